From an optimization exercise on the open Yosys and OpenROAD flow, aimed at small area and a short achievable clock period; shortcuts taken in it are not production practice.
RTL that was checked went through simulation tests only; none was proved equivalent to the original.
Order is by start time. A run may have started before the one above it ended, and the first run may already hold edits.
Not every run is shown, and edits may drop behaviour that the tests do not exercise.
Function not checked in runs 2 to 7: the RTL went through the layout flow alone.

`flow/design.v`:
```
`timescale 1ns/100ps
module buffer1#(
    parameter WORD_SIZE = 8
)(
    in,
    out,
    clk,
    clear
);
  input [0:WORD_SIZE-1] in;
  input clk,clear;
  output reg [0:WORD_SIZE-1] out;
  always @(posedge clk or posedge clear)
    begin
      if (clear)
        begin
          out <= {WORD_SIZE{1'b0}};
        end
      else
        begin
          out <= in;
        end
      end
endmodule
`timescale 1ns/100ps
module buffern#(
    parameter WORD_SIZE = 8,
    parameter LENGTH = 1
)(
    in,
    out,
    clk,
    clear
);
  input [0:WORD_SIZE-1] in;
  input clk,clear;
  output [0:WORD_SIZE-1] out;
  wire [0:(WORD_SIZE*(LENGTH + 1))-1] intermediates;
  assign intermediates [0:WORD_SIZE - 1] = in;
  assign out = intermediates [WORD_SIZE*LENGTH:WORD_SIZE*(LENGTH+1) - 1];
  genvar k;
  generate
  for(k=0; k < LENGTH; k = k + 1)
    begin:gen1
      buffer1#(
        .WORD_SIZE(WORD_SIZE)
        ) buffer(
          .in (intermediates[WORD_SIZE*k:WORD_SIZE*(k+1) -1]),
          .out(intermediates[WORD_SIZE*(k+1):WORD_SIZE*(k+2)-1]),
          .clk(clk),
          .clear(clear)
        );
    end
  endgenerate
endmodule
`timescale 1ns/100ps
module MAC#(
    parameter IN_WORD_SIZE = 8,
    parameter OUT_WORD_SIZE = 16
)(
    a,
    b,
    a_fwd,
    b_fwd,
    out,
    clk,
    clear
);
  input [0:IN_WORD_SIZE-1] a,b;
  input clk,clear;
  output reg [0:OUT_WORD_SIZE-1] out;
  output reg [0:IN_WORD_SIZE-1] a_fwd,b_fwd;
  wire [0:OUT_WORD_SIZE-1] mult_out;
  wire [0:OUT_WORD_SIZE-1] adder_out;
  assign mult_out = a * b;
  assign adder_out = mult_out + out;
  always @(posedge clk or posedge clear)
    begin
      if (clear)
        begin
          a_fwd <= {IN_WORD_SIZE{1'b0}};
          b_fwd <= {IN_WORD_SIZE{1'b0}};
          out <= {OUT_WORD_SIZE{1'b0}};
        end
      else
        begin
          a_fwd <= a;
          b_fwd <= b;
          out <= adder_out;
        end
      end
endmodule
`timescale 1ns/100ps
module systolic_array#(
    parameter NUM_ROW = 8,
    parameter NUM_COL = 8,
    parameter IN_WORD_SIZE = 8,
    parameter OUT_WORD_SIZE = 24
)(
    clk,
    rst,
    top_inputs,
    left_inputs,
    compute_done,
    cycles_count,
    pe_register_vals
);
input clk;
input rst;
input [0:NUM_COL * IN_WORD_SIZE-1] top_inputs;
input [0:NUM_ROW * IN_WORD_SIZE-1] left_inputs;
output reg compute_done;
output reg  [OUT_WORD_SIZE-1:0] cycles_count;
output [0 : (OUT_WORD_SIZE * NUM_ROW * NUM_COL) -1] pe_register_vals;
wire [0:IN_WORD_SIZE*(NUM_COL + NUM_COL * NUM_ROW)-1] top_fwd;
wire [0:IN_WORD_SIZE*(NUM_ROW + NUM_ROW * NUM_COL)-1] left_fwd;
wire [OUT_WORD_SIZE-1:0] tie_high;
assign tie_high ={OUT_WORD_SIZE{1'b1}};
assign left_fwd[0:IN_WORD_SIZE-1] = left_inputs[IN_WORD_SIZE*(NUM_ROW-1):IN_WORD_SIZE*(NUM_ROW)-1];
assign top_fwd[0:IN_WORD_SIZE-1] = top_inputs[IN_WORD_SIZE*(NUM_COL-1):IN_WORD_SIZE*(NUM_COL)-1];
genvar row,col;
generate
  for(col=1; col<NUM_COL; col=col+1)
    begin:gen1
     buffern #(
	.WORD_SIZE(IN_WORD_SIZE),
	.LENGTH(col)
	) buffer_inst_c(
	.in(top_inputs[IN_WORD_SIZE*(NUM_COL-1-col):IN_WORD_SIZE*(NUM_COL-col)-1]),
	.out(top_fwd[IN_WORD_SIZE*(col):IN_WORD_SIZE*(col+1)-1]),
	.clk(clk),
	.clear(rst)
	);
     end
  for(row=1; row<NUM_ROW; row=row+1)
   begin:gen2
      buffern #(
	.WORD_SIZE(IN_WORD_SIZE),
	.LENGTH(row)
	) buffer_inst_r(
	.in(left_inputs[IN_WORD_SIZE*(NUM_ROW-1-row):IN_WORD_SIZE*(NUM_ROW-row)-1]),
	.out(left_fwd[IN_WORD_SIZE*(row):IN_WORD_SIZE*(row+1)-1]),
	.clk(clk),
	.clear(rst)
	);
    end  
  for(row=0; row<NUM_ROW; row=row+1)
    begin:gen3
      for(col=0; col<NUM_COL; col=col+1)
        begin:gen4
          MAC #(
            .IN_WORD_SIZE(IN_WORD_SIZE),
            .OUT_WORD_SIZE(OUT_WORD_SIZE)
            ) mac_inst(
            .a        ( left_fwd[IN_WORD_SIZE*(row + col*NUM_ROW):IN_WORD_SIZE*(row + 1 + col*NUM_ROW)-1]       ),
            .b        ( top_fwd[IN_WORD_SIZE*(col + row*NUM_COL):IN_WORD_SIZE*(col + 1 + row*NUM_COL)-1]        ),
            .a_fwd    ( left_fwd[IN_WORD_SIZE*(row + (col + 1)*NUM_ROW):IN_WORD_SIZE*(row + 1 + (col + 1)*NUM_ROW)-1]   ),
            .b_fwd    ( top_fwd[IN_WORD_SIZE*(col + (row + 1)*NUM_COL):IN_WORD_SIZE*(col + 1 + (row + 1)*NUM_COL)-1]    ),
            .out      ( pe_register_vals[OUT_WORD_SIZE * (row * NUM_COL + col):OUT_WORD_SIZE * (row * NUM_COL + col + 1) - 1]       ),
            .clk      ( clk                                                                                                         ),
            .clear    ( rst                                                                                                         )
            );
        end
    end
endgenerate
always @(posedge clk)
begin
    if(rst==1'b1)
    begin
        compute_done <= 1'b0;
        cycles_count <= 0;
    end
    else
    begin
        cycles_count <= cycles_count + 1;
	if(cycles_count > (5+NUM_ROW+NUM_COL))
	begin
	  compute_done <= 1'b1;
        end
    end
end
endmodule
```
`flow/run.sh`:
```
#!/bin/bash
# synth_recipe.tcl (not shown) runs the flow's synth.tcl, then flattens the netlist and writes it again
# the make line also repeats each setting of config.mk as NAME=value (left out here)
make -C /OpenROAD-flow-scripts/flow DESIGN_CONFIG=/design/flow/config.mk WORK_HOME=/design/flow/orfs CLKGATE_MAP_FILE= SYNTH_SCRIPT=/design/flow/synth_recipe.tcl finish
```
`flow/config.mk`:
```
export PLATFORM = sky130hd
export DESIGN_NAME = systolic_array
export DESIGN_NICKNAME = systolic_array
export VERILOG_FILES = /design/flow/design.v
export SDC_FILE = /design/flow/constraint.sdc
export NUM_CORES = 4
export LEC_CHECK = 0
export CAP_MARGIN = 20
export CORE_MARGIN = 2
export CORE_UTILIZATION = 40
export SLEW_MARGIN = 20
```
`flow/constraint.sdc`:
```
create_clock -name core_clock -period 7.0 [get_ports {clk}]
set_input_delay 1.4000 -clock core_clock [delete_from_list [all_inputs] [get_ports {clk}]]
set_output_delay 1.4000 -clock core_clock [all_outputs]
set_load 0.01 [all_outputs]
```
==> summary.txt, run 1 <==
- Register area: 0.07257 mm^2
- Unrepaired setup endpoints after global routing: false
- Final instance area: 0.3021 mm^2
- Die Wd: 808.4 um
- Footprint of the multi-input gates: 0.1723 mm^2
- Simple-gate share of the synthesized area: 14.45%
- Post-synthesis async set-or-reset flop share: 99.14%
- CTS H-Tree Depth: 5
- First-pass GRT wire length: 1209000 um
- Vias per cell: 5.102
- Worst-path clk slew: 0.07 ns
- Slew Limit Headroom: 30.85%
- Clock latency on the worst-skew pair: 1.05 ns
- Worst-margin pin slew: 1.026 ns
- Residual DRC: 0
- Post-synth net total: 31314
- Max-capacitance violation count: 0
- Largest net degree at the start of global routing: 155
- EDFF count, synth: 0
- Dpl cell area: 0.2886 mm^2
- PortBufs: 1690
- Share of the synthesized area in the top cell type: 27.84%
- Max clock buf depth: 4
- CTS tree: yes
- Die Span Y: 808.4 um
- Routed WL: 790600 um
- Cts bufs inserted: 369
- Share of layout cells above drive strength 1: 3.585%
- Mean post-synth cell area: 10.21 um^2
- Fillers: 60692
- Kind of critical path: reg -> reg
- Synth-to-layout area growth: 16.71%
- Fmax achieved: 152.0 MHz
- # IOs: 1691
- Overall Global Routing Usage: 24.07%
- Multiplexer share of the synthesized area: 0.02417%
- Post-route minimum period: 6.581 ns
- Crit start category: flop
- Synth Area in Adders: 35.04%
- Cell taking the most area after synthesis: dfrtp_1
- Wire per inst: 21.57 um
- Post-Synth XOR/XNOR Area: 7.015%
- Total clock sinks: 2905
- Routed Antenna Nets: 0
- Worst-path fanout max: 9
- Post-synthesis register bit count: 2905
- Total number of vias: 186980
- Final period util: 94.01%
- GR Overflow Total: 0
- Vias in the first global route: 195824
- Drt first-iter violations: 9214
- Synth Area in Compound Gates: 10.05%
- Starting Density: 40.12%
- Synth cell types: 89
- Largest family of logic cells by synthesized area: adder cells
- HP Class: reg -> reg
- Gate Count Post-Synth: 25357
- CP Capture Type: flop
- Clock root buffer: clkbuf_16
- Ranking of synthesized cells by area: dfrtp_1, fa_1, ha_1
- Final setup viols: 0
- # rows: 295
- Seq/Total Area, Yosys: 28.04%
- Final net count: 33575
- Placer Congestion: 0.9098
- Initial antenna violation count: 46
- Hold-fix buffers, CTS: 0
- Synth warn: 3
- Fin. Hold Viols: 0
- Clock Skews: 0.08593 ns
- Syn Std Cell Area: 0.2588 mm^2
- Worst endpoint required time: 7.87 ns
- DR pass1 iterations: 6
- Status: complete, no violations
- Die area: 0.6535 mm^2
- Post-DP HPWL: 654400 um
- Core ar.: 0.6452 mm^2
- Max-slew violation count: 0
- Critical path arrival: 7.45 ns
- Main synth FF type: dfrtp_1
==> path summary, 6_finish.rpt <==
path,startpoint,end,slack [ns],cells past startpoint
max reg2reg,gen3[2].gen4[3].mac_inst.a_fwd[6],gen3[2].gen4[4].mac_inst.out[3],0.42,24
min,gen2[7].buffer_inst_r.gen1[1].buffer.out[0],gen2[7].buffer_inst_r.gen1[2].buffer.out[0],0.31,0
max in group asynchronous,rst,gen3[4].gen4[7].mac_inst.out[18],4.40,4
min reg2reg,gen2[7].buffer_inst_r.gen1[1].buffer.out[0],gen2[7].buffer_inst_r.gen1[2].buffer.out[0],0.31,0
max,gen3[2].gen4[3].mac_inst.a_fwd[6],gen3[2].gen4[4].mac_inst.out[3],0.42,24
min in group asynchronous,rst,gen1[7].buffer_inst_c.gen1[6].buffer.out[3],0.81,2
==> layer usage <==
metal  wire length (um)  GRT usage [%]
met5                125              0
met4              51190          12.59
met3              36420          3.851
met2             395600          42.96
met1             307300          27.76
==> registers in the layout, summed over array words and instances, names as in the netlist <==
name,flops
gen2.buffer_inst_r.gen1.buffer.out,224
gen3.gen4.mac_inst.b_fwd,448
cycles_count,24
compute_done,1
gen1.buffer_inst_c.gen1.buffer.out,224
gen3.gen4.mac_inst.out,1536
gen3.gen4.mac_inst.a_fwd,448
==> per-stage QoR <==
step | setup slack [ns] | util [%] | hold WS (ns) | TNS, ns | instances
6_report | 0.4193 | 46.82 | 0.3105 | 0 | 36647
5_1_grt | 0.005150 | 46.80 | 0.3039 | 0 | 36609
4_1_cts | 0.3797 | 46.78 | 0.3043 | 0 | 36538
3_5_place_dp | -0.3344 | 44.73 | 0.3347 | -2.294 | 35860
3_3_place_gp | -0.4355 | 44.73 | 0.3316 | -3.410 | 35860
2_1_floorplan | -34.63 | - | 0.3312 | - | 25357
==> placed cells by master, fill, tap and decap left out, types with 253 or more instances in the layout <==
cell and instances:
ha_1 3459, clkdlybuf4s50_1 1688, clkbuf_16 369, fa_1 2368
xor2_1 667, and3_1 253, xnor2_1 1406, a21oi_1 1361
nand3_1 273, o21ai_0 603, nand2_1 1256, dfrtp_1 2878
a21o_1 689, and2_1 3506, o21bai_1 279, inv_1 3650
nor2_1 764
==> synthesized netlist by cell type (69+ instances only) <==
cell	count
o21bai_1	279
and3_1	253
o21ai_0	603
xor2_1	667
nand2_1	1256
nor2b_1	174
ha_1	3459
fa_1	2368
nand4_1	78
o21a_1	193
a21o_1	689
xnor2_1	1406
nand3_1	273
nor2_1	764
a21oi_1	1361
nand2b_1	140
a211oi_1	124
nor3_1	119
a221oi_1	90
a31oi_1	107
dfrtp_1	2880
and2_1	3506
a221o_1	69
inv_1	3651
==> final cells by class <==
cell class              instances  share of cell area [%]
clock buffers                 471                   3.362
flip-flops and latches       2905                   24.02
repair buffers               1948                   6.367
inverters                    3651                   4.538
well taps                    8613                   3.568
diodes                        109                 0.09030
clock inverters               207                   1.002
multi-input cells           18743                   57.05
==> cell families after synthesis <==
kind of cell    after synthesis
fa+ha+maj                  5827
compound gates             4021
simple gates               6816
flops                      2905
xor+xnor                   2073
mux                           6
buf+inv                    3709
==> critical path: stages (launching register included) <==
cell	delay, ns
dfrtp_1	0.59
nand2_1	0.14
fa_1	0.49
fa_1	0.49
inv_1	0.05
fa_1	0.47
inv_1	0.05
fa_1	0.47
inv_1	0.04
ha_1	0.33
a21o_1	0.21
a221oi_1	0.44
nor2b_1	0.09
o21a_1	0.19
or3_1	0.31
a21oi_1	0.23
xnor2_1	0.12
ha_1	0.38
and3_1	0.22
nand3_1	0.10
o211a_1	0.22
o31a_1	0.13
a21oi_1	0.35
nand3_1	0.15
xnor2_1	0.14
==> what timing repair did <==
item | 4_1_cts | 5_1_grt
resized for setup | 0 | 2
setup buffers | 0 | 0
endpoints found under the setup margin | 0 | 2
endpoints found under the hold margin | 0 | 0
Power of run 1 is not shown: the default activity estimate is doubtful for this run.
==> inputs of run 2 (changes only) <==
==> flow/design.v (replaced) <==
`timescale 1ns/100ps
`timescale 1ns/100ps
`timescale 1ns/100ps
module fadd (input a, input b, input c, output s, output co);
  assign s  = a ^ b ^ c;
  assign co = (a & b) | (a & c) | (b & c);
endmodule
module hadd (input a, input b, output s, output co);
  assign s  = a ^ b;
  assign co = a & b;
endmodule
module mac_tree (input [7:0] a, input [7:0] b, input [23:0] acc, output [23:0] y);
  wire pp0_0 = a[0] & b[0];
  wire pp0_1 = a[0] & b[1];
  wire pp0_2 = a[0] & b[2];
  wire pp0_3 = a[0] & b[3];
  wire pp0_4 = a[0] & b[4];
  wire pp0_5 = a[0] & b[5];
  wire pp0_6 = a[0] & b[6];
  wire pp0_7 = a[0] & b[7];
  wire pp1_0 = a[1] & b[0];
  wire pp1_1 = a[1] & b[1];
  wire pp1_2 = a[1] & b[2];
  wire pp1_3 = a[1] & b[3];
  wire pp1_4 = a[1] & b[4];
  wire pp1_5 = a[1] & b[5];
  wire pp1_6 = a[1] & b[6];
  wire pp1_7 = a[1] & b[7];
  wire pp2_0 = a[2] & b[0];
  wire pp2_1 = a[2] & b[1];
  wire pp2_2 = a[2] & b[2];
  wire pp2_3 = a[2] & b[3];
  wire pp2_4 = a[2] & b[4];
  wire pp2_5 = a[2] & b[5];
  wire pp2_6 = a[2] & b[6];
  wire pp2_7 = a[2] & b[7];
  wire pp3_0 = a[3] & b[0];
  wire pp3_1 = a[3] & b[1];
  wire pp3_2 = a[3] & b[2];
  wire pp3_3 = a[3] & b[3];
  wire pp3_4 = a[3] & b[4];
  wire pp3_5 = a[3] & b[5];
  wire pp3_6 = a[3] & b[6];
  wire pp3_7 = a[3] & b[7];
  wire pp4_0 = a[4] & b[0];
  wire pp4_1 = a[4] & b[1];
  wire pp4_2 = a[4] & b[2];
  wire pp4_3 = a[4] & b[3];
  wire pp4_4 = a[4] & b[4];
  wire pp4_5 = a[4] & b[5];
  wire pp4_6 = a[4] & b[6];
  wire pp4_7 = a[4] & b[7];
  wire pp5_0 = a[5] & b[0];
  wire pp5_1 = a[5] & b[1];
  wire pp5_2 = a[5] & b[2];
  wire pp5_3 = a[5] & b[3];
  wire pp5_4 = a[5] & b[4];
  wire pp5_5 = a[5] & b[5];
  wire pp5_6 = a[5] & b[6];
  wire pp5_7 = a[5] & b[7];
  wire pp6_0 = a[6] & b[0];
  wire pp6_1 = a[6] & b[1];
  wire pp6_2 = a[6] & b[2];
  wire pp6_3 = a[6] & b[3];
  wire pp6_4 = a[6] & b[4];
  wire pp6_5 = a[6] & b[5];
  wire pp6_6 = a[6] & b[6];
  wire pp6_7 = a[6] & b[7];
  wire pp7_0 = a[7] & b[0];
  wire pp7_1 = a[7] & b[1];
  wire pp7_2 = a[7] & b[2];
  wire pp7_3 = a[7] & b[3];
  wire pp7_4 = a[7] & b[4];
  wire pp7_5 = a[7] & b[5];
  wire pp7_6 = a[7] & b[6];
  wire pp7_7 = a[7] & b[7];
  wire m0s, m0c;
  hadd m0 (.a(pp0_5), .b(pp1_4), .s(m0s), .co(m0c));
  wire m1s, m1c;
  fadd m1 (.a(pp0_6), .b(pp1_5), .c(pp2_4), .s(m1s), .co(m1c));
  wire m2s, m2c;
  hadd m2 (.a(pp3_3), .b(pp4_2), .s(m2s), .co(m2c));
  wire m3s, m3c;
  fadd m3 (.a(pp0_7), .b(pp1_6), .c(pp2_5), .s(m3s), .co(m3c));
  wire m4s, m4c;
  fadd m4 (.a(pp3_4), .b(pp4_3), .c(pp5_2), .s(m4s), .co(m4c));
  wire m5s, m5c;
  hadd m5 (.a(pp6_1), .b(pp7_0), .s(m5s), .co(m5c));
  wire m6s, m6c;
  fadd m6 (.a(pp1_7), .b(pp2_6), .c(pp3_5), .s(m6s), .co(m6c));
  wire m7s, m7c;
  fadd m7 (.a(pp4_4), .b(pp5_3), .c(pp6_2), .s(m7s), .co(m7c));
  wire m8s, m8c;
  hadd m8 (.a(pp7_1), .b(acc[8]), .s(m8s), .co(m8c));
  wire m9s, m9c;
  fadd m9 (.a(pp2_7), .b(pp3_6), .c(pp4_5), .s(m9s), .co(m9c));
  wire m10s, m10c;
  fadd m10 (.a(pp5_4), .b(pp6_3), .c(pp7_2), .s(m10s), .co(m10c));
  wire m11s, m11c;
  fadd m11 (.a(pp3_7), .b(pp4_6), .c(pp5_5), .s(m11s), .co(m11c));
  wire m12s, m12c;
  hadd m12 (.a(pp0_3), .b(pp1_2), .s(m12s), .co(m12c));
  wire m13s, m13c;
  fadd m13 (.a(pp0_4), .b(pp1_3), .c(pp2_2), .s(m13s), .co(m13c));
  wire m14s, m14c;
  hadd m14 (.a(pp3_1), .b(pp4_0), .s(m14s), .co(m14c));
  wire m15s, m15c;
  fadd m15 (.a(m0s), .b(pp2_3), .c(pp3_2), .s(m15s), .co(m15c));
  wire m16s, m16c;
  fadd m16 (.a(pp4_1), .b(pp5_0), .c(acc[5]), .s(m16s), .co(m16c));
  wire m17s, m17c;
  fadd m17 (.a(m0c), .b(m1s), .c(m2s), .s(m17s), .co(m17c));
  wire m18s, m18c;
  fadd m18 (.a(pp5_1), .b(pp6_0), .c(acc[6]), .s(m18s), .co(m18c));
  wire m19s, m19c;
  fadd m19 (.a(m1c), .b(m2c), .c(m3s), .s(m19s), .co(m19c));
  wire m20s, m20c;
  fadd m20 (.a(m4s), .b(m5s), .c(acc[7]), .s(m20s), .co(m20c));
  wire m21s, m21c;
  fadd m21 (.a(m3c), .b(m4c), .c(m5c), .s(m21s), .co(m21c));
  wire m22s, m22c;
  fadd m22 (.a(m6s), .b(m7s), .c(m8s), .s(m22s), .co(m22c));
  wire m23s, m23c;
  fadd m23 (.a(m6c), .b(m7c), .c(m8c), .s(m23s), .co(m23c));
  wire m24s, m24c;
  fadd m24 (.a(m9s), .b(m10s), .c(acc[9]), .s(m24s), .co(m24c));
  wire m25s, m25c;
  fadd m25 (.a(m9c), .b(m10c), .c(m11s), .s(m25s), .co(m25c));
  wire m26s, m26c;
  fadd m26 (.a(pp6_4), .b(pp7_3), .c(acc[10]), .s(m26s), .co(m26c));
  wire m27s, m27c;
  fadd m27 (.a(m11c), .b(pp4_7), .c(pp5_6), .s(m27s), .co(m27c));
  wire m28s, m28c;
  fadd m28 (.a(pp6_5), .b(pp7_4), .c(acc[11]), .s(m28s), .co(m28c));
  wire m29s, m29c;
  fadd m29 (.a(pp5_7), .b(pp6_6), .c(pp7_5), .s(m29s), .co(m29c));
  wire m30s, m30c;
  hadd m30 (.a(pp0_2), .b(pp1_1), .s(m30s), .co(m30c));
  wire m31s, m31c;
  fadd m31 (.a(m12s), .b(pp2_1), .c(pp3_0), .s(m31s), .co(m31c));
  wire m32s, m32c;
  fadd m32 (.a(m12c), .b(m13s), .c(m14s), .s(m32s), .co(m32c));
  wire m33s, m33c;
  fadd m33 (.a(m13c), .b(m14c), .c(m15s), .s(m33s), .co(m33c));
  wire m34s, m34c;
  fadd m34 (.a(m15c), .b(m16c), .c(m17s), .s(m34s), .co(m34c));
  wire m35s, m35c;
  fadd m35 (.a(m17c), .b(m18c), .c(m19s), .s(m35s), .co(m35c));
  wire m36s, m36c;
  fadd m36 (.a(m19c), .b(m20c), .c(m21s), .s(m36s), .co(m36c));
  wire m37s, m37c;
  fadd m37 (.a(m21c), .b(m22c), .c(m23s), .s(m37s), .co(m37c));
  wire m38s, m38c;
  fadd m38 (.a(m23c), .b(m24c), .c(m25s), .s(m38s), .co(m38c));
  wire m39s, m39c;
  fadd m39 (.a(m25c), .b(m26c), .c(m27s), .s(m39s), .co(m39c));
  wire m40s, m40c;
  fadd m40 (.a(m27c), .b(m28c), .c(m29s), .s(m40s), .co(m40c));
  wire m41s, m41c;
  fadd m41 (.a(m29c), .b(pp6_7), .c(pp7_6), .s(m41s), .co(m41c));
  wire m42s, m42c;
  hadd m42 (.a(pp0_1), .b(pp1_0), .s(m42s), .co(m42c));
  wire m43s, m43c;
  fadd m43 (.a(m30s), .b(pp2_0), .c(acc[2]), .s(m43s), .co(m43c));
  wire m44s, m44c;
  fadd m44 (.a(m30c), .b(m31s), .c(acc[3]), .s(m44s), .co(m44c));
  wire m45s, m45c;
  fadd m45 (.a(m31c), .b(m32s), .c(acc[4]), .s(m45s), .co(m45c));
  wire m46s, m46c;
  fadd m46 (.a(m32c), .b(m33s), .c(m16s), .s(m46s), .co(m46c));
  wire m47s, m47c;
  fadd m47 (.a(m33c), .b(m34s), .c(m18s), .s(m47s), .co(m47c));
  wire m48s, m48c;
  fadd m48 (.a(m34c), .b(m35s), .c(m20s), .s(m48s), .co(m48c));
  wire m49s, m49c;
  fadd m49 (.a(m35c), .b(m36s), .c(m22s), .s(m49s), .co(m49c));
  wire m50s, m50c;
  fadd m50 (.a(m36c), .b(m37s), .c(m24s), .s(m50s), .co(m50c));
  wire m51s, m51c;
  fadd m51 (.a(m37c), .b(m38s), .c(m26s), .s(m51s), .co(m51c));
  wire m52s, m52c;
  fadd m52 (.a(m38c), .b(m39s), .c(m28s), .s(m52s), .co(m52c));
  wire m53s, m53c;
  fadd m53 (.a(m39c), .b(m40s), .c(acc[12]), .s(m53s), .co(m53c));
  wire m54s, m54c;
  fadd m54 (.a(m40c), .b(m41s), .c(acc[13]), .s(m54s), .co(m54c));
  wire m55s, m55c;
  fadd m55 (.a(m41c), .b(pp7_7), .c(acc[14]), .s(m55s), .co(m55c));
  cpa_mac cpa (.x({acc[23], acc[22], acc[21], acc[20], acc[19], acc[18], acc[17], acc[16], m55c, m54c, m53c, m52c, m51c, m50c, m49c, m48c, m47c, m46c, m45c, m44c, m43c, m42c, m42s, pp0_0}), .z({acc[15], m55s, m54s, m53s, m52s, m51s, m50s, m49s, m48s, m47s, m46s, m45s, m44s, m43s, acc[1], acc[0]}), .y(y));
endmodule
module cpa_mac (input [23:0] x, input [15:0] z, output [23:0] y);
  assign y = x + z;
endmodule
module pp_tree (input [7:0] a, input [7:0] b, output [15:0] s, output [15:0] c);
  wire pp0_0 = a[0] & b[0];
  wire pp0_1 = a[0] & b[1];
  wire pp0_2 = a[0] & b[2];
  wire pp0_3 = a[0] & b[3];
  wire pp0_4 = a[0] & b[4];
  wire pp0_5 = a[0] & b[5];
  wire pp0_6 = a[0] & b[6];
  wire pp0_7 = a[0] & b[7];
  wire pp1_0 = a[1] & b[0];
  wire pp1_1 = a[1] & b[1];
  wire pp1_2 = a[1] & b[2];
  wire pp1_3 = a[1] & b[3];
  wire pp1_4 = a[1] & b[4];
  wire pp1_5 = a[1] & b[5];
  wire pp1_6 = a[1] & b[6];
  wire pp1_7 = a[1] & b[7];
  wire pp2_0 = a[2] & b[0];
  wire pp2_1 = a[2] & b[1];
  wire pp2_2 = a[2] & b[2];
  wire pp2_3 = a[2] & b[3];
  wire pp2_4 = a[2] & b[4];
  wire pp2_5 = a[2] & b[5];
  wire pp2_6 = a[2] & b[6];
  wire pp2_7 = a[2] & b[7];
  wire pp3_0 = a[3] & b[0];
  wire pp3_1 = a[3] & b[1];
  wire pp3_2 = a[3] & b[2];
  wire pp3_3 = a[3] & b[3];
  wire pp3_4 = a[3] & b[4];
  wire pp3_5 = a[3] & b[5];
  wire pp3_6 = a[3] & b[6];
  wire pp3_7 = a[3] & b[7];
  wire pp4_0 = a[4] & b[0];
  wire pp4_1 = a[4] & b[1];
  wire pp4_2 = a[4] & b[2];
  wire pp4_3 = a[4] & b[3];
  wire pp4_4 = a[4] & b[4];
  wire pp4_5 = a[4] & b[5];
  wire pp4_6 = a[4] & b[6];
  wire pp4_7 = a[4] & b[7];
  wire pp5_0 = a[5] & b[0];
  wire pp5_1 = a[5] & b[1];
  wire pp5_2 = a[5] & b[2];
  wire pp5_3 = a[5] & b[3];
  wire pp5_4 = a[5] & b[4];
  wire pp5_5 = a[5] & b[5];
  wire pp5_6 = a[5] & b[6];
  wire pp5_7 = a[5] & b[7];
  wire pp6_0 = a[6] & b[0];
  wire pp6_1 = a[6] & b[1];
  wire pp6_2 = a[6] & b[2];
  wire pp6_3 = a[6] & b[3];
  wire pp6_4 = a[6] & b[4];
  wire pp6_5 = a[6] & b[5];
  wire pp6_6 = a[6] & b[6];
  wire pp6_7 = a[6] & b[7];
  wire pp7_0 = a[7] & b[0];
  wire pp7_1 = a[7] & b[1];
  wire pp7_2 = a[7] & b[2];
  wire pp7_3 = a[7] & b[3];
  wire pp7_4 = a[7] & b[4];
  wire pp7_5 = a[7] & b[5];
  wire pp7_6 = a[7] & b[6];
  wire pp7_7 = a[7] & b[7];
  wire p0s, p0c;
  hadd p0 (.a(pp0_6), .b(pp1_5), .s(p0s), .co(p0c));
  wire p1s, p1c;
  fadd p1 (.a(pp0_7), .b(pp1_6), .c(pp2_5), .s(p1s), .co(p1c));
  wire p2s, p2c;
  hadd p2 (.a(pp3_4), .b(pp4_3), .s(p2s), .co(p2c));
  wire p3s, p3c;
  fadd p3 (.a(pp1_7), .b(pp2_6), .c(pp3_5), .s(p3s), .co(p3c));
  wire p4s, p4c;
  hadd p4 (.a(pp4_4), .b(pp5_3), .s(p4s), .co(p4c));
  wire p5s, p5c;
  fadd p5 (.a(pp2_7), .b(pp3_6), .c(pp4_5), .s(p5s), .co(p5c));
  wire p6s, p6c;
  hadd p6 (.a(pp0_4), .b(pp1_3), .s(p6s), .co(p6c));
  wire p7s, p7c;
  fadd p7 (.a(pp0_5), .b(pp1_4), .c(pp2_3), .s(p7s), .co(p7c));
  wire p8s, p8c;
  hadd p8 (.a(pp3_2), .b(pp4_1), .s(p8s), .co(p8c));
  wire p9s, p9c;
  fadd p9 (.a(p0s), .b(pp2_4), .c(pp3_3), .s(p9s), .co(p9c));
  wire p10s, p10c;
  fadd p10 (.a(pp4_2), .b(pp5_1), .c(pp6_0), .s(p10s), .co(p10c));
  wire p11s, p11c;
  fadd p11 (.a(p0c), .b(p1s), .c(p2s), .s(p11s), .co(p11c));
  wire p12s, p12c;
  fadd p12 (.a(pp5_2), .b(pp6_1), .c(pp7_0), .s(p12s), .co(p12c));
  wire p13s, p13c;
  fadd p13 (.a(p1c), .b(p2c), .c(p3s), .s(p13s), .co(p13c));
  wire p14s, p14c;
  fadd p14 (.a(p4s), .b(pp6_2), .c(pp7_1), .s(p14s), .co(p14c));
  wire p15s, p15c;
  fadd p15 (.a(p3c), .b(p4c), .c(p5s), .s(p15s), .co(p15c));
  wire p16s, p16c;
  fadd p16 (.a(pp5_4), .b(pp6_3), .c(pp7_2), .s(p16s), .co(p16c));
  wire p17s, p17c;
  fadd p17 (.a(p5c), .b(pp3_7), .c(pp4_6), .s(p17s), .co(p17c));
  wire p18s, p18c;
  fadd p18 (.a(pp5_5), .b(pp6_4), .c(pp7_3), .s(p18s), .co(p18c));
  wire p19s, p19c;
  fadd p19 (.a(pp4_7), .b(pp5_6), .c(pp6_5), .s(p19s), .co(p19c));
  wire p20s, p20c;
  hadd p20 (.a(pp0_3), .b(pp1_2), .s(p20s), .co(p20c));
  wire p21s, p21c;
  fadd p21 (.a(p6s), .b(pp2_2), .c(pp3_1), .s(p21s), .co(p21c));
  wire p22s, p22c;
  fadd p22 (.a(p6c), .b(p7s), .c(p8s), .s(p22s), .co(p22c));
  wire p23s, p23c;
  fadd p23 (.a(p7c), .b(p8c), .c(p9s), .s(p23s), .co(p23c));
  wire p24s, p24c;
  fadd p24 (.a(p9c), .b(p10c), .c(p11s), .s(p24s), .co(p24c));
  wire p25s, p25c;
  fadd p25 (.a(p11c), .b(p12c), .c(p13s), .s(p25s), .co(p25c));
  wire p26s, p26c;
  fadd p26 (.a(p13c), .b(p14c), .c(p15s), .s(p26s), .co(p26c));
  wire p27s, p27c;
  fadd p27 (.a(p15c), .b(p16c), .c(p17s), .s(p27s), .co(p27c));
  wire p28s, p28c;
  fadd p28 (.a(p17c), .b(p18c), .c(p19s), .s(p28s), .co(p28c));
  wire p29s, p29c;
  fadd p29 (.a(p19c), .b(pp5_7), .c(pp6_6), .s(p29s), .co(p29c));
  wire p30s, p30c;
  hadd p30 (.a(pp0_2), .b(pp1_1), .s(p30s), .co(p30c));
  wire p31s, p31c;
  fadd p31 (.a(p20s), .b(pp2_1), .c(pp3_0), .s(p31s), .co(p31c));
  wire p32s, p32c;
  fadd p32 (.a(p20c), .b(p21s), .c(pp4_0), .s(p32s), .co(p32c));
  wire p33s, p33c;
  fadd p33 (.a(p21c), .b(p22s), .c(pp5_0), .s(p33s), .co(p33c));
  wire p34s, p34c;
  fadd p34 (.a(p22c), .b(p23s), .c(p10s), .s(p34s), .co(p34c));
  wire p35s, p35c;
  fadd p35 (.a(p23c), .b(p24s), .c(p12s), .s(p35s), .co(p35c));
  wire p36s, p36c;
  fadd p36 (.a(p24c), .b(p25s), .c(p14s), .s(p36s), .co(p36c));
  wire p37s, p37c;
  fadd p37 (.a(p25c), .b(p26s), .c(p16s), .s(p37s), .co(p37c));
  wire p38s, p38c;
  fadd p38 (.a(p26c), .b(p27s), .c(p18s), .s(p38s), .co(p38c));
  wire p39s, p39c;
  fadd p39 (.a(p27c), .b(p28s), .c(pp7_4), .s(p39s), .co(p39c));
  wire p40s, p40c;
  fadd p40 (.a(p28c), .b(p29s), .c(pp7_5), .s(p40s), .co(p40c));
  wire p41s, p41c;
  fadd p41 (.a(p29c), .b(pp6_7), .c(pp7_6), .s(p41s), .co(p41c));
  assign s = {1'b0, p41c, p40c, p39c, p38c, p37c, p36c, p35c, p34c, p33c, p32c, p31c, p30c, p30s, pp0_1, pp0_0};
  assign c = {1'b0, pp7_7, p41s, p40s, p39s, p38s, p37s, p36s, p35s, p34s, p33s, p32s, p31s, pp2_0, pp1_0, 1'b0};
endmodule
module add3 (input [23:0] acc, input [15:0] s, input [15:0] c, output [23:0] y);
  wire q0s, q0c;
  hadd q0 (.a(acc[1]), .b(s[1]), .s(q0s), .co(q0c));
  wire q1s, q1c;
  fadd q1 (.a(acc[2]), .b(s[2]), .c(c[2]), .s(q1s), .co(q1c));
  wire q2s, q2c;
  fadd q2 (.a(acc[3]), .b(s[3]), .c(c[3]), .s(q2s), .co(q2c));
  wire q3s, q3c;
  fadd q3 (.a(acc[4]), .b(s[4]), .c(c[4]), .s(q3s), .co(q3c));
  wire q4s, q4c;
  fadd q4 (.a(acc[5]), .b(s[5]), .c(c[5]), .s(q4s), .co(q4c));
  wire q5s, q5c;
  fadd q5 (.a(acc[6]), .b(s[6]), .c(c[6]), .s(q5s), .co(q5c));
  wire q6s, q6c;
  fadd q6 (.a(acc[7]), .b(s[7]), .c(c[7]), .s(q6s), .co(q6c));
  wire q7s, q7c;
  fadd q7 (.a(acc[8]), .b(s[8]), .c(c[8]), .s(q7s), .co(q7c));
  wire q8s, q8c;
  fadd q8 (.a(acc[9]), .b(s[9]), .c(c[9]), .s(q8s), .co(q8c));
  wire q9s, q9c;
  fadd q9 (.a(acc[10]), .b(s[10]), .c(c[10]), .s(q9s), .co(q9c));
  wire q10s, q10c;
  fadd q10 (.a(acc[11]), .b(s[11]), .c(c[11]), .s(q10s), .co(q10c));
  wire q11s, q11c;
  fadd q11 (.a(acc[12]), .b(s[12]), .c(c[12]), .s(q11s), .co(q11c));
  wire q12s, q12c;
  fadd q12 (.a(acc[13]), .b(s[13]), .c(c[13]), .s(q12s), .co(q12c));
  wire q13s, q13c;
  fadd q13 (.a(acc[14]), .b(s[14]), .c(c[14]), .s(q13s), .co(q13c));
  cpa_add3 cpa (.x({acc[23], acc[22], acc[21], acc[20], acc[19], acc[18], acc[17], acc[16], q13c, q12c, q11c, q10c, q9c, q8c, q7c, q6c, q5c, q4c, q3c, q2c, q1c, q0c, q0s, acc[0]}), .z({acc[15], q13s, q12s, q11s, q10s, q9s, q8s, q7s, q6s, q5s, q4s, q3s, q2s, q1s, c[1], s[0]}), .y(y));
endmodule
module cpa_add3 (input [23:0] x, input [15:0] z, output [23:0] y);
  assign y = x + z;
endmodule
`timescale 1ns/100ps
module systolic_array#(
    parameter NUM_ROW = 8,
    parameter NUM_COL = 8,
    parameter IN_WORD_SIZE = 8,
    parameter OUT_WORD_SIZE = 24
)(
    clk,
    rst,
    top_inputs,
    left_inputs,
    compute_done,
    cycles_count,
    pe_register_vals
);
input clk;
input rst;
input [0:NUM_COL * IN_WORD_SIZE-1] top_inputs;
input [0:NUM_ROW * IN_WORD_SIZE-1] left_inputs;
output reg compute_done;
output reg  [OUT_WORD_SIZE-1:0] cycles_count;
output [0 : (OUT_WORD_SIZE * NUM_ROW * NUM_COL) -1] pe_register_vals;
wire [8*16*NUM_ROW-1:0] ldl;
wire [8*16*NUM_COL-1:0] tdl;
genvar r, c, k;
generate
  for (r = 0; r < NUM_ROW; r = r + 1) begin : lrow
    assign ldl[(16*r)*8 +: 8] = left_inputs[8*(NUM_ROW-1-r) +: 8];
    for (k = 1; k <= r + NUM_COL - 1; k = k + 1) begin : st
      reg [7:0] q;
      always @(posedge clk or posedge rst)
        if (rst) q <= 8'd0;
        else     q <= ldl[(16*r+k-1)*8 +: 8];
      assign ldl[(16*r+k)*8 +: 8] = q;
    end
  end
  for (c = 0; c < NUM_COL; c = c + 1) begin : tcol
    assign tdl[(16*c)*8 +: 8] = top_inputs[8*(NUM_COL-1-c) +: 8];
    for (k = 1; k <= c + NUM_ROW - 1; k = k + 1) begin : st
      reg [7:0] q;
      always @(posedge clk or posedge rst)
        if (rst) q <= 8'd0;
        else     q <= tdl[(16*c+k-1)*8 +: 8];
      assign tdl[(16*c+k)*8 +: 8] = q;
    end
  end
  for (r = 0; r < NUM_ROW; r = r + 1) begin : pr
    for (c = 0; c < NUM_COL; c = c + 1) begin : pc
      if (r + c == 0) begin : pe00
        wire [15:0] ps, pcy;
        wire [23:0] sum;
        reg  [14:0] s;
        reg  [14:1] cy;
        reg  [23:0] acc;
        pp_tree pt (
          .a(ldl[7:0]),
          .b(tdl[7:0]),
          .s(ps),
          .c(pcy)
        );
        add3 ad (
          .acc(acc),
          .s  ({1'b0, s}),
          .c  ({1'b0, cy, 1'b0}),
          .y  (sum)
        );
        always @(posedge clk or posedge rst)
          if (rst) begin
            s   <= 15'd0;
            cy  <= 14'd0;
            acc <= 24'd0;
          end else begin
            s   <= ps[14:0];
            cy  <= pcy[14:1];
            acc <= sum;
          end
        assign pe_register_vals[0 +: 24] = sum;
      end else begin : pe
        reg  [23:0] acc;
        wire [23:0] nxt;
        mac_tree mt (
          .a  (ldl[(16*r+r+c)*8 +: 8]),
          .b  (tdl[(16*c+r+c)*8 +: 8]),
          .acc(acc),
          .y  (nxt)
        );
        always @(posedge clk or posedge rst)
          if (rst) acc <= 24'd0;
          else     acc <= nxt;
        assign pe_register_vals[24*(NUM_COL*r+c) +: 24] = acc;
      end
    end
  end
endgenerate
always @(posedge clk)
begin
    if(rst==1'b1)
    begin
        compute_done <= 1'b0;
        cycles_count <= 0;
    end
    else
    begin
        cycles_count <= cycles_count + 1;
        if(cycles_count > (5+NUM_ROW+NUM_COL))
        begin
          compute_done <= 1'b1;
        end
    end
end
endmodule
--- a/flow/config.mk
+++ b/flow/config.mk
@@ -9,3 +9,5 @@
 export CORE_MARGIN = 2
 export CORE_UTILIZATION = 40
 export SLEW_MARGIN = 20
+export SYNTH_HIERARCHICAL = 1
+export SYNTH_MINIMUM_KEEP_SIZE = 0
==> run 2 against run 1 <==
Compared with the run above:
- critical path depth decreased by 15
- final cell count decreased by 21%
- synthesized area decreased by 12%
- die area decreased by 12%
- count of clock-buffer cells in the layout decreased by 10
- maximum frequency increased by 16%
- register-to-register slack improved by 1.6 ns
- via count decreased by 18%
- synthesized cell count decreased by 25%
- still clean
- highest routed layer unchanged
- routed wire length decreased by 8.9%
- final area decreased by 11%
==> summary.txt, run 2 <==
- Placer Congestion: 0.9210 (was 0.9098)
- Vias per cell: 5.296 (was 5.102)
- Hold-fix buffers, CTS: 0 (unchanged)
- Number of flip-flops in the largest register: 1512 (was 1536)
- Die Span Y: 760.5 um (was 808.4 um)
- Unrepaired setup endpoints after global routing: false (unchanged)
- Status: complete, no violations (unchanged)
- Overall Global Routing Usage: 25.03% (was 24.07%)
- Post-synth net total: 23946 (was 31314)
- # rows: 277 (was 295)
- Fmax achieved: 176.5 MHz (was 152.0 MHz)
- Total number of vias: 153241 (was 186980)
- Vias in the first global route: 167226 (was 195824)
- Synth-to-layout area growth: 16.84% (was 16.71%)
- Clock latency on the worst-skew pair: 1.01 ns (was 1.05 ns)
- Worst endpoint required time: 5.60 ns (was 7.87 ns)
- Reg2Reg Depth: 12 (was 24)
- Max clock buf depth: 4 (unchanged)
- Starting Density: 40.20% (was 40.12%)
- CTS-repair resized insts: 0 (unchanged)
- Final worst slack: 1.333 ns (was 0.4193 ns)
- Final period util: 80.96% (was 94.01%)
- Synth warn: 7 (was 3)
- Largest Register: pr.pc.pe.acc (was gen3.gen4.mac_inst.out)
- Commonest non-fill, non-tap cell in the layout: and2_1 (was inv_1)
- Max-slew violation count: 0 (unchanged)
- Clock Skews: 0.05745 ns (was 0.08593 ns)
- Largest net degree at the start of global routing: 167 (was 155)
- Final setup viols: 0 (unchanged)
- Clock root buffer: clkbuf_16 (unchanged)
- HP Class: reg -> reg (unchanged)
- Total clock sinks: 2934 (was 2905)
- PortBufs: 1690 (unchanged)
- Pre-CTS WS: 1.857 ns (was -0.3344 ns)
- Worst-margin pin slew: 1.034 ns (was 1.026 ns)
- Post-DP HPWL: 591300 um (was 654400 um)
- Kind of critical path: reg -> out (was reg -> reg)
- CTS H-Tree Depth: 5 (unchanged)
- Initial antenna violation count: 47 (was 46)
- CTS tree: yes (unchanged)
- DR pass1 iterations: 5 (was 6)
- Mean post-synth cell area: 11.96 um^2 (was 10.21 um^2)
- Wire per inst: 24.89 um (was 21.57 um)
- Cts bufs inserted: 356 (was 369)
- GR Overflow Total: 0 (unchanged)
- Slew Limit Headroom: 30.46% (was 30.85%)
- Worst-path fanout max: 5 (was 9)
- CP Capture Type: output pin (was flop)
- Crit start category: flop (unchanged)
- Post-route minimum period: 5.667 ns (was 6.581 ns)
- Fillers: 51615 (was 60692)
- Largest regs: pr.pc.pe.acc: 1512 flops, lrow.st.q: 672 flops, tcol.st.q: 672 flops (was gen3.gen4.mac_inst.out: 1536 flops, gen3.gen4.mac_inst.a_fwd: 448 flops, gen3.gen4.mac_inst.b_fwd: 448 flops)
- Critical path arrival: 4.27 ns (was 7.45 ns)
- Routed Antenna Nets: 0 (unchanged)
- Commonest non-fill, non-tap cells in the layout: and2_1, fa_1, dfrtp_1 (was inv_1, and2_1, ha_1)
- Final net count: 25884 (was 33575)
- Die area: 0.5783 mm^2 (was 0.6535 mm^2)
- First-pass GRT wire length: 1100000 um (was 1209000 um)
- Max-capacitance violation count: 0 (unchanged)
- Syn Std Cell Area: 0.2289 mm^2 (was 0.2588 mm^2)
- Setup TNS: 0 ns (unchanged)
- Fin. Hold Viols: 0 (unchanged)
- Post-CTS setup buffer count: 0 (unchanged)
- Core ar.: 0.5694 mm^2 (was 0.6452 mm^2)
- Gate Count Post-Synth: 19141 (was 25357)
- Die Wd: 760.5 um (was 808.4 um)
- Drt first-iter violations: 8606 (was 9214)
- Routed WL: 720100 um (was 790600 um)
- Share of layout cells above drive strength 1: 5.161% (was 3.585%)
- Worst-path clk slew: 0.06 ns (was 0.07 ns)
- Residual DRC: 0 (unchanged)
- Hold path depth: 0 (unchanged)
- # IOs: 1691 (unchanged)
==> run 2: through the flow <==
step | cells | hold slack [ns] | area (um^2) | util [%]
final | 28935 | 0.3177 | 267400 | 46.97
after global routing | 28919 | 0.3395 | 267400 | 46.96
after CTS | 28906 | 0.3228 | 267400 | 46.95
after detailed placement | 28254 | 0.3347 | 254700 | 44.72
after global placement | 28254 | 0.3313 | 254700 | 44.72
after floorplan | 19141 | 0.3312 | 228900 | -
==> run 2: final timing paths <==
path	from	endpoint	slack (ns)
max	pr[0].pc[0].pe00.acc[3]	pe_register_vals[2]	1.33
min	tcol[5].st[1].q[0]	tcol[5].st[2].q[0]	0.32
max reg2reg	tcol[4].st[8].q[4]	pr[4].pc[4].pe.acc[21]	1.99
min reg2reg	tcol[5].st[1].q[0]	tcol[5].st[2].q[0]	0.32
max in group asynchronous	rst	pr[4].pc[4].pe.acc[22]	3.89
min in group asynchronous	rst	pr[4].pc[2].pe.acc[16]	1.25
==> run 2: area by class of cell <==
type / count / area [um^2] / share of cell area (%)
flip-flops and latches: 2934 / 73300 / 27.41
well taps: 7533 / 9425 / 3.524
clock inverters: 191 / 2864 / 1.071
diodes: 29 / 72.57 / 0.02713
inverters: 198 / 747.0 / 0.2793
clock buffers: 461 / 9827 / 3.674
multi-input cells: 15845 / 153600 / 57.43
repair buffers: 1744 / 17610 / 6.586
==> run 2: metal layers <==
| metal | track usage [%] | vias up | wire length [um] |
|---|---|---|---|
| met4 | 10.41 | 14 | 35860 |
| met5 | 0 | - | 89 |
| li1 | - | 68655 | - |
| met1 | 31.87 | 80184 | 296800 |
| met3 | 5.162 | 939 | 43030 |
| met2 | 41.58 | 3449 | 344400 |
==> run 2: critical path, cell delays in order, from the launching register on <==
cell and delay (ns):
dfrtp_1 0.38, fa_1 0.48, ha_1 0.37, a21o_1 0.20, a21oi_1 0.26, a211oi_1 0.17
nor4_2 0.47, nor3b_1 0.13, xor2_1 0.22, clkdlybuf4s50_1 0.58
Power of run 2 is not shown: the default activity estimate is doubtful for this run.
==> inputs of run 3 (changes only) <==
--- a/flow/design.v
+++ b/flow/design.v
@@ -5,6 +5,10 @@
   assign s  = a ^ b ^ c;
   assign co = (a & b) | (a & c) | (b & c);
 endmodule
+module hadd_n (input a, input b, output s, output co);
+  assign s  = ~(a ^ b);
+  assign co = a | b;
+endmodule
 module hadd (input a, input b, output s, output co);
   assign s  = a ^ b;
   assign co = a & b;
@@ -191,192 +195,6 @@
 module cpa_mac (input [23:0] x, input [15:0] z, output [23:0] y);
   assign y = x + z;
 endmodule
-module pp_tree (input [7:0] a, input [7:0] b, output [15:0] s, output [15:0] c);
-  wire pp0_0 = a[0] & b[0];
-  wire pp0_1 = a[0] & b[1];
-  wire pp0_2 = a[0] & b[2];
-  wire pp0_3 = a[0] & b[3];
-  wire pp0_4 = a[0] & b[4];
-  wire pp0_5 = a[0] & b[5];
-  wire pp0_6 = a[0] & b[6];
-  wire pp0_7 = a[0] & b[7];
-  wire pp1_0 = a[1] & b[0];
-  wire pp1_1 = a[1] & b[1];
-  wire pp1_2 = a[1] & b[2];
-  wire pp1_3 = a[1] & b[3];
-  wire pp1_4 = a[1] & b[4];
-  wire pp1_5 = a[1] & b[5];
-  wire pp1_6 = a[1] & b[6];
-  wire pp1_7 = a[1] & b[7];
-  wire pp2_0 = a[2] & b[0];
-  wire pp2_1 = a[2] & b[1];
-  wire pp2_2 = a[2] & b[2];
-  wire pp2_3 = a[2] & b[3];
-  wire pp2_4 = a[2] & b[4];
-  wire pp2_5 = a[2] & b[5];
-  wire pp2_6 = a[2] & b[6];
-  wire pp2_7 = a[2] & b[7];
-  wire pp3_0 = a[3] & b[0];
-  wire pp3_1 = a[3] & b[1];
-  wire pp3_2 = a[3] & b[2];
-  wire pp3_3 = a[3] & b[3];
-  wire pp3_4 = a[3] & b[4];
-  wire pp3_5 = a[3] & b[5];
-  wire pp3_6 = a[3] & b[6];
-  wire pp3_7 = a[3] & b[7];
-  wire pp4_0 = a[4] & b[0];
-  wire pp4_1 = a[4] & b[1];
-  wire pp4_2 = a[4] & b[2];
-  wire pp4_3 = a[4] & b[3];
-  wire pp4_4 = a[4] & b[4];
-  wire pp4_5 = a[4] & b[5];
-  wire pp4_6 = a[4] & b[6];
-  wire pp4_7 = a[4] & b[7];
-  wire pp5_0 = a[5] & b[0];
-  wire pp5_1 = a[5] & b[1];
-  wire pp5_2 = a[5] & b[2];
-  wire pp5_3 = a[5] & b[3];
-  wire pp5_4 = a[5] & b[4];
-  wire pp5_5 = a[5] & b[5];
-  wire pp5_6 = a[5] & b[6];
-  wire pp5_7 = a[5] & b[7];
-  wire pp6_0 = a[6] & b[0];
-  wire pp6_1 = a[6] & b[1];
-  wire pp6_2 = a[6] & b[2];
-  wire pp6_3 = a[6] & b[3];
-  wire pp6_4 = a[6] & b[4];
-  wire pp6_5 = a[6] & b[5];
-  wire pp6_6 = a[6] & b[6];
-  wire pp6_7 = a[6] & b[7];
-  wire pp7_0 = a[7] & b[0];
-  wire pp7_1 = a[7] & b[1];
-  wire pp7_2 = a[7] & b[2];
-  wire pp7_3 = a[7] & b[3];
-  wire pp7_4 = a[7] & b[4];
-  wire pp7_5 = a[7] & b[5];
-  wire pp7_6 = a[7] & b[6];
-  wire pp7_7 = a[7] & b[7];
-  wire p0s, p0c;
-  hadd p0 (.a(pp0_6), .b(pp1_5), .s(p0s), .co(p0c));
-  wire p1s, p1c;
-  fadd p1 (.a(pp0_7), .b(pp1_6), .c(pp2_5), .s(p1s), .co(p1c));
-  wire p2s, p2c;
-  hadd p2 (.a(pp3_4), .b(pp4_3), .s(p2s), .co(p2c));
-  wire p3s, p3c;
-  fadd p3 (.a(pp1_7), .b(pp2_6), .c(pp3_5), .s(p3s), .co(p3c));
-  wire p4s, p4c;
-  hadd p4 (.a(pp4_4), .b(pp5_3), .s(p4s), .co(p4c));
-  wire p5s, p5c;
-  fadd p5 (.a(pp2_7), .b(pp3_6), .c(pp4_5), .s(p5s), .co(p5c));
-  wire p6s, p6c;
-  hadd p6 (.a(pp0_4), .b(pp1_3), .s(p6s), .co(p6c));
-  wire p7s, p7c;
-  fadd p7 (.a(pp0_5), .b(pp1_4), .c(pp2_3), .s(p7s), .co(p7c));
-  wire p8s, p8c;
-  hadd p8 (.a(pp3_2), .b(pp4_1), .s(p8s), .co(p8c));
-  wire p9s, p9c;
-  fadd p9 (.a(p0s), .b(pp2_4), .c(pp3_3), .s(p9s), .co(p9c));
-  wire p10s, p10c;
-  fadd p10 (.a(pp4_2), .b(pp5_1), .c(pp6_0), .s(p10s), .co(p10c));
-  wire p11s, p11c;
-  fadd p11 (.a(p0c), .b(p1s), .c(p2s), .s(p11s), .co(p11c));
-  wire p12s, p12c;
-  fadd p12 (.a(pp5_2), .b(pp6_1), .c(pp7_0), .s(p12s), .co(p12c));
-  wire p13s, p13c;
-  fadd p13 (.a(p1c), .b(p2c), .c(p3s), .s(p13s), .co(p13c));
-  wire p14s, p14c;
-  fadd p14 (.a(p4s), .b(pp6_2), .c(pp7_1), .s(p14s), .co(p14c));
-  wire p15s, p15c;
-  fadd p15 (.a(p3c), .b(p4c), .c(p5s), .s(p15s), .co(p15c));
-  wire p16s, p16c;
-  fadd p16 (.a(pp5_4), .b(pp6_3), .c(pp7_2), .s(p16s), .co(p16c));
-  wire p17s, p17c;
-  fadd p17 (.a(p5c), .b(pp3_7), .c(pp4_6), .s(p17s), .co(p17c));
-  wire p18s, p18c;
-  fadd p18 (.a(pp5_5), .b(pp6_4), .c(pp7_3), .s(p18s), .co(p18c));
-  wire p19s, p19c;
-  fadd p19 (.a(pp4_7), .b(pp5_6), .c(pp6_5), .s(p19s), .co(p19c));
-  wire p20s, p20c;
-  hadd p20 (.a(pp0_3), .b(pp1_2), .s(p20s), .co(p20c));
-  wire p21s, p21c;
-  fadd p21 (.a(p6s), .b(pp2_2), .c(pp3_1), .s(p21s), .co(p21c));
-  wire p22s, p22c;
-  fadd p22 (.a(p6c), .b(p7s), .c(p8s), .s(p22s), .co(p22c));
-  wire p23s, p23c;
-  fadd p23 (.a(p7c), .b(p8c), .c(p9s), .s(p23s), .co(p23c));
-  wire p24s, p24c;
-  fadd p24 (.a(p9c), .b(p10c), .c(p11s), .s(p24s), .co(p24c));
-  wire p25s, p25c;
-  fadd p25 (.a(p11c), .b(p12c), .c(p13s), .s(p25s), .co(p25c));
-  wire p26s, p26c;
-  fadd p26 (.a(p13c), .b(p14c), .c(p15s), .s(p26s), .co(p26c));
-  wire p27s, p27c;
-  fadd p27 (.a(p15c), .b(p16c), .c(p17s), .s(p27s), .co(p27c));
-  wire p28s, p28c;
-  fadd p28 (.a(p17c), .b(p18c), .c(p19s), .s(p28s), .co(p28c));
-  wire p29s, p29c;
-  fadd p29 (.a(p19c), .b(pp5_7), .c(pp6_6), .s(p29s), .co(p29c));
-  wire p30s, p30c;
-  hadd p30 (.a(pp0_2), .b(pp1_1), .s(p30s), .co(p30c));
-  wire p31s, p31c;
-  fadd p31 (.a(p20s), .b(pp2_1), .c(pp3_0), .s(p31s), .co(p31c));
-  wire p32s, p32c;
-  fadd p32 (.a(p20c), .b(p21s), .c(pp4_0), .s(p32s), .co(p32c));
-  wire p33s, p33c;
-  fadd p33 (.a(p21c), .b(p22s), .c(pp5_0), .s(p33s), .co(p33c));
-  wire p34s, p34c;
-  fadd p34 (.a(p22c), .b(p23s), .c(p10s), .s(p34s), .co(p34c));
-  wire p35s, p35c;
-  fadd p35 (.a(p23c), .b(p24s), .c(p12s), .s(p35s), .co(p35c));
-  wire p36s, p36c;
-  fadd p36 (.a(p24c), .b(p25s), .c(p14s), .s(p36s), .co(p36c));
-  wire p37s, p37c;
-  fadd p37 (.a(p25c), .b(p26s), .c(p16s), .s(p37s), .co(p37c));
-  wire p38s, p38c;
-  fadd p38 (.a(p26c), .b(p27s), .c(p18s), .s(p38s), .co(p38c));
-  wire p39s, p39c;
-  fadd p39 (.a(p27c), .b(p28s), .c(pp7_4), .s(p39s), .co(p39c));
-  wire p40s, p40c;
-  fadd p40 (.a(p28c), .b(p29s), .c(pp7_5), .s(p40s), .co(p40c));
-  wire p41s, p41c;
-  fadd p41 (.a(p29c), .b(pp6_7), .c(pp7_6), .s(p41s), .co(p41c));
-  assign s = {1'b0, p41c, p40c, p39c, p38c, p37c, p36c, p35c, p34c, p33c, p32c, p31c, p30c, p30s, pp0_1, pp0_0};
-  assign c = {1'b0, pp7_7, p41s, p40s, p39s, p38s, p37s, p36s, p35s, p34s, p33s, p32s, p31s, pp2_0, pp1_0, 1'b0};
-endmodule
-module add3 (input [23:0] acc, input [15:0] s, input [15:0] c, output [23:0] y);
-  wire q0s, q0c;
-  hadd q0 (.a(acc[1]), .b(s[1]), .s(q0s), .co(q0c));
-  wire q1s, q1c;
-  fadd q1 (.a(acc[2]), .b(s[2]), .c(c[2]), .s(q1s), .co(q1c));
-  wire q2s, q2c;
-  fadd q2 (.a(acc[3]), .b(s[3]), .c(c[3]), .s(q2s), .co(q2c));
-  wire q3s, q3c;
-  fadd q3 (.a(acc[4]), .b(s[4]), .c(c[4]), .s(q3s), .co(q3c));
-  wire q4s, q4c;
-  fadd q4 (.a(acc[5]), .b(s[5]), .c(c[5]), .s(q4s), .co(q4c));
-  wire q5s, q5c;
-  fadd q5 (.a(acc[6]), .b(s[6]), .c(c[6]), .s(q5s), .co(q5c));
-  wire q6s, q6c;
-  fadd q6 (.a(acc[7]), .b(s[7]), .c(c[7]), .s(q6s), .co(q6c));
-  wire q7s, q7c;
-  fadd q7 (.a(acc[8]), .b(s[8]), .c(c[8]), .s(q7s), .co(q7c));
-  wire q8s, q8c;
-  fadd q8 (.a(acc[9]), .b(s[9]), .c(c[9]), .s(q8s), .co(q8c));
-  wire q9s, q9c;
-  fadd q9 (.a(acc[10]), .b(s[10]), .c(c[10]), .s(q9s), .co(q9c));
-  wire q10s, q10c;
-  fadd q10 (.a(acc[11]), .b(s[11]), .c(c[11]), .s(q10s), .co(q10c));
-  wire q11s, q11c;
-  fadd q11 (.a(acc[12]), .b(s[12]), .c(c[12]), .s(q11s), .co(q11c));
-  wire q12s, q12c;
-  fadd q12 (.a(acc[13]), .b(s[13]), .c(c[13]), .s(q12s), .co(q12c));
-  wire q13s, q13c;
-  fadd q13 (.a(acc[14]), .b(s[14]), .c(c[14]), .s(q13s), .co(q13c));
-  cpa_add3 cpa (.x({acc[23], acc[22], acc[21], acc[20], acc[19], acc[18], acc[17], acc[16], q13c, q12c, q11c, q10c, q9c, q8c, q7c, q6c, q5c, q4c, q3c, q2c, q1c, q0c, q0s, acc[0]}), .z({acc[15], q13s, q12s, q11s, q10s, q9s, q8s, q7s, q6s, q5s, q4s, q3s, q2s, q1s, c[1], s[0]}), .y(y));
-endmodule
-module cpa_add3 (input [23:0] x, input [15:0] z, output [23:0] y);
-  assign y = x + z;
-endmodule
 `timescale 1ns/100ps
 module systolic_array#(
     parameter NUM_ROW = 8,
@@ -425,36 +243,7 @@
   end
   for (r = 0; r < NUM_ROW; r = r + 1) begin : pr
     for (c = 0; c < NUM_COL; c = c + 1) begin : pc
-      if (r + c == 0) begin : pe00
-        wire [15:0] ps, pcy;
-        wire [23:0] sum;
-        reg  [14:0] s;
-        reg  [14:1] cy;
-        reg  [23:0] acc;
-        pp_tree pt (
-          .a(ldl[7:0]),
-          .b(tdl[7:0]),
-          .s(ps),
-          .c(pcy)
-        );
-        add3 ad (
-          .acc(acc),
-          .s  ({1'b0, s}),
-          .c  ({1'b0, cy, 1'b0}),
-          .y  (sum)
-        );
-        always @(posedge clk or posedge rst)
-          if (rst) begin
-            s   <= 15'd0;
-            cy  <= 14'd0;
-            acc <= 24'd0;
-          end else begin
-            s   <= ps[14:0];
-            cy  <= pcy[14:1];
-            acc <= sum;
-          end
-        assign pe_register_vals[0 +: 24] = sum;
-      end else begin : pe
+      begin : pe
         reg  [23:0] acc;
         wire [23:0] nxt;
         mac_tree mt (
--- a/flow/config.mk
+++ b/flow/config.mk
@@ -7,7 +7,7 @@
 export LEC_CHECK = 0
 export CAP_MARGIN = 20
 export CORE_MARGIN = 2
-export CORE_UTILIZATION = 40
+export CORE_UTILIZATION = 55
 export SLEW_MARGIN = 20
 export SYNTH_HIERARCHICAL = 1
 export SYNTH_MINIMUM_KEEP_SIZE = 0
==> run 3 against run 2 <==
Compared with the run above:
- still clean
- routed wire length is 9.3% lower
- register-to-register slack worse by 0.14 ns
- flip-flop and latch count is 29 lower
- clock skew is 0.0029 ns lower
- synthesized cell count is 0.30% lower
- first-iteration DRC count is 3.6% higher
- count of clock-buffer cells in the layout is 6 higher
- maximum frequency is 8.8% higher
- sequential share of layout area is 0.13 points higher
- non-clock buffer count is 8 lower
- setup slack better by 0.46 ns
- final area is 1.4% lower
==> summary.txt, run 3 <==
- Status: complete, no violations (unchanged)
- Die Span Y: 647.8 um (was 760.5 um)
- Total number of vias: 151536 (was 153241)
- Routed WL: 652800 um (was 720100 um)
- Critical path arrival: 6.05 ns (was 4.27 ns)
- Max clock buf depth: 4 (unchanged)
- Starting Density: 55.22% (was 40.20%)
- CP Capture Type: flop (was output pin)
- Initial antenna violation count: 11 (was 47)
- Crit start category: primary input (was flop)
- Vias per cell: 5.657 (was 5.296)
- Routed Antenna Nets: 0 (unchanged)
- Clock Skews: 0.05458 ns (was 0.05745 ns)
- Die Wd: 647.8 um (was 760.5 um)
- # rows: 236 (was 277)
- Number of flip-flops in the largest register: 1536 (was 1512)
- CP top delay family: adder cells (unchanged)
- Commonest non-fill, non-tap cells in the layout: and2_1, fa_1, dfrtp_1 (unchanged)
- Synth cell count leaders: and2_1, fa_1, dfrtp_1
- Core ar.: 0.4128 mm^2 (was 0.5694 mm^2)
- Vias in the first global route: 165427 (was 167226)
- Cell taking the most area after synthesis: dfrtp_1
- Residual DRC: 0 (unchanged)
- Drt first-iter violations: 8914 (was 8606)
- Post-synthesis register bit count: 2905
- Overall Global Routing Usage: 31.79% (was 25.03%)
- Largest regs: pr.pc.pe.acc: 1536 flops, lrow.st.q: 672 flops, tcol.st.q: 672 flops (was pr.pc.pe.acc: 1512 flops, lrow.st.q: 672 flops, tcol.st.q: 672 flops)
- Register area: 0.07257 mm^2 (was 0.07330 mm^2)
- Post-synthesis async set-or-reset flop share: 99.14%
- Crit path cell chain: clkdlybuf4s50_1 > and2_1 > fa_1 > fa_1 > fa_1 > fa_1 > ha_1 > a21o_1 > a21oi_1 > o21ai_0 > nor4_2 > nor3b_1 > xor2_1 (was fa_1 > ha_1 > a21o_1 > a21oi_1 > a211oi_1 > nor4_2 > nor3b_1 > xor2_1 > clkdlybuf4s50_1)
- Clock root buffer: clkbuf_16 (unchanged)
- Critical Path Max Stage Delay: 0.63 ns (was 0.58 ns)
- Fmax achieved: 191.9 MHz (was 176.5 MHz)
- Largest Register: pr.pc.pe.acc (unchanged)
- CTS H-Tree Depth: 5 (unchanged)
- Mean post-synth cell area: 11.95 um^2 (was 11.96 um^2)
- Synth cell types: 50
- CP max-delay cell: clkdlybuf4s50_1 (unchanged)
- Post-CTS setup buffer count: 0 (unchanged)
- Footprint of the multi-input gates: 0.1536 mm^2 (about the same)
- Setup TNS: 0 ns (unchanged)
- Worst endpoint required time: 7.84 ns (was 5.60 ns)
- Clock latency on the worst-skew pair: 0.97 ns (was 1.01 ns)
- Final net count: 25834 (was 25884)
- Post-synth net total: 23888 (was 23946)
- Synth warn: 7 (unchanged)
- Synth-to-layout area growth: 15.62% (was 16.84%)
- CTS-repair resized insts: 0 (unchanged)
- CTS tree: yes (unchanged)
- Final period util: 74.44% (was 80.96%)
- Final setup viols: 0 (unchanged)
- Ranking of synthesized cells by area: dfrtp_1, fa_1, and2_1
- DR pass1 iterations: 6 (was 5)
- PortBufs: 1690 (unchanged)
- Commonest non-fill, non-tap cell in the layout: and2_1 (unchanged)
- Max-slew violation count: 0 (unchanged)
- Main synth FF type: dfrtp_1
- Cts bufs inserted: 343 (was 356)
- Wire per inst: 24.37 um (was 24.89 um)
- Total clock sinks: 2905 (was 2934)
- Fin. Hold Viols: 0 (unchanged)
- Seq/Total Area, Yosys: 31.83%
- Syn Std Cell Area: 0.2280 mm^2 (was 0.2289 mm^2)
- EDFF count, synth: 0
- Largest net degree at the start of global routing: 170 (was 167)
- Buf+Inv Stages, Crit Path: 1 (unchanged)
- # IOs: 1691 (unchanged)
- Max-capacitance violation count: 0 (unchanged)
- Kind of critical path: in -> reg (was reg -> out)
- Share of layout cells above drive strength 1: 5.074% (was 5.161%)
- Hold-fix buffers, CTS: 0 (unchanged)
- Die area: 0.4196 mm^2 (was 0.5783 mm^2)
- Fillers: 32880 (was 51615)
- First-pass GRT wire length: 1014000 um (was 1100000 um)
- Share of the synthesized area in the top cell type: 31.61%
- Slew Limit Headroom: 22.31% (was 30.46%)
- Post-route minimum period: 5.211 ns (was 5.667 ns)
- Worst-margin pin slew: 1.156 ns (was 1.034 ns)
- GR Overflow Total: 0 (unchanged)
- HP Class: reg -> reg (unchanged)
- Worst-path clk slew: 0.06 ns (about the same)
- Unrepaired setup endpoints after global routing: false (unchanged)
- Post-DP HPWL: 529300 um (was 591300 um)
- Gate Count Post-Synth: 19083 (was 19141)
- Worst-path fanout max: 9 (was 5)
- Most common cell in the netlist: and2_1
- Placer Congestion: 0.9247 (was 0.9210)
- Most Frequent Cell on Critical Path: fa_1
[run 3: cell count changes in the layout (fill, tap and decap cells not counted), sizes merged]
cell / before / now
bufinv: 52 / 50
clkbuf: 461 / 467
dfrtp: 2909 / 2880
buf: 54 / 46
diode: 29 / 10
clkinvlp: 40 / 28
clkinv: 83 / 59
inv: 214 / 215
[run 3: layout make-up]
cell class	instances	share of cell area (%)
inverters	198	0.2834
clock inverters	154	0.8464
well taps	5474	2.599
multi-input cells	15845	58.27
diodes	10	0.009494
repair buffers	1736	6.649
clock buffers	467	3.811
flip-flops and latches	2905	27.53
[run 3: final timing paths]
path                               startpoint                     end  slack, ns  depth (start not counted)
hold / removal             lrow[4].st[3].q[6]      lrow[4].st[4].q[6]       0.34                          0
setup / recovery              left_inputs[60]  pr[0].pc[0].pe.acc[19]       1.79                         13
hold reg to reg            lrow[4].st[3].q[6]      lrow[4].st[4].q[6]       0.34                          0
max in group asynchronous                 rst  pr[0].pc[3].pe.acc[22]       3.34                          4
min in group asynchronous                 rst      tcol[1].st[2].q[2]       1.89                          2
setup reg to reg           tcol[6].st[6].q[7]  pr[0].pc[6].pe.acc[19]       1.85                         12
[run 3: worst reg2reg max path, stage by stage, from the launching register on]
cell,delay (ns)
dfrtp_1,0.53
and2_1,0.24
fa_1,0.44
fa_1,0.46
fa_1,0.59
fa_1,0.43
ha_1,0.39
a21o_1,0.19
a21oi_1,0.20
o21ai_0,0.18
nor4_2,1.02
nor3b_1,0.18
xor2_1,0.20
[run 3: per-module statistics from Yosys, one instance, submodules excluded]
module	cells inside	cell area, um^2	flops+latches	times used
systolic_array	3019	73250	2905	1
cpa_mac	131	955.9	0	64
mac_tree	64	400.4	0	64
fadd	1	20.02	0	3072
hadd	1	12.51	0	512
[run 3: per-layer routing]
metal / track usage, % / share of wire (%)
met5: 0 / 0
met3: 6.040 / 5.7
met1: 39.80 / 40
met2: 51.57 / 47
met4: 18.95 / 7.4
[run 3: kinds of logic (layout without fill, tap and decap cells)]
family | Yosys count | in the layout | synth area share [%]
mux | 129 | 129 | 0.5670
xor+xnor | 1163 | 1163 | 4.468
other cells | 0 | 10 | 0
flops | 2905 | 2905 | 31.83
buf+inv | 333 | 2555 | 0.7975
compound gates | 2775 | 2775 | 8.172
simple gates | 7103 | 7103 | 18.17
fa+ha+maj | 4675 | 4675 | 35.99
[run 3: per-stage QoR]
stage          std cells  setup WS, ns  cell area, um^2  hold slack, ns  util [%]
3_3_place_gp       26158        0.7866           251300          0.3313     60.87
3_5_place_dp       26158        0.8272           251300          0.3347     60.87
6_report           26789         1.789           263600          0.3412     63.85
5_1_grt            26784         1.563           263600          0.3456     63.85
4_1_cts            26779         1.834           263500          0.3436     63.84
2_1_floorplan      19083        -35.79           228000          0.3312         -
Power of run 3 is not shown: the default activity estimate is doubtful for this run.
==> inputs of run 4 (changes only) <==
--- a/flow/design.v
+++ b/flow/design.v
@@ -6,8 +6,14 @@
   assign co = (a & b) | (a & c) | (b & c);
 endmodule
 module hadd_n (input a, input b, output s, output co);
-  assign s  = ~(a ^ b);
-  assign co = a | b;
+  xnor_g xs (.a(a), .b(b), .y(s));
+  or_g   xc (.a(a), .b(b), .y(co));
+endmodule
+module xnor_g (input a, input b, output y);
+  assign y = ~(a ^ b);
+endmodule
+module or_g (input a, input b, output y);
+  assign y = a | b;
 endmodule
 module hadd (input a, input b, output s, output co);
   assign s  = a ^ b;
@@ -193,7 +199,92 @@
   cpa_mac cpa (.x({acc[23], acc[22], acc[21], acc[20], acc[19], acc[18], acc[17], acc[16], m55c, m54c, m53c, m52c, m51c, m50c, m49c, m48c, m47c, m46c, m45c, m44c, m43c, m42c, m42s, pp0_0}), .z({acc[15], m55s, m54s, m53s, m52s, m51s, m50s, m49s, m48s, m47s, m46s, m45s, m44s, m43s, acc[1], acc[0]}), .y(y));
 endmodule
 module cpa_mac (input [23:0] x, input [15:0] z, output [23:0] y);
-  assign y = x + z;
+  wire g0 = x[0] & z[0];
+  wire p0 = x[0] ^ z[0];
+  wire g1 = x[1] & z[1];
+  wire p1 = x[1] ^ z[1];
+  wire g2 = x[2] & z[2];
+  wire p2 = x[2] ^ z[2];
+  wire g3 = x[3] & z[3];
+  wire p3 = x[3] ^ z[3];
+  wire g4 = x[4] & z[4];
+  wire p4 = x[4] ^ z[4];
+  wire g5 = x[5] & z[5];
+  wire p5 = x[5] ^ z[5];
+  wire g6 = x[6] & z[6];
+  wire p6 = x[6] ^ z[6];
+  wire g7 = x[7] & z[7];
+  wire p7 = x[7] ^ z[7];
+  wire g8 = x[8] & z[8];
+  wire p8 = x[8] ^ z[8];
+  wire g9 = x[9] & z[9];
+  wire p9 = x[9] ^ z[9];
+  wire g10 = x[10] & z[10];
+  wire p10 = x[10] ^ z[10];
+  wire g11 = x[11] & z[11];
+  wire p11 = x[11] ^ z[11];
+  wire g12 = x[12] & z[12];
+  wire p12 = x[12] ^ z[12];
+  wire g13 = x[13] & z[13];
+  wire p13 = x[13] ^ z[13];
+  wire g14 = x[14] & z[14];
+  wire p14 = x[14] ^ z[14];
+  wire g15 = x[15] & z[15];
+  wire p15 = x[15] ^ z[15];
+  wire G0 = g1 | (p1 & g0);
+  wire G1 = g3 | (p3 & g2);
+  wire P1 = p3 & p2;
+  wire G2 = g5 | (p5 & g4);
+  wire P2 = p5 & p4;
+  wire G3 = g7 | (p7 & g6);
+  wire P3 = p7 & p6;
+  wire G4 = g9 | (p9 & g8);
+  wire P4 = p9 & p8;
+  wire G5 = g11 | (p11 & g10);
+  wire P5 = p11 & p10;
+  wire G6 = g13 | (p13 & g12);
+  wire P6 = p13 & p12;
+  wire G7 = g15 | (p15 & g14);
+  wire P7 = p15 & p14;
+  wire G8 = G1 | (P1 & G0);
+  wire G9 = G3 | (P3 & G2);
+  wire P9 = P3 & P2;
+  wire G10 = G5 | (P5 & G4);
+  wire P10 = P5 & P4;
+  wire G11 = G7 | (P7 & G6);
+  wire P11 = P7 & P6;
+  wire G12 = G9 | (P9 & G8);
+  wire G13 = G11 | (P11 & G10);
+  wire P13 = P11 & P10;
+  wire G14 = G13 | (P13 & G12);
+  wire G15 = G10 | (P10 & G12);
+  wire G16 = G2 | (P2 & G8);
+  wire G17 = G4 | (P4 & G12);
+  wire G18 = G6 | (P6 & G15);
+  wire G19 = g2 | (p2 & G0);
+  wire G20 = g4 | (p4 & G8);
+  wire G21 = g6 | (p6 & G16);
+  wire G22 = g8 | (p8 & G12);
+  wire G23 = g10 | (p10 & G17);
+  wire G24 = g12 | (p12 & G15);
+  wire G25 = g14 | (p14 & G18);
+  assign y[0] = p0;
+  assign y[1] = p1 ^ g0;
+  assign y[2] = p2 ^ G0;
+  assign y[3] = p3 ^ G19;
+  assign y[4] = p4 ^ G8;
+  assign y[5] = p5 ^ G20;
+  assign y[6] = p6 ^ G16;
+  assign y[7] = p7 ^ G21;
+  assign y[8] = p8 ^ G12;
+  assign y[9] = p9 ^ G22;
+  assign y[10] = p10 ^ G17;
+  assign y[11] = p11 ^ G23;
+  assign y[12] = p12 ^ G15;
+  assign y[13] = p13 ^ G24;
+  assign y[14] = p14 ^ G18;
+  assign y[15] = p15 ^ G25;
+  assign y[23:16] = {x[23], x[22], x[21], x[20], x[19], x[18], x[17], x[16]} + G14;
 endmodule
 `timescale 1ns/100ps
 module systolic_array#(
@@ -235,28 +326,25 @@
     assign tdl[(16*c)*8 +: 8] = top_inputs[8*(NUM_COL-1-c) +: 8];
     for (k = 1; k <= c + NUM_ROW - 1; k = k + 1) begin : st
       reg [7:0] q;
-      always @(posedge clk or posedge rst)
-        if (rst) q <= 8'd0;
-        else     q <= tdl[(16*c+k-1)*8 +: 8];
+      always @(posedge clk)
+        q <= tdl[(16*c+k-1)*8 +: 8];
       assign tdl[(16*c+k)*8 +: 8] = q;
     end
   end
   for (r = 0; r < NUM_ROW; r = r + 1) begin : pr
     for (c = 0; c < NUM_COL; c = c + 1) begin : pc
-      begin : pe
-        reg  [23:0] acc;
-        wire [23:0] nxt;
-        mac_tree mt (
-          .a  (ldl[(16*r+r+c)*8 +: 8]),
-          .b  (tdl[(16*c+r+c)*8 +: 8]),
-          .acc(acc),
-          .y  (nxt)
-        );
-        always @(posedge clk or posedge rst)
-          if (rst) acc <= 24'd0;
-          else     acc <= nxt;
-        assign pe_register_vals[24*(NUM_COL*r+c) +: 24] = acc;
-      end
+      reg  [23:0] acc;
+      wire [23:0] nxt;
+      mac_tree mt (
+        .a  (ldl[(16*r+r+c)*8 +: 8]),
+        .b  (tdl[(16*c+r+c)*8 +: 8]),
+        .acc(acc),
+        .y  (nxt)
+      );
+      always @(posedge clk or posedge rst)
+        if (rst) acc <= 24'd0;
+        else     acc <= nxt;
+      assign pe_register_vals[24*(NUM_COL*r+c) +: 24] = acc;
     end
   end
 endgenerate
--- a/flow/config.mk
+++ b/flow/config.mk
@@ -8,6 +8,7 @@
 export CAP_MARGIN = 20
 export CORE_MARGIN = 2
 export CORE_UTILIZATION = 55
+export SETUP_SLACK_MARGIN = 2.5
 export SLEW_MARGIN = 20
 export SYNTH_HIERARCHICAL = 1
 export SYNTH_MINIMUM_KEEP_SIZE = 0
==> run 4 against run 3 <==
Compared with the run above:
- final cell count decreased by 7.8%
- synthesized area is 6.3% lower
- register-to-register slack gained 0.60 ns
- synthesized cell count shrank 13%
- non-clock buffer count up 583
- worst hold slack lost 0.026 ns
- final area shrank 0.82%
- clock skew decreased by 0.0062 ns
- setup slack improved by 0.66 ns
- critical path depth grew 1
- utilization increased by 3.8 points
- highest routed layer is now met5
==> summary.txt, run 4 <==
- Status: complete, no violations (unchanged)
- Finished Core Util: 67.68% (was 63.85%)
- Buf+Inv Stages, Crit Path: 0 (was 1)
- Critical path arrival: 5.37 ns (was 6.05 ns)
- Post-synthesis async set-or-reset flop share: 76.01% (was 99.14%)
- Mean post-synth cell area: 12.83 um^2 (was 11.95 um^2)
- CTS H-Tree Depth: 5 (unchanged)
- EDFF count, synth: 0 (unchanged)
- Largest Register: pr.pc.acc (was pr.pc.pe.acc)
- HP Start: tcol[7].st[1].q[1] (was lrow[4].st[3].q[6])
- Fin. Hold Viols: 0 (unchanged)
- Final net count: 24556 (was 25834)
- Unrepaired setup endpoints after global routing: true (was false)
- Crit path cell chain: and2_4 > fa_1 > fa_2 > fa_1 > fa_1 > ha_4 > o211ai_1 > nor2_1 > a41oi_2 > a21oi_4 > ha_4 > and3_4 > nand3_4 > xnor2_2 (was clkdlybuf4s50_1 > and2_1 > fa_1 > fa_1 > fa_1 > fa_1 > ha_1 > a21o_1 > a21oi_1 > o21ai_0 > nor4_2 > nor3b_1 > xor2_1)
- Die Span Y: 627.2 um (was 647.8 um)
- Routed Antenna Nets: 0 (unchanged)
- Die Wd: 627.2 um (was 647.8 um)
- Setup TNS: 0 ns (unchanged)
- Slew Limit Headroom: 23.19% (was 22.31%)
- Final period util: 65.05% (was 74.44%)
- Seq/Total Area, Yosys: 32.40% (was 31.83%)
- Crit Reg-Reg Startpoint: lrow[5].st[9].q[2] (was tcol[6].st[6].q[7])
- Dpl cell area: 0.2369 mm^2 (was 0.2513 mm^2)
- Worst endpoint required time: 7.82 ns (was 7.84 ns)
- # rows: 228 (was 236)
- Ranking of synthesized cells by area: fa_1, dfrtp_1, and2_1 (was dfrtp_1, fa_1, and2_1)
- Syn Std Cell Area: 0.2136 mm^2 (was 0.2280 mm^2)
- PortBufs: 1690 (unchanged)
- Wire per inst: 23.41 um (was 24.37 um)
- Crit start category: flop (was primary input)
- Post-synthesis register bit count: 2905 (unchanged)
- Share of layout cells above drive strength 1: 17.54% (was 5.074%)
- CP top delay family: adder cells (unchanged)
- Die area: 0.3934 mm^2 (was 0.4196 mm^2)
- CTS tree: yes (unchanged)
- Largest regs: pr.pc.acc: 1536 flops, lrow.st.q: 672 flops, tcol.st.q: 672 flops (was pr.pc.pe.acc: 1536 flops, lrow.st.q: 672 flops, tcol.st.q: 672 flops)
- Post-DP HPWL: 459900 um (was 529300 um)
- RR Endpoint: pr[5].pc[4].acc[23] (was pr[0].pc[6].pe.acc[19])
- Final setup viols: 0 (unchanged)
- GR Overflow Total: 0 (unchanged)
- Clock Skews: 0.04833 ns (was 0.05458 ns)
- Number of flip-flops in the largest register: 1536 (unchanged)
- Max clock buf depth: 4 (unchanged)
- Vias in the first global route: 147080 (was 165427)
- Share of the synthesized area in the top cell type: 33.59% (was 31.61%)
- Total number of vias: 131551 (was 151536)
- Max-capacitance violation count: 0 (unchanged)
- Hold path depth: 0 (unchanged)
- Reg2Reg Depth: 14 (was 12)
- Post-synth net total: 21968 (was 23888)
- Worst-path clk slew: 0.06 ns (about the same)
- Placer Congestion: 0.8951 (was 0.9247)
- Footprint of the multi-input gates: 0.1465 mm^2 (was 0.1536 mm^2)
- Hold path endpoint: tcol[7].st[2].q[1] (was lrow[4].st[4].q[6])
- Fillers: 28853 (was 32880)
- Gate Count Post-Synth: 16651 (was 19083)
- CP max-delay cell: fa_1 (was clkdlybuf4s50_1)
- DR pass1 iterations: 7 (was 6)
- Most common cell in the netlist: and2_1 (unchanged)
- Critical Path Max Stage Delay: 0.58 ns (was 0.63 ns)
- Post-route minimum period: 4.554 ns (was 5.211 ns)
- Starting Density: 55.31% (was 55.22%)
- Largest net degree at the start of global routing: 175 (was 170)
- Cts bufs inserted: 338 (was 343)
- Worst Setup SP: lrow[5].st[9].q[2] (was left_inputs[60])
- Vias per cell: 5.324 (was 5.657)
- R2r setup slk: 2.45 ns (was 1.85 ns)
- Overall Global Routing Usage: 29.91% (was 31.79%)
- Max-slew violation count: 0 (unchanged)
- # IOs: 1691 (unchanged)
- Synth warn: 7 (unchanged)
- Total clock sinks: 2905 (unchanged)
- Worst-path fanout max: 6 (was 9)
- Commonest non-fill, non-tap cell in the layout: and2_1 (unchanged)
- Worst-margin pin slew: 1.148 ns (was 1.156 ns)
- Register area: 0.07024 mm^2 (was 0.07257 mm^2)
- Kind of critical path: reg -> reg (was in -> reg)
- Commonest non-fill, non-tap cells in the layout: and2_1, fa_1, dfrtp_1 (unchanged)
- Residual DRC: 0 (unchanged)
- Cell taking the most area after synthesis: fa_1 (was dfrtp_1)
- CP Capture Type: flop (unchanged)
- Routed WL: 578500 um (was 652800 um)
- Final instance area: 0.2614 mm^2 (was 0.2636 mm^2)
- First-pass GRT wire length: 891800 um (was 1014000 um)
- Clock latency on the worst-skew pair: 0.98 ns (was 0.97 ns)
- Drt first-iter violations: 5655 (was 8914)
- Core ar.: 0.3863 mm^2 (was 0.4128 mm^2)
- Initial antenna violation count: 8 (was 11)
- Synth cell count leaders: and2_1, fa_1, dfrtp_1 (unchanged)
- Most Frequent Cell on Critical Path: fa_1 (unchanged)
- HP Class: reg -> reg (unchanged)
- Clock root buffer: clkbuf_16 (unchanged)
- Synth cell types: 42 (was 50)
- Fmax achieved: 219.6 MHz (was 191.9 MHz)
- Main synth FF type: dfrtp_1 (unchanged)
- Synth-to-layout area growth: 22.37% (was 15.62%)
-- run 4: kinds of logic after synthesis --
family / after synthesis / share of synthesized area [%]
AO/OA/AOI/OAI: 1367 / 4.709
XOR/XNOR: 843 / 3.456
adder cells (fa/ha/maj): 5187 / 42.97
buffers and inverters: 1229 / 2.277
flip-flops: 2905 / 32.40
multiplexers: 1 / 0.005271
AND/OR/NAND/NOR: 5119 / 14.18
-- run 4: routing by layer --
metal  routed length (um)  part of all wire [%]  up-vias  track usage [%]
met2               282300                    49     2531            49.72
met1               223100                    39    69407            36.58
met4                41830                   7.2        6            17.26
li1                     -                     -    58749                -
met5                   41                0.0071        -                0
met3                31140                   5.4      858            5.804
-- run 4: metrics by stage --
step	setup WS (ns)	hold WS, ns	instances
5_1_grt	2.320	0.3101	24706
6_report	2.446	0.3150	24707
3_5_place_dp	0.7166	0.3121	23476
2_1_floorplan	-26.34	0.3096	16651
3_3_place_gp	0.7513	0.3101	23476
4_1_cts	2.446	0.3029	24452
-- run 4: cell type report --
type                       count  share of cell area (%)
inverter                    1158                   1.664
timing repair buffer        2319                   8.354
antenna                        6                0.005743
clock buffer                 457                   3.718
multi-input combinational  12517                   56.03
tap                         5175                   2.477
clock inverter               170                  0.8773
sequential                  2905                   26.87
-- run 4: Yosys stat by module (local to each module, per instance) --
module          flops+latches  area, um^2  times used  cells
systolic_array           2905       69890           1   3019
fadd                        0       20.02        3072      1
hadd                        0       12.51         512      1
mac_tree                    0       400.4          64     64
cpa_mac                     0       784.5          64     93
-- run 4: worst register-to-register path, delay by kind of cell (launching register included) --
kind | cells | cell delay, ns
adders and majority gates | 6 | 2.57
AOI/OAI and AO/OA | 3 | 0.66
and+or+nand+nor | 4 | 0.62
DFF | 1 | 0.46
xor gates and xnor gates | 1 | 0.13
-- run 4: worst max-delay path by stage --
stage	slack [ns]	cells past startpoint	endpoint
2_1_floorplan	-26.34	5	cycles_count[11]
3_3_place_gp	0.75	15	pr[0].pc[0].acc[22]
3_5_place_dp	0.72	15	pr[0].pc[0].acc[21]
4_1_cts	2.45	14	pr[4].pc[4].acc[21]
5_1_grt	2.32	14	pr[3].pc[2].acc[23]
6_report	2.45	14	pr[5].pc[4].acc[23]
-- run 4: timing repair --
action / 4_1_cts / 5_1_grt
buffers inserted: 349 / 249
gates resized for setup: 1070 / 1180
pin swaps: 272 / 631
setup endpoints to repair: 488 / 576
hold buffers: 0 / 0
Power of run 4 is not shown: the default activity estimate is doubtful for this run.
==> inputs of run 5 (changes only) <==
==> flow/flow/run.sh (new file) <==
#!/bin/bash
set -euo pipefail
export BUFFER_PORTS_ARGS="-inputs -outputs -buffer_cell sky130_fd_sc_hd__buf_1"
bash standard.sh > make.log 2>&1
==> flow/standard.sh (new file) <==
#!/bin/bash
# synth_recipe.tcl (not shown) runs the flow's synth.tcl, then flattens the netlist and writes it again
# the make line also repeats each setting of config.mk as NAME=value (left out here)
make -C /OpenROAD-flow-scripts/flow DESIGN_CONFIG=/design/flow/config.mk WORK_HOME=/design/flow/orfs CLKGATE_MAP_FILE= SYNTH_SCRIPT=/design/flow/synth_recipe.tcl "${@:-finish}"
removed: flow/run.sh
==> run 5 against run 4 <==
Compared with the run above:
- flip-flop and latch count unchanged
- global-route usage decreased by 0.36 points
- critical path type unchanged
- synthesized area unchanged
- register-to-register slack improved by 0.02 ns
==> summary.txt, run 5 <==
- Cell taking the most area after synthesis: fa_1 (unchanged)
- Clock root buffer: clkbuf_16 (unchanged)
- Clock latency on the worst-skew pair: 0.99 ns (was 0.98 ns)
- HP Class: reg -> reg (unchanged)
- Final period util: 64.70% (was 65.05%)
- Routed Antenna Nets: 0 (unchanged)
- Routed WL: 573400 um (was 578500 um)
- Core ar.: 0.3863 mm^2 (unchanged)
- Fin. Hold Viols: 0 (unchanged)
- Unrepaired setup endpoints after global routing: true (unchanged)
- Most Frequent Cell on Critical Path: fa_1 (unchanged)
- Synth cell count leaders: and2_1, fa_1, dfrtp_1 (unchanged)
- Mean post-synth cell area: 12.83 um^2 (unchanged)
- Main synth FF type: dfrtp_1 (unchanged)
- DR pass1 iterations: 5 (was 7)
- Setup TNS: 0 ns (unchanged)
- Kind of critical path: reg -> reg (unchanged)
- EDFF count, synth: 0 (unchanged)
- Post-route minimum period: 4.529 ns (was 4.554 ns)
- Post-DP HPWL: 456500 um (was 459900 um)
- Worst-path clk slew: 0.06 ns (about the same)
- Starting Density: 55.31% (unchanged)
- CP Capture Type: flop (unchanged)
- Max-capacitance violation count: 0 (unchanged)
- # IOs: 1691 (unchanged)
- Synth warn: 7 (unchanged)
- Buf+Inv Stages, Crit Path: 0 (unchanged)
- Seq/Total Area, Yosys: 32.40% (unchanged)
- Number of flip-flops in the largest register: 1536 (unchanged)
- Gate Count Post-Synth: 16651 (unchanged)
- CTS tree: yes (unchanged)
- Die Span Y: 627.2 um (unchanged)
- Fillers: 30165 (was 28853)
- Placer Congestion: 0.8988 (was 0.8951)
- Worst-margin pin slew: 0.9050 ns (was 1.148 ns)
- Total clock sinks: 2905 (unchanged)
- Fmax achieved: 220.8 MHz (was 219.6 MHz)
- Status: complete, no violations (unchanged)
- Max clock buf depth: 4 (unchanged)
- Vias in the first global route: 145446 (was 147080)
- Largest Register: pr.pc.acc (unchanged)
- Die area: 0.3934 mm^2 (unchanged)
- Drt first-iter violations: 5780 (was 5655)
- Commonest non-fill, non-tap cell in the layout: and2_1 (unchanged)
- Cts bufs inserted: 339 (was 338)
- Slew Limit Headroom: 39.67% (was 23.19%)
- Commonest non-fill, non-tap cells in the layout: and2_1, fa_1, dfrtp_1 (unchanged)
- Critical path arrival: 5.40 ns (was 5.37 ns)
- Crit path cell chain: and2_4 > fa_2 > fa_1 > fa_1 > fa_1 > ha_4 > o211ai_1 > nor2_1 > a41oi_2 > a21oi_4 > ha_4 > and3_4 > nand3_2 > xnor2_1 (was and2_4 > fa_1 > fa_2 > fa_1 > fa_1 > ha_4 > o211ai_1 > nor2_1 > a41oi_2 > a21oi_4 > ha_4 > and3_4 > nand3_4 > xnor2_2)
- Largest regs: pr.pc.acc: 1536 flops, lrow.st.q: 672 flops, tcol.st.q: 672 flops (unchanged)
- Worst-path fanout max: 5 (was 6)
- Synth-to-layout area growth: 17.76% (was 22.37%)
- Post-synth net total: 21968 (unchanged)
- CTS H-Tree Depth: 5 (unchanged)
- Vias per cell: 5.301 (was 5.324)
- Largest net degree at the start of global routing: 159 (was 175)
- CP top delay family: adder cells (unchanged)
- # rows: 228 (unchanged)
- Syn Std Cell Area: 0.2136 mm^2 (unchanged)
- Initial antenna violation count: 9 (was 8)
- Ranking of synthesized cells by area: fa_1, dfrtp_1, and2_1 (unchanged)
- Share of the synthesized area in the top cell type: 33.59% (unchanged)
- Wire per inst: 23.16 um (was 23.41 um)
- Residual DRC: 0 (unchanged)
- GR Overflow Total: 0 (unchanged)
- Die Wd: 627.2 um (unchanged)
- Max-slew violation count: 0 (unchanged)
- Final net count: 24602 (was 24556)
- Most common cell in the netlist: and2_1 (unchanged)
- Clock Skews: 0.05364 ns (was 0.04833 ns)
- Post-synthesis async set-or-reset flop share: 76.01% (unchanged)
- Worst endpoint required time: 7.87 ns (was 7.82 ns)
- First-pass GRT wire length: 880700 um (was 891800 um)
- Critical Path Max Stage Delay: 0.56 ns (was 0.58 ns)
- Hold-fix buffers, CTS: 0 (unchanged)
- Final setup viols: 0 (unchanged)
- Crit start category: flop (unchanged)
- Overall Global Routing Usage: 29.55% (was 29.91%)
- Total number of vias: 131223 (was 131551)
- Share of layout cells above drive strength 1: 18.18% (was 17.54%)
- CP max-delay cell: fa_2 (was fa_1)
- Synth cell types: 42 (unchanged)
- PortBufs: 1690 (unchanged)
- Post-synthesis register bit count: 2905 (unchanged)
[run 5: cell counts after synthesis]
Identical to the previous run, type by type.
[run 5: final timing paths]
kind / from / end / slack [ns] / cells past startpoint
max: lrow[4].st[7].q[0] / pr[4].pc[3].acc[21] / 2.47 / 14
min: tcol[6].st[4].q[6] / tcol[6].st[5].q[6] / 0.31 / 0
max reg2reg: lrow[4].st[7].q[0] / pr[4].pc[3].acc[21] / 2.47 / 14
min reg2reg: tcol[6].st[4].q[6] / tcol[6].st[5].q[6] / 0.31 / 0
max in group asynchronous: rst / lrow[6].st[6].q[4] / 4.52 / 5
min in group asynchronous: rst / pr[6].pc[2].acc[9] / 1.11 / 4
[run 5: per-stage QoR]
stage	hold WS, ns	setup slack [ns]	cells	util, %	instance area, um^2
after floorplan	0.3096	-26.34	16651	-	213600
after global placement	0.3095	1.165	23476	58.62	226400
after detailed placement	0.3121	1.071	23476	58.62	226400
after CTS	0.3073	2.433	24461	63.17	244000
after global routing	0.3208	2.350	24754	65.13	251600
final	0.3112	2.471	24755	65.13	251600
[run 5: routing by layer]
layer  wire length (um)  part of all wire (%)  vias up  track usage, %
met4              42410                   7.4        4           17.37
met5                 25                0.0044        -               0
li1                   -                     -    58883               -
met1             222100                    39    69072           36.18
met3              31150                   5.4      897           5.939
met2             277700                    48     2367           48.77
[run 5: cells by family after synthesis]
family	Yosys count	synth area share (%)
buffers and inverters	1229	2.277
XOR/XNOR	843	3.456
flip-flops	2905	32.40
adder cells (fa/ha/maj)	5187	42.97
AND/OR/NAND/NOR	5119	14.18
multiplexers	1	0.005271
AO/OA/AOI/OAI	1367	4.709
[run 5: final cells by class]
cell class                 instances  area [um^2]  area share [%]
multi-input combinational      12517       146900           58.39
sequential                      2905        70310           27.95
timing repair buffer            2364        11740           4.668
clock buffer                     471         9858           3.919
tap                             5175         6475           2.574
inverter                        1158         4350           1.729
clock inverter                   159         1936          0.7694
antenna                            6        15.01        0.005968
[run 5: per-module statistics from Yosys (local to each module, per instance)]
module	area [um^2]	flops+latches	times used	cells
cpa_mac	784.5	0	64	93
fadd	20.02	0	3072	1
hadd	12.51	0	512	1
mac_tree	400.4	0	64	64
systolic_array	69890	2905	1	3019
[run 5: worst reg2reg max path, delay by kind of cell, from the launching register on]
kind	cells	cell delay (ns)
adder cells (fa/ha/maj)	6	2.48
flip-flops	1	0.44
AO/OA/AOI/OAI	3	0.71
AND/OR/NAND/NOR	4	0.66
XOR/XNOR	1	0.13
[run 5: what timing repair did]
action / 4_1_cts / 5_1_grt
pin swaps: 270 / 718
gates resized for setup: 1036 / 1268
setup buffers: 355 / 287
endpoints found under the setup margin: 490 / 562
cloned: 0 / 1
Power of run 5 is not shown: the default activity estimate is doubtful for this run.
==> inputs of run 6 (changes only) <==
--- a/flow/config.mk
+++ b/flow/config.mk
@@ -8,6 +8,7 @@
 export CAP_MARGIN = 20
 export CORE_MARGIN = 2
 export CORE_UTILIZATION = 55
+export CTS_BUF_LIST = sky130_fd_sc_hd__clkbuf_4 sky130_fd_sc_hd__clkbuf_8
 export SETUP_SLACK_MARGIN = 2.5
 export SLEW_MARGIN = 20
 export SYNTH_HIERARCHICAL = 1
==> run 6 against run 5 <==
Compared with the run above:
- synthesized area is the same
- still clean on timing, DRC and antenna
- register-to-register slack worse by 0.05 ns
- sequential share of layout area is essentially flat
==> summary.txt, run 6 <==
- Die Wd: 627.2 um (unchanged)
- Vias per cell: 5.274 (was 5.301)
- Setup TNS: 0 ns (unchanged)
- Routed WL: 574400 um (was 573400 um)
- Post-route minimum period: 4.576 ns (was 4.529 ns)
- Commonest non-fill, non-tap cell in the layout: and2_1 (unchanged)
- Synth cell count leaders: and2_1, fa_1, dfrtp_1 (unchanged)
- Synth Area in Compound Gates: 4.709% (unchanged)
- Synth Area in Adders: 42.97% (unchanged)
- Max clock buf depth: 4 (unchanged)
- Total clock sinks: 2905 (unchanged)
- Unrepaired setup endpoints after global routing: true (unchanged)
- Kind of critical path: reg -> reg (unchanged)
- Drt first-iter violations: 5846 (was 5780)
- Mean post-synth cell area: 12.83 um^2 (unchanged)
- Final setup viols: 0 (unchanged)
- Multiplexer share of the synthesized area: 0.005271% (unchanged)
- Residual DRC: 0 (unchanged)
- Largest family of logic cells by synthesized area: adder cells (unchanged)
- CTS tree: yes (unchanged)
- Most common cell in the netlist: and2_1 (unchanged)
- Minimum hold slack: 0.2892 ns (was 0.3112 ns)
- Critical path arrival: 5.66 ns (was 5.40 ns)
- PortBufs: 1690 (unchanged)
- Worst endpoint required time: 8.08 ns (was 7.87 ns)
- Worst-path clk slew: 0.06 ns (about the same)
- Seq/Total Area, Yosys: 32.40% (unchanged)
- Clock latency on the worst-skew pair: 1.21 ns (was 0.99 ns)
- Core ar.: 0.3863 mm^2 (unchanged)
- Worst Setup SP: lrow[5].st[9].q[2] (was lrow[4].st[7].q[0])
- Wire per inst: 22.88 um (was 23.16 um)
- Synth cell types: 42 (unchanged)
- Slew Limit Headroom: 36.05% (was 39.67%)
- Post-synth net total: 21968 (unchanged)
- Simple-gate share of the synthesized area: 14.18% (unchanged)
- Post-DP HPWL: 456500 um (unchanged)
- Largest net degree at the start of global routing: 159 (unchanged)
- Gate Count Post-Synth: 16651 (unchanged)
- Worst-path fanout max: 6 (was 5)
- Clock root buffer: clkbuf_8 (was clkbuf_16)
- Die Span Y: 627.2 um (unchanged)
- Total number of vias: 132362 (was 131223)
- Largest regs: pr.pc.acc: 1536 flops, lrow.st.q: 672 flops, tcol.st.q: 672 flops (unchanged)
- Starting Density: 55.31% (unchanged)
- Max-slew violation count: 0 (unchanged)
- First-pass GRT wire length: 883600 um (was 880700 um)
- Fillers: 30315 (was 30165)
- Crit start category: flop (unchanged)
- Vias in the first global route: 147222 (was 145446)
- Synth warn: 7 (unchanged)
- Crit Reg-Reg Startpoint: lrow[5].st[9].q[2] (was lrow[4].st[7].q[0])
- Number of flip-flops in the largest register: 1536 (unchanged)
- Commonest non-fill, non-tap cells in the layout: and2_1, fa_1, dfrtp_1 (unchanged)
- Post-synthesis async set-or-reset flop share: 76.01% (unchanged)
- Largest Register: pr.pc.acc (unchanged)
- HP Start: left_inputs[13] (was tcol[6].st[4].q[6])
- Finished Core Util: 65.09% (was 65.13%)
- Die area: 0.3934 mm^2 (unchanged)
- R2r setup slk: 2.42 ns (was 2.47 ns)
- Worst-margin pin slew: 0.9632 ns (was 0.9050 ns)
- Initial antenna violation count: 11 (was 9)
- Syn Std Cell Area: 0.2136 mm^2 (unchanged)
- CP Capture Type: flop (unchanged)
- Max-capacitance violation count: 0 (unchanged)
- Footprint of the multi-input gates: 0.1467 mm^2 (was 0.1469 mm^2)
- Final period util: 65.36% (was 64.70%)
- Cell taking the most area after synthesis: fa_1 (unchanged)
- Synth-to-layout area growth: 17.69% (was 17.76%)
- Ranking of synthesized cells by area: fa_1, dfrtp_1, and2_1 (unchanged)
- Final net count: 24784 (was 24602)
- Overall Global Routing Usage: 29.62% (was 29.55%)
- Status: complete, no violations (unchanged)
- Placer Congestion: 0.8988 (unchanged)
- Share of layout cells above drive strength 1: 19.79% (was 18.18%)
- Fin. Hold Viols: 0 (unchanged)
- Post-Synth XOR/XNOR Area: 3.456% (unchanged)
- Register area: 0.07027 mm^2 (was 0.07031 mm^2)
- HP Class: in -> reg (was reg -> reg)
- Share of the synthesized area in the top cell type: 33.59% (unchanged)
- DR pass1 iterations: 7 (was 5)
- CTS H-Tree Depth: 6 (was 5)
- Clock Skews: 0.04832 ns (was 0.05364 ns)
- # IOs: 1691 (unchanged)
- Routed Antenna Nets: 0 (unchanged)
- Cts bufs inserted: 539 (was 339)
- # rows: 228 (unchanged)
- Fmax achieved: 218.6 MHz (was 220.8 MHz)
- GR Overflow Total: 0 (unchanged)
- Main synth FF type: dfrtp_1 (unchanged)
- EDFF count, synth: 0 (unchanged)
- Post-synthesis register bit count: 2905 (unchanged)
run 6: cell count changes in the layout (fill, tap and decap cells not counted), sizes merged:
cell	previous run	this run
clkinvlp	22	32
buf	2351	2326
inv	1173	1176
bufinv	35	28
clkbuf	480	841
diode	6	7
run 6: worst max-delay path, cell delays in order, from the launching register on:
cell      delay [ns]
dfrtp_2         0.44
and2_1          0.19
fa_2            0.54
fa_1            0.46
fa_1            0.58
fa_1            0.47
ha_4            0.33
o211ai_1        0.10
nor2_1          0.15
a41oi_2         0.18
a21oi_4         0.38
ha_4            0.21
and3_4          0.22
nand3_2         0.08
xnor2_1         0.14
run 6: kinds of logic (layout without fill, tap and decap cells):
logic type | Yosys count | count (layout)
compound gates | 1367 | 1367
xor+xnor | 843 | 843
fa+ha+maj | 5187 | 5187
buf+inv | 1229 | 4494
flops | 2905 | 2905
mux | 1 | 1
other cells | 0 | 7
simple gates | 5119 | 5119
run 6: per-module statistics from Yosys (local to each module, per instance):
module / flops+latches / area [um^2]
cpa_mac: 0 / 784.5
fadd: 0 / 20.02
hadd: 0 / 12.51
mac_tree: 0 / 400.4
systolic_array: 2905 / 69890
run 6: cell type report:
type	instances	share of cell area, %
multi-input cells	12517	58.35
flip-flops and latches	2905	27.95
repair buffers	2346	4.593
clock buffers	825	4.103
well taps	5175	2.575
inverters	1158	1.730
clock inverters	165	0.6957
diodes	7	0.006967
run 6: layer usage:
layer  GRT usage (%)  vias to the layer above  part of all wire [%]
met5               0                        -                 0.020
met4           17.76                       18                   7.4
met3           6.403                      967                   5.7
met2           48.59                     2556                    48
met1           36.06                    69488                    39
li1                -                    59333                     -
run 6: through the flow:
stage	cell area (um^2)	std cells	worst slack (ns)
floorplan	213600	16651	-26.34
global route	251400	25096	2.340
finish	251400	25098	2.424
global placement	226400	23476	1.165
detailed placement	226400	23476	1.071
CTS	244300	24818	2.432
run 6: path summary, 6_finish.rpt:
| path | end | cells after the start |
|---|---|---|
| min | lrow[6].st[1].q[2] | 1 |
| max in group asynchronous | lrow[6].st[6].q[6] | 5 |
| min reg2reg | tcol[6].st[5].q[7] | 0 |
| min in group asynchronous | pr[6].pc[2].acc[9] | 4 |
| max | pr[5].pc[4].acc[21] | 14 |
| max reg2reg | pr[5].pc[4].acc[21] | 14 |
run 6: timing repair:
item / in CTS / in global routing
endpoints found under the setup margin: 484 / 552
pin swaps: 285 / 695
hold buffers: 0 / 0
gates resized for setup: 1029 / 1215
setup buffers: 352 / 273
Power of run 6 is not shown: the default activity estimate is doubtful for this run.
==> inputs of run 7 (changes only) <==
--- a/flow/config.mk
+++ b/flow/config.mk
@@ -8,7 +8,7 @@
 export CAP_MARGIN = 20
 export CORE_MARGIN = 2
 export CORE_UTILIZATION = 55
-export CTS_BUF_LIST = sky130_fd_sc_hd__clkbuf_4 sky130_fd_sc_hd__clkbuf_8
+export CTS_BUF_LIST = sky130_fd_sc_hd__clkbuf_8
 export SETUP_SLACK_MARGIN = 2.5
 export SLEW_MARGIN = 20
 export SYNTH_HIERARCHICAL = 1
==> run 7 against run 6 <==
Compared with the run above:
- final cell count barely moved
- count of clock-buffer cells in the layout fell by 166
- via count barely moved
- critical endpoint is now pr[0].pc[1].acc[14]
- synthesized area did not move
- critical path depth did not move
- flip-flop and latch count did not move
==> summary.txt, run 7 <==
- Post-Synth XOR/XNOR Area: 3.456% (unchanged)
- Slew Limit Headroom: 35.78% (was 36.05%)
- Total clock sinks: 2905 (unchanged)
- Unrepaired setup endpoints after global routing: true (unchanged)
- Max clock buf depth: 4 (unchanged)
- Drt first-iter violations: 5957 (was 5846)
- Worst-path clk slew: 0.06 ns (about the same)
- Synth cell count leaders: and2_1, fa_1, dfrtp_1 (unchanged)
- Share of the synthesized area in the top cell type: 33.59% (unchanged)
- Final net count: 24786 (was 24784)
- CP top delay family: adder cells (unchanged)
- Synth Area in Compound Gates: 4.709% (unchanged)
- Main synth FF type: dfrtp_1 (unchanged)
- Critical path arrival: 5.59 ns (was 5.66 ns)
- First-pass GRT wire length: 883200 um (was 883600 um)
- Worst-path fanout max: 6 (unchanged)
- Largest family of logic cells by synthesized area: adder cells (unchanged)
- Routed WL: 573600 um (was 574400 um)
- Buf+Inv Stages, Crit Path: 3 (was 0)
- Commonest non-fill, non-tap cell in the layout: and2_1 (unchanged)
- Dpl cell area: 0.2264 mm^2 (unchanged)
- GR Overflow Total: 0 (unchanged)
- CP max-delay cell: fa_2 (was fa_1)
- Multiplexer share of the synthesized area: 0.005271% (unchanged)
- Final period util: 64.49% (was 65.36%)
- Fmax achieved: 221.5 MHz (was 218.6 MHz)
- EDFF count, synth: 0 (unchanged)
- Commonest non-fill, non-tap cells in the layout: and2_1, fa_1, dfrtp_1 (unchanged)
- Max-slew violation count: 0 (unchanged)
- Gate Count Post-Synth: 16651 (unchanged)
- Worst-margin pin slew: 0.9672 ns (was 0.9632 ns)
- Largest Register: pr.pc.acc (unchanged)
- Status: complete, no violations (unchanged)
- Syn Std Cell Area: 0.2136 mm^2 (unchanged)
- Number of flip-flops in the largest register: 1536 (unchanged)
- Met3 usage: 6.413% (was 6.403%)
- Ranking of synthesized cells by area: fa_1, dfrtp_1, and2_1 (unchanged)
- Placer Congestion: 0.8988 (unchanged)
- Clock latency on the worst-skew pair: 1.22 ns (was 1.21 ns)
- M2 GR Usage: 48.41% (was 48.59%)
- Initial antenna violation count: 11 (unchanged)
- Clock root buffer: clkbuf_8 (unchanged)
- Global routing's busiest layer: met2 (unchanged)
- Simple-gate share of the synthesized area: 14.18% (unchanged)
- Starting Density: 55.31% (unchanged)
- Synth-to-layout area growth: 17.39% (was 17.69%)
- Residual DRC: 0 (unchanged)
- CTS tree: yes (unchanged)
- Kind of critical path: reg -> reg (unchanged)
- Hold-fix buffers, CTS: 0 (unchanged)
- Synth warn: 7 (unchanged)
- Synth cell types: 42 (unchanged)
- Die area: 0.3934 mm^2 (unchanged)
- Crit path cell chain: and2_4 > fa_2 > fa_2 > fa_1 > fa_2 > ha_4 > nor3_1 > nor2_2 > a41oi_4 > buf_6 > buf_6 > a22o_1 > fa_2 > inv_2 (was and2_1 > fa_2 > fa_1 > fa_1 > fa_1 > ha_4 > o211ai_1 > nor2_1 > a41oi_2 > a21oi_4 > ha_4 > and3_4 > nand3_2 > xnor2_1)
- Vias per cell: 5.270 (was 5.274)
- HP Class: in -> reg (unchanged)
- Finished Core Util: 64.92% (was 65.09%)
- Crit start category: flop (unchanged)
- Fin. Hold Viols: 0 (unchanged)
- Synth Area in Adders: 42.97% (unchanged)
- Most common cell in the netlist: and2_1 (unchanged)
- Met1 track demand over resource: 36.05% (was 36.06%)
- Die Wd: 627.2 um (unchanged)
- Max-capacitance violation count: 0 (unchanged)
- # rows: 228 (unchanged)
- Largest regs: pr.pc.acc: 1536 flops, lrow.st.q: 672 flops, tcol.st.q: 672 flops (unchanged)
- Total number of vias: 132278 (was 132362)
- Wire per inst: 22.85 um (was 22.88 um)
- DR pass1 iterations: 6 (was 7)
- Cell taking the most area after synthesis: fa_1 (unchanged)
- Share of layout cells above drive strength 1: 18.92% (was 19.79%)
- Routed Antenna Nets: 0 (unchanged)
- Post-route minimum period: 4.515 ns (was 4.576 ns)
- Setup TNS: 0 ns (unchanged)
- Worst endpoint required time: 8.08 ns (about the same)
- Vias in the first global route: 147050 (was 147222)
- Cts bufs inserted: 539 (unchanged)
- Critical Path Max Stage Delay: 0.54 ns (was 0.58 ns)
- Final setup viols: 0 (unchanged)
- Die Span Y: 627.2 um (unchanged)
- Final instance area: 0.2508 mm^2 (was 0.2514 mm^2)
- Largest net degree at the start of global routing: 159 (unchanged)
- Most Frequent Cell on Critical Path: fa_2 (was fa_1)
- # IOs: 1691 (unchanged)
- Post-synthesis async set-or-reset flop share: 76.01% (unchanged)
- Seq/Total Area, Yosys: 32.40% (unchanged)
- Overall Global Routing Usage: 29.60% (was 29.62%)
- Clock Skews: 0.04820 ns (was 0.04832 ns)
- Post-DP HPWL: 456500 um (unchanged)
- CTS H-Tree Depth: 6 (unchanged)
- PortBufs: 1690 (unchanged)
- Core ar.: 0.3863 mm^2 (unchanged)
- Post-synth net total: 21968 (unchanged)
- Mean post-synth cell area: 12.83 um^2 (unchanged)
- Post-synthesis register bit count: 2905 (unchanged)
- Minimum hold slack: 0.2913 ns (was 0.2892 ns)
- CP Capture Type: flop (unchanged)
## run 7: cell counts after synthesis
Identical to the previous run, type by type.
## run 7: layout make-up
cell class | instances | area (um^2)
antenna | 8 | 20.02
clock buffer | 659 | 9070
clock inverter | 331 | 2372
fill | 30395 | 135500
inverter | 1158 | 4350
multi-input combinational | 12517 | 146700
sequential | 2905 | 70270
tap | 5175 | 6475
timing repair buffer | 2348 | 11550
## run 7: kinds of logic (layout without fill, tap and decap cells)
logic type,count (synthesis),after routing
simple gates,5119,5119
xor+xnor,843,843
mux,1,1
other cells,0,8
compound gates,1367,1367
fa+ha+maj,5187,5187
buf+inv,1229,4496
flops,2905,2905
## run 7: layer usage
metal | vias to the layer above | share of wire (%)
met5 | - | 0.019
met4 | 18 | 7.5
met3 | 982 | 5.6
met2 | 2520 | 48
met1 | 69437 | 39
li1 | 59321 | -
## run 7: final timing paths
path	start	end	slack [ns]	cells after the start
max in group asynchronous	rst	lrow[6].st[6].q[6]	4.73	5
worst min-delay path	left_inputs[13]	lrow[6].st[1].q[2]	0.29	1
worst max-delay path	lrow[0].st[1].q[2]	pr[0].pc[1].acc[14]	2.49	14
min in group asynchronous	rst	pr[6].pc[2].acc[9]	0.86	4
worst min register to register	tcol[6].st[4].q[7]	tcol[6].st[5].q[7]	0.31	0
worst max register to register	lrow[0].st[1].q[2]	pr[0].pc[1].acc[14]	2.49	14
## run 7: what timing repair did
action,4_1_cts,5_1_grt
setup endpoints to repair,484,556
pin swaps,280,699
setup buffers,353,274
gates resized for setup,1022,1213
## run 7: per-module statistics from Yosys, one instance, submodules excluded
module | flip-flops and latches | cell area, um^2 | cells | copies in the design
systolic_array | 2905 | 69890 | 3019 | 1
cpa_mac | 0 | 784.5 | 93 | 64
mac_tree | 0 | 400.4 | 64 | 64
fadd | 0 | 20.02 | 1 | 3072
hadd | 0 | 12.51 | 1 | 512
## run 7: through the flow
step	setup slack, ns	instances
2_1_floorplan	-26.34	16651
3_3_place_gp	1.165	23476
3_5_place_dp	1.071	23476
4_1_cts	2.432	24819
5_1_grt	2.357	25098
6_report	2.485	25101
Power of run 7 is not shown: the default activity estimate is doubtful for this run.
==> inputs of run 8 (changes only) <==
--- a/flow/design.v
+++ b/flow/design.v
@@ -284,7 +284,9 @@
   assign y[13] = p13 ^ G24;
   assign y[14] = p14 ^ G18;
   assign y[15] = p15 ^ G25;
-  assign y[23:16] = {x[23], x[22], x[21], x[20], x[19], x[18], x[17], x[16]} + G14;
+  wire [7:0] xh = {x[23], x[22], x[21], x[20], x[19], x[18], x[17], x[16]};
+  wire [7:0] xh1 = xh + 1'b1;
+  assign y[23:16] = G14 ? xh1 : xh;
 endmodule
 `timescale 1ns/100ps
 module systolic_array#(
--- a/flow/config.mk
+++ b/flow/config.mk
@@ -8,7 +8,6 @@
 export CAP_MARGIN = 20
 export CORE_MARGIN = 2
 export CORE_UTILIZATION = 55
-export CTS_BUF_LIST = sky130_fd_sc_hd__clkbuf_8
 export SETUP_SLACK_MARGIN = 2.5
 export SLEW_MARGIN = 20
 export SYNTH_HIERARCHICAL = 1
==> run 8 against run 7 <==
Compared with the run above:
- still clean on timing, DRC and antenna
- final cell count is 0.78% lower
- flip-flop and latch count stayed put
- synthesized area is 1.2% higher
- utilization is 1.9 points lower
- clock skew is 0.0089 ns lower
- sequential share of layout area is 0.35 points higher
- synthesized cell count is 2.3% higher
- setup slack better by 0.049 ns
- maximum frequency is 1.1% higher
- count of clock-buffer cells in the layout is 197 lower
- critical path type is now in -> reg
==> summary.txt, run 8 <==
- Status: complete, no violations (unchanged)
- Share of layout cells above drive strength 1: 12.37% (was 18.92%)
- Crit Reg-Reg Startpoint: lrow[4].st[4].q[0] (was lrow[0].st[1].q[2])
- Final net count: 24647 (was 24786)
- Total clock sinks: 2905 (unchanged)
- Placer Congestion: 0.9248 (was 0.8988)
- Initial antenna violation count: 7 (was 11)
- Die Span Y: 630.8 um (was 627.2 um)
- # rows: 230 (was 228)
- HP Start: tcol[5].st[3].q[4] (was left_inputs[13])
- Post-route minimum period: 4.465 ns (was 4.515 ns)
- Max-slew violation count: 0 (unchanged)
- Max-capacitance violation count: 0 (unchanged)
- Post-DP HPWL: 494100 um (was 456500 um)
- First-pass GRT wire length: 926700 um (was 883200 um)
- Largest regs: pr.pc.acc: 1536 flops, lrow.st.q: 672 flops, tcol.st.q: 672 flops (unchanged)
- Post-synthesis register bit count: 2905 (unchanged)
- RR Endpoint: pr[4].pc[0].acc[20] (was pr[0].pc[1].acc[14])
- Most common cell in the netlist: and2_1 (unchanged)
- Fin. Hold Viols: 0 (unchanged)
- Routed Antenna Nets: 0 (unchanged)
- CTS H-Tree Depth: 5 (was 6)
- Synth warn: 7 (unchanged)
- Total number of vias: 135127 (was 132278)
- R2r setup slk: 2.58 ns (was 2.49 ns)
- Cell taking the most area after synthesis: fa_1 (unchanged)
- Gate Count Post-Synth: 17035 (was 16651)
- GR Overflow Total: 0 (unchanged)
- Hold path endpoint: tcol[5].st[4].q[4] (was lrow[6].st[1].q[2])
- Clock root buffer: clkbuf_16 (was clkbuf_8)
- Wire per inst: 24.34 um (was 22.85 um)
- Overall Global Routing Usage: 30.98% (was 29.60%)
- Reg2Reg Depth: 11 (was 14)
- Max clock buf depth: 4 (unchanged)
- Worst endpoint required time: 7.83 ns (was 8.08 ns)
- Clock latency on the worst-skew pair: 0.96 ns (was 1.22 ns)
- Synth cell types: 43 (was 42)
- Mean post-synth cell area: 12.69 um^2 (was 12.83 um^2)
- Seq/Total Area, Yosys: 32.02% (was 32.40%)
- Register area: 0.07011 mm^2 (was 0.07027 mm^2)
- CP Capture Type: flop (unchanged)
- Minimum hold slack: 0.3182 ns (was 0.2913 ns)
- Unrepaired setup endpoints after global routing: true (unchanged)
- # IOs: 1691 (unchanged)
- Fmax achieved: 223.9 MHz (was 221.5 MHz)
- Number of flip-flops in the largest register: 1536 (unchanged)
- HP Class: reg -> reg (was in -> reg)
- Hold path depth: 0 (was 1)
- Kind of critical path: in -> reg (was reg -> reg)
- CTS tree: yes (unchanged)
- Finished Core Util: 63.05% (was 64.92%)
- Setup TNS: 0 ns (unchanged)
- Footprint of the multi-input gates: 0.1455 mm^2 (was 0.1467 mm^2)
- Core ar.: 0.3920 mm^2 (was 0.3863 mm^2)
- Residual DRC: 0 (unchanged)
- Post-synth net total: 22288 (was 21968)
- Vias per cell: 5.425 (was 5.270)
- Starting Density: 55.14% (was 55.31%)
- Share of the synthesized area in the top cell type: 33.20% (was 33.59%)
- Synth-to-layout area growth: 14.35% (was 17.39%)
- Ranking of synthesized cells by area: fa_1, dfrtp_1, and2_1 (unchanged)
- PortBufs: 1690 (unchanged)
- DR pass1 iterations: 7 (was 6)
- Largest net degree at the start of global routing: 165 (was 159)
- Die area: 0.3980 mm^2 (was 0.3934 mm^2)
- Worst-path fanout max: 8 (was 6)
- Pre-CTS WS: 1.200 ns (was 1.071 ns)
- Drt first-iter violations: 6465 (was 5957)
- Routed WL: 606200 um (was 573600 um)
- Cts bufs inserted: 339 (was 539)
- Slew Limit Headroom: 27.56% (was 35.78%)
- Syn Std Cell Area: 0.2161 mm^2 (was 0.2136 mm^2)
- Main synth FF type: dfrtp_1 (unchanged)
- Die Wd: 630.8 um (was 627.2 um)
- Post-synthesis async set-or-reset flop share: 76.01% (unchanged)
- Worst-path clk slew: 0.07 ns (was 0.06 ns)
- Commonest non-fill, non-tap cells in the layout: and2_1, fa_1, dfrtp_1 (unchanged)
- Final worst slack: 2.535 ns (was 2.485 ns)
- Final period util: 63.79% (was 64.49%)
- Crit start category: primary input (was flop)
- Commonest non-fill, non-tap cell in the layout: and2_1 (unchanged)
- Worst-margin pin slew: 1.091 ns (was 0.9672 ns)
- EDFF count, synth: 0 (unchanged)
- Critical path arrival: 5.29 ns (was 5.59 ns)
- Vias in the first global route: 148325 (was 147050)
- Clock Skews: 0.03929 ns (was 0.04820 ns)
- Largest Register: pr.pc.acc (unchanged)
- Final setup viols: 0 (unchanged)
- Hold-fix buffers, CTS: 0 (unchanged)
- Fillers: 31473 (was 30395)
- Synth cell count leaders: and2_1, fa_1, dfrtp_1 (unchanged)
## run 8: changes by cell type in the layout (fill, tap and decap cells not counted), sizes merged, moves of 128 or more
cell | before | now
inv | 1342 | 1003
a21oi | 459 | 715
clkbuf | 675 | 476
nand2 | 265 | 393
xor2 | 260 | 580
xnor2 | 583 | 263
buf | 2328 | 2074
## run 8: worst max path at each step
stage	end	cells past startpoint	from	slack [ns]
2_1_floorplan	cycles_count[11]	5	rst	-26.34
3_3_place_gp	pr[0].pc[0].acc[15]	13	left_inputs[61]	1.25
3_5_place_dp	pr[0].pc[0].acc[15]	13	top_inputs[59]	1.20
4_1_cts	pr[5].pc[4].acc[15]	12	lrow[5].st[9].q[0]	2.49
5_1_grt	pr[6].pc[4].acc[17]	12	lrow[6].st[10].q[1]	2.44
6_report	pr[0].pc[0].acc[20]	12	top_inputs[58]	2.53
## run 8: routing by layer
metal	track usage, %	vias to the layer above	wire, um
met3	6.855	955	36550
met4	20.14	0	49460
met1	37.84	71084	233200
met5	0	-	0
met2	49.91	2649	287000
li1	-	60439	-
## run 8: per-module statistics from Yosys (local to each module, per instance)
module / cells inside / cell area (um^2) / copies in the design / flops+latches
cpa_mac: 99 / 823.3 / 64 / 0
fadd: 1 / 20.02 / 3072 / 0
hadd: 1 / 12.51 / 512 / 0
mac_tree: 64 / 400.4 / 64 / 0
systolic_array: 3019 / 69890 / 1 / 2905
## run 8: cells by family (layout without fill, tap and decap cells)
family                     count (synthesis)  count (layout)  share of synthesized area [%]
buffers and inverters                   1037            3685                          1.917
other                                      0               3                              0
adders and majority gates               5123            5123                          42.11
muxes                                     65              65                         0.3387
and+or+nand+nor                         5375            5375                          14.84
DFF                                     2905            2905                          32.02
AOI/OAI and AO/OA                       1687            1687                          5.359
xor gates and xnor gates                 843             843                          3.416
## run 8: layout make-up
type | instances | share of cell area [%]
multi-input combinational | 13093 | 58.88
inverter | 966 | 1.469
antenna | 3 | 0.003038
timing repair buffer | 2089 | 3.870
clock inverter | 168 | 0.8283
clock buffer | 462 | 3.933
tap | 5220 | 2.643
sequential | 2905 | 28.37
## run 8: timing repair
action / CTS / global route
buffers inserted: 48 / 310
hold endpoints to repair: 0 / 0
endpoints found under the setup margin: 301 / 472
gates resized for setup: 365 / 959
pin swaps: 48 / 205
## run 8: per-stage QoR
| stage | cell area [um^2] | cells |
|---|---|---|
| floorplan | 216100 | 17035 |
| global placement | 229000 | 23915 |
| detailed placement | 229000 | 23915 |
| CTS | 241800 | 24593 |
| global route | 247100 | 24904 |
| finish | 247100 | 24906 |
## run 8: critical path: stages
cell,delay [ns]
buf_12,0.12
and2_4,0.16
fa_2,0.59
fa_2,0.44
fa_1,0.57
fa_1,0.46
ha_4,0.32
o211ai_1,0.09
nor2_2,0.20
a41oi_2,0.19
or4_1,0.50
a32o_1,0.25
Power of run 8 is not shown: the default activity estimate is doubtful for this run.
==> inputs of run 9 (changes only) <==
--- a/flow/config.mk
+++ b/flow/config.mk
@@ -7,8 +7,11 @@
 export LEC_CHECK = 0
 export CAP_MARGIN = 20
 export CORE_MARGIN = 2
-export CORE_UTILIZATION = 55
-export SETUP_SLACK_MARGIN = 2.5
+export CORE_UTILIZATION = 65
+export CTS_BUF_LIST = sky130_fd_sc_hd__clkbuf_8
+export PLACE_DENSITY = 0.7
+export SETUP_SLACK_MARGIN = 2.7
 export SLEW_MARGIN = 20
 export SYNTH_HIERARCHICAL = 1
 export SYNTH_MINIMUM_KEEP_SIZE = 0
+export TNS_END_PERCENT = 0
==> run 9 against run 8 <==
Compared with the run above:
- register-to-register slack got worse by 0.02 ns
- first-iteration DRC count is 14% higher
- global-route usage grew 6.0 points
- routed wire length barely moved
- clock skew grew 0.010 ns
- sequential share of layout area increased by 0.21 points
- synthesized area unchanged
- maximum frequency rose by 0.59%
- non-clock buffer count fell by 103
- flip-flop and latch count unchanged
- worst hold slack lost 0.027 ns
- via count is 2.6% higher
- critical endpoint is now pr[2].pc[1].acc[20]
- highest routed layer is now met5
==> summary.txt, run 9 <==
- Status: complete, no violations (unchanged)
- Post-route minimum period: 4.439 ns (was 4.465 ns)
- Placer Congestion: 1.002 (was 0.9248)
- Share of layout cells above drive strength 1: 12.13% (was 12.37%)
- R2r setup slk: 2.56 ns (was 2.58 ns)
- Fillers: 23080 (was 31473)
- Die Wd: 580.6 um (was 630.8 um)
- Commonest non-fill, non-tap cells in the layout: and2_1, fa_1, dfrtp_1 (unchanged)
- Max clock buf depth: 4 (unchanged)
- Total clock sinks: 2905 (unchanged)
- Mean post-synth cell area: 12.69 um^2 (unchanged)
- Synth cell types: 43 (unchanged)
- CTS H-Tree Depth: 6 (was 5)
- Met2 routed WL: 273000 um (was 287000 um)
- Gate Count Post-Synth: 17035 (unchanged)
- Initial antenna violation count: 10 (was 7)
- Final setup viols: 0 (unchanged)
- DR top layer: met5 (was met4)
- Die Span Y: 580.6 um (was 630.8 um)
- Routed wl met3: 55430 um (was 36550 um)
- Routed Antenna Nets: 0 (unchanged)
- Core ar.: 0.3305 mm^2 (was 0.3920 mm^2)
- CTS tree: yes (unchanged)
- Share of the synthesized area in the top cell type: 33.20% (unchanged)
- Vias in the first global route: 153071 (was 148325)
- Final worst slack: 2.561 ns (was 2.535 ns)
- Largest Register: pr.pc.acc (unchanged)
- Drt first-iter violations: 7391 (was 6465)
- Fmax achieved: 225.3 MHz (was 223.9 MHz)
- Hold-fix buffers, CTS: 0 (unchanged)
- Crit Reg-Reg Startpoint: tcol[1].st[3].q[2] (was lrow[4].st[4].q[0])
- Wire per inst: 24.95 um (was 24.34 um)
- Pre-CTS WS: 1.263 ns (was 1.200 ns)
- Fin. Hold Viols: 0 (unchanged)
- Post-synth net total: 22288 (unchanged)
- Metal-1 WL: 225600 um (was 233200 um)
- Starting Density: 65.38% (was 55.14%)
- Critical path arrival: 5.53 ns (was 5.29 ns)
- Cts bufs inserted: 523 (was 339)
- Crit start category: flop (was primary input)
- Overall Global Routing Usage: 36.97% (was 30.98%)
- Setup TNS: 0 ns (unchanged)
- Slew Limit Headroom: 29.48% (was 27.56%)
- Residual DRC: 0 (unchanged)
- Clock Skews: 0.04929 ns (was 0.03929 ns)
- Syn Std Cell Area: 0.2161 mm^2 (unchanged)
- Clock latency on the worst-skew pair: 1.20 ns (was 0.96 ns)
- Worst Setup SP: tcol[1].st[3].q[2] (was top_inputs[58])
- Kind of critical path: reg -> reg (was in -> reg)
- DR pass1 iterations: 8 (was 7)
- Total number of vias: 138684 (was 135127)
- Post-synthesis async set-or-reset flop share: 76.01% (unchanged)
- Most common cell in the netlist: and2_1 (unchanged)
- GR Overflow Total: 0 (unchanged)
- Finished Core Util: 74.04% (was 63.05%)
- PortBufs: 1690 (unchanged)
- HP Start: left_inputs[42] (was tcol[5].st[3].q[4])
- Final net count: 24728 (was 24647)
- HP Class: in -> reg (was reg -> reg)
- Largest net degree at the start of global routing: 163 (was 165)
- Cell taking the most area after synthesis: fa_1 (unchanged)
- Largest regs: pr.pc.acc: 1536 flops, lrow.st.q: 672 flops, tcol.st.q: 672 flops (unchanged)
- Routed WL: 606000 um (was 606200 um)
- Clock root buffer: clkbuf_8 (was clkbuf_16)
- EDFF count, synth: 0 (unchanged)
- Max-capacitance violation count: 0 (unchanged)
- Commonest non-fill, non-tap cell in the layout: and2_1 (unchanged)
- Post-synthesis register bit count: 2905 (unchanged)
- Synth-to-layout area growth: 13.24% (was 14.35%)
- Post-DP HPWL: 490200 um (was 494100 um)
- Max-slew violation count: 0 (unchanged)
- Main synth FF type: dfrtp_1 (unchanged)
- Worst endpoint required time: 8.09 ns (was 7.83 ns)
- CP Capture Type: flop (unchanged)
- Seq/Total Area, Yosys: 32.02% (unchanged)
- Final period util: 63.42% (was 63.79%)
- Number of flip-flops in the largest register: 1536 (unchanged)
- Unrepaired setup endpoints after global routing: true (unchanged)
- Ranking of synthesized cells by area: fa_1, dfrtp_1, and2_1 (unchanged)
- Worst-margin pin slew: 1.058 ns (was 1.091 ns)
- Vias per cell: 5.711 (was 5.425)
- # rows: 211 (was 230)
- Worst-path clk slew: 0.06 ns (was 0.07 ns)
- # IOs: 1691 (unchanged)
- Synth cell count leaders: and2_1, fa_1, dfrtp_1 (unchanged)
- First-pass GRT wire length: 935100 um (was 926700 um)
- Synth warn: 7 (unchanged)
- Die area: 0.3371 mm^2 (was 0.3980 mm^2)
- Worst-path fanout max: 9 (was 8)
run 9: cell counts after synthesis:
No cell type changed its count.
run 9: worst paths after layout:
path	endpoint	cells past startpoint
hold / removal	lrow[2].st[1].q[5]	1
setup reg to reg	pr[2].pc[1].acc[20]	11
setup / recovery	pr[2].pc[1].acc[20]	11
hold reg to reg	tcol[5].st[5].q[7]	0
max in group asynchronous	pr[3].pc[7].acc[10]	5
min in group asynchronous	pr[7].pc[1].acc[14]	3
run 9: logic make-up after synthesis:
logic type	Yosys count	synth area share [%]
AND/OR/NAND/NOR	5375	14.84
adder cells (fa/ha/maj)	5123	42.11
flip-flops	2905	32.02
AO/OA/AOI/OAI	1687	5.359
buffers and inverters	1037	1.917
XOR/XNOR	843	3.416
multiplexers	65	0.3387
run 9: metrics by stage:
stage | hold WS [ns] | cells | area, um^2
detailed placement | 0.3121 | 23051 | 227800
floorplan | 0.3096 | 17035 | 216100
global placement | 0.3096 | 23051 | 227800
global route | 0.2544 | 24282 | 244700
finish | 0.2910 | 24284 | 244700
CTS | 0.1801 | 24142 | 242000
run 9: cell type report:
class	count	area, um^2	area share [%]
Multi-Input combinational cell	13093	145300	59.37
Sequential cell	2905	69950	28.58
Timing Repair Buffer	1986	8760	3.579
Clock buffer	634	8726	3.566
Tap cell	4366	5463	2.232
Inverter	966	3630	1.483
Clock inverter	325	2879	1.176
Antenna cell	9	22.52	0.009203
run 9: routing by layer:
metal / GRT usage, % / vias up
met3: 12.17 / 1285
met2: 55.79 / 3976
met4: 26.07 / 4
met1: 45.14 / 72709
met5: 0 / -
li1: - / 60710
run 9: worst max-delay path: stages (launching register included):
cell	delay, ns
dfxtp_1	0.55
and2_1	0.22
fa_1	0.49
fa_2	0.44
fa_1	0.56
fa_2	0.49
ha_1	0.30
o211ai_1	0.11
nor2_2	0.18
a41oi_2	0.18
or4_4	0.58
a32o_1	0.27
run 9: per-module statistics from Yosys, one instance, submodules excluded:
module / copies in the design / flops+latches
cpa_mac: 64 / 0
fadd: 3072 / 0
hadd: 512 / 0
mac_tree: 64 / 0
systolic_array: 1 / 2905
run 9: what timing repair did:
item                       4_1_cts  5_1_grt
setup endpoints to repair      702      837
setup buffers                  132      133
cloned                           0        0
pin swaps                       78      123
hold endpoints to repair         0        0
resized for setup              661      465
Power of run 9 is not shown: the default activity estimate is doubtful for this run.
==> inputs of run 10 (changes only) <==
--- a/flow/config.mk
+++ b/flow/config.mk
@@ -8,9 +8,8 @@
 export CAP_MARGIN = 20
 export CORE_MARGIN = 2
 export CORE_UTILIZATION = 65
-export CTS_BUF_LIST = sky130_fd_sc_hd__clkbuf_8
 export PLACE_DENSITY = 0.7
-export SETUP_SLACK_MARGIN = 2.7
+export SETUP_SLACK_MARGIN = 2.6
 export SLEW_MARGIN = 20
 export SYNTH_HIERARCHICAL = 1
 export SYNTH_MINIMUM_KEEP_SIZE = 0
==> run 10 against run 9 <==
Compared with the run above:
- flip-flop and latch count stayed put
- routed wire length hardly changed
- largest cell class unchanged
- maximum frequency is 1.0% lower
- first-iteration DRC count is 5.6% higher
- synthesized cell count stayed put
- synthesized area stayed put
==> summary.txt, run 10 <==
- Status: complete, no violations (unchanged)
- Largest regs: pr.pc.acc: 1536 flops, lrow.st.q: 672 flops, tcol.st.q: 672 flops (unchanged)
- CP Capture Point: pr[2].pc[1].acc[20] (unchanged)
- Clock Skews: 0.05082 ns (was 0.04929 ns)
- Worst endpoint required time: 7.85 ns (was 8.09 ns)
- Fin. Hold Viols: 0 (unchanged)
- Main synth FF type: dfrtp_1 (unchanged)
- Gate Count Post-Synth: 17035 (unchanged)
- Largest Register: pr.pc.acc (unchanged)
- Worst-margin pin slew: 1.031 ns (was 1.058 ns)
- Hold-fix buffers, CTS: 0 (unchanged)
- Cell taking the most area after synthesis: fa_1 (unchanged)
- Routed Antenna Nets: 0 (unchanged)
- RR Endpoint: pr[2].pc[1].acc[20] (unchanged)
- Cts bufs inserted: 327 (was 523)
- Die area: 0.3371 mm^2 (unchanged)
- CTS H-Tree Depth: 5 (was 6)
- Max clock buf depth: 4 (unchanged)
- Synth cell types: 43 (unchanged)
- Syn Std Cell Area: 0.2161 mm^2 (unchanged)
- Dpl cell area: 0.2278 mm^2 (unchanged)
- Kind of critical path: reg -> reg (unchanged)
- Worst-path clk slew: 0.07 ns (was 0.06 ns)
- Final period util: 64.09% (was 63.42%)
- Post-synth net total: 22288 (unchanged)
- Clock root buffer: clkbuf_16 (was clkbuf_8)
- Crit start category: flop (unchanged)
- Critical path arrival: 5.33 ns (was 5.53 ns)
- Unrepaired setup endpoints after global routing: true (unchanged)
- Synth warn: 7 (unchanged)
- Commonest non-fill, non-tap cells in the layout: and2_1, fa_1, dfrtp_1 (unchanged)
- Slew Limit Headroom: 31.56% (was 29.48%)
- Total number of vias: 137633 (was 138684)
- EDFF count, synth: 0 (unchanged)
- Worst-path fanout max: 8 (was 9)
- R2r setup slk: 2.51 ns (was 2.56 ns)
- DR pass1 iterations: 6 (was 8)
- CTS tree: yes (unchanged)
- # rows: 211 (unchanged)
- Synth cell count leaders: and2_1, fa_1, dfrtp_1 (unchanged)
- Reg2Reg Depth: 11 (unchanged)
- Final setup viols: 0 (unchanged)
- Die Wd: 580.6 um (unchanged)
- Overall Global Routing Usage: 36.87% (was 36.97%)
- PortBufs: 1690 (unchanged)
- Max-capacitance violation count: 0 (unchanged)
- Synth-to-layout area growth: 12.85% (was 13.24%)
- Post-synthesis async set-or-reset flop share: 76.01% (unchanged)
- Mean post-synth cell area: 12.69 um^2 (unchanged)
- First-pass GRT wire length: 931400 um (was 935100 um)
- Routed WL: 605800 um (was 606000 um)
- Max-slew violation count: 0 (unchanged)
- Residual DRC: 0 (unchanged)
- Total clock sinks: 2905 (unchanged)
- HP Class: reg -> reg (was in -> reg)
- Minimum hold slack: 0.3201 ns (was 0.2910 ns)
- Seq/Total Area, Yosys: 32.02% (unchanged)
- Core ar.: 0.3305 mm^2 (unchanged)
- Final net count: 24487 (was 24728)
- GR Overflow Total: 0 (unchanged)
- Largest net degree at the start of global routing: 163 (unchanged)
- Fillers: 23042 (was 23080)
- Setup TNS: 0 ns (unchanged)
- Finished Core Util: 73.78% (was 74.04%)
- Worst Setup SP: lrow[2].st[3].q[1] (was tcol[1].st[3].q[2])
- Drt first-iter violations: 7806 (was 7391)
- Final instance area: 0.2439 mm^2 (was 0.2447 mm^2)
- Initial antenna violation count: 8 (was 10)
- Die Span Y: 580.6 um (unchanged)
- Most common cell in the netlist: and2_1 (unchanged)
- Vias in the first global route: 151047 (was 153071)
- Clock latency on the worst-skew pair: 0.96 ns (was 1.20 ns)
- Post-route minimum period: 4.486 ns (was 4.439 ns)
- Post-DP HPWL: 490200 um (unchanged)
- Share of layout cells above drive strength 1: 10.32% (was 12.13%)
- Share of the synthesized area in the top cell type: 33.20% (unchanged)
- # IOs: 1691 (unchanged)
- Wire per inst: 25.36 um (was 24.95 um)
- Starting Density: 65.38% (unchanged)
- Ranking of synthesized cells by area: fa_1, dfrtp_1, and2_1 (unchanged)
- Number of flip-flops in the largest register: 1536 (unchanged)
- Commonest non-fill, non-tap cell in the layout: and2_1 (unchanged)
- Crit Reg-Reg Startpoint: lrow[2].st[3].q[1] (was tcol[1].st[3].q[2])
- CP Capture Type: flop (unchanged)
- Vias per cell: 5.761 (was 5.711)
- Placer Congestion: 1.002 (unchanged)
- Fmax achieved: 222.9 MHz (was 225.3 MHz)
- Post-synthesis register bit count: 2905 (unchanged)
run 10: cell counts after synthesis:
No cell type changed its count.
run 10: per-stage QoR:
stage                     cells  setup slack [ns]
final                     23890             2.514
after global routing      23887             2.399
after CTS                 23669             2.333
after detailed placement  23051             1.263
after global placement    23051             1.255
after floorplan           17035            -26.34
run 10: worst max-delay path: stages (launching register included):
cell and delay [ns]:
dfrtp_2 0.48, and2_1 0.20, fa_1 0.53, fa_1 0.44
fa_1 0.48, fa_1 0.54, ha_4 0.32, o211ai_1 0.12
nor2_2 0.19, a41oi_2 0.21, or4_4 0.59, a32o_1 0.27
run 10: cells by family (layout without fill, tap and decap cells):
group,Yosys count,after routing,share of synthesized area [%]
and+or+nand+nor,5375,5375,14.84
DFF,2905,2905,32.02
buffers and inverters,1037,3515,1.917
xor gates and xnor gates,843,843,3.416
other,0,11,0
adders and majority gates,5123,5123,42.11
muxes,65,65,0.3387
AOI/OAI and AO/OA,1687,1687,5.359
run 10: per-layer routing:
metal | global-route usage [%] | wire length (um) | vias to the layer above
li1 | - | - | 60104
met1 | 45.67 | 226800 | 72450
met2 | 56.08 | 274100 | 3897
met3 | 11.65 | 54410 | 1182
met4 | 24.30 | 50390 | 0
met5 | 0 | 0 | -
run 10: timing repair:
action / CTS / global route
resized for setup: 51 / 1013
setup buffers: 10 / 210
setup endpoints to repair: 534 / 863
pin swaps: 13 / 163
run 10: worst min-delay path by stage:
| stage | cells after the start | to | slack, ns | from |
|---|---|---|---|---|
| after floorplan | 0 | tcol[2].st[2].q[0] | 0.31 | tcol[2].st[1].q[0] |
| after global placement | 0 | tcol[7].st[3].q[1] | 0.31 | tcol[7].st[2].q[1] |
| after detailed placement | 0 | tcol[2].st[2].q[0] | 0.31 | tcol[2].st[1].q[0] |
| after CTS | 0 | tcol[6].st[4].q[0] | 0.32 | tcol[6].st[3].q[0] |
| after global routing | 0 | tcol[7].st[4].q[2] | 0.33 | tcol[7].st[3].q[2] |
| final | 0 | tcol[7].st[5].q[2] | 0.32 | tcol[7].st[4].q[2] |
run 10: modules after synthesis, one instance, submodules excluded:
module | copies in the design | cells | area [um^2]
cpa_mac | 64 | 99 | 823.3
fadd | 3072 | 1 | 20.02
hadd | 512 | 1 | 12.51
mac_tree | 64 | 64 | 400.4
systolic_array | 1 | 3019 | 69890
run 10: final cells by class:
class	instances	area [um^2]	share of cell area, %
tap	4366	5463	2.240
clock buffer	462	9423	3.864
inverter	966	3630	1.488
timing repair buffer	1941	8437	3.459
sequential	2905	69900	28.66
antenna	11	27.53	0.01129
multi-input combinational	13093	144900	59.43
clock inverter	146	2076	0.8511
Power of run 10 is not shown: the default activity estimate is doubtful for this run.
==> inputs of run 11 (changes only) <==
--- a/flow/design.v
+++ b/flow/design.v
@@ -5,16 +5,6 @@
   assign s  = a ^ b ^ c;
   assign co = (a & b) | (a & c) | (b & c);
 endmodule
-module hadd_n (input a, input b, output s, output co);
-  xnor_g xs (.a(a), .b(b), .y(s));
-  or_g   xc (.a(a), .b(b), .y(co));
-endmodule
-module xnor_g (input a, input b, output y);
-  assign y = ~(a ^ b);
-endmodule
-module or_g (input a, input b, output y);
-  assign y = a | b;
-endmodule
 module hadd (input a, input b, output s, output co);
   assign s  = a ^ b;
   assign co = a & b;
--- a/flow/config.mk
+++ b/flow/config.mk
@@ -8,8 +8,10 @@
 export CAP_MARGIN = 20
 export CORE_MARGIN = 2
 export CORE_UTILIZATION = 65
+export CTS_CLUSTER_DIAMETER = 120
+export CTS_CLUSTER_SIZE = 20
 export PLACE_DENSITY = 0.7
-export SETUP_SLACK_MARGIN = 2.6
+export SETUP_SLACK_MARGIN = 2.7
 export SLEW_MARGIN = 20
 export SYNTH_HIERARCHICAL = 1
 export SYNTH_MINIMUM_KEEP_SIZE = 0
==> run 11 against run 10 <==
Compared with the run above:
- clock skew up 0.019 ns
- global-route usage fell by 0.18 points
- flip-flop and latch count stayed put
- final cell count down 0.82%
- setup slack improved by 0.042 ns
==> summary.txt, run 11 <==
- Status: complete, no violations (unchanged)
- Share of layout cells above drive strength 1: 9.742% (was 10.32%)
- Most common cell in the netlist: and2_1 (unchanged)
- Post-route minimum period: 4.444 ns (was 4.486 ns)
- Main synth FF type: dfrtp_1 (unchanged)
- DR pass1 iterations: 5 (was 6)
- Gate Count Post-Synth: 17035 (unchanged)
- Global routing's busiest layer: met2 (unchanged)
- Starting Density: 65.38% (unchanged)
- # rows: 211 (unchanged)
- Fillers: 23792 (was 23042)
- Seq/Total Area, Yosys: 32.02% (unchanged)
- Dpl cell area: 0.2278 mm^2 (unchanged)
- Commonest non-fill, non-tap cell in the layout: and2_1 (unchanged)
- Largest regs: pr.pc.acc: 1536 flops, lrow.st.q: 672 flops, tcol.st.q: 672 flops (unchanged)
- Slew Limit Headroom: 29.76% (was 31.56%)
- Post-synthesis register bit count: 2905 (unchanged)
- PortBufs: 1690 (unchanged)
- Share of the synthesized area in the top cell type: 33.20% (unchanged)
- Clock latency on the worst-skew pair: 0.96 ns (about the same)
- Crit start category: flop (unchanged)
- First-pass GRT wire length: 926600 um (was 931400 um)
- # IOs: 1691 (unchanged)
- CTS tree: yes (unchanged)
- Critical path arrival: 5.30 ns (was 5.33 ns)
- Vias in the first global route: 149644 (was 151047)
- Final setup viols: 0 (unchanged)
- Ranking of synthesized cells by area: fa_1, dfrtp_1, and2_1 (unchanged)
- Worst-path fanout max: 5 (was 8)
- Synth cell count leaders: and2_1, fa_1, dfrtp_1 (unchanged)
- Residual DRC: 0 (unchanged)
- Met1 track demand over resource: 45.62% (was 45.67%)
- Final period util: 63.49% (was 64.09%)
- Drt first-iter violations: 7787 (was 7806)
- Syn Std Cell Area: 0.2161 mm^2 (unchanged)
- Synth cell types: 43 (unchanged)
- Core ar.: 0.3305 mm^2 (unchanged)
- Final net count: 24433 (was 24487)
- Max clock buf depth: 4 (unchanged)
- Vias per cell: 5.771 (was 5.761)
- Clock Skews: 0.07030 ns (was 0.05082 ns)
- Fin. Hold Viols: 0 (unchanged)
- EDFF count, synth: 0 (unchanged)
- Die Span Y: 580.6 um (unchanged)
- Largest net degree at the start of global routing: 163 (unchanged)
- Post-synthesis async set-or-reset flop share: 76.01% (unchanged)
- Number of flip-flops in the largest register: 1536 (unchanged)
- Routed Antenna Nets: 0 (unchanged)
- Footprint of the multi-input gates: 0.1450 mm^2 (was 0.1449 mm^2)
- Cell taking the most area after synthesis: fa_1 (unchanged)
- Total number of vias: 136751 (was 137633)
- Met3 usage: 11.22% (was 11.65%)
- Synth warn: 7 (unchanged)
- Post-synth net total: 22288 (unchanged)
- Post-DP HPWL: 490200 um (unchanged)
- Overall Global Routing Usage: 36.68% (was 36.87%)
- Final instance area: 0.2383 mm^2 (was 0.2439 mm^2)
- Largest Register: pr.pc.acc (unchanged)
- Unrepaired setup endpoints after global routing: true (unchanged)
- Cts bufs inserted: 168 (was 327)
- Wire per inst: 25.32 um (was 25.36 um)
- HP Class: reg -> reg (unchanged)
- Routed WL: 599900 um (was 605800 um)
- Kind of critical path: reg -> reg (unchanged)
- CTS H-Tree Depth: 4 (was 5)
- Setup TNS: 0 ns (unchanged)
- Worst-margin pin slew: 1.054 ns (was 1.031 ns)
- Clock root buffer: clkbuf_16 (unchanged)
- Die Wd: 580.6 um (unchanged)
- Mean post-synth cell area: 12.69 um^2 (unchanged)
- GR Overflow Total: 0 (unchanged)
- Worst endpoint required time: 7.86 ns (was 7.85 ns)
- Synth-to-layout area growth: 10.26% (was 12.85%)
- Register area: 0.07001 mm^2 (was 0.06990 mm^2)
- Total clock sinks: 2905 (unchanged)
- Die area: 0.3371 mm^2 (unchanged)
- Fmax achieved: 225.0 MHz (was 222.9 MHz)
- Worst-path clk slew: 0.09 ns (was 0.07 ns)
- Placer Congestion: 1.002 (unchanged)
- CP Capture Type: flop (unchanged)
- Commonest non-fill, non-tap cells in the layout: and2_1, fa_1, dfrtp_1 (unchanged)
- Max-capacitance violation count: 0 (unchanged)
- Initial antenna violation count: 9 (was 8)
- Max-slew violation count: 0 (unchanged)
- M2 GR Usage: 55.84% (was 56.08%)
run 11: cell count changes in the layout (fill, tap and decap cells not counted), moves of 11 or more:
cell        delta
clkbuf_16    -166
buf_4        +111
clkbuf_8      -49
clkbuf_1      +48
dfrtp_1       -48
dfrtp_2       +48
clkinv_2      -46
bufinv_16     -41
dfxtp_1       -41
dfxtp_2       +40
clkinvlp_4    -17
clkbuf_2      -12
a21oi_1       -11
run 11: critical path: stages, from the launching register on:
cell	delay (ns)
dfrtp_2	0.47
and2_1	0.20
fa_1	0.51
fa_1	0.46
fa_1	0.50
fa_1	0.53
ha_4	0.32
o211ai_1	0.09
nor2_2	0.25
a41oi_2	0.19
or4_1	0.55
a32o_1	0.27
run 11: per-module statistics from Yosys, one instance, submodules excluded:
| module | area [um^2] | cells inside | times used |
|---|---|---|---|
| fadd | 20.02 | 1 | 3072 |
| systolic_array | 69890 | 3019 | 1 |
| hadd | 12.51 | 1 | 512 |
| mac_tree | 400.4 | 64 | 64 |
| cpa_mac | 823.3 | 99 | 64 |
run 11: layer usage:
metal | part of all wire, % | up-vias
met5 | 0.0045 | -
li1 | - | 59799
met4 | 8.4 | 4
met2 | 45 | 3634
met3 | 8.7 | 1098
met1 | 38 | 72216
run 11: cells by family after synthesis:
kind of cell	count (synthesis)	share of synthesized area, %
AND/OR/NAND/NOR	5375	14.84
adder cells (fa/ha/maj)	5123	42.11
flip-flops	2905	32.02
AO/OA/AOI/OAI	1687	5.359
buffers and inverters	1037	1.917
XOR/XNOR	843	3.416
multiplexers	65	0.3387
run 11: final timing paths:
path                                  endpoint  cells past startpoint  slack, ns                from
hold / removal              tcol[7].st[4].q[2]                      0       0.30  tcol[7].st[3].q[2]
max in group asynchronous   lrow[1].st[1].q[0]                      5       4.12                 rst
hold reg to reg             tcol[7].st[4].q[2]                      0       0.30  tcol[7].st[3].q[2]
setup / recovery           pr[6].pc[0].acc[20]                     11       2.56  lrow[6].st[6].q[1]
min in group asynchronous  pr[7].pc[1].acc[14]                      3       0.97                 rst
setup reg to reg           pr[6].pc[0].acc[20]                     11       2.56  lrow[6].st[6].q[1]
run 11: final cells by class:
cell class,instances,share of cell area [%]
Multi-Input combinational cell,13093,60.85
Sequential cell,2905,29.38
Timing Repair Buffer,2046,3.864
Tap cell,4366,2.292
Clock buffer,295,2.004
Inverter,966,1.523
Clock inverter,13,0.06983
Antenna cell,11,0.01155
run 11: through the flow:
stage                     instances  utilization [%]  hold slack, ns  setup WS [ns]
after floorplan               17035                -          0.3096         -26.34
after global placement        23051            68.92          0.3096          1.255
after detailed placement      23051            68.92          0.3121          1.263
after CTS                     23566            71.41          0.2935          2.595
after global routing          23691            72.09          0.3013          2.436
final                         23695            72.09          0.2962          2.556
run 11: repair_timing:
item	CTS	global route
hold buffers	0	0
endpoints found under the setup margin	701	821
pin swaps	93	95
resized for setup	764	402
setup buffers	207	118
Power of run 11 is not shown: the default activity estimate is doubtful for this run.
==> inputs of run 12 (changes only) <==
--- a/flow/design.v
+++ b/flow/design.v
@@ -236,47 +236,59 @@
   wire P6 = p13 & p12;
   wire G7 = g15 | (p15 & g14);
   wire P7 = p15 & p14;
-  wire G8 = G1 | (P1 & G0);
-  wire G9 = G3 | (P3 & G2);
-  wire P9 = P3 & P2;
-  wire G10 = G5 | (P5 & G4);
-  wire P10 = P5 & P4;
-  wire G11 = G7 | (P7 & G6);
-  wire P11 = P7 & P6;
-  wire G12 = G9 | (P9 & G8);
-  wire G13 = G11 | (P11 & G10);
-  wire P13 = P11 & P10;
-  wire G14 = G13 | (P13 & G12);
-  wire G15 = G10 | (P10 & G12);
-  wire G16 = G2 | (P2 & G8);
-  wire G17 = G4 | (P4 & G12);
-  wire G18 = G6 | (P6 & G15);
-  wire G19 = g2 | (p2 & G0);
-  wire G20 = g4 | (p4 & G8);
-  wire G21 = g6 | (p6 & G16);
-  wire G22 = g8 | (p8 & G12);
-  wire G23 = g10 | (p10 & G17);
-  wire G24 = g12 | (p12 & G15);
-  wire G25 = g14 | (p14 & G18);
+  wire G8 = g2 | (p2 & G0);
+  wire G9 = G1 | (P1 & G0);
+  wire G10 = g6 | (p6 & G2);
+  wire P10 = p6 & P2;
+  wire G11 = G3 | (P3 & G2);
+  wire P11 = P3 & P2;
+  wire G12 = g10 | (p10 & G4);
+  wire P12 = p10 & P4;
+  wire G13 = G5 | (P5 & G4);
+  wire P13 = P5 & P4;
+  wire G14 = g14 | (p14 & G6);
+  wire P14 = p14 & P6;
+  wire G15 = G7 | (P7 & G6);
+  wire P15 = P7 & P6;
+  wire G16 = g4 | (p4 & G9);
+  wire G17 = G2 | (P2 & G9);
+  wire G18 = G10 | (P10 & G9);
+  wire G19 = G11 | (P11 & G9);
+  wire G20 = g12 | (p12 & G13);
+  wire P20 = p12 & P13;
+  wire G21 = G6 | (P6 & G13);
+  wire P21 = P6 & P13;
+  wire G22 = G14 | (P14 & G13);
+  wire P22 = P14 & P13;
+  wire G23 = G15 | (P15 & G13);
+  wire P23 = P15 & P13;
+  wire G24 = g8 | (p8 & G19);
+  wire G25 = G4 | (P4 & G19);
+  wire G26 = G12 | (P12 & G19);
+  wire G27 = G13 | (P13 & G19);
+  wire G28 = G20 | (P20 & G19);
+  wire G29 = G21 | (P21 & G19);
+  wire G30 = G22 | (P22 & G19);
+  wire G31 = G23 | (P23 & G19);
   assign y[0] = p0;
   assign y[1] = p1 ^ g0;
   assign y[2] = p2 ^ G0;
-  assign y[3] = p3 ^ G19;
-  assign y[4] = p4 ^ G8;
-  assign y[5] = p5 ^ G20;
-  assign y[6] = p6 ^ G16;
-  assign y[7] = p7 ^ G21;
-  assign y[8] = p8 ^ G12;
-  assign y[9] = p9 ^ G22;
-  assign y[10] = p10 ^ G17;
-  assign y[11] = p11 ^ G23;
-  assign y[12] = p12 ^ G15;
-  assign y[13] = p13 ^ G24;
-  assign y[14] = p14 ^ G18;
-  assign y[15] = p15 ^ G25;
+  assign y[3] = p3 ^ G8;
+  assign y[4] = p4 ^ G9;
+  assign y[5] = p5 ^ G16;
+  assign y[6] = p6 ^ G17;
+  assign y[7] = p7 ^ G18;
+  assign y[8] = p8 ^ G19;
+  assign y[9] = p9 ^ G24;
+  assign y[10] = p10 ^ G25;
+  assign y[11] = p11 ^ G26;
+  assign y[12] = p12 ^ G27;
+  assign y[13] = p13 ^ G28;
+  assign y[14] = p14 ^ G29;
+  assign y[15] = p15 ^ G30;
   wire [7:0] xh = {x[23], x[22], x[21], x[20], x[19], x[18], x[17], x[16]};
   wire [7:0] xh1 = xh + 1'b1;
-  assign y[23:16] = G14 ? xh1 : xh;
+  assign y[23:16] = G31 ? xh1 : xh;
 endmodule
 `timescale 1ns/100ps
 module systolic_array#(
==> run 12 against run 11 <==
Compared with the run above:
- still clean
- first-iteration DRC count down 1.1%
- clock skew up 0.010 ns
- critical path depth rose by 2
- flip-flop and latch count is the same
- synthesized area decreased by 1.9%
- via count is 2.4% lower
- register-to-register slack improved by 0.16 ns
- highest routed layer unchanged
==> summary.txt, run 12 <==
- Critical path arrival: 5.06 ns (was 5.30 ns)
- Main synth FF type: dfrtp_1 (unchanged)
- Worst endpoint required time: 7.77 ns (was 7.86 ns)
- CTS H-Tree Depth: 4 (unchanged)
- Routed WL: 562800 um (was 599900 um)
- Mean post-synth cell area: 12.89 um^2 (was 12.69 um^2)
- Status: complete, no violations (unchanged)
- Wire per inst: 24.32 um (was 25.32 um)
- Crit start category: primary input (was flop)
- First-pass GRT wire length: 868000 um (was 926600 um)
- Total number of vias: 133450 (was 136751)
- Post-synthesis async set-or-reset flop share: 76.01% (unchanged)
- # IOs: 1691 (unchanged)
- Hold-fix buffers, CTS: 0 (unchanged)
- Placer Congestion: 0.9559 (was 1.002)
- PortBufs: 1690 (unchanged)
- Worst-path clk slew: 0.10 ns (was 0.09 ns)
- Reg2Reg Depth: 12 (was 11)
- RR Endpoint: pr[1].pc[7].acc[11] (was pr[6].pc[0].acc[20])
- Synth cell types: 47 (was 43)
- Largest family of logic cells by synthesized area: adder cells (unchanged)
- Simple-gate share of the synthesized area: 15.98% (was 14.84%)
- Final setup viols: 0 (unchanged)
- Setup TNS: 0 ns (unchanged)
- Final period util: 61.37% (was 63.49%)
- Worst-margin pin slew: 0.9991 ns (was 1.054 ns)
- Worst Setup SP: left_inputs[59] (was lrow[6].st[6].q[1])
- Max clock buf depth: 4 (unchanged)
- Share of the synthesized area in the top cell type: 31.41% (was 33.20%)
- Die Wd: 575.2 um (was 580.6 um)
- Fillers: 23240 (was 23792)
- CTS tree: yes (unchanged)
- Clock Skews: 0.08052 ns (was 0.07030 ns)
- Cell taking the most area after synthesis: fa_1 (unchanged)
- Cts bufs inserted: 168 (unchanged)
- Seq/Total Area, Yosys: 32.63% (was 32.02%)
- Commonest non-fill, non-tap cells in the layout: and2_1, fa_1, dfrtp_1 (unchanged)
- Most common cell in the netlist: and2_1 (unchanged)
- Unrepaired setup endpoints after global routing: true (unchanged)
- Minimum hold slack: 0.3150 ns (was 0.2962 ns)
- Register area: 0.07000 mm^2 (was 0.07001 mm^2)
- EDFF count, synth: 0 (unchanged)
- # rows: 209 (was 211)
- Post-synthesis register bit count: 2905 (unchanged)
- Residual DRC: 0 (unchanged)
- Crit Reg-Reg Startpoint: tcol[7].st[8].q[5] (was lrow[6].st[6].q[1])
- Synth Area in Compound Gates: 4.969% (was 5.359%)
- Slew Limit Headroom: 33.66% (was 29.76%)
- Fmax achieved: 232.8 MHz (was 225.0 MHz)
- Post-synth net total: 21456 (was 22288)
- Post-Synth XOR/XNOR Area: 4.538% (was 3.416%)
- Clock root buffer: clkbuf_16 (unchanged)
- Commonest non-fill, non-tap cell in the layout: and2_1 (unchanged)
- Max-slew violation count: 0 (unchanged)
- Overall Global Routing Usage: 34.51% (was 36.68%)
- HP Class: reg -> reg (unchanged)
- Final net count: 23664 (was 24433)
- Synth warn: 7 (unchanged)
- Largest Register: pr.pc.acc (unchanged)
- Kind of critical path: in -> reg (was reg -> reg)
- GR Overflow Total: 0 (unchanged)
- Routed Antenna Nets: 0 (unchanged)
- Clock latency on the worst-skew pair: 0.94 ns (was 0.96 ns)
- Core ar.: 0.3245 mm^2 (was 0.3305 mm^2)
- Syn Std Cell Area: 0.2121 mm^2 (was 0.2161 mm^2)
- Max-capacitance violation count: 0 (unchanged)
- Vias in the first global route: 143747 (was 149644)
- Largest regs: pr.pc.acc: 1536 flops, lrow.st.q: 672 flops, tcol.st.q: 672 flops (unchanged)
- Final cell count without fillers: 23137 (was 23695)
- Share of layout cells above drive strength 1: 10.34% (was 9.742%)
- CP Capture Point: pr[0].pc[0].acc[16] (was pr[6].pc[0].acc[20])
- Gate Count Post-Synth: 16459 (was 17035)
- Drt first-iter violations: 7698 (was 7787)
- R2r setup slk: 2.72 ns (was 2.56 ns)
- Total clock sinks: 2905 (unchanged)
- Ranking of synthesized cells by area: fa_1, dfrtp_1, and2_1 (unchanged)
- Fin. Hold Viols: 0 (unchanged)
- Initial antenna violation count: 10 (was 9)
- Multiplexer share of the synthesized area: 0.4583% (was 0.3387%)
- CP Capture Type: flop (unchanged)
- Number of flip-flops in the largest register: 1536 (unchanged)
- Worst-path fanout max: 9 (was 5)
- Footprint of the multi-input gates: 0.1432 mm^2 (was 0.1450 mm^2)
- Vias per cell: 5.768 (was 5.771)
- Largest net degree at the start of global routing: 173 (was 163)
- Die Span Y: 575.2 um (was 580.6 um)
- Post-DP HPWL: 453200 um (was 490200 um)
- Starting Density: 65.36% (was 65.38%)
- Die area: 0.3309 mm^2 (was 0.3371 mm^2)
- Synth Area in Adders: 40.49% (was 42.11%)
- Placed Cells: 22435 (was 23051)
- Post-route minimum period: 4.296 ns (was 4.444 ns)
- DR pass1 iterations: 6 (was 5)
- Synth cell count leaders: and2_1, fa_1, dfrtp_1 (unchanged)
- Synth-to-layout area growth: 10.72% (was 10.26%)
==> run 12: per-layer routing <==
layer | global-route usage [%] | share of wire (%) | vias to the layer above
li1 | - | - | 59018
met1 | 44.13 | 39 | 70403
met2 | 54.52 | 47 | 3134
met3 | 9.103 | 7.4 | 893
met4 | 18.12 | 6.6 | 2
met5 | 0 | 0.0021 | -
==> run 12: timing repair <==
item	in CTS	in global routing
pin swaps	12	246
setup buffers	7	379
gates resized for setup	93	970
endpoints found under the setup margin	536	936
==> run 12: final cells by class <==
class,instances,area share [%]
inverters,390,0.6250
clock inverters,13,0.09164
multi-input cells,13093,60.99
diodes,7,0.007459
repair buffers,2109,4.131
well taps,4325,2.304
clock buffers,295,2.042
flip-flops and latches,2905,29.81
==> run 12: worst min path at each step <==
stage | start | endpoint | slack [ns] | cells after the start
finish | tcol[4].st[1].q[1] | tcol[4].st[2].q[1] | 0.32 | 0
floorplan | tcol[2].st[1].q[0] | tcol[2].st[2].q[0] | 0.31 | 0
CTS | tcol[4].st[2].q[4] | tcol[4].st[3].q[4] | 0.32 | 0
global placement | tcol[7].st[5].q[2] | tcol[7].st[6].q[2] | 0.31 | 0
global route | tcol[4].st[1].q[1] | tcol[4].st[2].q[1] | 0.33 | 0
detailed placement | tcol[4].st[1].q[6] | tcol[4].st[2].q[6] | 0.31 | 0
==> run 12: kinds of logic after synthesis <==
family / Yosys count
flip-flops: 2905
AO/OA/AOI/OAI: 1495
adder cells (fa/ha/maj): 4867
AND/OR/NAND/NOR: 5567
XOR/XNOR: 1099
buffers and inverters: 461
multiplexers: 65
==> run 12: metrics by stage <==
step / setup WS [ns] / instance area (um^2) / utilization (%)
3_5_place_dp: 1.388 / 223800 / 68.96
3_3_place_gp: 1.362 / 223800 / 68.96
6_report: 2.704 / 234800 / 72.37
4_1_cts: 2.587 / 229200 / 70.61
2_1_floorplan: -26.34 / 212100 / -
5_1_grt: 2.530 / 234800 / 72.37
==> run 12: worst max-delay path, stage by stage <==
cell and delay, ns:
buf_2 0.19, and2_1 0.21, fa_1 0.46, fa_1 0.54
fa_1 0.45, fa_1 0.57, ha_4 0.23, a21oi_1 0.15
o21ai_0 0.14, a31oi_1 0.23, nand2_2 0.17, buf_4 0.18
xor2_1 0.13
==> run 12: Yosys stat by module, one instance, submodules excluded <==
module	cells inside	times used	flops+latches	area [um^2]
systolic_array	3019	1	2905	69890
fadd	1	3072	0	20.02
cpa_mac	90	64	0	760.7
hadd	1	512	0	12.51
mac_tree	64	64	0	400.4
Power of run 12 is not shown: the default activity estimate is doubtful for this run.
==> inputs of run 13 (changes only) <==
--- a/flow/config.mk
+++ b/flow/config.mk
@@ -11,7 +11,7 @@
 export CTS_CLUSTER_DIAMETER = 120
 export CTS_CLUSTER_SIZE = 20
 export PLACE_DENSITY = 0.7
-export SETUP_SLACK_MARGIN = 2.7
+export SETUP_SLACK_MARGIN = 2.9
 export SLEW_MARGIN = 20
 export SYNTH_HIERARCHICAL = 1
 export SYNTH_MINIMUM_KEEP_SIZE = 0
==> run 13 against run 12 <==
Compared with the run above:
- first-iteration DRC count grew 3.4%
- clock skew shrank 0.0018 ns
- final cell count grew 0.80%
- final area grew 2.1%
- synthesized cell count is the same
- routed wire length grew 1.5%
- count of clock-buffer cells in the layout is the same
- utilization grew 1.5 points
- critical path depth grew 1
- die area is the same
- global-route usage grew 0.41 points
- sequential share of layout area shrank 0.55 points
- critical path type unchanged
- critical endpoint is now pr[0].pc[0].acc[9]
- largest cell class unchanged
- highest routed layer is now met4
==> summary.txt, run 13 <==
- DR pass1 iterations: 6 (unchanged)
- Total clock sinks: 2905 (unchanged)
- Buf+Inv Stages, Crit Path: 1 (was 2)
- Post-route minimum period: 4.241 ns (was 4.296 ns)
- Vias in the first global route: 145796 (was 143747)
- Post-DP HPWL: 453200 um (unchanged)
- Largest net degree at the start of global routing: 173 (unchanged)
- Worst endpoint required time: 7.82 ns (was 7.77 ns)
- Clock root buffer: clkbuf_16 (unchanged)
- CP max-delay cell: fa_2 (was fa_1)
- Crit start category: primary input (unchanged)
- # IOs: 1691 (unchanged)
- Post-synthesis register bit count: 2905 (unchanged)
- Status: complete, no violations (unchanged)
- Slew Limit Headroom: 32.39% (was 33.66%)
- Fillers: 22477 (was 23240)
- Synth cell types: 47 (unchanged)
- # rows: 209 (unchanged)
- Max-slew violation count: 0 (unchanged)
- CTS H-Tree Depth: 4 (unchanged)
- Fmax achieved: 235.8 MHz (was 232.8 MHz)
- Largest Register: pr.pc.acc (unchanged)
- Worst-path fanout max: 9 (unchanged)
- Residual DRC: 0 (unchanged)
- Routed Antenna Nets: 0 (unchanged)
- Fin. Hold Viols: 0 (unchanged)
- Main synth FF type: dfrtp_1 (unchanged)
- EDFF count, synth: 0 (unchanged)
- Drt first-iter violations: 7957 (was 7698)
- Crit path cell chain: buf_4 > and2_1 > ha_4 > fa_1 > fa_1 > fa_2 > ha_4 > o211ai_1 > o21ai_1 > and2_4 > o21ai_1 > nand2b_1 > fa_2 > xor2_1 (was buf_2 > and2_1 > fa_1 > fa_1 > fa_1 > fa_1 > ha_4 > a21oi_1 > o21ai_0 > a31oi_1 > nand2_2 > buf_4 > xor2_1)
- Die Wd: 575.2 um (unchanged)
- Ranking of synthesized cells by area: fa_1, dfrtp_1, and2_1 (unchanged)
- Unrepaired setup endpoints after global routing: true (unchanged)
- Total number of vias: 134752 (was 133450)
- Placed Cells: 22435 (unchanged)
- Minimum hold slack: 0.3155 ns (was 0.3150 ns)
- Final cell count without fillers: 23323 (was 23137)
- Share of layout cells above drive strength 1: 14.01% (was 10.34%)
- Core ar.: 0.3245 mm^2 (unchanged)
- Most common cell in the netlist: and2_1 (unchanged)
- Setup TNS: 0 ns (unchanged)
- Worst-path clk slew: 0.10 ns (about the same)
- Die area: 0.3309 mm^2 (unchanged)
- Routed WL: 571400 um (was 562800 um)
- Final worst slack: 2.759 ns (was 2.704 ns)
- Gate Count Post-Synth: 16459 (unchanged)
- Number of flip-flops in the largest register: 1536 (unchanged)
- Worst-margin pin slew: 1.018 ns (was 0.9991 ns)
- Overall Global Routing Usage: 34.93% (was 34.51%)
- Commonest non-fill, non-tap cells in the layout: and2_1, fa_1, dfrtp_1 (unchanged)
- Clock Skews: 0.07869 ns (was 0.08052 ns)
- Wire per inst: 24.50 um (was 24.32 um)
- Mean post-synth cell area: 12.89 um^2 (unchanged)
- CP Capture Type: flop (unchanged)
- Largest regs: pr.pc.acc: 1536 flops, lrow.st.q: 672 flops, tcol.st.q: 672 flops (unchanged)
- Synth cell count leaders: and2_1, fa_1, dfrtp_1 (unchanged)
- Post-synthesis async set-or-reset flop share: 76.01% (unchanged)
- Seq/Total Area, Yosys: 32.63% (unchanged)
- Initial antenna violation count: 10 (unchanged)
- Syn Std Cell Area: 0.2121 mm^2 (unchanged)
- Clock latency on the worst-skew pair: 0.94 ns (about the same)
- Commonest non-fill, non-tap cell in the layout: and2_1 (unchanged)
- Synth-to-layout area growth: 13.07% (was 10.72%)
- Die Span Y: 575.2 um (unchanged)
- Max clock buf depth: 4 (unchanged)
- Cell taking the most area after synthesis: fa_1 (unchanged)
- PortBufs: 1690 (unchanged)
- Synth warn: 7 (unchanged)
- Post-synth net total: 21456 (unchanged)
- Starting Density: 65.36% (unchanged)
- Final net count: 23849 (was 23664)
- Final period util: 60.58% (was 61.37%)
- Final setup viols: 0 (unchanged)
- Share of the synthesized area in the top cell type: 31.41% (unchanged)
- Critical path arrival: 5.06 ns (about the same)
- Kind of critical path: in -> reg (unchanged)
- CP top delay family: adder cells (unchanged)
- CTS tree: yes (unchanged)
- GR Overflow Total: 0 (unchanged)
- Placer Congestion: 0.9559 (unchanged)
- Pre-CTS WS: 1.388 ns (unchanged)
- First-pass GRT wire length: 878300 um (was 868000 um)
- Cts bufs inserted: 168 (unchanged)
- Hold-fix buffers, CTS: 0 (unchanged)
- Max-capacitance violation count: 0 (unchanged)
- Vias per cell: 5.778 (was 5.768)
- Critical Path Max Stage Delay: 0.62 ns (was 0.57 ns)
- HP Class: reg -> reg (unchanged)
run 13: logic make-up (layout without fill, tap and decap cells):
logic type	Yosys count	in the layout	synth area share, %
AO/OA/AOI/OAI	1495	1495	4.969
XOR/XNOR	1099	1099	4.538
adder cells (fa/ha/maj)	4867	4867	40.49
buffers and inverters	461	2992	0.9344
flip-flops	2905	2905	32.63
multiplexers	65	65	0.4583
other	0	8	0
AND/OR/NAND/NOR	5567	5567	15.98
run 13: timing repair:
| item | in CTS | in global routing |
|---|---|---|
| pin swaps | 174 | 457 |
| setup buffers | 320 | 251 |
| gates resized for setup | 836 | 875 |
| setup endpoints to repair | 969 | 1004 |
run 13: final timing paths:
path                       cells past startpoint          startpoint                  end  slack [ns]
min                                            0  tcol[4].st[1].q[1]   tcol[4].st[2].q[1]        0.32
max                                           14     left_inputs[62]   pr[0].pc[0].acc[9]        2.76
max in group asynchronous                      6                 rst  pr[0].pc[5].acc[11]        4.16
min reg2reg                                    0  tcol[4].st[1].q[1]   tcol[4].st[2].q[1]        0.32
max reg2reg                                   12  lrow[4].st[8].q[2]  pr[4].pc[4].acc[23]        2.77
min in group asynchronous                      3                 rst   pr[7].pc[1].acc[0]        0.94
run 13: stage by stage:
stage          util (%)  instance area [um^2]
6_report          73.90                239800
5_1_grt           73.90                239800
4_1_cts           72.01                233700
3_5_place_dp      68.96                223800
3_3_place_gp      68.96                223800
2_1_floorplan         -                212100
run 13: layout make-up:
type                            count  area [um^2]  share of cell area [%]
Antenna cell                        8        20.02                0.008347
Clock buffer                      295         4795                   1.999
Clock inverter                     13        215.2                 0.08973
Inverter                          390         1468                  0.6119
Multi-Input combinational cell  13093       146600                   61.11
Sequential cell                  2905        70180                   29.26
Tap cell                         4325         5411                   2.256
Timing Repair Buffer             2294        11190                   4.664
run 13: layer usage:
layer  track usage (%)  share of wire [%]  vias up
met5                 0                  0        -
met4             19.45                6.9        0
met3             9.279                7.6      947
li1                  -                  -    59371
met1             44.39                 39    71111
met2             54.89                 47     3323
run 13: modules after synthesis, one instance, submodules excluded:
module,area (um^2),times used,flops+latches,cells
fadd,20.02,3072,0,1
hadd,12.51,512,0,1
systolic_array,69890,1,2905,3019
cpa_mac,760.7,64,0,90
mac_tree,400.4,64,0,64
Power of run 13 is not shown: the default activity estimate is doubtful for this run.

[separate check: timing with driven ports]
Ports are ideal in the flow. The routed layouts listed here were re-timed in OpenROAD. Step 1 sets driving cells, clkbuf_16 on the clock port and buf_2 on the other inputs (assumed; they add their load-dependent delay and slew). Step 2 adds t to the input delays and takes it off the output delays; t is the mean of the earliest and latest rising clock arrival at the registers after step 1. Input paths then give back, and output paths get back, about the clock's delay inside the block. Three values: ideal, step 1, step 2; two values: the first two.
| run | shift t [ns] | setup WS [ns] | worst setup path at the end | slew at the worst register clock pin (ns) |
|---|---|---|---|---|
| run 1 | 1.154 | 0.419 / 0.419 / -0.469 | input to register | 0.07 / 0.07 |
| run 2 | 1.114 | 1.333 / 1.196 / 1.992 | register to register | 0.07 / 0.07 |
| run 3 | 1.077 | 1.789 / 1.847 / 0.816 | input to register | 0.07 / 0.07 |
| run 4 | 1.059 | 2.446 / 2.446 / 1.554 | input to register | 0.07 / 0.07 |
| run 5 | 1.070 | 2.471 / 2.471 / 1.458 | input to register | 0.07 / 0.07 |
| run 6 | 1.297 | 2.424 / 2.424 / 1.428 | input to register | 0.07 / 0.07 |
| run 7 | 1.300 | 2.485 / 2.485 / 1.423 | input to register | 0.07 / 0.07 |
| run 8 | 1.058 | 2.535 / 2.572 / 1.514 | input to register | 0.07 / 0.07 |
| run 9 | 1.293 | 2.561 / 2.561 / 1.393 | input to register | 0.07 / 0.07 |
| run 10 | 1.054 | 2.514 / 2.514 / 1.545 | input to register | 0.07 / 0.07 |
| run 11 | 1.056 | 2.556 / 2.556 / 1.590 | input to register | 0.10 / 0.10 |
| run 12 | 1.026 | 2.704 / 2.720 / 1.747 | input to register | 0.11 / 0.11 |
| run 13 | 1.030 | 2.759 / 2.775 / 1.788 | input to register | 0.11 / 0.11 |
With both steps, setup timing fails in run 1, where it was met with ideal ports. For run 9, which loses most, drivers alone change the setup slack by 0.000 ns; drivers and shift together by -1.168 ns.
